Context: an optimization exercise on an open-source flow, tuned for small area. The choices shown serve that exercise and are no tape-out recipe. RTL that was checked went through simulation tests only; none was proved equivalent to the original. Runs are listed by start time; runs that overlapped did not see each other's results, and the first one shown may already differ from the original design. The series may have gaps, and a smaller design here may also do less where the tests do not look. Function not checked in runs 1, 4 to 6, 13 and 14: the RTL went through the layout flow alone.

==> flow/design.v <==
module i2c_master(dout,sda,scl,sda_drv,scl_drv,done,ack_err,busy,clk,rst,din,newd,addr,op);
input clk,rst,op,newd;
input [7:0] din;
input [6:0] addr;
output [7:0] dout;
input sda;
input scl;
output sda_drv;
output scl_drv;
output reg done, ack_err, busy;
parameter sys_freq = 40000000; 
parameter i2c_freq = 100000; 
parameter clk_count4 = sys_freq / i2c_freq;
parameter clk_count1 = clk_count4/4;
reg sda_t, scl_t, scl_en;
reg r_scl;
reg [1:0] pulse;
integer count1;
always @(posedge clk) begin
	if(rst) begin
		pulse <= 0;
		count1 <= 0;
	end
	else if(busy == 0) begin
		pulse <= 0;
		count1 <= 0;
	end
	else if(count1 == clk_count1-1) begin
		pulse <= 1;
		count1 <= count1+1;
	end
	else if(count1 == clk_count1*2-1) begin
		pulse <= 2;
		count1 <= count1+1;
	end
	else if(count1 == clk_count1*3-1) begin
		pulse <= 3;
		count1 <= count1+1;
	end
	else if(count1 == clk_count1*4-1) begin
		pulse <= 0;
		count1 <= 0;
	end
	else begin
		count1 <= count1 + 1;
	end
end
typedef enum logic [3:0]
		  {IDLE = 4'd0, 
		  START = 4'd1, 
		  WRITE_ADD = 4'd2, 
		  ACK_1 = 4'd3, 
		  WRITE_DATA = 4'd4, 
		  ACK_2 = 4'd5, 
		  STOP = 4'd6, 
		  MASTER_NACK = 4'd7,
		  READ_DATA = 4'd8} state_type;
state_type state;
reg [7:0] tx_data, rx_data;
reg [7:0] add;
reg sda_en, r_ack;
reg [3:0] bit_count;
always@(posedge clk) begin
	if(rst) begin
		state <= IDLE;
		bit_count <= 0;
		sda_t <= 0;
		scl_t <= 0;
		scl_en <= 1;
		tx_data <= 0;
		add <= 0;
		ack_err <= 0;
		busy <= 0;
		done <= 0;
		sda_en <= 0;
		r_ack <= 0;
		rx_data <= 0;
		r_scl <= 0;
	end
	else
		case(state) 
			IDLE: begin
				done <= 0;
				if(newd) begin
					state <= START;
					tx_data <= din;
					add <= {addr,op};
					busy <= 1;
					ack_err <= 0;
				end
				else begin
					state <= IDLE;
					tx_data <= 0;
					add <= 0;
					busy <= 0;
					ack_err <= 0;
				end
			end
			START: begin
				sda_en <= 1'b1;
				case(pulse)
					0: begin sda_t <= 1'b1; scl_t <= 1; end
					1: begin sda_t <= 1'b1; scl_t <= 1; end
					2: begin sda_t <= 1'b0; scl_t <= 1; end
					3: begin sda_t <= 1'b0; scl_t <= 1; end
				endcase
				if(count1 == clk_count1*4-1) begin
					sda_en <= 1;
					state <= WRITE_ADD;
					scl_t <= 0;
				end
				else begin
					state <= START;
				end
			end 
			WRITE_ADD: begin
				if(bit_count<=7) begin
					case(pulse) 
					0: begin scl_t <= 0; sda_t <= 1'b0; end
					1: begin scl_t <= 0; sda_t <= add[7-bit_count]; end
					2: begin scl_t <= 1;  end
					3: begin scl_t <= 1;  end
					endcase
					if(count1 == clk_count1*4-1) begin
						bit_count <= bit_count + 1;
						scl_t <= 0;
						state <= WRITE_ADD;
					end
					else begin
						state <= WRITE_ADD;
					end
				end
				else begin
					bit_count <= 0;
					state <= ACK_1;
					scl_t <= 0;
					sda_en <= 0;
				end
			end
			ACK_1: begin
				sda_en <= 0;
				case(pulse) 
					0: begin 
						scl_en <= 0;  
						if(count1 == 20)
							r_scl <= scl;
						else 	
							r_scl <= r_scl;
					end
					1: begin 
						scl_en <= 1;
						sda_t<= 1'b0; r_ack <= sda;
						scl_t <= (r_scl == 1'b1) ? 1'b0: 1'b0;
					end
					2: begin 
						scl_en <= 1;
						scl_t <= (r_scl == 1'b1) ? 1'b1: 1'b0;
					end
					3: begin 
						scl_en <= 1;
						scl_t <= (r_scl == 1'b1) ? 1'b1: 1'b0;
					end
				endcase
				if(count1 == clk_count1*4-1) begin
					if(r_scl == 1'b0) 
						state <= ACK_1;
					else if(r_ack == 0 && add[0] == 0) begin
						state <= WRITE_DATA;
						sda_en <= 1;
						scl_t <= 0;
						bit_count <= 0;
					end
					else if(r_ack == 0 && add[0] == 1) begin
						state <= READ_DATA;
						sda_en <= 0;
						scl_t <= 0;
						bit_count <= 0;
					end
					else begin
						state <= STOP;
						sda_en <= 1;
						ack_err <= 1;
					end
				end
				else begin
					state <= ACK_1;
				end
			end
			WRITE_DATA: begin
				sda_en <= 1'b1;
				if(bit_count <= 7) begin
					case(pulse) 
						0: begin scl_t <= 0; sda_t <= 1'b0; end
						1: begin scl_t <= 0; sda_t <= tx_data[7-bit_count]; end
						2: begin scl_t <= 1;  end
						3: begin scl_t <= 1;  end
					endcase
					if(count1 == clk_count1*4-1) begin
						bit_count <= bit_count + 1;
						state <= WRITE_DATA;
						scl_t <= 0;
					end
					else 
						state <= WRITE_DATA;
				end
				else begin
					state <= ACK_2;
					bit_count <= 0;
					sda_en <= 0;
				end
			end
			READ_DATA: begin
				sda_en <= 0;
				if(bit_count <= 7) begin
					case(pulse) 
						0: begin scl_t <= 0; sda_t <= 1'b0; end
						1: begin scl_t <= 0; sda_t <= 1'b0;end
						2: begin scl_t <= 1; rx_data <= (count1 == 200)?{rx_data[6:0],sda}: rx_data; end
						3: begin scl_t <= 1;  end
					endcase
					if(count1 == clk_count1*4-1) begin
						bit_count <= bit_count + 1;
						state <= READ_DATA;
						scl_t <= 0;
					end
					else 
						state <= READ_DATA;
				end
				else begin
					state <= MASTER_NACK;
					bit_count <= 0;
					sda_en <= 1;
				end
			end
			ACK_2: begin
				sda_en <= 0;
				case(pulse) 
					0: begin scl_t <= 0; sda_t <= 1'b0; end
					1: begin scl_t <= 0; sda_t <= 1'b0;end
					2: begin scl_t <= 1; sda_t<= 1'b0; r_ack <= 0; end
					3: begin scl_t <= 1;  end
				endcase
				if(count1 == clk_count1*4-1) begin
					scl_t <= 1;
					sda_t <= 0;
					if(r_ack == 0) begin
						state <= STOP;
						sda_en <= 1;
					end
					else begin
						state <= STOP;
						sda_en <= 1;
						ack_err <= 1;
					end
				end
				else begin
					state <= ACK_2;
				end
			end
			MASTER_NACK: begin
				sda_en <= 1;
				case(pulse) 
					0: begin scl_t <= 0; sda_t <= 1'b1; end
					1: begin scl_t <= 0; sda_t <= 1'b1; end
					2: begin scl_t <= 1; sda_t <= 1'b1; end
					3: begin scl_t <= 1; sda_t <= 1'b1; end
				endcase
				if(count1== clk_count1*4-1) begin
					scl_t <= 1;
					sda_t <= 0;
					state <= STOP;
				end
				else 
					state <= MASTER_NACK;
			end
			STOP: begin
				case(pulse) 
					0: begin scl_t <= 1; sda_t <= 1'b0; end
					1: begin scl_t <= 1; sda_t <= 1'b0; end
					2: begin scl_t <= 1; sda_t <= 1'b1; end
					3: begin scl_t <= 1; sda_t <= 1'b1; end
				endcase
				if(count1== clk_count1*4-1) begin
					state <= IDLE;
					done <= 1;
					busy <= 0;
					sda_en <= 1;
					scl_t <= 0;
				end
				else 
					state <= STOP;
			end
		endcase
end
assign sda_drv = (sda_en)?(sda_t==1'b0)?1'b0:1'b1:1'b1;
assign scl_drv = (scl_en==1'b1) ? scl_t : 1'b1;
assign dout = rx_data;
endmodule
module i2c_Slave(scl,sda,sda_drv,scl_drv,ack_err,clk,rst,stretch,done);
input scl,clk,rst,stretch;
input sda;
output sda_drv, scl_drv;
output reg done,ack_err;
reg sda_en,sda_t,scl_t,scl_en;
parameter sys_freq = 40000000;
parameter i2c_freq = 100000;  
parameter clk_count4 = sys_freq/i2c_freq;
parameter clk_count1 = clk_count4/4;
integer count1,i;
reg [1:0] pulse;
reg [7:0] mem[128];
reg busy;
reg [7:0] din,dout;
reg r_mem,w_mem;
reg [6:0] addr;
reg [7:0] r_addr;
always@(posedge clk) begin
	if(rst) begin
		for(i = 0;i<128;i=i+1) 
			mem[i] <= i;
		dout <= 8'b0;
	end
	else if(r_mem == 1'b1)
		dout <= mem[addr];
	else if(w_mem == 1'b1)
		mem[addr] <= din;
end
always@(posedge clk) begin
	if(rst) begin
		pulse <= 0;
		count1 <= 0;
	end
	else if(busy == 1'b0) begin
		pulse <= 2;
		count1 <= 202;
	end
	else if(count1 == clk_count1-1)begin
		pulse <= 1;
		count1 <= count1 + 1;
    end
	else if(count1 == clk_count1*2-1)begin
		pulse <= 2;
		count1 <= count1 + 1;
    end
	else if(count1 == clk_count1*3-1)begin
		pulse <= 3;
		count1 <= count1 + 1;
    end
	else if(count1 == clk_count1*4-1) begin
		pulse <= 0;
		count1 <= 0;
	end
	else begin
		count1 <= count1 + 1;
	end
end
typedef enum logic [3:0] {idle = 0, read_addr = 1, send_ack1 = 2, send_data = 3, master_ack = 4, read_data = 5, send_ack2 = 6, wait_p = 7, detect_stop = 8,wait_stretch = 9} state_type;
state_type state;
reg [3:0] bitcnt;
reg r_ack;
always@(posedge clk) begin
	if(rst) begin
		state <= idle;
		bitcnt <= 0;
		busy <= 0;
		din <= 8'd0;
		done <= 0;
		ack_err <= 0;
		sda_en <= 0;
		sda_t <= 0;
		r_mem <= 0;
		r_addr <= 0;
		addr <= 0;
		scl_t <= 0;
		scl_en <= 0;
		w_mem <= 0;
		r_ack <= 0;
	end
	else begin
		case(state) 
			idle: begin
				done <= 0;
				sda_en <= 1'b0;
				scl_en <= 0;
				if(sda == 1'b0 && scl == 1'b1) begin
					state <= wait_p;
					busy <= 1;
				end
				else 
					state <= idle;
			end
			wait_p: begin
				if(pulse == 2'b11 && count1 == 399) begin
					state <= read_addr;
				end
				else 
					state <= wait_p;
			end
			read_addr: begin
				sda_en <= 0;
				if(bitcnt <= 7) begin
					case(pulse)
						0: begin end
						1: begin end
						2: begin r_addr <= (count1==200)?{r_addr[6:0],sda}:r_addr; end
						3: begin end
					endcase
					if(count1 == clk_count1*4-1) begin
						bitcnt <= bitcnt + 1;
						state <= read_addr;
					end
					else 
						state <= read_addr;
			     end
					else begin
						if(stretch == 1'b1) begin
							state <= wait_stretch;
							bitcnt <= 0;
							scl_en <= 1;
							addr <= r_addr[7:1];
						end
						else begin
							state <= send_ack1;
							bitcnt <= 0;
							sda_en <= 1;
							scl_en <= 0;
							addr <= r_addr[7:1];
						end
					end
			end
			wait_stretch: begin
				case(pulse) 
					0: begin 
						scl_en <= 1;
						scl_t <= 0;
					end
					1: begin 
					   scl_en <= 1;
					   scl_t <= 0;
					 end
					2: begin scl_en <= 0;end
					3: begin end
				endcase
				if(count1 == clk_count1*4-1) begin
						if(stretch == 1'b1)
							state <= wait_stretch;
						else begin
							state <= send_ack1;
							scl_en <= 1'b0;
							sda_en <= 1'b1;
						end
					end
					else 
					   state <= wait_stretch;
			end
			send_ack1: begin
				sda_en <= 1;
				case(pulse)
					0: begin sda_t <= 0; scl_en <= 1; scl_t <= 1; end
					1: begin scl_en <= 0; end
					2: begin end
					3: begin end
				endcase
				if(count1 == clk_count1*4-1) begin
					if(r_addr[0] == 1'b0) begin
						state <= read_data;
						r_mem <= 1'b0;
					end
					else begin
						state <= send_data;
						r_mem <= 1'b1;
					end
				end
				else 
					state <= send_ack1;
			end
			send_data: begin
				sda_en <= 1;
				if(bitcnt <= 7) begin
					r_mem <= 0;
					case(pulse)
					0: begin end
					1: begin sda_t <= (count1==100)?dout[7-bitcnt] : sda_t; end
					2: begin end
					3: begin end
					endcase
					if(count1 == clk_count1*4-1) begin
						bitcnt<= bitcnt + 1;
						state <= send_data;
					end
					else begin
						state <= send_data;
					end
				end
				else begin
					state <= master_ack;
					bitcnt <= 0;
					sda_en <= 0;
				end
			end
			read_data: begin
				sda_en <= 0;
				if(bitcnt<= 7) begin
					case(pulse)
					0: begin end
					1: begin end
					2: begin din <=(count1==200)?{din[6:0],sda}:din; end
					3: begin end
					endcase
					if(count1 == clk_count1*4-1) begin
						state<= read_data;
						bitcnt <= bitcnt + 1;
					end
					else	
						state <= read_data;
				end
				else begin
					state <= send_ack2;
					bitcnt <= 0;
					sda_en <= 1;
					w_mem <= 1;
				end
			end
			send_ack2: begin
			sda_en <= 1;
				case(pulse)
					0: begin sda_t <= 0; end
					1: begin w_mem <= 0; end
					2: begin end
					3: begin end
				endcase
				if(count1 == clk_count1*4-1) begin
					state <= detect_stop;
					sda_en <= 0;
				end
				else 
					state <= send_ack2;
			end
			master_ack: begin
				case(pulse)
					0: begin end
					1: begin end
					2: begin r_ack <=(count1==200)?sda:r_ack; end
					3: begin end
				endcase
				if(count1 == clk_count1*4-1) begin
					if(r_ack == 1'b1) begin
						state <= detect_stop;
						sda_en <= 0;
						ack_err <= 1;
					end
					else begin
						state <= detect_stop;
						sda_en <= 0;
						ack_err <= 0;
					end
				end
				else 
					state <= master_ack;
			end
			detect_stop: begin
				sda_en <= 0;
				if(count1 == 399 && pulse == 2'b11) begin
					state <= idle;
					done <= 1;
					busy <= 0;
				end
				else 
					state <= detect_stop;
			end
			default: state <= idle;
		endcase
	end
end
assign sda_drv = (sda_en==1'b1)?sda_t:1'b1;
assign scl_drv = (scl_en == 1'b1) ? scl_t: 1'b1;
endmodule
`timescale 1ns / 1ps
module i2c_top(
input clk, rst, newd, op, stretch,
input [6:0] addr,
input [7:0] din,
output [7:0] dout,
output busy,ack_err,
output done,
output sda, scl
);
wire ack_errm, ack_errs;
wire sda_m, scl_m, sda_s, scl_s;
i2c_master master (dout,sda,scl,sda_m,scl_m,done,ack_errm,busy,clk,rst,din,newd,addr,op);
i2c_Slave slave (.clk(clk),.rst(rst),.stretch(stretch),.sda(sda),.scl(scl),.sda_drv(sda_s),.scl_drv(scl_s),.ack_err(ack_errs),.done() );
assign sda = sda_m & sda_s;
assign scl = scl_m & scl_s;
assign ack_err = ack_errs | ack_errm;
endmodule
==> flow/run.sh <==
#!/bin/bash
# synth_recipe.tcl (not shown) runs the flow's synth.tcl, then flattens the netlist and writes it again
# the make line also repeats each setting of config.mk as NAME=value (left out here)
make -C /OpenROAD-flow-scripts/flow DESIGN_CONFIG=/design/flow/config.mk WORK_HOME=/design/flow/orfs CLKGATE_MAP_FILE= SYNTH_SCRIPT=/design/flow/synth_recipe.tcl finish
==> flow/config.mk <==
export PLATFORM = sky130hd
export DESIGN_NAME = i2c_top
export DESIGN_NICKNAME = i2c_top
export VERILOG_FILES = /design/flow/design.v
export SDC_FILE = /design/flow/constraint.sdc
export NUM_CORES = 4
export LEC_CHECK = 0
export CAP_MARGIN = 20
export CORE_MARGIN = 2
export CORE_UTILIZATION = 40
export SLEW_MARGIN = 20
==> flow/constraint.sdc <==
create_clock -name core_clock -period 10.0 [get_ports {clk}]
set_input_delay 2.0000 -clock core_clock [delete_from_list [all_inputs] [get_ports {clk}]]
set_output_delay 2.0000 -clock core_clock [all_outputs]
set_load 0.01 [all_outputs]
==> summary.md, run 1 <==
| Metric | Value |
|---|---|
| Run status | complete, no violations |
| Initial drt markers | 5,518 |
| CORE AREA | 138,000 um2 |
| Final std cells w/o fill | 6,328 |
| Synthesized flop and latch total | 1,181 |
| Crit path max-delay family | simple AND/OR/NAND/NOR gates |
| Reg2Reg Depth | 10 |
| Most common cell after layout, fill and taps aside | edfxtp_1 |
| Root Driver | clkbuf_16 |
| Layout Area Growth over Synthesis | 10.0% |
| Share of layout cells above drive strength 1 | 0.132 |
| Worst-path clk slew | 0.06 ns |
| Hold Buf Count CTS | 0 |
| Syn Area/Cell | 12.0 um2 |
| Post-layout min period | 4.73 ns |
| Synthesized Nets | 4,679 |
| Kind of critical path | flip-flop to flip-flop |
| Fin area | 61,300 um2 |
| CP required | 10.61 ns |
| Num CTS Buffers | 131 |
| CTS tree | done |
| Max_slew headroom | 0.185 |
| All-Layer GR Usage | 0.250 |
| Via/cell ratio | 6.19 |
| Number of global-route vias before repair | 37,100 |
| Skew final | 0.0346 ns |
| Die area | 142,000 um2 |
| Fill count | 12,500 |
| Final wirelength | 180,000 um |
| H-tree depth reported by CTS | 4 |
| Die H | 377 um |
| Critical path arrival | 5.35 ns |
| Layout Nets | 4,457 |
| CP max-delay cell | nor4_1 |
| Hold Path Cell Cnt | 2 |
| Clock Latency Late Sink | 0.78 ns |
| Mapped Cells | 4,653 |
| R2r setup slk | 5.27 ns |
| Final TNS setup | 0 ns |
| RSZ-0062 raised after global routing | false |
| Synthesized cell area | 55,700 um2 |
| Primary FF master, synth | edfxtp_1 |
| Hold Startpoint | master.ack_err |
| Slew @ Worst Pin | 1.22 ns |
| Pre-CTS WS | 4.99 ns |
| DP Area | 57,300 um2 |
| Final number of setup-violating endpoints | 0 |
| Max cap viols | 0 |
| Antenna viol nets, final | 0 |
| Initial Util | 0.404 |
| Row Count | 136 |
| Post-CTS setup repair buffer count | 0 |
| Sequential share of the synthesized area | 0.608 |
| Die width | 377 um |
| Dpl cells | 6,091 |
| GPL Wtd Cong | 0.901 |
| Pre-antenna DRT Iters | 8 |
| Clock Path Buffers | 3 |
| Largest net degree at the start of global routing | 132 |
| Resized cells post-CTS | 0 |
| Top Ports | 33 |
| WHS Endpoint | master.ack_err |
| Startpoint Class | flip-flop |
| Final Cycle Share | 0.473 |
| Slew Limit Fails | 0 |
| Reg-to-reg critical path endpoint | slave.dout[2] |
| CP Capture Type | flip-flop |
| Distinct cells, synth | 79 |
| Global-route wire length before repair | 260,000 um |
| Critical path peak fanout | 43 |
| TritonCTS Sinks | 1,181 |
| DRC Markers | 0 |
| Gr ovfl total | 0 |
| Crit path top cell by count | buf_4 |
| Buf/Inv on CP | 3 |
| Max Clk Rate | 0.211 GHz |
| Total number of vias | 39,200 |
| Worst reg2reg startpoint | slave.addr[1] |
| DPL Wire Length | 106,000 um |
| Post-route setup slack | 5.27 ns |
| Initial antenna violation count | 7 |
| Most frequent cells in the layout | edfxtp_1, or3_1, and2_1 |
| Port bufs | 32 |
| Worst path cell trace | buf_4 -> buf_4 -> or2_2 -> nor2_1 -> buf_4 -> a22o_1 -> nor3_1 -> o21ai_0 -> nor4_1 -> a311oi_1 |
| Final Hold Viols | 0 |
| Yosys warning total | 2 |
| Post-synth EDFFs | 1,024 |
| Hold crit path type | flip-flop to flip-flop |
| Async S/R FF share, synth | 0 |
| Max stage delay on crit path | 0.65 ns |
| Mean routed wirelength per cell | 28.5 um |
## cell families (layout without fill, tap and decap cells)
family          count (synthesis)  in the layout  share of synthesized area
simple gates                 1940           1940                      0.192
flops                        1181           1181                      0.608
other cells                     0              4                          0
buf+inv                       500            377                     0.0353
xor+xnor                       49             49                    0.00770
mux                           308            308                     0.0721
compound gates                669            669                     0.0831
fa+ha+maj                       6              6                    0.00135
## tightest hold or removal path, stage by stage (launching register included)
cell,delay [ns]
dfxtp_1,0.31
nand2_1,0.05
nand2_1,0.04
## sequential cells by signal, indices dropped and copies added (netlist names), 4 cells and up
register	cells
slave.addr	7
master.tx_data	8
slave.din	8
slave.bitcnt	4
master.count1	32
slave.r_addr	8
master.bit_count	4
master.state	4
slave.count1	32
master.add	8
slave.mem	1024
master.rx_data	8
slave.state	4
slave.dout	8
## metal layers
layer  track usage  routed length, um
met1         0.346              73100
met2         0.385              81600
met3        0.0515              19000
met4        0.0929               6260
met5             0                 53
## worst max-delay path by stage
stage / startpoint / to / cells after the start
global route: slave.addr[1] / slave.dout[2] / 10
floorplan: rst / slave.mem[127][0] / 8
global placement: rst / slave.mem[7][6] / 7
detailed placement: rst / slave.mem[7][1] / 7
CTS: slave.addr[1] / slave.dout[2] / 10
finish: slave.addr[1] / slave.dout[2] / 10
## layout make-up
cell class | count | area [um2] | share of cell area
flip-flops and latches | 1181 | 33900 | 0.554
diodes | 4 | 10.0 | 0.000163
multi-input cells | 2972 | 20000 | 0.326
well taps | 1794 | 2240 | 0.0366
repair buffers | 119 | 1030 | 0.0168
inverters | 26 | 101 | 0.00165
clock inverters | 61 | 447 | 0.00729
clock buffers | 171 | 3510 | 0.0573
## per-stage QoR
stage	hold slack, ns	utilization
after floorplan	0.415	-
after global placement	0.437	0.416
after detailed placement	0.442	0.416
after CTS	0.450	0.444
after global routing	0.483	0.445
final	0.448	0.445
## synth_stat cells, types with 28 or more instances
cell | number | area [um2]
nor4_1 | 28 | 175
mux4_2 | 66 | 1490
nor3_1 | 168 | 841
or2_2 | 137 | 857
nand2b_1 | 29 | 181
edfxtp_1 | 1024 | 30700
o21ai_0 | 118 | 591
dfxtp_1 | 157 | 3140
nor2_1 | 344 | 1290
nand2_1 | 160 | 601
or3_1 | 455 | 2850
o22ai_1 | 32 | 200
clkbuf_1 | 387 | 1450
a21oi_1 | 138 | 691
and3_1 | 35 | 219
a22o_1 | 35 | 307
xor2_1 | 32 | 280
a22oi_1 | 79 | 593
buf_2 | 62 | 310
mux2i_1 | 156 | 1560
mux2_2 | 86 | 968
and2_1 | 442 | 2770
nand3_1 | 53 | 265
a221oi_1 | 103 | 902
Power of run 1 is not shown: the default activity estimate is doubtful for this run.
==> run 2: changes to the inputs <==
==> flow/design.v (replaced) <==
module i2c_master(dout,sda,scl,sda_drv,scl_drv,done,ack_err,busy,clk,rst,din,newd,addr,op);
input clk,rst,op,newd;
input [7:0] din;
input [6:0] addr;
output [7:0] dout;
input sda;
input scl;
output sda_drv;
output scl_drv;
output reg done, ack_err, busy;
reg sda_t, scl_t, scl_en;
reg r_scl;
reg [1:0] pulse;
reg [6:0] sub;
wire sub_end = (sub == 7'd99);
wire bit_end = sub_end && (pulse == 2'd3);
always @(posedge clk) begin
	if(rst || busy == 1'b0) begin
		pulse <= 0;
		sub <= 0;
	end
	else if(sub_end) begin
		pulse <= pulse + 1'b1;
		sub <= 0;
	end
	else
		sub <= sub + 1'b1;
end
localparam IDLE = 4'd0, START = 4'd1, WRITE_ADD = 4'd2, ACK_1 = 4'd3, WRITE_DATA = 4'd4,
	ACK_2 = 4'd5, STOP = 4'd6, MASTER_NACK = 4'd7, READ_DATA = 4'd8;
reg [3:0] state;
reg [7:0] tx_data, rx_data;
reg [7:0] add;
reg sda_en, r_ack;
reg [3:0] bit_count;
always@(posedge clk)
	if(state == IDLE && newd) begin
		tx_data <= din;
		add <= {addr,op};
	end
always@(posedge clk) begin
	if(rst) begin
		state <= IDLE;
		bit_count <= 0;
		sda_t <= 0;
		scl_t <= 0;
		scl_en <= 1;
		ack_err <= 0;
		busy <= 0;
		done <= 0;
		sda_en <= 0;
		r_ack <= 0;
		rx_data <= 0;
		r_scl <= 0;
	end
	else
		case(state) 
			IDLE: begin
				done <= 0;
				ack_err <= 0;
				if(newd) begin
					state <= START;
					busy <= 1;
				end
				else
					busy <= 0;
			end
			START: begin
				sda_en <= 1'b1;
				scl_t <= 1;
				sda_t <= ~pulse[1];
				if(bit_end) begin
					state <= WRITE_ADD;
					scl_t <= 0;
				end
			end 
			WRITE_ADD: begin
				if(~bit_count[3]) begin
					scl_t <= pulse[1];
					case(pulse) 
					0: sda_t <= 1'b0;
					1: sda_t <= add[~bit_count[2:0]];
					default: ;
					endcase
					if(bit_end) begin
						bit_count <= bit_count + 1;
						scl_t <= 0;
					end
				end
				else begin
					bit_count <= 0;
					state <= ACK_1;
					scl_t <= 0;
					sda_en <= 0;
				end
			end
			ACK_1: begin
				sda_en <= 0;
				case(pulse) 
					0: begin 
						scl_en <= 0;  
						if(sub == 7'd20)
							r_scl <= scl;
					end
					1: begin 
						scl_en <= 1;
						sda_t<= 1'b0; r_ack <= sda;
						scl_t <= 1'b0;
					end
					default: begin 
						scl_en <= 1;
						scl_t <= r_scl;
					end
				endcase
				if(bit_end) begin
					if(r_scl == 1'b0) 
						state <= ACK_1;
					else if(r_ack == 0 && add[0] == 0) begin
						state <= WRITE_DATA;
						sda_en <= 1;
						scl_t <= 0;
						bit_count <= 0;
					end
					else if(r_ack == 0 && add[0] == 1) begin
						state <= READ_DATA;
						sda_en <= 0;
						scl_t <= 0;
						bit_count <= 0;
					end
					else begin
						state <= STOP;
						sda_en <= 1;
						ack_err <= 1;
					end
				end
			end
			WRITE_DATA: begin
				sda_en <= 1'b1;
				if(~bit_count[3]) begin
					scl_t <= pulse[1];
					case(pulse) 
						0: sda_t <= 1'b0;
						1: sda_t <= tx_data[~bit_count[2:0]];
						default: ;
					endcase
					if(bit_end) begin
						bit_count <= bit_count + 1;
						scl_t <= 0;
					end
				end
				else begin
					state <= ACK_2;
					bit_count <= 0;
					sda_en <= 0;
				end
			end
			READ_DATA: begin
				sda_en <= 0;
				if(~bit_count[3]) begin
					scl_t <= pulse[1];
					if(pulse[1] == 1'b0) sda_t <= 1'b0;
					if(pulse == 2'd2 && sub == 7'd0) rx_data <= {rx_data[6:0],sda};
					if(bit_end) begin
						bit_count <= bit_count + 1;
						scl_t <= 0;
					end
				end
				else begin
					state <= MASTER_NACK;
					bit_count <= 0;
					sda_en <= 1;
				end
			end
			ACK_2: begin
				sda_en <= 0;
				scl_t <= pulse[1];
				if(pulse != 2'd3) sda_t <= 1'b0;
				if(pulse == 2'd2) r_ack <= 0;
				if(bit_end) begin
					scl_t <= 1;
					sda_t <= 0;
					state <= STOP;
					sda_en <= 1;
					if(r_ack) ack_err <= 1;
				end
			end
			MASTER_NACK: begin
				sda_en <= 1;
				scl_t <= pulse[1];
				sda_t <= 1'b1;
				if(bit_end) begin
					scl_t <= 1;
					sda_t <= 0;
					state <= STOP;
				end
			end
			STOP: begin
				scl_t <= 1;
				sda_t <= pulse[1];
				if(bit_end) begin
					state <= IDLE;
					done <= 1;
					busy <= 0;
					sda_en <= 1;
					scl_t <= 0;
				end
			end
			default: ;
		endcase
end
assign sda_drv = ~sda_en | sda_t;
assign scl_drv = ~scl_en | scl_t;
assign dout = rx_data;
endmodule
module i2c_Slave(scl,sda,sda_drv,scl_drv,ack_err,clk,rst,stretch,done);
input scl,clk,rst,stretch;
input sda;
output sda_drv, scl_drv;
output reg done,ack_err;
reg sda_en,sda_t,scl_t,scl_en;
reg busy;
reg [7:0] din;
reg [6:0] addr;
reg [7:0] r_addr;
reg [1:0] pulse;
reg [6:0] sub;
wire sub_end = (sub == 7'd99);
wire bit_end = sub_end && (pulse == 2'd3);
always@(posedge clk) begin
	if(rst) begin
		pulse <= 0;
		sub <= 0;
	end
	else if(busy == 1'b0) begin
		pulse <= 2;
		sub <= 2;
	end
	else if(sub_end) begin
		pulse <= pulse + 1'b1;
		sub <= 0;
	end
	else
		sub <= sub + 1'b1;
end
reg [6:0] pos;
reg scrub;
reg [127:0] ring [0:7];
wire hit = (pos == addr);
localparam idle = 4'd0, read_addr = 4'd1, send_ack1 = 4'd2, send_data = 4'd3, master_ack = 4'd4,
	read_data = 4'd5, send_ack2 = 4'd6, wait_p = 4'd7, detect_stop = 4'd8, wait_stretch = 4'd9;
reg [3:0] state;
wire wr = hit && (state == send_ack2);
wire [7:0] init = {1'b0, pos};
reg [7:0] dout;
integer b;
always@(posedge clk) begin
	if(rst) begin
		pos <= 0;
		scrub <= 1;
	end
	else begin
		pos <= pos + 1'b1;
		if(pos == 7'd127) scrub <= 0;
	end
	for(b = 0; b < 8; b = b + 1)
		ring[b] <= {scrub ? init[b] : wr ? din[b] : ring[b][0], ring[b][127:1]};
end
always@(posedge clk)
	if(hit)
		for(b = 0; b < 8; b = b + 1)
			dout[b] <= ring[b][0];
reg [3:0] bitcnt;
reg r_ack;
always@(posedge clk) begin
	if(rst) begin
		state <= idle;
		bitcnt <= 0;
		busy <= 0;
		din <= 8'd0;
		done <= 0;
		ack_err <= 0;
		sda_en <= 0;
		sda_t <= 0;
		r_addr <= 0;
		addr <= 0;
		scl_t <= 0;
		scl_en <= 0;
		r_ack <= 0;
	end
	else begin
		case(state) 
			idle: begin
				done <= 0;
				sda_en <= 1'b0;
				scl_en <= 0;
				if(sda == 1'b0 && scl == 1'b1) begin
					state <= wait_p;
					busy <= 1;
				end
			end
			wait_p: begin
				if(bit_end)
					state <= read_addr;
			end
			read_addr: begin
				sda_en <= 0;
				if(~bitcnt[3]) begin
					if(pulse == 2'd2 && sub == 7'd0) r_addr <= {r_addr[6:0],sda};
					if(bit_end)
						bitcnt <= bitcnt + 1;
				end
				else begin
					bitcnt <= 0;
					addr <= r_addr[7:1];
					if(stretch == 1'b1) begin
						state <= wait_stretch;
						scl_en <= 1;
					end
					else begin
						state <= send_ack1;
						sda_en <= 1;
						scl_en <= 0;
					end
				end
			end
			wait_stretch: begin
				if(~pulse[1]) begin
					scl_en <= 1;
					scl_t <= 0;
				end
				else if(~pulse[0])
					scl_en <= 0;
				if(bit_end) begin
					if(stretch == 1'b0) begin
						state <= send_ack1;
						scl_en <= 1'b0;
						sda_en <= 1'b1;
					end
				end
			end
			send_ack1: begin
				sda_en <= 1;
				case(pulse)
					0: begin sda_t <= 0; scl_en <= 1; scl_t <= 1; end
					1: begin scl_en <= 0; end
					default: ;
				endcase
				if(bit_end)
					state <= r_addr[0] ? send_data : read_data;
			end
			send_data: begin
				sda_en <= 1;
				if(~bitcnt[3]) begin
					if(pulse == 2'd1 && sub == 7'd0) sda_t <= dout[~bitcnt[2:0]];
					if(bit_end)
						bitcnt<= bitcnt + 1;
				end
				else begin
					state <= master_ack;
					bitcnt <= 0;
					sda_en <= 0;
				end
			end
			read_data: begin
				sda_en <= 0;
				if(~bitcnt[3]) begin
					if(pulse == 2'd2 && sub == 7'd0) din <= {din[6:0],sda};
					if(bit_end)
						bitcnt <= bitcnt + 1;
				end
				else begin
					state <= send_ack2;
					bitcnt <= 0;
					sda_en <= 1;
				end
			end
			send_ack2: begin
				sda_en <= 1;
				if(pulse == 2'd0) sda_t <= 0;
				if(bit_end) begin
					state <= detect_stop;
					sda_en <= 0;
				end
			end
			master_ack: begin
				if(pulse == 2'd2 && sub == 7'd0) r_ack <= sda;
				if(bit_end) begin
					state <= detect_stop;
					sda_en <= 0;
					ack_err <= r_ack;
				end
			end
			detect_stop: begin
				sda_en <= 0;
				if(bit_end) begin
					state <= idle;
					done <= 1;
					busy <= 0;
				end
			end
			default: state <= idle;
		endcase
	end
end
assign sda_drv = ~sda_en | sda_t;
assign scl_drv = ~scl_en | scl_t;
endmodule
`timescale 1ns / 1ps
module i2c_top(
input clk, rst, newd, op, stretch,
input [6:0] addr,
input [7:0] din,
output [7:0] dout,
output busy,ack_err,
output done,
output sda, scl
);
wire ack_errm, ack_errs;
wire sda_m, scl_m, sda_s, scl_s;
i2c_master master (dout,sda,scl,sda_m,scl_m,done,ack_errm,busy,clk,rst,din,newd,addr,op);
i2c_Slave slave (.clk(clk),.rst(rst),.stretch(stretch),.sda(sda),.scl(scl),.sda_drv(sda_s),.scl_drv(scl_s),.ack_err(ack_errs),.done() );
assign sda = sda_m & sda_s;
assign scl = scl_m & scl_s;
assign ack_err = ack_errs | ack_errm;
endmodule
==> run 2 against run 1 <==
Still clean. Register-to-register slack improved by 1.7 ns. Non-clock buffer count down 85. Fmax increased by 17%. Critical path depth down 7. Flip-flop and latch count fell by 44. Setup slack improved by 0.69 ns. Clock skew decreased by 0.0073 ns. Hold slack worse by 0.14 ns. Synthesized area fell by 53%. Final cell count shrank 57%. Wire length is 81% lower. Sequential share of layout area rose by 19 points. Critical path type is now flip-flop to output pin. Critical endpoint is now sda. Highest routed layer is now met4.
==> summary.md, run 2 <==
| Metric | Value |
|---|---|
| Run status | complete, no violations |
| GPL Wtd Cong | 0.747 (-17%) |
| Final wirelength | 33,400 um (-81%) |
| Final Cycle Share | 0.404 (-0.0692) |
| Max cap viols | 0 (unchanged) |
| Port bufs | 32 (unchanged) |
| Post-layout min period | 4.04 ns (-0.692 ns) |
| Total number of vias | 11,100 (-72%) |
| Num CTS Buffers | 98 (-25%) |
| Top post-synthesis cells by count | dfxtp_1, nor2_1, mux2i_1 |
| Layout Area Growth over Synthesis | 17.9% |
| Yosys warning total | 3 (+1) |
| Number of global-route vias before repair | 11,300 (-70%) |
| Slew Limit Fails | 0 (unchanged) |
| Register area | 23,000 um2 (-32%) |
| Gr ovfl total | 0 (unchanged) |
| Final Hold Viols | 0 (unchanged) |
| Hold Startpoint | slave.ring[7][21] |
| Root Driver | clkbuf_16 |
| Max Clk Rate | 0.247 GHz (+17%) |
| Clock Path Buffers | 3 (unchanged) |
| Hold Buf Count CTS | 0 (unchanged) |
| TritonCTS Sinks | 1,137 (-3.7%) |
| Top Ports | 33 (unchanged) |
| Die area | 67,800 um2 (-52%) |
| Worst reg2reg startpoint | slave.pos[2] |
| Multi-input logic area | 3080 um2 (-85%) |
| Initial drt markers | 523 (-91%) |
| Final number of setup-violating endpoints | 0 (unchanged) |
| H-tree depth reported by CTS | 3 (-1) |
| Final TNS setup | 0 ns (unchanged) |
| Hold crit path type | flip-flop to flip-flop |
| Most common cell after layout, fill and taps aside | dfxtp_1 |
| Largest net degree at the start of global routing | 81 (-39%) |
| Worst path cell trace | nand2b_1 -> and2_1 -> clkdlybuf4s50_1 |
| Crit path max-delay family | buffers and inverters |
| CORE AREA | 64,700 um2 (-53%) |
| Max stage delay on crit path | 0.61 ns (-0.04 ns) |
| Cell with the most instances after synthesis | dfxtp_1 |
| Die H | 260 um (-31%) |
| Critical path arrival | 2.04 ns (-3.31 ns) |
| Max reg flops | 1,024 (unchanged) |
| R2r setup slk | 6.95 ns (+1.68 ns) |
| Skew final | 0.0273 ns (-0.00728 ns) |
| Synthesized cell area | 26,300 um2 (-53%) |
| Initial Util | 0.406 (+0.00197) |
| Distinct cells, synth | 67 (-15%) |
| CP Capture Type | output pin |
| Post-synth EDFFs | 24 (-98%) |
| Sequential share of the synthesized area | 0.875 (+0.267) |
| Die width | 260 um (-31%) |
| Synthesized flop and latch total | 1,137 (-3.7%) |
| Biggest register | slave.ring |
| Worst-path clk slew | 0.06 ns (about the same) |
| DPL Wire Length | 17,500 um (-84%) |
| CP required | 8.00 ns (-2.61 ns) |
| Post-layout util | 0.479 (+0.0341) |
| Slew @ Worst Pin | 0.964 ns (-0.252 ns) |
| Synthesized Nets | 1,696 (-64%) |
| Clock Latency Late Sink | 0.63 ns (-0.15 ns) |
| All-Layer GR Usage | 0.103 (-0.147) |
| Layout Nets | 1,795 (-60%) |
| Fill count | 5,541 (-56%) |
| Post-CTS setup repair buffer count | 0 (unchanged) |
| Setup crit start | master.sda_t |
| CP max-delay cell | clkdlybuf4s50_1 |
| Antenna viol nets, final | 0 (unchanged) |
| Primary FF master, synth | dfxtp_1 |
| Kind of critical path | flip-flop to output pin |
| Max_slew headroom | 0.352 (+0.167) |
| Pre-antenna DRT Iters | 4 (-4) |
| Syn Area/Cell | 15.8 um2 (+32%) |
| CTS tree | done |
| Initial antenna violation count | 0 (-7) |
| Mapped Cells | 1,661 (-64%) |
| Global-route wire length before repair | 56,900 um (-78%) |
| Startpoint Class | flip-flop |
| Top-area cell type share of the netlist area | 0.848 (+0.296) |
| Share of layout cells above drive strength 1 | 0.100 (-0.0318) |
| RSZ-0062 raised after global routing | false |
| Critical path peak fanout | 6 (-86%) |
| Most frequent cells in the layout | dfxtp_1, nor2_1, clkbuf_16 |
| Area leader, netlist | dfxtp_1 |
| Async S/R FF share, synth | 0 (unchanged) |
| Largest cells by area after synthesis | dfxtp_1, edfxtp_1, mux2i_1, nor2_1, a21oi_1 |
| Row Count | 93 (-32%) |
| Buf/Inv on CP | 1 (-2) |
| Resized cells post-CTS | 0 (unchanged) |
| Mean routed wirelength per cell | 12.4 um (-57%) |
| DRC Markers | 0 (unchanged) |
| Via/cell ratio | 4.10 (-34%) |
[run 2: changes by cell type after synthesis, moves of 135 or more]
cell / change
edfxtp_1: -1000
dfxtp_1: +956
or3_1: -451
and2_1: -441
clkbuf_1: -359
nor2_1: -245
nor3_1: -159
or2_2: -135
[run 2: through the flow]
| step | setup WS [ns] | hold WS [ns] | area, um2 | cells |
|---|---|---|---|---|
| 5_1_grt | 5.85 | 0.311 | 31000 | 2697 |
| 2_1_floorplan | 7.06 | 0.310 | 26300 | 1661 |
| 3_5_place_dp | 6.38 | 0.312 | 27500 | 2515 |
| 4_1_cts | 5.91 | 0.306 | 31000 | 2697 |
| 6_report | 5.96 | 0.304 | 31000 | 2698 |
| 3_3_place_gp | 6.38 | 0.310 | 27500 | 2515 |
[run 2: worst register-to-register path, cell delays in order (launching register included)]
cell	delay, ns
dfxtp_1	0.46
xnor2_1	0.16
nand4_1	0.13
nor4_2	0.74
nand3_1	0.62
mux2i_1	0.27
o21ai_0	0.53
[run 2: cell type report]
cell class | instances | share of cell area
flip-flops and latches | 1137 | 0.743
inverters | 13 | 0.00158
repair buffers | 34 | 0.0107
clock buffers | 143 | 0.0928
diodes | 1 | 0.0000808
multi-input cells | 476 | 0.0995
well taps | 855 | 0.0345
clock inverters | 39 | 0.0181
[run 2: logic make-up (layout without fill, tap and decap cells)]
kind of cell / Yosys count / after routing / share of synthesized area
AOI/OAI and AO/OA: 125 / 125 / 0.0305
xor gates and xnor gates: 23 / 23 / 0.00767
adders and majority gates: 15 / 15 / 0.00714
buffers and inverters: 48 / 229 / 0.00733
DFF: 1137 / 1137 / 0.875
muxes: 53 / 53 / 0.0212
other: 0 / 1 / 0
and+or+nand+nor: 260 / 260 / 0.0508
[run 2: final timing paths]
check,to,cells after the start
setup reg to reg,slave.ring[5][127],6
setup / recovery,sda,3
hold reg to reg,slave.ring[7][20],0
hold / removal,slave.ring[7][20],0
[run 2: per-layer routing]
metal | GRT usage | up-vias | wire (um)
li1 | - | 5626 | -
met1 | 0.149 | 5217 | 17700
met2 | 0.143 | 157 | 13400
met3 | 0.0273 | 65 | 1350
met4 | 0.0448 | 0 | 883
met5 | 0 | - | 0
Power of run 2 is not shown: the default activity estimate is doubtful for this run.
==> run 3: changes to the inputs <==
==> flow/design.v (replaced) <==
module i2c_master(clk, rst, newd, op, din, addr, dout, busy, done, sda, stretching,
	sda_drv, scl_drv, pulse_o, sub_o, state_o, bit_count_o, add_o, tx_data_o);
input clk,rst,op,newd;
input [7:0] din;
input [6:0] addr;
output [7:0] dout;
input sda;
input stretching;
output sda_drv;
output scl_drv;
output reg done, busy;
output [1:0] pulse_o;
output [6:0] sub_o;
output [3:0] state_o;
output [3:0] bit_count_o;
output [7:0] add_o, tx_data_o;
reg sda_t, scl_t, scl_en;
reg [1:0] pulse;
reg [6:0] sub;
wire sub_end = (sub == 7'd99);
wire bit_end = sub_end && (pulse == 2'd3);
always @(posedge clk) begin
	if(rst || busy == 1'b0) begin
		pulse <= 0;
		sub <= 0;
	end
	else if(sub_end) begin
		pulse <= pulse + 1'b1;
		sub <= 0;
	end
	else
		sub <= sub + 1'b1;
end
localparam IDLE = 4'd0, START = 4'd1, WRITE_ADD = 4'd2, ACK_1 = 4'd3, WRITE_DATA = 4'd4,
	ACK_2 = 4'd5, STOP = 4'd6, MASTER_NACK = 4'd7, READ_DATA = 4'd8;
reg [3:0] state;
reg [7:0] tx_data, rx_data;
reg [7:0] add;
reg sda_en;
reg [3:0] bit_count;
always@(posedge clk)
	if(state == IDLE && newd) begin
		tx_data <= din;
		add <= {addr,op};
	end
always@(posedge clk) begin
	if(rst) begin
		state <= IDLE;
		bit_count <= 0;
		sda_t <= 0;
		scl_t <= 0;
		scl_en <= 1;
		busy <= 0;
		done <= 0;
		sda_en <= 0;
		rx_data <= 0;
	end
	else
		case(state) 
			IDLE: begin
				done <= 0;
				if(newd) begin
					state <= START;
					busy <= 1;
				end
				else
					busy <= 0;
			end
			START: begin
				sda_en <= 1'b1;
				scl_t <= 1;
				sda_t <= ~pulse[1];
				if(bit_end) begin
					state <= WRITE_ADD;
					scl_t <= 0;
				end
			end 
			WRITE_ADD: begin
				if(~bit_count[3]) begin
					scl_t <= pulse[1];
					case(pulse) 
					0: sda_t <= 1'b0;
					1: sda_t <= add[~bit_count[2:0]];
					default: ;
					endcase
					if(bit_end) begin
						bit_count <= bit_count + 1;
						scl_t <= 0;
					end
				end
				else begin
					bit_count <= 0;
					state <= ACK_1;
					scl_t <= 0;
					sda_en <= 0;
				end
			end
			ACK_1: begin
				sda_en <= 0;
				case(pulse) 
					0: scl_en <= 0;
					1: begin 
						scl_en <= 1;
						sda_t<= 1'b0;
						scl_t <= 1'b0;
					end
					default: begin 
						scl_en <= 1;
						scl_t <= ~stretching;
					end
				endcase
				if(bit_end && !stretching) begin
					state <= add[0] ? READ_DATA : WRITE_DATA;
					sda_en <= ~add[0];
					scl_t <= 0;
					bit_count <= 0;
				end
			end
			WRITE_DATA: begin
				sda_en <= 1'b1;
				if(~bit_count[3]) begin
					scl_t <= pulse[1];
					case(pulse) 
						0: sda_t <= 1'b0;
						1: sda_t <= tx_data[~bit_count[2:0]];
						default: ;
					endcase
					if(bit_end) begin
						bit_count <= bit_count + 1;
						scl_t <= 0;
					end
				end
				else begin
					state <= ACK_2;
					bit_count <= 0;
					sda_en <= 0;
				end
			end
			READ_DATA: begin
				sda_en <= 0;
				if(~bit_count[3]) begin
					scl_t <= pulse[1];
					if(pulse[1] == 1'b0) sda_t <= 1'b0;
					if(pulse == 2'd2 && sub == 7'd0) rx_data <= {rx_data[6:0],sda};
					if(bit_end) begin
						bit_count <= bit_count + 1;
						scl_t <= 0;
					end
				end
				else begin
					state <= MASTER_NACK;
					bit_count <= 0;
					sda_en <= 1;
				end
			end
			ACK_2: begin
				sda_en <= 0;
				scl_t <= pulse[1];
				if(pulse != 2'd3) sda_t <= 1'b0;
				if(bit_end) begin
					scl_t <= 1;
					sda_t <= 0;
					state <= STOP;
					sda_en <= 1;
				end
			end
			MASTER_NACK: begin
				sda_en <= 1;
				scl_t <= pulse[1];
				sda_t <= 1'b1;
				if(bit_end) begin
					scl_t <= 1;
					sda_t <= 0;
					state <= STOP;
				end
			end
			STOP: begin
				scl_t <= 1;
				sda_t <= pulse[1];
				if(bit_end) begin
					state <= IDLE;
					done <= 1;
					busy <= 0;
					sda_en <= 1;
					scl_t <= 0;
				end
			end
			default: ;
		endcase
end
assign sda_drv = ~sda_en | sda_t;
assign scl_drv = ~scl_en | scl_t;
assign dout = rx_data;
assign pulse_o = pulse;
assign sub_o = sub;
assign state_o = state;
assign bit_count_o = bit_count;
assign add_o = add;
assign tx_data_o = tx_data;
endmodule
module i2c_Slave(clk, rst, stretch, pulse, sub, mstate, bit_count, add, tx_data,
	stretching, sda_drv, scl_drv, ack_err);
input clk, rst, stretch;
input [1:0] pulse;
input [6:0] sub;
input [3:0] mstate;
input [3:0] bit_count;
input [7:0] add, tx_data;
output reg stretching;
output sda_drv, scl_drv;
output reg ack_err;
localparam IDLE = 4'd0, START = 4'd1, WRITE_ADD = 4'd2, ACK_1 = 4'd3, WRITE_DATA = 4'd4,
	ACK_2 = 4'd5, STOP = 4'd6, MASTER_NACK = 4'd7, READ_DATA = 4'd8;
wire bit_end = (pulse == 2'd3) && (sub == 7'd99);
wire bit8 = bit_count[3];
wire s_read_addr   = (mstate == WRITE_ADD);
wire s_wait_p      = (mstate == START) && pulse[1] && !(pulse == 2'd2 && sub < 7'd2);
wire s_wait_str    = (mstate == ACK_1) && stretching;
wire s_send_ack1   = (mstate == ACK_1) && !stretching;
wire s_send_data   = (mstate == READ_DATA);
wire s_read_data   = (mstate == WRITE_DATA);
wire s_send_ack2   = (mstate == ACK_2);
wire s_master_ack  = (mstate == MASTER_NACK);
wire s_detect_stop = (mstate == STOP);
wire s_idle = !(s_wait_p | s_read_addr | (mstate == ACK_1) | s_send_data | s_read_data |
	s_send_ack2 | s_master_ack | s_detect_stop);
reg [6:0] pos;
reg scrub;
reg [127:0] ring [0:7];
wire hit = (pos == add[7:1]);
wire wr = hit && s_send_ack2;
wire [7:0] init = {1'b0, pos};
integer b;
always@(posedge clk) begin
	if(rst) begin
		pos <= 0;
		scrub <= 1;
	end
	else begin
		pos <= pos + 1'b1;
		if(pos == 7'd127) scrub <= 0;
	end
	for(b = 0; b < 8; b = b + 1)
		ring[b] <= {scrub ? init[b] : wr ? tx_data[b] : ring[b][0], ring[b][127:1]};
end
reg [7:0] dout;
always@(posedge clk)
	if(hit)
		for(b = 0; b < 8; b = b + 1)
			dout[b] <= ring[b][0];
always@(posedge clk)
	if((s_read_addr && bit8) || (s_wait_str && bit_end))
		stretching <= stretch;
reg sda_en, sda_t, scl_en, scl_t;
always@(posedge clk) begin
	if(rst) begin
		ack_err <= 0;
		sda_en <= 0;
		sda_t <= 0;
		scl_t <= 0;
		scl_en <= 0;
	end
	else begin
		if(s_idle) begin
			sda_en <= 0;
			scl_en <= 0;
		end
		if(s_read_addr) begin
			sda_en <= 0;
			if(bit8) begin
				if(stretch)
					scl_en <= 1;
				else begin
					sda_en <= 1;
					scl_en <= 0;
				end
			end
		end
		if(s_wait_str) begin
			if(~pulse[1]) begin
				scl_en <= 1;
				scl_t <= 0;
			end
			else if(~pulse[0])
				scl_en <= 0;
			if(bit_end && !stretch) begin
				scl_en <= 0;
				sda_en <= 1;
			end
		end
		if(s_send_ack1) begin
			sda_en <= 1;
			if(pulse == 2'd0) begin
				sda_t <= 0; scl_en <= 1; scl_t <= 1;
			end
			if(pulse == 2'd1)
				scl_en <= 0;
		end
		if(s_send_data) begin
			sda_en <= ~bit8;
			if(~bit8 && pulse == 2'd1 && sub == 7'd0) sda_t <= dout[~bit_count[2:0]];
		end
		if(s_read_data)
			sda_en <= bit8;
		if(s_send_ack2) begin
			sda_en <= ~bit_end;
			if(pulse == 2'd0) sda_t <= 0;
		end
		if(s_master_ack) begin
			if(bit_end) begin
				sda_en <= 0;
				ack_err <= 1;
			end
		end
		if(s_detect_stop)
			sda_en <= 0;
	end
end
assign sda_drv = ~sda_en | sda_t;
assign scl_drv = ~scl_en | scl_t;
endmodule
`timescale 1ns / 1ps
module i2c_top(
input clk, rst, newd, op, stretch,
input [6:0] addr,
input [7:0] din,
output [7:0] dout,
output busy,ack_err,
output done,
output sda, scl
);
wire [1:0] pulse;
wire [6:0] sub;
wire [3:0] state;
wire [3:0] bit_count;
wire [7:0] add, tx_data;
wire stretching;
wire sda_m, scl_m, sda_s, scl_s;
i2c_master master (.clk(clk), .rst(rst), .newd(newd), .op(op), .din(din), .addr(addr),
	.dout(dout), .busy(busy), .done(done), .sda(sda), .stretching(stretching),
	.sda_drv(sda_m), .scl_drv(scl_m), .pulse_o(pulse), .sub_o(sub), .state_o(state),
	.bit_count_o(bit_count), .add_o(add), .tx_data_o(tx_data));
i2c_Slave slave (.clk(clk), .rst(rst), .stretch(stretch), .pulse(pulse), .sub(sub),
	.mstate(state), .bit_count(bit_count), .add(add), .tx_data(tx_data),
	.stretching(stretching), .sda_drv(sda_s), .scl_drv(scl_s), .ack_err(ack_err));
assign sda = sda_m & sda_s;
assign scl = scl_m & scl_s;
endmodule
==> run 3 against run 2 <==
Hold slack improved by 0.0076 ns. Die area shrank 8.0%. Synthesized area decreased by 8.1%. Wire length fell by 11%. Synthesized cell count is 15% lower. Largest cell class unchanged. Final cell count fell by 12%. Count of clock-buffer cells in the layout shrank 6. Via count is 15% lower. Clock skew decreased by 0.012 ns. Flip-flop and latch count decreased by 44. First-iteration DRC count fell by 19%.
==> summary.md, run 3 <==
| Metric | Value |
|---|---|
| Total number of vias | 9,458 (-15%) |
| Top post-synthesis cells by count | dfxtp_1, nor2_1, nand2_1 |
| Max_slew headroom | 0.416 (+0.0635) |
| Run status | complete, no violations |
| Worst-path clk slew | 0.07 ns (about the same) |
| Initial antenna violation count | 0 (unchanged) |
| Share of layout cells above drive strength 1 | 0.108 (+0.00720) |
| Critical path arrival | 1.87 ns (-0.17 ns) |
| Yosys warning total | 3 (unchanged) |
| Slew Limit Fails | 0 (unchanged) |
| Die H | 250 um (-4.1%) |
| Synthesized cell area | 24,100 um2 (-8.1%) |
| Most common cell after layout, fill and taps aside | dfxtp_1 |
| Final Cycle Share | 0.387 (-0.0172) |
| Die area | 62,300 um2 (-8.0%) |
| CORE AREA | 60,000 um2 (-7.2%) |
| Number of global-route vias before repair | 9,645 (-15%) |
| Kind of critical path | flip-flop to output pin |
| Final wirelength | 29,800 um (-11%) |
| Buf/Inv on CP | 1 (unchanged) |
| Synthesized Nets | 1,442 (-15%) |
| N_diodes | 0 (-1) |
| Critical path peak fanout | 2 (-4) |
| Final TNS setup | 0 ns (unchanged) |
| Slew @ Worst Pin | 0.875 ns (-0.0890 ns) |
| Crit path max-delay family | buffers and inverters |
| Initial drt markers | 423 (-19%) |
| Gr ovfl total | 0 (unchanged) |
| Layout Nets | 1,553 (-13%) |
| CP required | 8.00 ns (about the same) |
| Initial Util | 0.402 (-0.00385) |
| CP Capture Type | output pin |
| Post-synth EDFFs | 25 (+4.2%) |
| Top-area cell type share of the netlist area | 0.885 (+0.0375) |
| Distinct cells, synth | 61 (-9.0%) |
| RSZ-0062 raised after global routing | false |
| GPL Wtd Cong | 0.763 (+2.2%) |
| Top Ports | 33 (unchanged) |
| Async S/R FF share, synth | 0 (unchanged) |
| Post-CTS setup repair buffer count | 0 (unchanged) |
| Fill count | 4,985 (-10%) |
| Hold Buf Count CTS | 0 (unchanged) |
| Syn Area/Cell | 17.1 um2 (+7.9%) |
| Post-layout min period | 3.87 ns (-0.172 ns) |
| Via/cell ratio | 3.97 (-3.1%) |
| Max cap viols | 0 (unchanged) |
| Hold crit path type | flip-flop to flip-flop |
| Most frequent cells in the layout | dfxtp_1, clkbuf_16, nor2_1 |
| Worst path cell trace | a22oi_1 -> clkdlybuf4s50_1 |
| Max reg flops | 1,024 (unchanged) |
| CTS tree | done |
| Startpoint Class | flip-flop |
| Die width | 250 um (-4.1%) |
| Max stage delay on crit path | 0.60 ns (about the same) |
| Clock Path Buffers | 3 (unchanged) |
| Layout Area Growth over Synthesis | 18.5% |
| Final Hold Viols | 0 (unchanged) |
| Num CTS Buffers | 94 (-4.1%) |
| Mapped Cells | 1,414 (-15%) |
| Resized cells post-CTS | 0 (unchanged) |
| Max Clk Rate | 0.258 GHz (+4.4%) |
| Row Count | 90 (-3.2%) |
| DRC Markers | 0 (unchanged) |
| Primary FF master, synth | dfxtp_1 |
| Pre-antenna DRT Iters | 4 (unchanged) |
| Antenna viol nets, final | 0 (unchanged) |
| Port bufs | 32 (unchanged) |
| CP max-delay cell | clkdlybuf4s50_1 |
| Cell with the most instances after synthesis | dfxtp_1 |
| Register area | 22,100 um2 (-3.8%) |
| Largest net degree at the start of global routing | 39 (-52%) |
| WHS | 0.312 ns (+0.00764 ns) |
| Largest cells by area after synthesis | dfxtp_1, edfxtp_1, mux2i_1, nor2_1, nand2_1 |
| Multi-input logic area | 1860 um2 (-40%) |
| Root Driver | clkbuf_16 |
| H-tree depth reported by CTS | 3 (unchanged) |
| DPL Wire Length | 15,400 um (-12%) |
| TritonCTS Sinks | 1,093 (-3.9%) |
| Skew final | 0.0153 ns (-0.0121 ns) |
| Sequential share of the synthesized area | 0.917 (+0.0412) |
| Synthesized flop and latch total | 1,093 (-3.9%) |
| Clock Latency Late Sink | 0.62 ns (about the same) |
| All-Layer GR Usage | 0.0988 (-0.00378) |
| Global-route wire length before repair | 49,700 um (-13%) |
| Mean routed wirelength per cell | 12.5 um (+1.2%) |
| Biggest register | slave.ring |
| Area leader, netlist | dfxtp_1 |
| Final number of setup-violating endpoints | 0 (unchanged) |
## run 3: per-layer routing
| layer | share of wire | wire length [um] | GRT usage | up-vias |
|---|---|---|---|---|
| li1 | - | - | - | 4797 |
| met1 | 0.54 | 16000 | 0.146 | 4422 |
| met2 | 0.39 | 11500 | 0.130 | 175 |
| met3 | 0.047 | 1410 | 0.0278 | 64 |
| met4 | 0.029 | 864 | 0.0522 | 0 |
| met5 | 0 | 0 | 0 | - |
## run 3: worst reg2reg max path: stages, from the launching register on
cell and delay (ns):
dfxtp_1 0.30, buf_4 0.28, clkinv_1 0.32, nor3_1 0.60
nand2_1 0.44, mux2i_1 0.22, o21ai_0 0.39
## run 3: final cells by class
class,instances,share of cell area
multi-input cells,281,0.0651
flip-flops and latches,1093,0.774
clock buffers,137,0.0985
clock inverters,32,0.0135
inverters,16,0.00210
repair buffers,39,0.0130
well taps,782,0.0342
## run 3: cells by family (layout without fill, tap and decap cells)
logic type                 after synthesis  count (layout)  synth area share
DFF                                   1093            1093             0.917
buffers and inverters                   40             224           0.00674
xor gates and xnor gates                18              18           0.00653
AOI/OAI and AO/OA                       85              85            0.0234
and+or+nand+nor                        145             145            0.0298
muxes                                   25              25            0.0127
adders and majority gates                8               8           0.00415
## run 3: worst paths after layout
path | startpoint | end | slack, ns | cells after the start
max | master.sda_en | sda | 6.13 | 2
min | slave.ring[7][88] | slave.ring[7][87] | 0.31 | 0
max reg2reg | master.state[0] | slave.ring[5][127] | 7.30 | 6
min reg2reg | slave.ring[7][88] | slave.ring[7][87] | 0.31 | 0
## run 3: metrics by stage
step	utilization	worst slack, ns	instance area (um2)	instances
floorplan	-	5.95	24100	1414
global placement	0.423	5.63	25400	2211
detailed placement	0.423	5.89	25400	2211
CTS	0.477	6.05	28600	2380
global route	0.477	6.05	28600	2380
finish	0.477	6.13	28600	2380
Power of run 3 is not shown: the default activity estimate is doubtful for this run.
==> run 4: changes to the inputs <==
--- a/flow/design.v
+++ b/flow/design.v
@@ -1,10 +1,10 @@
-module i2c_master(clk, rst, newd, op, din, addr, dout, busy, done, sda, stretching,
-	sda_drv, scl_drv, pulse_o, sub_o, state_o, bit_count_o, add_o, tx_data_o);
+module i2c_master(clk, rst, newd, op, addr, dout, busy, done, sda, stretching, data_bit,
+	sda_drv, scl_drv, pulse_o, sub_o, state_o, bit_count_o, add_o);
 input clk,rst,op,newd;
-input [7:0] din;
 input [6:0] addr;
 output [7:0] dout;
 input sda;
 input stretching;
+input data_bit;
 output sda_drv;
 output scl_drv;
@@ -14,5 +14,5 @@
 output [3:0] state_o;
 output [3:0] bit_count_o;
-output [7:0] add_o, tx_data_o;
+output [7:0] add_o;
 reg sda_t, scl_t, scl_en;
 reg [1:0] pulse;
@@ -35,5 +35,5 @@
 	ACK_2 = 4'd5, STOP = 4'd6, MASTER_NACK = 4'd7, READ_DATA = 4'd8;
 reg [3:0] state;
-reg [7:0] tx_data, rx_data;
+reg [7:0] rx_data;
 reg [7:0] add;
 reg sda_en;
@@ -41,5 +41,4 @@
 always@(posedge clk)
 	if(state == IDLE && newd) begin
-		tx_data <= din;
 		add <= {addr,op};
 	end
@@ -123,5 +122,5 @@
 					case(pulse) 
 						0: sda_t <= 1'b0;
-						1: sda_t <= tx_data[~bit_count[2:0]];
+						1: sda_t <= data_bit;
 						default: ;
 					endcase
@@ -197,14 +196,15 @@
 assign bit_count_o = bit_count;
 assign add_o = add;
-assign tx_data_o = tx_data;
 endmodule
-module i2c_Slave(clk, rst, stretch, pulse, sub, mstate, bit_count, add, tx_data,
-	stretching, sda_drv, scl_drv, ack_err);
-input clk, rst, stretch;
+module i2c_Slave(clk, rst, stretch, newd, din, pulse, sub, mstate, bit_count, add,
+	stretching, data_bit, sda_drv, scl_drv, ack_err);
+input clk, rst, stretch, newd;
+input [7:0] din;
+output data_bit;
 input [1:0] pulse;
 input [6:0] sub;
 input [3:0] mstate;
 input [3:0] bit_count;
-input [7:0] add, tx_data;
+input [7:0] add;
 output reg stretching;
 output sda_drv, scl_drv;
@@ -242,11 +242,16 @@
 	end
 	for(b = 0; b < 8; b = b + 1)
-		ring[b] <= {scrub ? init[b] : wr ? tx_data[b] : ring[b][0], ring[b][127:1]};
+		ring[b] <= {scrub ? init[b] : wr ? data[b] : ring[b][0], ring[b][127:1]};
 end
-reg [7:0] dout;
+reg [7:0] data;
 always@(posedge clk)
-	if(hit)
+	if(mstate == IDLE) begin
+		if(newd)
+			data <= din;
+	end
+	else if(hit && add[0])
 		for(b = 0; b < 8; b = b + 1)
-			dout[b] <= ring[b][0];
+			data[b] <= ring[b][0];
+assign data_bit = data[~bit_count[2:0]];
 always@(posedge clk)
 	if((s_read_addr && bit8) || (s_wait_str && bit_end))
@@ -299,5 +304,5 @@
 		if(s_send_data) begin
 			sda_en <= ~bit8;
-			if(~bit8 && pulse == 2'd1 && sub == 7'd0) sda_t <= dout[~bit_count[2:0]];
+			if(~bit8 && pulse == 2'd1 && sub == 7'd0) sda_t <= data_bit;
 		end
 		if(s_read_data)
@@ -334,13 +339,14 @@
 wire [3:0] state;
 wire [3:0] bit_count;
-wire [7:0] add, tx_data;
+wire [7:0] add;
+wire data_bit;
 wire stretching;
 wire sda_m, scl_m, sda_s, scl_s;
-i2c_master master (.clk(clk), .rst(rst), .newd(newd), .op(op), .din(din), .addr(addr),
+i2c_master master (.clk(clk), .rst(rst), .newd(newd), .op(op), .addr(addr), .data_bit(data_bit),
 	.dout(dout), .busy(busy), .done(done), .sda(sda), .stretching(stretching),
 	.sda_drv(sda_m), .scl_drv(scl_m), .pulse_o(pulse), .sub_o(sub), .state_o(state),
-	.bit_count_o(bit_count), .add_o(add), .tx_data_o(tx_data));
-i2c_Slave slave (.clk(clk), .rst(rst), .stretch(stretch), .pulse(pulse), .sub(sub),
-	.mstate(state), .bit_count(bit_count), .add(add), .tx_data(tx_data),
+	.bit_count_o(bit_count), .add_o(add));
+i2c_Slave slave (.clk(clk), .rst(rst), .stretch(stretch), .newd(newd), .din(din), .pulse(pulse), .sub(sub),
+	.mstate(state), .bit_count(bit_count), .add(add), .data_bit(data_bit),
 	.stretching(stretching), .sda_drv(sda_s), .scl_drv(scl_s), .ack_err(ack_err));
 assign sda = sda_m & sda_s;
--- a/flow/config.mk
+++ b/flow/config.mk
@@ -9,3 +9,4 @@
 export CORE_MARGIN = 2
 export CORE_UTILIZATION = 40
+export CTS_BUF_LIST = sky130_fd_sc_hd__clkbuf_2
 export SLEW_MARGIN = 20
==> run 4 against run 3 <==
Clock skew rose by 0.061 ns. Largest cell class unchanged. First-iteration DRC count grew 11%. Synthesized cell count rose by 1.3%. Design area is 4.6% lower. Still clean. Critical endpoint unchanged. Synthesized area is 0.29% lower.
==> summary.md, run 4 <==
| Metric | Value |
|---|---|
| Layout Area Growth over Synthesis | 13.3% |
| Final TNS setup | 0 ns (unchanged) |
| Primary FF master, synth | dfxtp_1 |
| Layout Nets | 1,705 (+9.8%) |
| Post-synth EDFFs | 17 (-32%) |
| Root Driver | clkbuf_2 |
| Startpoint Class | flip-flop |
| Die width | 249 um (-0.14%) |
| Post-CTS setup repair buffer count | 0 (unchanged) |
| TritonCTS Sinks | 1,085 (-0.73%) |
| Antenna viol nets, final | 0 (unchanged) |
| Fin area | 27,300 um2 (-4.6%) |
| Final std cells w/o fill | 2,601 (+9.3%) |
| Via/cell ratio | 4.00 (+0.56%) |
| Synthesized flop and latch total | 1,085 (-0.73%) |
| Hold crit path type | flip-flop to flip-flop |
| Kind of critical path | flip-flop to output pin |
| Resized cells post-CTS | 0 (unchanged) |
| R2r setup slk | 7.39 ns (+0.09 ns) |
| Initial drt markers | 468 (+11%) |
| GPL Wtd Cong | 0.792 (+3.8%) |
| Most common cell after layout, fill and taps aside | dfxtp_1 |
| Num CTS Buffers | 230 (+140%) |
| CP required | 8.00 ns (about the same) |
| Top Ports | 33 (unchanged) |
| Pre-antenna DRT Iters | 4 (unchanged) |
| Max_slew headroom | 0.311 (-0.105) |
| Final wirelength | 31,300 um (+5.2%) |
| Die area | 62,200 um2 (-0.28%) |
| Synthesized cell area | 24,100 um2 (-0.29%) |
| Cell with the most instances after synthesis | dfxtp_1 |
| Most frequent cells in the layout | dfxtp_1, clkbuf_2, nand2_1 |
| Top-area cell type share of the netlist area | 0.888 (+0.00253) |
| Row Count | 89 (-1.1%) |
| Port bufs | 32 (unchanged) |
| CORE AREA | 59,200 um2 (-1.3%) |
| Dpl cells | 2,218 (+0.32%) |
| Mapped Cells | 1,433 (+1.3%) |
| RSZ-0062 raised after global routing | false |
| Global-route wire length before repair | 52,900 um (+6.3%) |
| Slew Limit Fails | 0 (unchanged) |
| Top post-synthesis cells by count | dfxtp_1, nand2_1, nor2_1 |
| DRC Markers | 0 (unchanged) |
| DP Area | 25,300 um2 (-0.41%) |
| Max Clk Rate | 0.222 GHz (-14%) |
| Sequential share of the synthesized area | 0.909 (-0.00736) |
| Max reg flops | 1,024 (unchanged) |
| CP Capture Type | output pin |
| Hold Buf Count CTS | 0 (unchanged) |
| Skew final | 0.0767 ns (+0.0614 ns) |
| Die H | 249 um (-0.14%) |
| Worst reg2reg startpoint | master.state[0] |
| Run status | complete, no violations |
| Initial Util | 0.406 (+0.00412) |
| Pre-CTS WS | 6.54 ns (+0.646 ns) |
| Total number of vias | 10,400 (+9.9%) |
| Mean routed wirelength per cell | 12.0 um (-3.7%) |
| Biggest register | slave.ring |
| Reg2Reg Depth | 4 (-2) |
| Post-route setup slack | 5.49 ns (-0.637 ns) |
| Max cap viols | 0 (unchanged) |
| Post-layout min period | 4.51 ns (+0.637 ns) |
| Area leader, netlist | dfxtp_1 |
| All-Layer GR Usage | 0.106 (+0.00746) |
| Share of layout cells above drive strength 1 | 0.207 (+0.0998) |
| Yosys warning total | 3 (unchanged) |
| Final Hold Viols | 0 (unchanged) |
| Initial antenna violation count | 1 (+1) |
| Final Cycle Share | 0.451 (+0.0637) |
| Largest net degree at the start of global routing | 42 (+7.7%) |
| Largest cells by area after synthesis | dfxtp_1, edfxtp_1, mux2i_1, nand2_1, nor2_1 |
| DPL Wire Length | 16,100 um (+5.1%) |
| Critical path peak fanout | 2 (unchanged) |
| Final number of setup-violating endpoints | 0 (unchanged) |
| Critical path arrival | 2.51 ns (+0.64 ns) |
| Slew @ Worst Pin | 1.03 ns (+0.155 ns) |
| CTS tree | done |
| Distinct cells, synth | 64 (+4.9%) |
| Clock Latency Late Sink | 1.30 ns (+0.68 ns) |
| Clock Path Buffers | 3 (unchanged) |
| Syn Area/Cell | 16.8 um2 (-1.6%) |
| Reg-to-reg critical path endpoint | slave.data[7] |
| Async S/R FF share, synth | 0 (unchanged) |
| Gr ovfl total | 0 (unchanged) |
| Setup crit start | slave.sda_en |
| H-tree depth reported by CTS | 4 (+1) |
| Synthesized Nets | 1,461 (+1.3%) |
| Worst-path clk slew | 0.10 ns (+0.03 ns) |
| Number of global-route vias before repair | 11,100 (+15%) |
| CP Capture Point | sda |
-- run 4: changes by cell type after synthesis, moves of 4 or more --
cell	before	now
nand2_1	33	47
nand2b_1	3	13
edfxtp_1	25	17
and3_1	9	2
nor3_1	12	6
nor2_1	51	46
a21oi_1	21	25
o211ai_1	6	2
xor2_1	8	12
-- run 4: cell type report --
type	count	area, um2
timing repair buffer	38	365
fill	5273	32000
sequential	1085	21900
inverter	16	60.1
clock inverter	51	324
clock buffer	331	1660
antenna	1	2.50
tap	773	967
multi-input combinational	306	2020
-- run 4: worst min-delay path by stage --
stage               depth (start not counted)  slack, ns                  to               start
floorplan                                   0       0.31    slave.ring[0][0]    slave.ring[0][1]
global placement                            0       0.31   slave.ring[5][29]   slave.ring[5][30]
detailed placement                          0       0.31  slave.ring[2][113]  slave.ring[2][114]
CTS                                         0       0.24   slave.ring[3][30]   slave.ring[3][31]
global route                                0       0.25  slave.ring[6][116]  slave.ring[6][117]
finish                                      0       0.26    slave.ring[4][4]    slave.ring[4][5]
-- run 4: worst max-delay path: stages (launching register included) --
cell             delay (ns)
dfxtp_1                0.37
a22oi_1                0.25
clkdlybuf4s50_1        0.60
-- run 4: metal layers --
layer  global-route usage  vias to the layer above  wire length [um]
met2                0.140                      199             12900
met1                0.140                     4888             15800
met5                    0                        -                 0
met4               0.0773                        0               960
li1                     -                     5237                 -
met3               0.0413                       70              1650
-- run 4: metrics by stage --
stage | util | hold slack (ns)
final | 0.461 | 0.263
after global routing | 0.461 | 0.249
after CTS | 0.461 | 0.245
after detailed placement | 0.427 | 0.312
after global placement | 0.427 | 0.311
after floorplan | - | 0.310
-- run 4: logic make-up (layout without fill, tap and decap cells) --
logic type | Yosys count | after routing | synth area share
AO/OA/AOI/OAI | 93 | 93 | 0.0269
XOR/XNOR | 19 | 19 | 0.00691
adder cells (fa/ha/maj) | 8 | 8 | 0.00416
buffers and inverters | 42 | 436 | 0.00702
flip-flops | 1085 | 1085 | 0.909
multiplexers | 23 | 23 | 0.0112
other | 0 | 1 | 0
AND/OR/NAND/NOR | 163 | 163 | 0.0346
Power of run 4 is not shown: the default activity estimate is doubtful for this run.
==> run 5: changes to the inputs <==
--- a/flow/config.mk
+++ b/flow/config.mk
@@ -9,4 +9,4 @@
 export CORE_MARGIN = 2
 export CORE_UTILIZATION = 40
-export CTS_BUF_LIST = sky130_fd_sc_hd__clkbuf_2
+export CTS_BUF_LIST = sky130_fd_sc_hd__clkbuf_4
 export SLEW_MARGIN = 20
==> run 5 against run 4 <==
Still clean. Setup slack improved by 0.33 ns. Non-clock buffer count unchanged. Critical path depth rose by 1. Register-to-register slack lost 0.04 ns. Sequential share of layout area fell by 2.9 points. Highest routed layer unchanged.
==> summary.md, run 5 <==
| Metric | Value |
|---|---|
| Run status | complete, no violations |
| WHS | 0.281 ns (+0.0173 ns) |
| Post-layout min period | 4.18 ns (-0.327 ns) |
| Global-route wire length before repair | 53,700 um (+1.6%) |
| Initial drt markers | 502 (+7.3%) |
| Root Driver | clkbuf_4 |
| Synthesized cell area | 24,100 um2 (unchanged) |
| Distinct cells, synth | 64 (unchanged) |
| Post-CTS setup repair buffer count | 0 (unchanged) |
| Top-area cell type share of the netlist area | 0.888 (unchanged) |
| DRC Markers | 0 (unchanged) |
| Gr ovfl total | 0 (unchanged) |
| Share of layout cells above drive strength 1 | 0.211 (+0.00311) |
| Mapped Cells | 1,433 (unchanged) |
| Clock Path Buffers | 3 (unchanged) |
| Async S/R FF share, synth | 0 (unchanged) |
| Reg2Reg Depth | 4 (unchanged) |
| Hold Startpoint | slave.ring[4][122] |
| Die width | 249 um (unchanged) |
| Top post-synthesis cells by count | dfxtp_1, nand2_1, nor2_1 |
| Number of global-route vias before repair | 11,200 (+1.0%) |
| Row Count | 89 (unchanged) |
| Initial antenna violation count | 2 (+1) |
| Via/cell ratio | 3.99 (-0.10%) |
| H-tree depth reported by CTS | 4 (unchanged) |
| Worst-path clk slew | 0.07 ns (-0.03 ns) |
| Final number of setup-violating endpoints | 0 (unchanged) |
| Synthesized flop and latch total | 1,085 (unchanged) |
| R2r setup slk | 7.35 ns (-0.04 ns) |
| Layout Area Growth over Synthesis | 17.6% |
| Largest net degree at the start of global routing | 42 (unchanged) |
| Layout Nets | 1,712 (+0.41%) |
| Port bufs | 32 (unchanged) |
| CORE AREA | 59,200 um2 (unchanged) |
| Skew final | 0.0521 ns (-0.0246 ns) |
| Pre-antenna DRT Iters | 4 (unchanged) |
| Max cap viols | 0 (unchanged) |
| Most frequent cells in the layout | dfxtp_1, clkbuf_4, clkinv_1 |
| WHS Endpoint | slave.ring[4][121] |
| Num CTS Buffers | 237 (+3.0%) |
| Biggest register | slave.ring |
| Kind of critical path | flip-flop to output pin |
| Hold Path Cell Cnt | 0 (unchanged) |
| Hold crit path type | flip-flop to flip-flop |
| Initial Util | 0.406 (unchanged) |
| CP required | 8.00 ns (about the same) |
| Most common cell after layout, fill and taps aside | dfxtp_1 |
| Worst reg2reg startpoint | master.state[0] |
| Die H | 249 um (unchanged) |
| RSZ-0062 raised after global routing | false |
| Final Hold Viols | 0 (unchanged) |
| Antenna viol nets, final | 0 (unchanged) |
| Cell with the most instances after synthesis | dfxtp_1 |
| Post-synth EDFFs | 17 (unchanged) |
| Hold Buf Count CTS | 0 (unchanged) |
| Reg-to-reg critical path endpoint | slave.data[3] |
| Startpoint Class | flip-flop |
| Final TNS setup | 0 ns (unchanged) |
| Resized cells post-CTS | 0 (unchanged) |
| CP Capture Type | output pin |
| CTS tree | done |
| Synthesized Nets | 1,461 (unchanged) |
| Area leader, netlist | dfxtp_1 |
| Die area | 62,200 um2 (unchanged) |
| Clock Latency Late Sink | 0.98 ns (-0.32 ns) |
| TritonCTS Sinks | 1,085 (unchanged) |
| Final Cycle Share | 0.418 (-0.0327) |
| Slew @ Worst Pin | 1.02 ns (-0.0145 ns) |
| Max Clk Rate | 0.239 GHz (+7.8%) |
| Mean routed wirelength per cell | 12.0 um (about the same) |
| GPL Wtd Cong | 0.792 (unchanged) |
| Largest cells by area after synthesis | dfxtp_1, edfxtp_1, mux2i_1, nand2_1, nor2_1 |
| Final wirelength | 31,700 um (+1.1%) |
| Max reg flops | 1,024 (unchanged) |
| Syn Area/Cell | 16.8 um2 (unchanged) |
| Slew Limit Fails | 0 (unchanged) |
| Sequential share of the synthesized area | 0.909 (unchanged) |
| Total number of vias | 10,500 (+1.1%) |
| Critical path arrival | 2.18 ns (-0.33 ns) |
| Top Ports | 33 (unchanged) |
| Critical path peak fanout | 2 (unchanged) |
| Max_slew headroom | 0.321 (+0.00967) |
| Primary FF master, synth | dfxtp_1 |
| DPL Wire Length | 16,100 um (unchanged) |
| All-Layer GR Usage | 0.108 (+0.00154) |
| Yosys warning total | 3 (unchanged) |
run 5: cell counts after synthesis:
Identical to the previous run, type by type.
run 5: layer usage:
metal  routed length [um]  vias up  GRT usage
li1                     -     5291          -
met3                 1800       44     0.0429
met1                15800     4973      0.142
met4                  749        0     0.0754
met2                13300      199      0.144
met5                    0        -          0
run 5: worst max-delay path by stage:
| stage | cells after the start | slack (ns) | endpoint | startpoint |
|---|---|---|---|---|
| 2_1_floorplan | 5 | 7.22 | master.state[0] | newd |
| 3_3_place_gp | 5 | 6.59 | master.sub[2] | rst |
| 3_5_place_dp | 5 | 6.54 | master.sub[2] | rst |
| 4_1_cts | 3 | 5.63 | sda | slave.sda_t |
| 5_1_grt | 3 | 5.60 | sda | slave.sda_t |
| 6_report | 3 | 5.82 | sda | slave.sda_t |
run 5: final cells by class:
class,count,area (um2)
flip-flops and latches,1085,21900
fillers,5151,30900
clock inverters,73,474
repair buffers,38,365
clock buffers,339,2540
diodes,2,5.00
inverters,16,60.1
well taps,773,967
multi-input cells,306,2020
run 5: logic make-up (layout without fill, tap and decap cells):
kind of cell	Yosys count	count (layout)	share of synthesized area
AO/OA/AOI/OAI	93	93	0.0269
XOR/XNOR	19	19	0.00691
adder cells (fa/ha/maj)	8	8	0.00416
buffers and inverters	42	466	0.00702
flip-flops	1085	1085	0.909
multiplexers	23	23	0.0112
other	0	2	0
AND/OR/NAND/NOR	163	163	0.0346
run 5: through the flow:
step	cells	setup WS, ns	util	instance area, um2
after floorplan	1433	7.22	-	24100
after global placement	2218	6.59	0.427	25300
after detailed placement	2218	6.54	0.427	25300
after CTS	2630	5.63	0.478	28300
after global routing	2632	5.60	0.478	28300
final	2632	5.82	0.478	28300
run 5: worst max-delay path, cell delays in order (launching register included):
cell             delay (ns)
dfxtp_1                0.33
inv_1                  0.05
a22oi_1                0.24
clkdlybuf4s50_1        0.59
Power of run 5 is not shown: the default activity estimate is doubtful for this run.
==> run 6: changes to the inputs <==
--- a/flow/design.v
+++ b/flow/design.v
@@ -9,5 +9,6 @@
 output sda_drv;
 output scl_drv;
-output reg done, busy;
+output reg done;
+output busy;
 output [1:0] pulse_o;
 output [6:0] sub_o;
@@ -15,4 +16,7 @@
 output [3:0] bit_count_o;
 output [7:0] add_o;
+localparam IDLE = 4'd0, START = 4'd1, WRITE_ADD = 4'd2, ACK_1 = 4'd3, WRITE_DATA = 4'd4,
+	ACK_2 = 4'd5, STOP = 4'd6, MASTER_NACK = 4'd7, READ_DATA = 4'd8;
+reg [3:0] state;
 reg sda_t, scl_t, scl_en;
 reg [1:0] pulse;
@@ -21,5 +25,5 @@
 wire bit_end = sub_end && (pulse == 2'd3);
 always @(posedge clk) begin
-	if(rst || busy == 1'b0) begin
+	if(rst || state == IDLE) begin
 		pulse <= 0;
 		sub <= 0;
@@ -32,7 +36,4 @@
 		sub <= sub + 1'b1;
 end
-localparam IDLE = 4'd0, START = 4'd1, WRITE_ADD = 4'd2, ACK_1 = 4'd3, WRITE_DATA = 4'd4,
-	ACK_2 = 4'd5, STOP = 4'd6, MASTER_NACK = 4'd7, READ_DATA = 4'd8;
-reg [3:0] state;
 reg [7:0] rx_data;
 reg [7:0] add;
@@ -50,5 +51,4 @@
 		scl_t <= 0;
 		scl_en <= 1;
-		busy <= 0;
 		done <= 0;
 		sda_en <= 0;
@@ -59,10 +59,6 @@
 			IDLE: begin
 				done <= 0;
-				if(newd) begin
+				if(newd)
 					state <= START;
-					busy <= 1;
-				end
-				else
-					busy <= 0;
 			end
 			START: begin
@@ -180,5 +176,4 @@
 					state <= IDLE;
 					done <= 1;
-					busy <= 0;
 					sda_en <= 1;
 					scl_t <= 0;
@@ -191,4 +186,5 @@
 assign scl_drv = ~scl_en | scl_t;
 assign dout = rx_data;
+assign busy = (state != IDLE);
 assign pulse_o = pulse;
 assign sub_o = sub;
@@ -257,5 +253,5 @@
 	if((s_read_addr && bit8) || (s_wait_str && bit_end))
 		stretching <= stretch;
-reg sda_en, sda_t, scl_en, scl_t;
+reg sda_en, sda_t;
 always@(posedge clk) begin
 	if(rst) begin
@@ -263,42 +259,21 @@
 		sda_en <= 0;
 		sda_t <= 0;
-		scl_t <= 0;
-		scl_en <= 0;
 	end
 	else begin
-		if(s_idle) begin
+		if(s_idle)
 			sda_en <= 0;
-			scl_en <= 0;
-		end
 		if(s_read_addr) begin
 			sda_en <= 0;
-			if(bit8) begin
-				if(stretch)
-					scl_en <= 1;
-				else begin
-					sda_en <= 1;
-					scl_en <= 0;
-				end
-			end
+			if(bit8 && !stretch)
+				sda_en <= 1;
 		end
 		if(s_wait_str) begin
-			if(~pulse[1]) begin
-				scl_en <= 1;
-				scl_t <= 0;
-			end
-			else if(~pulse[0])
-				scl_en <= 0;
-			if(bit_end && !stretch) begin
-				scl_en <= 0;
+			if(bit_end && !stretch)
 				sda_en <= 1;
-			end
 		end
 		if(s_send_ack1) begin
 			sda_en <= 1;
-			if(pulse == 2'd0) begin
-				sda_t <= 0; scl_en <= 1; scl_t <= 1;
-			end
-			if(pulse == 2'd1)
-				scl_en <= 0;
+			if(pulse == 2'd0)
+				sda_t <= 0;
 		end
 		if(s_send_data) begin
@@ -323,5 +298,5 @@
 end
 assign sda_drv = ~sda_en | sda_t;
-assign scl_drv = ~scl_en | scl_t;
+assign scl_drv = ~s_wait_str;
 endmodule
 `timescale 1ns / 1ps
==> flow/flow/run.sh (new file) <==
#!/bin/bash
# Standard ORFS layout, with a lighter clock tree (small buffers, no dummy
# loads) and the smallest buffer on the ports.
set -uo pipefail
export CTS_ARGS="-sink_clustering_enable -repair_clock_nets -dont_use_dummy_load -buf_list sky130_fd_sc_hd__clkbuf_2"
export BUFFER_PORTS_ARGS="-buffer_cell sky130_fd_sc_hd__buf_1"
bash standard.sh > standard.log 2>&1
==> flow/standard.sh (new file) <==
#!/bin/bash
# synth_recipe.tcl (not shown) runs the flow's synth.tcl, then flattens the netlist and writes it again
# the make line also repeats each setting of config.mk as NAME=value (left out here)
make -C /OpenROAD-flow-scripts/flow DESIGN_CONFIG=/design/flow/config.mk WORK_HOME=/design/flow/orfs CLKGATE_MAP_FILE= SYNTH_SCRIPT=/design/flow/synth_recipe.tcl "${@:-finish}"
--- a/flow/config.mk
+++ b/flow/config.mk
@@ -9,4 +9,3 @@
 export CORE_MARGIN = 2
 export CORE_UTILIZATION = 40
-export CTS_BUF_LIST = sky130_fd_sc_hd__clkbuf_4
 export SLEW_MARGIN = 20
removed: flow/run.sh
==> run 6 against run 5 <==
Still clean. Utilization down 3.6 points. Flip-flop and latch count down 3. Wire length down 2.5%. Hold slack worse by 0.049 ns. Final cell count down 7.4%. Non-clock buffer count unchanged. Design area down 7.9%. Critical path type unchanged.
==> summary.md, run 6 <==
| Metric | Value |
|---|---|
| CP max-delay cell | dfxtp_1 |
| Reg-to-reg critical path endpoint | slave.ring[1][127] |
| Mapped Cells | 1,411 (-1.5%) |
| Top Ports | 33 (unchanged) |
| Global-route wire length before repair | 52,300 um (-2.7%) |
| RSZ-0062 raised after global routing | false |
| TritonCTS Sinks | 1,082 (-0.28%) |
| CORE AREA | 59,000 um2 (-0.38%) |
| Resized cells post-CTS | 0 (unchanged) |
| Final TNS setup | 0 ns (unchanged) |
| Buf/Inv on CP | 1 (-1) |
| Slew @ Worst Pin | 0.944 ns (-0.0718 ns) |
| Yosys warning total | 3 (unchanged) |
| DPL Wire Length | 16,000 um (-0.88%) |
| Hold Path Cell Cnt | 0 (unchanged) |
| Initial Util | 0.404 (-0.00203) |
| Skew final | 0.108 ns (+0.0563 ns) |
| Hold crit path type | flip-flop to flip-flop |
| Max reg flops | 1,024 (unchanged) |
| R2r setup slk | 7.34 ns (about the same) |
| Max_slew headroom | 0.370 (+0.0495) |
| Share of layout cells above drive strength 1 | 0.156 (-0.0544) |
| Sequential share of the synthesized area | 0.915 (+0.00549) |
| Synthesized Nets | 1,439 (-1.5%) |
| Most frequent cells in the layout | dfxtp_1, clkbuf_2, nand2_1 |
| Synthesized cell area | 23,900 um2 (-0.87%) |
| Max cap viols | 0 (unchanged) |
| Final Cycle Share | 0.490 (+0.0715) |
| All-Layer GR Usage | 0.108 (+0.000444) |
| Most common cell after layout, fill and taps aside | dfxtp_1 |
| Gr ovfl total | 0 (unchanged) |
| Via/cell ratio | 4.08 (+2.3%) |
| Primary FF master, synth | dfxtp_1 |
| Run status | complete, no violations |
| H-tree depth reported by CTS | 4 (unchanged) |
| Area leader, netlist | dfxtp_1 |
| Max Clk Rate | 0.204 GHz (-15%) |
| Layout Area Growth over Synthesis | 9.31% |
| Initial drt markers | 335 (-33%) |
| Reg2Reg Depth | 4 (unchanged) |
| Largest cells by area after synthesis | dfxtp_1, edfxtp_1, mux2i_1, nand2_1, nor2_1 |
| CP Capture Type | output pin |
| Initial antenna violation count | 2 (unchanged) |
| Total number of vias | 9,947 (-5.3%) |
| Hold Buf Count CTS | 0 (unchanged) |
| Crit path max-delay family | flip-flops |
| Port bufs | 32 (unchanged) |
| Die width | 248 um (-0.43%) |
| Num CTS Buffers | 237 (unchanged) |
| Slew Limit Fails | 0 (unchanged) |
| Syn Area/Cell | 16.9 um2 (+0.67%) |
| Register area | 21,800 um2 (-0.27%) |
| Layout Nets | 1,689 (-1.3%) |
| Final number of setup-violating endpoints | 0 (unchanged) |
| Final wirelength | 30,900 um (-2.5%) |
| Antenna viol nets, final | 0 (unchanged) |
| Row Count | 89 (unchanged) |
| Post-layout min period | 4.90 ns (+0.715 ns) |
| Startpoint Class | flip-flop |
| Cell with the most instances after synthesis | dfxtp_1 |
| Worst reg2reg startpoint | master.state[1] |
| Mean routed wirelength per cell | 12.7 um (+5.4%) |
| Top post-synthesis cells by count | dfxtp_1, nand2_1, nor2_1 |
| Post-CTS setup repair buffer count | 0 (unchanged) |
| Async S/R FF share, synth | 0 (unchanged) |
| Multi-input logic area | 1870 um2 (-7.1%) |
| Kind of critical path | flip-flop to output pin |
| Largest net degree at the start of global routing | 38 (-9.5%) |
| Post-synth EDFFs | 17 (unchanged) |
| Number of global-route vias before repair | 10,700 (-4.1%) |
| Worst-path clk slew | 0.11 ns (+0.04 ns) |
| Root Driver | clkbuf_2 |
| Die H | 248 um (-0.43%) |
| WHS Endpoint | slave.ring[3][44] |
| CTS tree | done |
| GPL Wtd Cong | 0.789 (-0.34%) |
| Biggest register | slave.ring |
| Clock Path Buffers | 3 (unchanged) |
| Top-area cell type share of the netlist area | 0.893 (+0.00530) |
| Final Hold Viols | 0 (unchanged) |
| Clock Latency Late Sink | 1.27 ns (+0.29 ns) |
| Hold Startpoint | slave.ring[3][45] |
| DRC Markers | 0 (unchanged) |
| Die area | 61,600 um2 (-0.86%) |
| Fill count | 5,245 (+1.8%) |
| Worst path cell trace | and4bb_2 -> a21oi_1 -> buf_1 |
| CP required | 8.00 ns (about the same) |
| Max stage delay on crit path | 0.94 ns (+0.35 ns) |
| Synthesized flop and latch total | 1,082 (-0.28%) |
| Pre-antenna DRT Iters | 4 (unchanged) |
| Critical path arrival | 2.90 ns (+0.72 ns) |
| Critical path peak fanout | 27 (+25) |
| Distinct cells, synth | 61 (-4.7%) |
[run 6: cell count changes after synthesis, sizes merged, moves of 5 or more]
cell,delta
a21oi,-9
buf,+6
clkbuf,-5
nor2,-6
o21ai,+5
xnor2,+7
xor2,-7
[run 6: logic make-up (layout without fill, tap and decap cells)]
family	after synthesis	after routing	synth area share
compound gates	82	82	0.0232
xor+xnor	19	19	0.00697
fa+ha+maj	8	8	0.00419
buf+inv	42	290	0.00729
flops	1082	1082	0.915
mux	26	26	0.0125
other cells	0	4	0
simple gates	152	152	0.0311
[run 6: how the worst max path moves through the flow]
stage / from / endpoint / slack, ns / depth (start not counted)
after floorplan: master.state[1] / busy / 6.66 / 4
after global placement: master.state[1] / scl / 6.36 / 3
after detailed placement: master.state[1] / scl / 6.35 / 3
after CTS: master.state[1] / scl / 4.81 / 3
after global routing: master.state[1] / scl / 4.77 / 3
final: master.state[1] / scl / 5.10 / 3
[run 6: per-layer routing]
metal	vias to the layer above	routed length (um)	track usage
li1	5017	-	-
met1	4659	16600	0.151
met2	217	11800	0.133
met3	54	1700	0.0475
met4	0	801	0.0707
met5	-	0	0
[run 6: layout make-up]
type	instances	area share
Multi-Input combinational cell	287	0.0718
Antenna cell	4	0.000384
Clock buffer	237	0.0455
Sequential cell	1082	0.837
Tap cell	773	0.0371
Timing Repair Buffer	38	0.00633
Inverter	15	0.00216
[run 6: worst register-to-register path: cells and delay by family, from the launching register on]
family | cells | cell delay [ns]
mux | 1 | 0.54
compound gates | 1 | 0.27
simple gates | 2 | 0.82
flops | 1 | 0.94
[run 6: through the flow]
| stage | hold WS [ns] | util | area, um2 | setup slack [ns] | cells |
|---|---|---|---|---|---|
| after floorplan | 0.310 | - | 23900 | 6.66 | 1411 |
| after global placement | 0.311 | 0.422 | 24900 | 6.36 | 2195 |
| after detailed placement | 0.312 | 0.422 | 24900 | 6.35 | 2195 |
| after CTS | 0.196 | 0.442 | 26100 | 4.81 | 2432 |
| after global routing | 0.223 | 0.442 | 26100 | 4.77 | 2434 |
| final | 0.232 | 0.442 | 26100 | 5.10 | 2436 |
Power of run 6 is not shown: the default activity estimate is doubtful for this run.
==> run 7: changes to the inputs <==
--- a/flow/design.v
+++ b/flow/design.v
@@ -1,4 +1,4 @@
 module i2c_master(clk, rst, newd, op, addr, dout, busy, done, sda, stretching, data_bit,
-	sda_drv, scl_drv, pulse_o, sub_o, state_o, bit_count_o, add_o);
+	sda_drv, scl_drv, pulse_o, sub0_o, sub1_o, bit_end_o, state_o, bit_count_o, add_o);
 input clk,rst,op,newd;
 input [6:0] addr;
@@ -12,5 +12,5 @@
 output busy;
 output [1:0] pulse_o;
-output [6:0] sub_o;
+output sub0_o, sub1_o, bit_end_o;
 output [3:0] state_o;
 output [3:0] bit_count_o;
@@ -19,20 +19,21 @@
 	ACK_2 = 4'd5, STOP = 4'd6, MASTER_NACK = 4'd7, READ_DATA = 4'd8;
 reg [3:0] state;
+localparam [6:0] SUB0 = 7'd1, SUB1 = 7'd2, SUB_END = 7'd93;
 reg sda_t, scl_t, scl_en;
 reg [1:0] pulse;
 reg [6:0] sub;
-wire sub_end = (sub == 7'd99);
+wire sub_end = (sub == SUB_END);
 wire bit_end = sub_end && (pulse == 2'd3);
 always @(posedge clk) begin
 	if(rst || state == IDLE) begin
 		pulse <= 0;
-		sub <= 0;
+		sub <= SUB0;
 	end
 	else if(sub_end) begin
 		pulse <= pulse + 1'b1;
-		sub <= 0;
+		sub <= SUB0;
 	end
 	else
-		sub <= sub + 1'b1;
+		sub <= {sub[5:0], sub[6] ^ sub[5]};
 end
 reg [7:0] rx_data;
@@ -137,5 +138,5 @@
 					scl_t <= pulse[1];
 					if(pulse[1] == 1'b0) sda_t <= 1'b0;
-					if(pulse == 2'd2 && sub == 7'd0) rx_data <= {rx_data[6:0],sda};
+					if(pulse == 2'd2 && sub == SUB0) rx_data <= {rx_data[6:0],sda};
 					if(bit_end) begin
 						bit_count <= bit_count + 1;
@@ -188,10 +189,12 @@
 assign busy = (state != IDLE);
 assign pulse_o = pulse;
-assign sub_o = sub;
+assign sub0_o = (sub == SUB0);
+assign sub1_o = (sub == SUB1);
+assign bit_end_o = bit_end;
 assign state_o = state;
 assign bit_count_o = bit_count;
 assign add_o = add;
 endmodule
-module i2c_Slave(clk, rst, stretch, newd, din, pulse, sub, mstate, bit_count, add,
+module i2c_Slave(clk, rst, stretch, newd, din, pulse, sub0, sub1, bit_end, mstate, bit_count, add,
 	stretching, data_bit, sda_drv, scl_drv, ack_err);
 input clk, rst, stretch, newd;
@@ -199,5 +202,5 @@
 output data_bit;
 input [1:0] pulse;
-input [6:0] sub;
+input sub0, sub1, bit_end;
 input [3:0] mstate;
 input [3:0] bit_count;
@@ -208,8 +211,7 @@
 localparam IDLE = 4'd0, START = 4'd1, WRITE_ADD = 4'd2, ACK_1 = 4'd3, WRITE_DATA = 4'd4,
 	ACK_2 = 4'd5, STOP = 4'd6, MASTER_NACK = 4'd7, READ_DATA = 4'd8;
-wire bit_end = (pulse == 2'd3) && (sub == 7'd99);
 wire bit8 = bit_count[3];
 wire s_read_addr   = (mstate == WRITE_ADD);
-wire s_wait_p      = (mstate == START) && pulse[1] && !(pulse == 2'd2 && sub < 7'd2);
+wire s_wait_p      = (mstate == START) && pulse[1] && !(pulse == 2'd2 && (sub0 || sub1));
 wire s_wait_str    = (mstate == ACK_1) && stretching;
 wire s_send_ack1   = (mstate == ACK_1) && !stretching;
@@ -234,6 +236,6 @@
 	end
 	else begin
-		pos <= pos + 1'b1;
-		if(pos == 7'd127) scrub <= 0;
+		pos <= {pos[5:0], pos[6] ^ pos[5] ^ (pos[5:0] == 6'd0)};
+		if(pos == 7'd64) scrub <= 0;
 	end
 	for(b = 0; b < 8; b = b + 1)
@@ -279,5 +281,5 @@
 		if(s_send_data) begin
 			sda_en <= ~bit8;
-			if(~bit8 && pulse == 2'd1 && sub == 7'd0) sda_t <= data_bit;
+			if(~bit8 && pulse == 2'd1 && sub0) sda_t <= data_bit;
 		end
 		if(s_read_data)
@@ -311,5 +313,5 @@
 );
 wire [1:0] pulse;
-wire [6:0] sub;
+wire sub0, sub1, bit_end;
 wire [3:0] state;
 wire [3:0] bit_count;
@@ -320,7 +322,7 @@
 i2c_master master (.clk(clk), .rst(rst), .newd(newd), .op(op), .addr(addr), .data_bit(data_bit),
 	.dout(dout), .busy(busy), .done(done), .sda(sda), .stretching(stretching),
-	.sda_drv(sda_m), .scl_drv(scl_m), .pulse_o(pulse), .sub_o(sub), .state_o(state),
+	.sda_drv(sda_m), .scl_drv(scl_m), .pulse_o(pulse), .sub0_o(sub0), .sub1_o(sub1), .bit_end_o(bit_end), .state_o(state),
 	.bit_count_o(bit_count), .add_o(add));
-i2c_Slave slave (.clk(clk), .rst(rst), .stretch(stretch), .newd(newd), .din(din), .pulse(pulse), .sub(sub),
+i2c_Slave slave (.clk(clk), .rst(rst), .stretch(stretch), .newd(newd), .din(din), .pulse(pulse), .sub0(sub0), .sub1(sub1), .bit_end(bit_end),
 	.mstate(state), .bit_count(bit_count), .add(add), .data_bit(data_bit),
 	.stretching(stretching), .sda_drv(sda_s), .scl_drv(scl_s), .ack_err(ack_err));
==> flow/flow/run.sh (replaced) <==
#!/bin/bash
# Standard ORFS layout, with a lighter clock tree (no dummy loads, chosen
# buffer and cluster size) and the smallest buffer on the ports.
set -uo pipefail
export CTS_ARGS="-sink_clustering_enable -repair_clock_nets -dont_use_dummy_load -buf_list sky130_fd_sc_hd__clkbuf_8 -sink_clustering_size 22 -sink_clustering_max_diameter 45"
export BUFFER_PORTS_ARGS="-buffer_cell sky130_fd_sc_hd__buf_1"
bash standard.sh > standard.log 2>&1
==> run 7 against run 6 <==
Still clean on timing, DRC and antenna. Final cell count shrank 8.0%. Fmax grew 12%. Non-clock buffer count fell by 1. Register-to-register slack worse by 0.13 ns. Via count fell by 9.5%. Critical endpoint unchanged. Highest routed layer unchanged.
==> summary.md, run 7 <==
| Metric | Value |
|---|---|
| Run status | complete, no violations |
| Final wirelength | 28,300 um (-8.4%) |
| Buf/Inv on CP | 1 (unchanged) |
| Setup crit start | master.state[1] |
| Crit path max-delay family | flip-flops |
| Distinct cells, synth | 61 (unchanged) |
| Mapped Cells | 1,371 (-2.8%) |
| Cell with the most instances after synthesis | dfxtp_1 |
| Area leader, netlist | dfxtp_1 |
| Resized cells post-CTS | 0 (unchanged) |
| Biggest register | slave.ring |
| Global-route wire length before repair | 47,000 um (-10%) |
| CORE AREA | 58,700 um2 (-0.57%) |
| Max cap viols | 0 (unchanged) |
| Post-CTS setup repair buffer count | 0 (unchanged) |
| Port bufs | 32 (unchanged) |
| Worst-path clk slew | 0.12 ns (about the same) |
| Most common cell after layout, fill and taps aside | dfxtp_1 |
| Final TNS setup | 0 ns (unchanged) |
| Async S/R FF share, synth | 0 (unchanged) |
| Top-area cell type share of the netlist area | 0.902 (+0.00865) |
| Final std cells w/o fill | 2,241 (-8.0%) |
| Layout Area Growth over Synthesis | 9.05% |
| CP required | 8.00 ns (about the same) |
| DPL Wire Length | 15,200 um (-4.9%) |
| Fill count | 5,077 (-3.2%) |
| Clock Latency Late Sink | 0.65 ns (-0.62 ns) |
| Multi-input logic area | 1690 um2 (-10%) |
| Final Cycle Share | 0.437 (-0.0527) |
| Yosys warning total | 3 (unchanged) |
| Post-layout min period | 4.37 ns (-0.527 ns) |
| Largest cells by area after synthesis | dfxtp_1, edfxtp_1, mux2i_1, nand2_1, nor2_1 |
| Top post-synthesis cells by count | dfxtp_1, nand2_1, nor2_1 |
| Die width | 247 um (-0.47%) |
| Startpoint Class | flip-flop |
| Clock Path Buffers | 3 (unchanged) |
| Number of global-route vias before repair | 9,128 (-15%) |
| Max Clk Rate | 0.229 GHz (+12%) |
| Worst path cell trace | nor2b_1 -> nand3_1 -> a21boi_0 -> buf_1 |
| DRC Markers | 0 (unchanged) |
| Synthesized Nets | 1,396 (-3.0%) |
| Hold Buf Count CTS | 0 (unchanged) |
| H-tree depth reported by CTS | 3 (-1) |
| Mean routed wirelength per cell | 12.6 um (-0.42%) |
| Initial antenna violation count | 1 (-1) |
| Hold crit path type | flip-flop to flip-flop |
| Initial drt markers | 370 (+10%) |
| CP max-delay cell | dfxtp_1 |
| Initial Util | 0.403 (-0.00160) |
| Synthesized cell area | 23,600 um2 (-0.96%) |
| Num CTS Buffers | 79 (-67%) |
| Synthesized flop and latch total | 1,082 (unchanged) |
| Via/cell ratio | 4.02 (-1.6%) |
| Slew Limit Fails | 0 (unchanged) |
| Dpl cells | 2,161 (-1.5%) |
| Primary FF master, synth | dfxtp_1 |
| Final Hold Viols | 0 (unchanged) |
| Top Ports | 33 (unchanged) |
| Critical path peak fanout | 22 (-19%) |
| Layout Nets | 1,494 (-12%) |
| Final number of setup-violating endpoints | 0 (unchanged) |
| TritonCTS Sinks | 1,082 (unchanged) |
| Slew @ Worst Pin | 0.766 ns (-0.178 ns) |
| CTS tree | done |
| Die area | 61,100 um2 (-0.94%) |
| Most frequent cells in the layout | dfxtp_1, clkbuf_8, nand2_1 |
| Worst reg2reg startpoint | master.state[1] |
| All-Layer GR Usage | 0.0965 (-0.0117) |
| Critical path arrival | 2.37 ns (-0.53 ns) |
| Share of layout cells above drive strength 1 | 0.0654 (-0.0907) |
| Root Driver | clkbuf_8 |
| Max reg flops | 1,024 (unchanged) |
| Register area | 21,800 um2 (unchanged) |
| Die H | 247 um (-0.47%) |
| Max stage delay on crit path | 0.81 ns (-0.13 ns) |
| Post-synth EDFFs | 17 (unchanged) |
| Row Count | 89 (unchanged) |
| Pre-antenna DRT Iters | 4 (unchanged) |
| GPL Wtd Cong | 0.748 (-5.2%) |
| Skew final | 0.0855 ns (-0.0229 ns) |
| Syn Area/Cell | 17.2 um2 (+1.9%) |
| Total number of vias | 9,006 (-9.5%) |
| Kind of critical path | flip-flop to output pin |
| CP Capture Type | output pin |
| Gr ovfl total | 0 (unchanged) |
| Sequential share of the synthesized area | 0.924 (+0.00886) |
| RSZ-0062 raised after global routing | false |
| Antenna viol nets, final | 0 (unchanged) |
| Max_slew headroom | 0.486 (+0.116) |
| Largest net degree at the start of global routing | 36 (-5.3%) |
| Hold Startpoint | slave.ring[5][94] |
[run 7: metal layers]
layer | global-route usage | vias up | wire, um
met5 | 0 | - | 0
met3 | 0.0308 | 86 | 1240
li1 | - | 4535 | -
met1 | 0.140 | 4267 | 15300
met2 | 0.128 | 118 | 10700
met4 | 0.0485 | 0 | 1110
[run 7: final cells by class]
cell class | count | share of cell area
Inverter | 12 | 0.00175
Timing Repair Buffer | 37 | 0.00612
Tap cell | 773 | 0.0375
Antenna cell | 1 | 0.0000971
Sequential cell | 1082 | 0.847
Clock buffer | 79 | 0.0422
Multi-Input combinational cell | 257 | 0.0654
[run 7: worst paths after layout]
kind | to | slack [ns] | cells past startpoint
worst max-delay path | scl | 5.63 | 4
worst min-delay path | slave.ring[5][93] | 0.24 | 0
worst max register to register | master.rx_data[6] | 7.21 | 5
worst min register to register | slave.ring[5][93] | 0.24 | 0
[run 7: worst reg2reg max path: stages (launching register included)]
cell and delay, ns:
dfxtp_1 0.55, or4b_1 0.85, nor4b_2 0.36, and3_1 0.57, mux2i_1 0.27, nor2_1 0.06
[run 7: cells by family (layout without fill, tap and decap cells)]
family,count (synthesis),count (layout),synth area share
flops,1082,1082,0.924
other cells,0,1,0
simple gates,137,137,0.0291
buf+inv,32,128,0.00535
xor+xnor,12,12,0.00445
fa+ha+maj,5,5,0.00265
mux,27,27,0.0136
compound gates,76,76,0.0213
[run 7: per-stage QoR]
step	hold slack [ns]	utilization	cell area, um2	setup slack, ns
finish	0.242	0.439	25800	5.63
global route	0.237	0.439	25800	5.44
CTS	0.249	0.439	25800	5.58
detailed placement	0.312	0.421	24700	6.23
global placement	0.311	0.421	24700	6.30
floorplan	0.310	-	23600	6.56
Power of run 7 is not shown: the default activity estimate is doubtful for this run.
==> run 8: changes to the inputs <==
==> flow/flow/run.sh (replaced) <==
#!/bin/bash
# Standard ORFS layout, with a lighter clock tree (no dummy loads, chosen
# buffer and cluster size) and the smallest buffer on the ports.
set -uo pipefail
export CTS_ARGS="-sink_clustering_enable -repair_clock_nets -dont_use_dummy_load -buf_list sky130_fd_sc_hd__clkbuf_4 -sink_clustering_size 12 -sink_clustering_max_diameter 40"
export BUFFER_PORTS_ARGS="-buffer_cell sky130_fd_sc_hd__buf_1"
bash standard.sh > standard.log 2>&1
==> run 8 against run 7 <==
Die area did not move. Synthesized cell count did not move. Global-route usage rose by 0.17 points. Critical path type unchanged. Fmax fell by 4.8%.
==> summary.md, run 8 <==
| Metric | Value |
|---|---|
| Layout Area Growth over Synthesis | 7.92% |
| Post-CTS setup repair buffer count | 0 (unchanged) |
| TritonCTS Sinks | 1,082 (unchanged) |
| Final TNS setup | 0 ns (unchanged) |
| Startpoint Class | flip-flop |
| Worst-path clk slew | 0.11 ns (about the same) |
| Area leader, netlist | dfxtp_1 |
| Share of layout cells above drive strength 1 | 0.0836 (+0.0181) |
| Num CTS Buffers | 108 (+37%) |
| Kind of critical path | flip-flop to output pin |
| Sequential share of the synthesized area | 0.924 (unchanged) |
| Mean routed wirelength per cell | 12.5 um (-0.68%) |
| Worst reg2reg startpoint | master.state[1] |
| Critical path arrival | 2.59 ns (+0.22 ns) |
| Critical path peak fanout | 25 (+14%) |
| Total number of vias | 9,174 (+1.9%) |
| Max Clk Rate | 0.218 GHz (-4.8%) |
| Run status | complete, no violations |
| CP Capture Type | output pin |
| Largest cells by area after synthesis | dfxtp_1, edfxtp_1, mux2i_1, nand2_1, nor2_1 |
| Setup crit start | master.state[0] |
| DP Area | 24,700 um2 (unchanged) |
| Hold Buf Count CTS | 0 (unchanged) |
| Hold Path Cell Cnt | 0 (unchanged) |
| Crit path max-delay family | simple AND/OR/NAND/NOR gates |
| Synthesized flop and latch total | 1,082 (unchanged) |
| Synthesized Nets | 1,396 (unchanged) |
| Gr ovfl total | 0 (unchanged) |
| Hold crit path type | flip-flop to flip-flop |
| Post-layout util | 0.435 (-0.00454) |
| Largest net degree at the start of global routing | 36 (unchanged) |
| Max cap viols | 0 (unchanged) |
| Top post-synthesis cells by count | dfxtp_1, nand2_1, nor2_1 |
| CP Capture Point | scl |
| Final number of setup-violating endpoints | 0 (unchanged) |
| Mapped Cells | 1,371 (unchanged) |
| Final Cycle Share | 0.459 (+0.0222) |
| Pre-antenna DRT Iters | 4 (unchanged) |
| Die width | 247 um (unchanged) |
| Primary FF master, synth | dfxtp_1 |
| Initial Util | 0.403 (unchanged) |
| Post-synth EDFFs | 17 (unchanged) |
| DPL Wire Length | 15,200 um (unchanged) |
| RSZ-0062 raised after global routing | false |
| Slew Limit Fails | 0 (unchanged) |
| All-Layer GR Usage | 0.0982 (+0.00171) |
| Final Hold Viols | 0 (unchanged) |
| Clock Latency Late Sink | 0.81 ns (+0.16 ns) |
| CP max-delay cell | nor2b_1 |
| Biggest register | slave.ring |
| Reg-to-reg critical path endpoint | master.rx_data[6] |
| Cell with the most instances after synthesis | dfxtp_1 |
| Yosys warning total | 3 (unchanged) |
| Most frequent cells in the layout | dfxtp_1, clkbuf_4, nand2_1 |
| Most common cell after layout, fill and taps aside | dfxtp_1 |
| CTS tree | done |
| Top Ports | 33 (unchanged) |
| Initial drt markers | 408 (+10%) |
| Skew final | 0.0631 ns (-0.0224 ns) |
| Antenna viol nets, final | 0 (unchanged) |
| R2r setup slk | 7.29 ns (+0.08 ns) |
| Syn Area/Cell | 17.2 um2 (unchanged) |
| Global-route wire length before repair | 47,900 um (+1.8%) |
| Root Driver | clkbuf_4 |
| CORE AREA | 58,700 um2 (unchanged) |
| Die area | 61,100 um2 (unchanged) |
| Layout Nets | 1,523 (+1.9%) |
| Port bufs | 32 (unchanged) |
| Top-area cell type share of the netlist area | 0.902 (unchanged) |
| CP required | 8.00 ns (about the same) |
| Reg2Reg Depth | 5 (unchanged) |
| Slew @ Worst Pin | 0.743 ns (-0.0226 ns) |
| Initial antenna violation count | 2 (+1) |
| Buf/Inv on CP | 2 (+1) |
| Synthesized cell area | 23,600 um2 (unchanged) |
| Final wirelength | 28,500 um (+0.78%) |
| GPL Wtd Cong | 0.748 (unchanged) |
| Worst path cell trace | buf_4 -> nor2b_1 -> nand3_1 -> a21boi_0 -> buf_1 |
| Row Count | 89 (unchanged) |
| Via/cell ratio | 4.03 (+0.39%) |
| DRC Markers | 0 (unchanged) |
| Resized cells post-CTS | 0 (unchanged) |
| Async S/R FF share, synth | 0 (unchanged) |
| Post-layout min period | 4.59 ns (+0.222 ns) |
| Die H | 247 um (unchanged) |
| Fin area | 25,500 um2 (-1.0%) |
| Max stage delay on crit path | 0.61 ns (-0.20 ns) |
| Max reg flops | 1,024 (unchanged) |
| Max_slew headroom | 0.504 (+0.0178) |
| Critical path depth | 5 (+1) |
| H-tree depth reported by CTS | 3 (unchanged) |
| Distinct cells, synth | 61 (unchanged) |
| Clock Path Buffers | 3 (unchanged) |
| Number of global-route vias before repair | 9,425 (+3.3%) |
-- run 8: cell counts after synthesis --
No cell type changed its count.
-- run 8: area by class of cell --
class	instances	area (um2)
diodes	5	12.5
clock buffers	108	811
fillers	5155	33200
inverters	12	45.0
multi-input cells	257	1690
flip-flops and latches	1082	21800
well taps	773	967
repair buffers	37	158
-- run 8: metrics by stage --
step,instances,setup WS (ns),hold slack [ns]
2_1_floorplan,1371,6.56,0.310
3_3_place_gp,2161,6.30,0.311
3_5_place_dp,2161,6.23,0.312
4_1_cts,2269,5.30,0.248
5_1_grt,2274,5.18,0.241
6_report,2274,5.41,0.251
-- run 8: worst min path at each step --
stage	start	to	slack, ns
2_1_floorplan	slave.ring[0][1]	slave.ring[0][0]	0.31
3_3_place_gp	slave.ring[4][38]	slave.ring[4][37]	0.31
3_5_place_dp	slave.ring[0][39]	slave.ring[0][38]	0.31
4_1_cts	slave.ring[7][88]	slave.ring[7][87]	0.25
5_1_grt	slave.ring[7][88]	slave.ring[7][87]	0.24
6_report	slave.ring[7][88]	slave.ring[7][87]	0.25
-- run 8: logic make-up after synthesis --
group,share of synthesized area
flops,0.924
fa+ha+maj,0.00265
buf+inv,0.00535
mux,0.0136
compound gates,0.0213
simple gates,0.0291
xor+xnor,0.00445
-- run 8: routing by layer --
layer  GRT usage  wire length (um)  part of all wire
met4      0.0524               910             0.032
met1       0.139             15200              0.53
met3      0.0345              1370             0.048
met2       0.130             11100              0.39
met5           0                 0                 0
Power of run 8 is not shown: the default activity estimate is doubtful for this run.
==> run 9: changes to the inputs <==
--- a/flow/config.mk
+++ b/flow/config.mk
@@ -6,4 +6,5 @@
 export NUM_CORES = 4
 export LEC_CHECK = 0
+export ABC_AREA = 1
 export CAP_MARGIN = 20
 export CORE_MARGIN = 2
==> run 9 against run 8 <==
Critical path type unchanged. Clock skew is 0.020 ns higher. Via count is 2.8% higher. Hold slack better by 0.0051 ns. Still clean. Non-clock buffer count is 5 lower. Design area is 0.18% lower. Count of clock-buffer cells in the layout is 1 lower. Synthesized cell count is 6.9% higher. Setup slack better by 0.32 ns. Critical endpoint is now busy. Final cell count is 4.5% higher. Die area is 0.19% lower. Fmax is 7.6% higher.
==> summary.md, run 9 <==
| Metric | Value |
|---|---|
| CTS tree | done |
| Synth Area in Compound Gates | 0.0173 (-0.00399) |
| Critical path arrival | 2.27 ns (-0.32 ns) |
| GPL Wtd Cong | 0.812 (+8.6%) |
| Slew @ Worst Pin | 0.819 ns (+0.0760 ns) |
| CP required | 8.00 ns (about the same) |
| Die area | 60,900 um2 (-0.19%) |
| Sequential share of the synthesized area | 0.925 (+0.00186) |
| Layout Area Growth over Synthesis | 7.95% (about the same) |
| Final wirelength | 28,400 um (-0.30%) |
| DPL Wire Length | 15,900 um (+4.1%) |
| Num CTS Buffers | 107 (-0.93%) |
| Synthesized Nets | 1,491 (+6.8%) |
| Top-area cell type share of the netlist area | 0.904 (+0.00182) |
| Layout Nets | 1,626 (+6.8%) |
| Pre-antenna DRT Iters | 5 (+1) |
| Async S/R FF share, synth | 0 (unchanged) |
| Area leader, netlist | dfxtp_1 |
| Gr ovfl total | 0 (unchanged) |
| Post-CTS setup repair buffer count | 0 (unchanged) |
| Max_slew headroom | 0.454 (-0.0500) |
| Clock Latency Late Sink | 0.83 ns (+0.02 ns) |
| Top post-synthesis cells by count | dfxtp_1, nand2_1, nor2_1 |
| Synth Area in XOR/XNOR | 0.00260 (-0.00185) |
| Largest family of logic cells by synthesized area | simple AND/OR/NAND/NOR gates |
| Final Hold Viols | 0 (unchanged) |
| Antenna viol nets, final | 0 (unchanged) |
| Pre-CTS WS | 6.35 ns (+0.113 ns) |
| Max reg flops | 1,024 (unchanged) |
| Skew final | 0.0836 ns (+0.0205 ns) |
| WHS Endpoint | slave.ring[5][12] |
| Reg2Reg Depth | 4 (-1) |
| Via/cell ratio | 3.97 (-1.6%) |
| Synth Area in Adders | 0.00265 (+0.00000533) |
| Resized cells post-CTS | 0 (unchanged) |
| Die width | 247 um (about the same) |
| Top Ports | 33 (unchanged) |
| Hold Startpoint | slave.ring[5][13] |
| Cell with the most instances after synthesis | dfxtp_1 |
| CP Capture Type | output pin |
| Initial drt markers | 389 (-4.7%) |
| Number of global-route vias before repair | 9,352 (-0.77%) |
| Final number of setup-violating endpoints | 0 (unchanged) |
| Max cap viols | 0 (unchanged) |
| TritonCTS Sinks | 1,082 (unchanged) |
| Total number of vias | 9,429 (+2.8%) |
| Root Driver | clkbuf_4 |
| Post-layout min period | 4.27 ns (-0.324 ns) |
| Mux contribution to synthesized area | 0 (-0.0136) |
| Register area | 21,800 um2 (unchanged) |
| Multi-input logic area | 1500 um2 (-11%) |
| Dpl cells | 2,265 (+4.8%) |
| Fill count | 5,179 (+0.47%) |
| Mean routed wirelength per cell | 12.0 um (-4.6%) |
| RSZ-0062 raised after global routing | false |
| Distinct cells, synth | 31 (-49%) |
| Critical path peak fanout | 16 (-36%) |
| Global-route wire length before repair | 47,000 um (-1.7%) |
| Biggest register | slave.ring |
| R2r setup slk | 7.38 ns (+0.09 ns) |
| H-tree depth reported by CTS | 3 (unchanged) |
| Primary FF master, synth | dfxtp_1 |
| Largest cells by area after synthesis | dfxtp_1, edfxtp_1, nand2_1, nor2_1, inv_1 |
| Post-Synth Simple-Gate Area | 0.0412 (+0.0121) |
| Syn Area/Cell | 16.1 um2 (-6.7%) |
| Hold crit path type | flip-flop to flip-flop |
| Startpoint Class | flip-flop |
| Row Count | 89 (unchanged) |
| Final Cycle Share | 0.427 (-0.0324) |
| Port bufs | 32 (unchanged) |
| Worst reg2reg startpoint | master.state[0] |
| Synthesized flop and latch total | 1,082 (unchanged) |
| Largest net degree at the start of global routing | 20 (-44%) |
| Post-route setup slack | 5.73 ns (+0.324 ns) |
| CORE AREA | 58,700 um2 (unchanged) |
| Most common cell after layout, fill and taps aside | dfxtp_1 |
| Kind of critical path | flip-flop to output pin |
| Yosys warning total | 3 (unchanged) |
| Initial antenna violation count | 5 (+3) |
| Worst-path clk slew | 0.11 ns (about the same) |
| Most frequent cells in the layout | dfxtp_1, nand2_1, clkbuf_4 |
| Hold Path Cell Cnt | 0 (unchanged) |
| Die H | 247 um (about the same) |
| Share of layout cells above drive strength 1 | 0.0826 (-0.00100) |
| Initial Util | 0.402 (-0.000810) |
| Mapped Cells | 1,466 (+6.9%) |
| Final std cells w/o fill | 2,376 (+4.5%) |
| Slew Limit Fails | 0 (unchanged) |
| Post-synth EDFFs | 17 (unchanged) |
| Clock Path Buffers | 3 (unchanged) |
| Reg-to-reg critical path endpoint | slave.data[1] |
| Hold Buf Count CTS | 0 (unchanged) |
| Synthesized cell area | 23,600 um2 (-0.20%) |
| Max Clk Rate | 0.234 GHz (+7.6%) |
| Final TNS setup | 0 ns (unchanged) |
| DRC Markers | 0 (unchanged) |
| Run status | complete, no violations |
| All-Layer GR Usage | 0.0972 (-0.00104) |
run 9: cell count changes in the layout (fill, tap and decap cells not counted), moves of 10 or more:
cell,before,now
nor2_1,34,56
nand3_1,7,31
nor2b_1,10,0
mux2i_1,22,0
inv_1,11,51
o21ai_1,0,17
nand2_1,40,118
run 9: logic make-up after synthesis:
group,count (synthesis)
AOI/OAI and AO/OA,76
adders and majority gates,5
DFF,1082
and+or+nand+nor,229
xor gates and xnor gates,7
buffers and inverters,67
run 9: worst max-delay path by stage:
stage / depth (start not counted) / end / start
6_report: 3 / busy / master.state[0]
5_1_grt: 3 / busy / master.state[0]
2_1_floorplan: 3 / slave.data[0] / newd
4_1_cts: 3 / busy / master.state[3]
3_3_place_gp: 3 / master.done / rst
3_5_place_dp: 3 / master.done / rst
run 9: stage by stage:
step / utilization / area, um2 / hold slack [ns]
floorplan: - / 23600 / 0.310
global placement: 0.420 / 24700 / 0.310
detailed placement: 0.420 / 24700 / 0.312
CTS: 0.434 / 25500 / 0.237
global route: 0.434 / 25500 / 0.249
finish: 0.434 / 25500 / 0.256
run 9: critical path, cell delays in order (launching register included):
cell and delay [ns]:
dfxtp_1 0.40, nor2_2 0.27, nand2_1 0.48, buf_1 0.27
run 9: final cells by class:
type                    count  area share
diodes                      4    0.000393
clock buffers             107      0.0315
inverters                  61     0.00899
multi-input cells         317      0.0591
flip-flops and latches   1082       0.857
well taps                 773      0.0380
repair buffers             32     0.00472
run 9: metal layers:
metal | global-route usage | wire, um | vias to the layer above
met5 | 0 | 0 | -
met4 | 0.0441 | 1010 | 0
met3 | 0.0333 | 1540 | 87
met2 | 0.123 | 10200 | 174
met1 | 0.147 | 15700 | 4352
li1 | - | - | 4816
Power of run 9 is not shown: the default activity estimate is doubtful for this run.
==> run 10: changes to the inputs <==
==> flow/flow/run.sh (replaced) <==
#!/bin/bash
# Standard ORFS layout, with a lighter clock tree (no dummy loads, chosen
# buffer and cluster size) and the smallest buffer on the ports.
set -uo pipefail
export CTS_ARGS="-sink_clustering_enable -repair_clock_nets -dont_use_dummy_load -buf_list sky130_fd_sc_hd__clkbuf_16 -sink_clustering_size 40 -sink_clustering_max_diameter 40"
export BUFFER_PORTS_ARGS="-buffer_cell sky130_fd_sc_hd__buf_1"
bash standard.sh > standard.log 2>&1
--- a/flow/config.mk
+++ b/flow/config.mk
@@ -10,3 +10,4 @@
 export CORE_MARGIN = 2
 export CORE_UTILIZATION = 40
+export PLACE_DENSITY = 0.8
 export SLEW_MARGIN = 20
==> run 10 against run 9 <==
Non-clock buffer count is the same. Global-route usage grew 1.4 points. Critical path type unchanged. Fmax grew 5.6%. Setup slack gained 0.22 ns. Critical endpoint is now scl. First-iteration DRC count grew 60%. Highest routed layer unchanged. Still clean on timing, DRC and antenna.
==> summary.md, run 10 <==
| Metric | Value |
|---|---|
| Run status | complete, no violations |
| Largest cells by area after synthesis | dfxtp_1, edfxtp_1, nand2_1, nor2_1, inv_1 |
| DPL Wire Length | 17,400 um (+9.9%) |
| Final Cycle Share | 0.404 (-0.0224) |
| Via/cell ratio | 4.01 (+1.0%) |
| CORE AREA | 58,700 um2 (unchanged) |
| Initial Util | 0.402 (unchanged) |
| Async S/R FF share, synth | 0 (unchanged) |
| Syn Area/Cell | 16.1 um2 (unchanged) |
| Die area | 60,900 um2 (unchanged) |
| Startpoint Class | flip-flop |
| Final TNS setup | 0 ns (unchanged) |
| Layout Area Growth over Synthesis | 13.6% |
| Critical path arrival | 2.04 ns (-0.23 ns) |
| DRC Markers | 0 (unchanged) |
| Sequential share of the synthesized area | 0.925 (unchanged) |
| Antenna viol nets, final | 0 (unchanged) |
| Fin area | 26,800 um2 (+5.3%) |
| DP Area | 24,700 um2 (unchanged) |
| RSZ-0062 raised after global routing | false |
| Initial drt markers | 622 (+60%) |
| Reg2Reg Depth | 4 (unchanged) |
| All-Layer GR Usage | 0.111 (+0.0138) |
| Root Driver | clkbuf_16 |
| Largest net degree at the start of global routing | 27 (+35%) |
| Slew Limit Fails | 0 (unchanged) |
| Max reg flops | 1,024 (unchanged) |
| Critical path peak fanout | 10 (-6) |
| Synthesized Nets | 1,491 (unchanged) |
| Die width | 247 um (unchanged) |
| CTS tree | done |
| Kind of critical path | flip-flop to output pin |
| Post-CTS setup repair buffer count | 0 (unchanged) |
| Max Clk Rate | 0.247 GHz (+5.6%) |
| WHS | 0.246 ns (-0.0103 ns) |
| Top post-synthesis cells by count | dfxtp_1, nand2_1, nor2_1 |
| Mapped Cells | 1,466 (unchanged) |
| Max cap viols | 0 (unchanged) |
| Clock Path Buffers | 3 (unchanged) |
| Max_slew headroom | 0.548 (+0.0939) |
| Mean routed wirelength per cell | 13.7 um (+14%) |
| Final Hold Viols | 0 (unchanged) |
| Most common cell after layout, fill and taps aside | dfxtp_1 |
| Cell with the most instances after synthesis | dfxtp_1 |
| Worst-path clk slew | 0.09 ns (-0.02 ns) |
| CP Capture Type | output pin |
| Final wirelength | 32,100 um (+13%) |
| GPL Wtd Cong | 0.756 (-6.9%) |
| Share of layout cells above drive strength 1 | 0.0703 (-0.0122) |
| Biggest register | slave.ring |
| Pre-antenna DRT Iters | 5 (unchanged) |
| Primary FF master, synth | dfxtp_1 |
| Num CTS Buffers | 86 (-20%) |
| Area leader, netlist | dfxtp_1 |
| Hold Buf Count CTS | 0 (unchanged) |
| Hold crit path type | flip-flop to flip-flop |
| Post-synth EDFFs | 17 (unchanged) |
| H-tree depth reported by CTS | 3 (unchanged) |
| Gr ovfl total | 0 (unchanged) |
| Global-route wire length before repair | 52,700 um (+12%) |
| Row Count | 89 (unchanged) |
| Synthesized cell area | 23,600 um2 (unchanged) |
| Most frequent cells in the layout | dfxtp_1, nand2_1, clkbuf_16 |
| CP required | 8.00 ns (about the same) |
| Number of global-route vias before repair | 9,791 (+4.7%) |
| Skew final | 0.0956 ns (+0.0121 ns) |
| Die H | 247 um (unchanged) |
| Top-area cell type share of the netlist area | 0.904 (unchanged) |
| Layout Nets | 1,605 (-1.3%) |
| Top Ports | 33 (unchanged) |
| Distinct cells, synth | 31 (unchanged) |
| Yosys warning total | 3 (unchanged) |
| Initial antenna violation count | 2 (-3) |
| Slew @ Worst Pin | 0.678 ns (-0.141 ns) |
| Synthesized flop and latch total | 1,082 (unchanged) |
| Dpl cells | 2,265 (unchanged) |
| Final std cells w/o fill | 2,352 (-1.0%) |
| Clock Latency Late Sink | 0.60 ns (-0.23 ns) |
| Post-layout min period | 4.04 ns (-0.224 ns) |
| Final number of setup-violating endpoints | 0 (unchanged) |
| TritonCTS Sinks | 1,082 (unchanged) |
| Port bufs | 32 (unchanged) |
| Total number of vias | 9,427 (-0.021%) |
| Resized cells post-CTS | 0 (unchanged) |
| Hold Path Cell Cnt | 0 (unchanged) |
==> run 10: cell count changes in the layout (fill, tap and decap cells not counted) <==
cell,before,now
clkbuf_16,0,86
clkbuf_4,107,0
diode_2,4,1
==> run 10: per-layer routing <==
| layer | vias up | wire, um | global-route usage |
|---|---|---|---|
| met5 | - | 0 | 0 |
| met4 | 0 | 1010 | 0.0470 |
| met3 | 81 | 1210 | 0.0277 |
| met2 | 147 | 14600 | 0.173 |
| met1 | 4451 | 15300 | 0.147 |
| li1 | 4748 | - | - |
==> run 10: cell type report <==
cell class | count | area, um2
fill | 4800 | 31900
sequential | 1082 | 21800
clock buffer | 86 | 2150
multi-input combinational | 317 | 1500
tap | 773 | 967
inverter | 61 | 229
timing repair buffer | 32 | 120
antenna | 1 | 2.50
==> run 10: worst max-delay path, stage by stage, from the launching register on <==
cell     delay, ns
dfxtp_1       0.37
nor2_1        0.32
nand2_2       0.21
o21ai_0       0.32
inv_1         0.09
buf_1         0.14
==> run 10: metrics by stage <==
step | utilization | worst slack, ns
CTS | 0.457 | 5.90
global placement | 0.420 | 6.53
finish | 0.457 | 5.96
floorplan | - | 6.97
global route | 0.457 | 5.83
detailed placement | 0.420 | 6.48
==> run 10: final timing paths <==
| kind | startpoint | endpoint | slack, ns |
|---|---|---|---|
| max reg2reg | master.state[3] | slave.data[3] | 7.56 |
| min reg2reg | slave.ring[7][121] | slave.ring[7][120] | 0.25 |
| max | master.state[3] | scl | 5.96 |
| min | slave.ring[7][121] | slave.ring[7][120] | 0.25 |
==> run 10: logic make-up after synthesis <==
kind of cell,count (synthesis),synth area share
compound gates,76,0.0173
buf+inv,67,0.0108
flops,1082,0.925
fa+ha+maj,5,0.00265
xor+xnor,7,0.00260
simple gates,229,0.0412
Power of run 10 is not shown: the default activity estimate is doubtful for this run.
==> run 11: changes to the inputs <==
==> flow/flow/run.sh (replaced) <==
#!/bin/bash
# The standard ORFS layout with three changes:
#  - synthesis maps logic with an area-oriented ABC script (flow/area.abc);
#  - a lighter clock tree: small buffers, no dummy loads;
#  - the smallest buffer on the ports.
set -uo pipefail
HERE=$(pwd)
export AREA_ABC_SCRIPT=$HERE/flow/area.abc
export CTS_ARGS="-sink_clustering_enable -repair_clock_nets -dont_use_dummy_load -buf_list sky130_fd_sc_hd__clkbuf_4 -sink_clustering_size 12 -sink_clustering_max_diameter 40"
export BUFFER_PORTS_ARGS="-buffer_cell sky130_fd_sc_hd__buf_1"
cat flow/synth_abc.tcl synth_recipe.tcl > area_synth.tcl
sed "s#SYNTH_SCRIPT=[^ ]*#SYNTH_SCRIPT=$HERE/area_synth.tcl#" standard.sh > area_standard.sh
bash area_standard.sh > standard.log 2>&1
==> flow/flow/area.abc (new file) <==
strash
&get -n
&deepsyn -T 60
&put
dch -f
amap
topo
==> flow/flow/synth_abc.tcl (new file) <==
# Run ORFS's abc step with an area-oriented script (flow/area.abc) in place
# of ORFS's own; everything else in the standard flow's synthesis stays as it is.
proc abc {args} {
  set i [lsearch -exact $args -script]
  if { $i >= 0 } { set args [lreplace $args $i [expr {$i + 1}] -script $::env(AREA_ABC_SCRIPT)] }
  yosys abc {*}$args
}
--- a/flow/config.mk
+++ b/flow/config.mk
@@ -10,4 +10,3 @@
 export CORE_MARGIN = 2
 export CORE_UTILIZATION = 40
-export PLACE_DENSITY = 0.8
 export SLEW_MARGIN = 20
==> run 11 against run 10 <==
Global-route usage down 1.2 points. Synthesized area is 1.6% lower. Register-to-register slack lost 0.58 ns. Die area is 1.6% lower. Critical path depth is 3 higher. Critical path type unchanged. Critical endpoint unchanged. Highest routed layer is now met5.
==> summary.md, run 11 <==
| Metric | Value |
|---|---|
| Run status | complete, no violations |
| Die area | 60,000 um2 (-1.6%) |
| Reg2Reg Depth | 11 (+7) |
| Distinct cells, synth | 33 (+6.5%) |
| Max reg flops | 1,024 (unchanged) |
| Kind of critical path | flip-flop to output pin |
| Critical path depth | 8 (+3) |
| Number of global-route vias before repair | 9,268 (-5.3%) |
| Clock Path Buffers | 3 (unchanged) |
| Critical path arrival | 2.86 ns (+0.82 ns) |
| Largest net degree at the start of global routing | 17 (-37%) |
| Sequential share of the synthesized area | 0.940 (+0.0148) |
| Hold Buf Count CTS | 0 (unchanged) |
| Top-area cell type share of the netlist area | 0.918 (+0.0145) |
| Initial drt markers | 321 (-48%) |
| Max stage delay on crit path | 0.49 ns (+0.12 ns) |
| Post-synth EDFFs | 17 (unchanged) |
| CP required | 8.00 ns (about the same) |
| Via/cell ratio | 4.00 (-0.12%) |
| Synthesized cell area | 23,200 um2 (-1.6%) |
| Crit path max-delay family | buffers and inverters |
| DPL Wire Length | 15,600 um (-11%) |
| Die width | 245 um (-0.78%) |
| Slew Limit Fails | 0 (unchanged) |
| Hold crit path type | flip-flop to flip-flop |
| Post-layout min period | 4.86 ns (+0.818 ns) |
| Most frequent cells in the layout | dfxtp_1, clkbuf_4, nor2_1 |
| Global-route wire length before repair | 47,700 um (-9.5%) |
| Synthesized Nets | 1,379 (-7.5%) |
| Startpoint Class | flip-flop |
| Synthesized flop and latch total | 1,082 (unchanged) |
| Max Clk Rate | 0.206 GHz (-17%) |
| Resized cells post-CTS | 0 (unchanged) |
| Mapped Cells | 1,354 (-7.6%) |
| Port bufs | 32 (unchanged) |
| Final TNS setup | 0 ns (unchanged) |
| Slew @ Worst Pin | 0.813 ns (+0.134 ns) |
| Met1 usage | 0.142 (-0.00578) |
| CP Capture Type | output pin |
| Critical path peak fanout | 7 (-3) |
| H-tree depth reported by CTS | 3 (unchanged) |
| All-Layer GR Usage | 0.0994 (-0.0116) |
| Initial antenna violation count | 8 (+6) |
| CP max-delay cell | dfxtp_1 |
| Skew final | 0.0627 ns (-0.0329 ns) |
| Row Count | 88 (-1.1%) |
| Num CTS Buffers | 107 (+24%) |
| Worst-path clk slew | 0.11 ns (+0.02 ns) |
| CORE AREA | 57,600 um2 (-1.9%) |
| Largest cells by area after synthesis | dfxtp_1, edfxtp_1, nor2_1, clkinv_1, o22ai_1 |
| Most common cell after layout, fill and taps aside | dfxtp_1 |
| Final number of setup-violating endpoints | 0 (unchanged) |
| Layout Nets | 1,522 (-5.2%) |
| Multi-input logic area | 1150 um2 (-23%) |
| Final Hold Viols | 0 (unchanged) |
| Max_slew headroom | 0.452 (-0.0954) |
| Final Cycle Share | 0.486 (+0.0818) |
| TritonCTS Sinks | 1,082 (unchanged) |
| Worst path cell trace | clkinv_1 -> nor2_1 -> clkinv_1 -> nor2_1 -> clkinv_1 -> nor2_1 -> a21oi_1 -> buf_1 |
| RSZ-0062 raised after global routing | false |
| Total number of vias | 9,067 (-3.8%) |
| Async S/R FF share, synth | 0 (unchanged) |
| Share of layout cells above drive strength 1 | 0.0729 (+0.00257) |
| Post-CTS setup repair buffer count | 0 (unchanged) |
| Antenna viol nets, final | 0 (unchanged) |
| Mean routed wirelength per cell | 12.5 um (-8.8%) |
| Top post-synthesis cells by count | dfxtp_1, nor2_1, clkinv_1 |
| M3 GR Usage | 0.0413 (+0.0137) |
| Layout Area Growth over Synthesis | 8.22% |
| Gr ovfl total | 0 (unchanged) |
| Syn Area/Cell | 17.1 um2 (+6.6%) |
| GRT busiest layer | met1 |
| Primary FF master, synth | dfxtp_1 |
| Die H | 245 um (-0.78%) |
| Root Driver | clkbuf_4 |
| Max cap viols | 0 (unchanged) |
| CTS tree | done |
| Final wirelength | 28,200 um (-12%) |
| Hold Path Cell Cnt | 0 (unchanged) |
| Cell with the most instances after synthesis | dfxtp_1 |
| Met2 Use GR | 0.127 (-0.0458) |
| Buf/Inv on CP | 4 (+2) |
| Fill count | 5,066 (+5.5%) |
| Initial Util | 0.403 (+0.00122) |
| Biggest register | slave.ring |
| GPL Wtd Cong | 0.802 (+6.1%) |
| DRC Markers | 0 (unchanged) |
| Area leader, netlist | dfxtp_1 |
| Top Ports | 33 (unchanged) |
| Clock Latency Late Sink | 0.85 ns (+0.25 ns) |
| Register area | 21,800 um2 (unchanged) |
| Yosys warning total | 3 (unchanged) |
| Pre-antenna DRT Iters | 4 (-1) |
run 11: cell types whose count changed after synthesis, moves of 14 or more:
cell	previous run	this run
clkinv_1	1	62
o22ai_1	1	19
nor2_1	56	70
o21ai_1	17	0
nand2_1	118	17
inv_1	51	0
nand3_1	31	6
o21ai_0	26	9
run 11: area by class of cell:
type | instances | area share
Sequential cell | 1082 | 0.869
Tap cell | 765 | 0.0381
Multi-Input combinational cell | 210 | 0.0460
Clock buffer | 107 | 0.0320
Inverter | 62 | 0.00926
Antenna cell | 5 | 0.000498
Timing Repair Buffer | 34 | 0.00538
run 11: metal layers:
| metal | vias up | share of wire |
|---|---|---|
| met2 | 172 | 0.37 |
| met3 | 107 | 0.068 |
| li1 | 4567 | - |
| met5 | - | 0.0018 |
| met4 | 8 | 0.039 |
| met1 | 4213 | 0.52 |
run 11: worst register-to-register path: cells and delay by family, from the launching register on:
family | cells | cell delay, ns
flops | 1 | 0.43
buf+inv | 3 | 0.60
simple gates | 4 | 1.17
compound gates | 4 | 0.76
run 11: final timing paths:
check	end	start	slack [ns]
worst max-delay path	scl	master.state[0]	5.14
worst min-delay path	slave.ring[7][74]	slave.ring[7][75]	0.27
worst min register to register	slave.ring[7][74]	slave.ring[7][75]	0.27
worst max register to register	master.sda_t	master.state[2]	6.98
run 11: kinds of logic (layout without fill, tap and decap cells):
logic type / Yosys count / after routing / share of synthesized area
DFF: 1082 / 1082 / 0.940
adders and majority gates: 5 / 5 / 0.00269
and+or+nand+nor: 118 / 118 / 0.0217
AOI/OAI and AO/OA: 87 / 87 / 0.0253
other: 0 / 5 / 0
buffers and inverters: 62 / 203 / 0.0100
run 11: metrics by stage:
step / hold WS, ns / utilization / setup WS (ns) / instances / area, um2
after floorplan: 0.310 / - / 6.46 / 1354 / 23200
after global placement: 0.311 / 0.422 / 6.09 / 2153 / 24300
after detailed placement: 0.312 / 0.422 / 6.05 / 2153 / 24300
after CTS: 0.262 / 0.436 / 5.09 / 2260 / 25100
after global routing: 0.259 / 0.436 / 4.89 / 2263 / 25100
final: 0.268 / 0.436 / 5.14 / 2265 / 25100
Power of run 11 is not shown: the default activity estimate is doubtful for this run.
==> run 12: changes to the inputs <==
==> flow/flow/area.abc (replaced) <==
strash
dch -f
amap
topo
==> run 12 against run 11 <==
Clock skew up 0.015 ns. Fmax is 0.34% higher. Hold slack better by 0.013 ns. Largest cell class unchanged. Highest routed layer is now met4.
==> summary.md, run 12 <==
| Metric | Value |
|---|---|
| Run status | complete, no violations |
| Layout Area Growth over Synthesis | 8.23% (about the same) |
| Slew @ Worst Pin | 1.02 ns (+0.206 ns) |
| R2r setup slk | 6.47 ns (-0.51 ns) |
| Yosys warning total | 3 (unchanged) |
| Async S/R FF share, synth | 0 (unchanged) |
| Startpoint Class | flip-flop |
| Num CTS Buffers | 108 (+0.93%) |
| Share of layout cells above drive strength 1 | 0.0741 (+0.00124) |
| Initial Util | 0.404 (+0.00110) |
| Initial antenna violation count | 2 (-6) |
| Kind of critical path | flip-flop to output pin |
| Largest cells by area after synthesis | dfxtp_1, edfxtp_1, nor2_1, clkinv_1, o221a_1 |
| Slew Limit Fails | 0 (unchanged) |
| Sequential share of the synthesized area | 0.936 (-0.00434) |
| Die H | 245 um (+0.23%) |
| Final number of setup-violating endpoints | 0 (unchanged) |
| Synth Area in XOR/XNOR | 0 (unchanged) |
| Post-CTS setup repair buffer count | 0 (unchanged) |
| Max Clk Rate | 0.206 GHz (+0.34%) |
| Post-layout min period | 4.84 ns (-0.0165 ns) |
| Die area | 60,300 um2 (+0.46%) |
| CP required | 8.00 ns (about the same) |
| Largest net degree at the start of global routing | 23 (+6) |
| Hold Buf Count CTS | 0 (unchanged) |
| CTS tree | done |
| Mapped Cells | 1,355 (+0.074%) |
| Final Hold Viols | 0 (unchanged) |
| All-Layer GR Usage | 0.0984 (-0.00107) |
| H-tree depth reported by CTS | 3 (unchanged) |
| Max reg flops | 1,024 (unchanged) |
| Synthesized Nets | 1,380 (+0.073%) |
| Final wirelength | 28,000 um (-0.97%) |
| DPL Wire Length | 15,300 um (-1.9%) |
| TritonCTS Sinks | 1,082 (unchanged) |
| Area leader, netlist | dfxtp_1 |
| Post-Synth Simple-Gate Area | 0.0229 (+0.00113) |
| Max stage delay on crit path | 0.55 ns (+0.06 ns) |
| Worst path cell trace | clkinv_1 -> nand2_1 -> nor2_1 -> clkinv_1 -> nor2_1 -> clkinv_1 -> buf_1 |
| Row Count | 88 (unchanged) |
| Most frequent cells in the layout | dfxtp_1, clkbuf_4, nor2_1 |
| Gr ovfl total | 0 (unchanged) |
| Skew final | 0.0775 ns (+0.0148 ns) |
| Top post-synthesis cells by count | dfxtp_1, nor2_1, clkinv_1 |
| Cell with the most instances after synthesis | dfxtp_1 |
| Antenna viol nets, final | 0 (unchanged) |
| Resized cells post-CTS | 0 (unchanged) |
| Die width | 245 um (+0.23%) |
| Clock Latency Late Sink | 0.84 ns (about the same) |
| Largest family of logic cells by synthesized area | compound AO/OA/AOI/OAI gates |
| Port bufs | 32 (unchanged) |
| Total number of vias | 9,222 (+1.7%) |
| Number of global-route vias before repair | 9,423 (+1.7%) |
| Synthesized flop and latch total | 1,082 (unchanged) |
| RSZ-0062 raised after global routing | false |
| Most common cell after layout, fill and taps aside | dfxtp_1 |
| Pre-antenna DRT Iters | 4 (unchanged) |
| WHS | 0.281 ns (+0.0130 ns) |
| Worst-path clk slew | 0.11 ns (about the same) |
| DRC Markers | 0 (unchanged) |
| Synth Area in Compound Gates | 0.0313 (+0.00600) |
| CP Capture Type | output pin |
| Global-route wire length before repair | 47,800 um (+0.23%) |
| Distinct cells, synth | 36 (+9.1%) |
| Max cap viols | 0 (unchanged) |
| Final TNS setup | 0 ns (unchanged) |
| Biggest register | slave.ring |
| CP max-delay cell | nor2_1 |
| Via/cell ratio | 4.07 (+1.7%) |
| Root Driver | clkbuf_4 |
| Crit path top cell by count | clkinv_1 |
| CORE AREA | 57,700 um2 (+0.19%) |
| Mean routed wirelength per cell | 12.3 um (-1.0%) |
| Hold crit path type | flip-flop to flip-flop |
| Mux contribution to synthesized area | 0 (unchanged) |
| Post-route setup slack | 5.16 ns (+0.0165 ns) |
| Initial drt markers | 363 (+13%) |
| Top-area cell type share of the netlist area | 0.914 (-0.00424) |
| Top Ports | 33 (unchanged) |
| Layout Nets | 1,524 (+0.13%) |
| Pre-CTS WS | 5.94 ns (-0.110 ns) |
| Fill count | 5,186 (+2.4%) |
| Synth Area in Adders | 0.00268 (-0.0000124) |
| Critical path arrival | 2.84 ns (-0.02 ns) |
| GPL Wtd Cong | 0.768 (-4.3%) |
| Post-synth EDFFs | 17 (unchanged) |
| Max_slew headroom | 0.319 (-0.133) |
| Syn Area/Cell | 17.2 um2 (+0.39%) |
| Critical path peak fanout | 13 (+6) |
| Synthesized cell area | 23,300 um2 (+0.46%) |
| Final Cycle Share | 0.484 (-0.00165) |
| Primary FF master, synth | dfxtp_1 |
| Clock Path Buffers | 3 (unchanged) |
## run 12: changes by cell type after synthesis, moves of 4 or more
cell	change
nand2_1	+7
o32ai_1	+6
clkinv_1	-17
a22oi_1	+6
o22a_1	+5
a211oi_1	-4
nor2_1	+4
o22ai_1	-12
o221a_1	+10
## run 12: cell families after synthesis
| family | after synthesis |
|---|---|
| buf+inv | 45 |
| fa+ha+maj | 5 |
| simple gates | 127 |
| flops | 1082 |
| compound gates | 96 |
## run 12: area by class of cell
| cell class | instances | area [um2] | area share |
|---|---|---|---|
| clock buffers | 108 | 811 | 0.0321 |
| flip-flops and latches | 1082 | 21800 | 0.865 |
| diodes | 4 | 10.0 | 0.000396 |
| repair buffers | 34 | 135 | 0.00535 |
| well taps | 765 | 957 | 0.0379 |
| inverters | 45 | 169 | 0.00669 |
| multi-input cells | 228 | 1330 | 0.0528 |
## run 12: worst max-delay path: cells and delay by family, from the launching register on
family	cells	cell delay [ns]
buffers and inverters	4	0.96
flip-flops	1	0.34
AND/OR/NAND/NOR	3	0.76
## run 12: final timing paths
path / from / endpoint / cells past startpoint
max: master.state[1] / busy / 7
max reg2reg: master.sub[5] / master.state[1] / 14
min: slave.ring[6][54] / slave.ring[6][53] / 0
min reg2reg: slave.ring[6][54] / slave.ring[6][53] / 0
## run 12: per-layer routing
metal	GRT usage	share of wire
met1	0.141	0.53
met2	0.129	0.39
met3	0.0324	0.048
met4	0.0542	0.038
met5	0	0
## run 12: metrics by stage
step	cell area, um2	instances	util
global placement	24400	2154	0.423
detailed placement	24400	2154	0.423
CTS	25200	2262	0.437
global route	25200	2266	0.438
finish	25200	2266	0.438
floorplan	23300	1355	-
Power of run 12 is not shown: the default activity estimate is doubtful for this run.
==> run 13: changes to the inputs <==
==> flow/design.v (replaced) <==
module i2c_master(clk, rst, newd, op, addr, stretch, stretching, data_bit, dout, busy, done,
	ack_err, sda, scl, state_o, bit_count_o, add_o, bit_end_o);
input clk, rst, op, newd, stretch;
input [6:0] addr;
input stretching;	 
input data_bit;		 
output [7:0] dout;
output busy;
output reg done, ack_err;
output reg sda, scl;	 
output [3:0] state_o, bit_count_o;
output [7:0] add_o;
output bit_end_o;
localparam IDLE = 4'd0, START = 4'd1, WRITE_ADD = 4'd2, ACK_1 = 4'd3, WRITE_DATA = 4'd4,
	ACK_2 = 4'd5, STOP = 4'd6, MASTER_NACK = 4'd7, READ_DATA = 4'd8;
reg [3:0] state;
localparam [6:0] SUB0 = 7'd1, SUB_END = 7'd93;
reg [1:0] pulse;
reg [6:0] sub;
wire sub_end = (sub == SUB_END);
wire bit_end = sub_end && (pulse == 2'd3);
wire at_phase_start = (sub == SUB0);
always @(posedge clk) begin
	if(rst || state == IDLE) begin
		pulse <= 0;
		sub <= SUB0;
	end
	else if(sub_end) begin
		pulse <= pulse + 1'b1;
		sub <= SUB0;
	end
	else
		sub <= {sub[5:0], sub[6] ^ sub[5]};
end
reg [7:0] rx_data;
reg [7:0] add;
reg [3:0] bit_count;
wire bit8 = bit_count[3];
wire add_bit = add[~bit_count[2:0]];
reg last_bit;
always @(posedge clk)
	if(state == IDLE && newd)
		add <= {addr,op};
always @(posedge clk) begin
	if(rst) begin
		state <= IDLE;
		bit_count <= 0;
		done <= 0;
		ack_err <= 0;
		rx_data <= 0;
		last_bit <= 0;
		sda <= 1;
		scl <= 0;
	end
	else begin
		done <= (state == STOP) && bit_end;
		case(state)
			IDLE: begin
				sda <= 1;
				scl <= 0;
				if(newd)
					state <= START;
			end
			START: begin
				sda <= ~pulse[1];
				scl <= ~bit_end;
				if(bit_end)
					state <= WRITE_ADD;
			end
			WRITE_ADD: begin
				if(~bit8) begin
					sda <= (pulse != 2'd0) && add_bit;
					scl <= pulse[1] && !bit_end;
					if(bit_end)
						bit_count <= bit_count + 1'b1;
				end
				else begin
					sda <= stretch | last_bit;
					scl <= 0;
					bit_count <= 0;
					state <= ACK_1;
				end
			end
			ACK_1: begin
				if(stretching) begin
					sda <= !(bit_end && !stretch) | last_bit;
					scl <= 0;
				end
				else begin
					sda <= 0;
					scl <= (pulse == 2'd0) || (pulse[1] && !bit_end);
					if(bit_end)
						state <= add[0] ? READ_DATA : WRITE_DATA;
				end
			end
			WRITE_DATA: begin
				if(~bit8) begin
					sda <= (pulse != 2'd0) && data_bit;
					scl <= pulse[1] && !bit_end;
					if(bit_end)
						bit_count <= bit_count + 1'b1;
				end
				else begin
					sda <= 0;
					scl <= 0;
					bit_count <= 0;
					state <= ACK_2;
				end
			end
			READ_DATA: begin
				if(~bit8) begin
					if(pulse != 2'd0)
						sda <= data_bit;
					if(pulse == 2'd1 && at_phase_start)
						last_bit <= data_bit;
					if(pulse == 2'd2 && at_phase_start)
						rx_data <= {rx_data[6:0], sda};
					scl <= pulse[1] && !bit_end;
					if(bit_end)
						bit_count <= bit_count + 1'b1;
				end
				else begin
					sda <= 0;
					scl <= 0;
					bit_count <= 0;
					state <= MASTER_NACK;
				end
			end
			ACK_2: begin
				sda <= 0;
				scl <= pulse[1];
				last_bit <= 0;
				if(bit_end)
					state <= STOP;
			end
			MASTER_NACK: begin
				sda <= ~bit_end;
				scl <= pulse[1];
				if(bit_end) begin
					state <= STOP;
					ack_err <= 1;
				end
			end
			STOP: begin
				sda <= pulse[1];
				scl <= ~bit_end;
				if(bit_end)
					state <= IDLE;
			end
			default: ;
		endcase
	end
end
assign dout = rx_data;
assign busy = (state != IDLE);
assign state_o = state;
assign bit_count_o = bit_count;
assign add_o = add;
assign bit_end_o = bit_end;
endmodule
module i2c_Slave(clk, rst, stretch, newd, din, mstate, bit_count, add, bit_end,
	stretching, data_bit);
input clk, rst, stretch, newd;
input [7:0] din;
input [3:0] mstate;
input [3:0] bit_count;
input [7:0] add;
input bit_end;
output reg stretching;
output data_bit;
localparam IDLE = 4'd0, START = 4'd1, WRITE_ADD = 4'd2, ACK_1 = 4'd3, WRITE_DATA = 4'd4,
	ACK_2 = 4'd5, STOP = 4'd6, MASTER_NACK = 4'd7, READ_DATA = 4'd8;
always@(posedge clk)
	if((mstate == WRITE_ADD && bit_count[3]) || (mstate == ACK_1 && bit_end))
		stretching <= stretch;
reg [6:0] pos;
reg scrub;
reg [127:0] ring [0:7];
wire hit = (pos == add[7:1]);
wire wr = hit && (mstate == ACK_2);
wire [7:0] init = {1'b0, pos};
reg [7:0] data;
integer b;
always@(posedge clk) begin
	if(rst) begin
		pos <= 0;
		scrub <= 1;
	end
	else begin
		pos <= {pos[5:0], pos[6] ^ pos[5] ^ (pos[5:0] == 6'd0)};
		if(pos == 7'd64) scrub <= 0;
	end
	for(b = 0; b < 8; b = b + 1)
		ring[b] <= {scrub ? init[b] : wr ? data[b] : ring[b][0], ring[b][127:1]};
end
always@(posedge clk)
	if(mstate == IDLE) begin
		if(newd)
			data <= din;
	end
	else if(hit && add[0])
		for(b = 0; b < 8; b = b + 1)
			data[b] <= ring[b][0];
assign data_bit = data[~bit_count[2:0]];
endmodule
`timescale 1ns / 1ps
module i2c_top(
input clk, rst, newd, op, stretch,
input [6:0] addr,
input [7:0] din,
output [7:0] dout,
output busy,ack_err,
output done,
output sda, scl
);
wire [3:0] state;
wire [3:0] bit_count;
wire [7:0] add;
wire bit_end, stretching, data_bit;
i2c_master master (.clk(clk), .rst(rst), .newd(newd), .op(op), .addr(addr), .stretch(stretch),
	.stretching(stretching), .data_bit(data_bit), .dout(dout), .busy(busy), .done(done),
	.ack_err(ack_err), .sda(sda), .scl(scl), .state_o(state), .bit_count_o(bit_count),
	.add_o(add), .bit_end_o(bit_end));
i2c_Slave slave (.clk(clk), .rst(rst), .stretch(stretch), .newd(newd), .din(din),
	.mstate(state), .bit_count(bit_count), .add(add), .bit_end(bit_end),
	.stretching(stretching), .data_bit(data_bit));
endmodule
==> run 13 against run 12 <==
Still clean. Critical path depth down 2. Synthesized area down 1.3%. First-iteration DRC count up 18%. Hold slack worse by 0.013 ns. Die area down 1.3%. Final cell count down 2.3%. Register-to-register slack better by 0.46 ns. Critical endpoint unchanged.
==> summary.md, run 13 <==
| Metric | Value |
|---|---|
| RSZ-0062 raised after global routing | false |
| Syn Area/Cell | 17.6 um2 (+2.1%) |
| CTS tree | done |
| Mean routed wirelength per cell | 12.2 um (-1.4%) |
| Biggest register | slave.ring |
| All-Layer GR Usage | 0.0956 (-0.00277) |
| Final Cycle Share | 0.457 (-0.0270) |
| Clock Path Buffers | 3 (unchanged) |
| Critical path peak fanout | 12 (-1) |
| Kind of critical path | flip-flop to output pin |
| Max cap viols | 0 (unchanged) |
| Die H | 244 um (-0.64%) |
| DRC Markers | 0 (unchanged) |
| Skew final | 0.111 ns (+0.0336 ns) |
| Top post-synthesis cells by count | dfxtp_1, nor2_1, clkinv_1 |
| Hold crit path type | flip-flop to flip-flop |
| Global-route wire length before repair | 45,500 um (-4.7%) |
| DPL Wire Length | 14,400 um (-6.1%) |
| GPL Wtd Cong | 0.802 (+4.5%) |
| CORE AREA | 56,600 um2 (-1.9%) |
| Largest net degree at the start of global routing | 29 (+26%) |
| Largest cells by area after synthesis | dfxtp_1, edfxtp_1, nor2_1, a22oi_1, clkinv_1 |
| Clock Latency Late Sink | 0.87 ns (+0.03 ns) |
| Slew @ Worst Pin | 0.979 ns (-0.0406 ns) |
| Initial Util | 0.407 (+0.00244) |
| Most common cell after layout, fill and taps aside | dfxtp_1 |
| Distinct cells, synth | 31 (-14%) |
| Area leader, netlist | dfxtp_1 |
| Resized cells post-CTS | 0 (unchanged) |
| Slew Limit Fails | 0 (unchanged) |
| Port bufs | 32 (unchanged) |
| Primary FF master, synth | dfxtp_1 |
| Initial antenna violation count | 4 (+2) |
| Via/cell ratio | 3.97 (-2.5%) |
| Synthesized flop and latch total | 1,079 (-0.28%) |
| Post-synth EDFFs | 17 (unchanged) |
| Gr ovfl total | 0 (unchanged) |
| Synthesized Nets | 1,335 (-3.3%) |
| Die area | 59,500 um2 (-1.3%) |
| Total number of vias | 8,789 (-4.7%) |
| Initial drt markers | 429 (+18%) |
| Synthesized cell area | 23,000 um2 (-1.3%) |
| Critical path arrival | 2.57 ns (-0.27 ns) |
| Row Count | 87 (-1.1%) |
| CP required | 8.00 ns (about the same) |
| Final number of setup-violating endpoints | 0 (unchanged) |
| Number of global-route vias before repair | 9,117 (-3.2%) |
| Most frequent cells in the layout | dfxtp_1, clkbuf_4, nor2_1 |
| Share of layout cells above drive strength 1 | 0.0783 (+0.00415) |
| Run status | complete, no violations |
| CP Capture Type | output pin |
| H-tree depth reported by CTS | 3 (unchanged) |
| Multi-input logic area | 1130 um2 (-15%) |
| Cell with the most instances after synthesis | dfxtp_1 |
| Pre-antenna DRT Iters | 4 (unchanged) |
| Async S/R FF share, synth | 0 (unchanged) |
| Yosys warning total | 3 (unchanged) |
| Sequential share of the synthesized area | 0.946 (+0.00970) |
| Layout Area Growth over Synthesis | 8.37% |
| Worst-path clk slew | 0.11 ns (about the same) |
| Layout Nets | 1,483 (-2.7%) |
| Antenna viol nets, final | 0 (unchanged) |
| Mapped Cells | 1,310 (-3.3%) |
| Num CTS Buffers | 112 (+3.7%) |
| Fill count | 4,999 (-3.6%) |
| Final TNS setup | 0 ns (unchanged) |
| Register area | 21,800 um2 (-0.27%) |
| Max_slew headroom | 0.346 (+0.0271) |
| Hold Buf Count CTS | 0 (unchanged) |
| Top Ports | 33 (unchanged) |
| Max reg flops | 1,024 (unchanged) |
| Final Hold Viols | 0 (unchanged) |
| Post-CTS setup repair buffer count | 0 (unchanged) |
| Final wirelength | 27,000 um (-3.6%) |
| Die width | 244 um (-0.64%) |
| Startpoint Class | flip-flop |
| TritonCTS Sinks | 1,079 (-0.28%) |
| Top-area cell type share of the netlist area | 0.923 (+0.00941) |
| Post-layout min period | 4.57 ns (-0.270 ns) |
| Max Clk Rate | 0.219 GHz (+5.9%) |
| Root Driver | clkbuf_4 |
run 13: cell families (layout without fill, tap and decap cells):
family,count (synthesis),in the layout,share of synthesized area
AOI/OAI and AO/OA,85,85,0.0260
other,0,2,0
DFF,1079,1079,0.946
buffers and inverters,33,179,0.00538
adders and majority gates,5,5,0.00272
and+or+nand+nor,108,108,0.0203
run 13: final cells by class:
type                            count  area share
Inverter                           33     0.00496
Antenna cell                        2    0.000201
Multi-Input combinational cell    198      0.0452
Clock buffer                      112      0.0337
Timing Repair Buffer               34     0.00542
Sequential cell                  1079       0.873
Tap cell                          756      0.0379
run 13: final timing paths:
check                         from                 to  slack [ns]  cells after the start
setup / recovery   master.state[1]               busy        5.43                      5
setup reg to reg   master.state[1]  master.rx_data[1]        6.93                      8
hold / removal    slave.ring[4][4]   slave.ring[4][3]        0.27                      0
hold reg to reg   slave.ring[4][4]   slave.ring[4][3]        0.27                      0
run 13: per-layer routing:
| metal | part of all wire | wire length [um] | global-route usage | vias up |
|---|---|---|---|---|
| met1 | 0.55 | 14800 | 0.142 | 4071 |
| met5 | 0 | 0 | 0 | - |
| li1 | - | - | - | 4465 |
| met4 | 0.033 | 889 | 0.0610 | 0 |
| met3 | 0.051 | 1380 | 0.0282 | 77 |
| met2 | 0.37 | 9910 | 0.118 | 176 |
run 13: metrics by stage:
stage | instance area, um2 | worst slack [ns] | hold slack (ns) | utilization | instances
floorplan | 23000 | 6.43 | 0.310 | - | 1310
global placement | 24100 | 6.32 | 0.310 | 0.426 | 2100
detailed placement | 24100 | 6.29 | 0.312 | 0.426 | 2100
CTS | 24900 | 5.30 | 0.265 | 0.441 | 2212
global route | 24900 | 5.14 | 0.267 | 0.441 | 2213
finish | 25000 | 5.43 | 0.268 | 0.441 | 2214
run 13: critical path: stages (launching register included):
cell	delay [ns]
dfxtp_1	0.39
nor3_1	0.35
clkinv_1	0.18
nor2_1	0.18
clkinv_1	0.37
buf_1	0.30
Power of run 13 is not shown: the default activity estimate is doubtful for this run.
==> run 14: changes to the inputs <==
==> flow/flow/area.abc (replaced) <==
strash
&get -n
&deepsyn -T 60
&put
dch -f
amap
topo
==> run 14 against run 13 <==
Clock skew fell by 0.055 ns. Die area fell by 0.23%. Non-clock buffer count fell by 2. Hold slack improved by 0.014 ns. Count of clock-buffer cells in the layout fell by 5. Flip-flop and latch count did not move.
==> summary.md, run 14 <==
| Metric | Value |
|---|---|
| Run status | complete, no violations |
| Top Ports | 33 (unchanged) |
| Pre-antenna DRT Iters | 4 (unchanged) |
| Slew Limit Fails | 0 (unchanged) |
| Crit path top cell by count | clkinv_1 |
| Largest cells by area after synthesis | dfxtp_1, edfxtp_1, clkinv_1, nor2_1, nand2_1 |
| Mux contribution to synthesized area | 0 (unchanged) |
| Final Cycle Share | 0.523 (+0.0657) |
| Layout Nets | 1,475 (-0.54%) |
| CORE AREA | 56,600 um2 (unchanged) |
| Hold crit path type | flip-flop to flip-flop |
| Synthesized Nets | 1,334 (-0.075%) |
| Number of global-route vias before repair | 8,759 (-3.9%) |
| RSZ-0062 raised after global routing | false |
| Cell with the most instances after synthesis | dfxtp_1 |
| Critical path arrival | 3.23 ns (+0.66 ns) |
| Slew @ Worst Pin | 0.843 ns (-0.135 ns) |
| Num CTS Buffers | 107 (-4.5%) |
| Post-Synth Simple-Gate Area | 0.0215 (+0.00124) |
| CP max-delay cell | nor2_1 |
| TritonCTS Sinks | 1,079 (unchanged) |
| Resized cells post-CTS | 0 (unchanged) |
| H-tree depth reported by CTS | 3 (unchanged) |
| All-Layer GR Usage | 0.0912 (-0.00441) |
| Worst reg2reg startpoint | master.state[0] |
| Setup crit start | master.state[0] |
| R2r setup slk | 7.07 ns (+0.14 ns) |
| Clock Latency Late Sink | 0.84 ns (-0.03 ns) |
| Mean routed wirelength per cell | 11.8 um (-3.0%) |
| Most frequent cells in the layout | dfxtp_1, clkbuf_4, clkinv_1 |
| Final Hold Viols | 0 (unchanged) |
| Die H | 244 um (-0.11%) |
| Crit path max-delay family | buffers and inverters |
| Yosys warning total | 3 (unchanged) |
| Largest family of logic cells by synthesized area | simple AND/OR/NAND/NOR gates |
| Most common cell after layout, fill and taps aside | dfxtp_1 |
| Max Clk Rate | 0.191 GHz (-13%) |
| Multi-input logic area | 1020 um2 (-10%) |
| Post-route setup slack | 4.77 ns (-0.657 ns) |
| Pre-CTS WS | 5.58 ns (-0.714 ns) |
| Synth Area in Compound Gates | 0.0200 (-0.00604) |
| Async S/R FF share, synth | 0 (unchanged) |
| Register area | 21,800 um2 (unchanged) |
| Largest net degree at the start of global routing | 16 (-45%) |
| Top post-synthesis cells by count | dfxtp_1, clkinv_1, nor2_1 |
| Worst path cell trace | nor3_1 -> clkinv_1 -> nor2_1 -> clkinv_1 -> buf_1 |
| Critical path peak fanout | 14 (+2) |
| Share of layout cells above drive strength 1 | 0.0739 (-0.00440) |
| Global-route wire length before repair | 43,500 um (-4.4%) |
| Die area | 59,400 um2 (-0.23%) |
| CTS tree | done |
| Mapped Cells | 1,309 (-0.076%) |
| Distinct cells, synth | 33 (+6.5%) |
| Reg2Reg Depth | 6 (-2) |
| Clock Path Buffers | 3 (unchanged) |
| Skew final | 0.0558 ns (-0.0553 ns) |
| Startpoint Class | flip-flop |
| Reg-to-reg critical path endpoint | slave.data[5] |
| Syn Area/Cell | 17.5 um2 (-0.15%) |
| DPL Wire Length | 13,900 um (-2.9%) |
| Final wirelength | 26,100 um (-3.2%) |
| DRC Markers | 0 (unchanged) |
| Gr ovfl total | 0 (unchanged) |
| Hold Buf Count CTS | 0 (unchanged) |
| Worst-path clk slew | 0.11 ns (about the same) |
| Area leader, netlist | dfxtp_1 |
| Max reg flops | 1,024 (unchanged) |
| Layout Area Growth over Synthesis | 8.18% |
| Synth Area in Adders | 0.00272 (+0.00000622) |
| GPL Wtd Cong | 0.802 (about the same) |
| Initial drt markers | 413 (-3.7%) |
| Sequential share of the synthesized area | 0.948 (+0.00216) |
| Max stage delay on crit path | 0.67 ns (+0.28 ns) |
| Synthesized flop and latch total | 1,079 (unchanged) |
| Buf/Inv on CP | 3 (unchanged) |
| Max_slew headroom | 0.436 (+0.0895) |
| Biggest register | slave.ring |
| Synth Area in XOR/XNOR | 0 (unchanged) |
| Post-synth EDFFs | 17 (unchanged) |
| Row Count | 87 (unchanged) |
| Primary FF master, synth | dfxtp_1 |
| Kind of critical path | flip-flop to output pin |
| Initial Util | 0.406 (-0.000928) |
| Final number of setup-violating endpoints | 0 (unchanged) |
| CP Capture Type | output pin |
| Fill count | 5,063 (+1.3%) |
| Port bufs | 32 (unchanged) |
| Post-CTS setup repair buffer count | 0 (unchanged) |
| CP Capture Point | busy |
| Final TNS setup | 0 ns (unchanged) |
| Via/cell ratio | 3.91 (-1.4%) |
| Synthesized cell area | 23,000 um2 (-0.23%) |
| Antenna viol nets, final | 0 (unchanged) |
| Root Driver | clkbuf_4 |
| Post-layout min period | 5.23 ns (+0.657 ns) |
| CP required | 8.00 ns (about the same) |
| Critical path depth | 5 (unchanged) |
| Initial antenna violation count | 2 (-2) |
| Top-area cell type share of the netlist area | 0.926 (+0.00211) |
| Die width | 244 um (-0.11%) |
| Total number of vias | 8,639 (-1.7%) |
| Max cap viols | 0 (unchanged) |
## run 14: changes by cell type in the layout (fill, tap and decap cells not counted), moves of 7 or more
cell      change
a22oi_1      -17
clkinv_1     +16
nor2_1       -14
o22a_1       -10
o22ai_1       +7
o32ai_1       -7
## run 14: metrics by stage
step,hold slack (ns),cell area (um2),utilization,cells
finish,0.282,24900,0.439,2208
global placement,0.310,24000,0.425,2097
detailed placement,0.312,24000,0.425,2097
floorplan,0.310,23000,-,1309
CTS,0.272,24800,0.439,2204
global route,0.277,24900,0.439,2208
## run 14: worst min-delay path by stage
stage | from | end | cells past startpoint
floorplan | slave.ring[0][1] | slave.ring[0][0] | 0
CTS | slave.ring[3][19] | slave.ring[3][18] | 0
detailed placement | slave.ring[1][28] | slave.ring[1][27] | 0
finish | slave.ring[4][76] | slave.ring[4][75] | 0
global route | slave.ring[4][93] | slave.ring[4][92] | 0
global placement | slave.ring[4][98] | slave.ring[4][97] | 0
## run 14: final cells by class
class | instances | share of cell area
tap | 756 | 0.0381
clock buffer | 107 | 0.0323
sequential | 1079 | 0.876
timing repair buffer | 32 | 0.00483
multi-input combinational | 181 | 0.0409
antenna | 4 | 0.000403
inverter | 49 | 0.00740
## run 14: layer usage
layer,routed length [um],GRT usage,part of all wire,up-vias
li1,-,-,-,4418
met1,14000,0.132,0.54,3988
met2,9720,0.116,0.37,148
met3,1350,0.0302,0.052,85
met4,1030,0.0540,0.040,0
met5,0,0,0,-
## run 14: cells by family (layout without fill, tap and decap cells)
| kind of cell | after synthesis | in the layout |
|---|---|---|
| and+or+nand+nor | 111 | 111 |
| AOI/OAI and AO/OA | 65 | 65 |
| adders and majority gates | 5 | 5 |
| DFF | 1079 | 1079 |
| other | 0 | 4 |
| buffers and inverters | 49 | 188 |
Power of run 14 is not shown: the default activity estimate is doubtful for this run.
==> run 15: changes to the inputs <==
--- a/flow/design.v
+++ b/flow/design.v
@@ -22,12 +22,10 @@
 wire at_phase_start = (sub == SUB0);
 always @(posedge clk) begin
-	if(rst || state == IDLE) begin
+	if(rst)
 		pulse <= 0;
+	else if(sub_end)
+		pulse <= pulse + 1'b1;
+	if(rst || state == IDLE || sub_end)
 		sub <= SUB0;
-	end
-	else if(sub_end) begin
-		pulse <= pulse + 1'b1;
-		sub <= SUB0;
-	end
 	else
 		sub <= {sub[5:0], sub[6] ^ sub[5]};
@@ -40,5 +38,5 @@
 reg last_bit;
 always @(posedge clk)
-	if(state == IDLE && newd)
+	if(state == IDLE)
 		add <= {addr,op};
 always @(posedge clk) begin
@@ -159,7 +157,7 @@
 assign bit_end_o = bit_end;
 endmodule
-module i2c_Slave(clk, rst, stretch, newd, din, mstate, bit_count, add, bit_end,
+module i2c_Slave(clk, rst, stretch, din, mstate, bit_count, add, bit_end,
 	stretching, data_bit);
-input clk, rst, stretch, newd;
+input clk, rst, stretch;
 input [7:0] din;
 input [3:0] mstate;
@@ -195,8 +193,6 @@
 end
 always@(posedge clk)
-	if(mstate == IDLE) begin
-		if(newd)
-			data <= din;
-	end
+	if(mstate == IDLE)
+		data <= din;
 	else if(hit && add[0])
 		for(b = 0; b < 8; b = b + 1)
@@ -222,5 +218,5 @@
 	.ack_err(ack_err), .sda(sda), .scl(scl), .state_o(state), .bit_count_o(bit_count),
 	.add_o(add), .bit_end_o(bit_end));
-i2c_Slave slave (.clk(clk), .rst(rst), .stretch(stretch), .newd(newd), .din(din),
+i2c_Slave slave (.clk(clk), .rst(rst), .stretch(stretch), .din(din),
 	.mstate(state), .bit_count(bit_count), .add(add), .bit_end(bit_end),
 	.stretching(stretching), .data_bit(data_bit));
==> run 15 against run 14 <==
Still clean on timing, DRC and antenna. Non-clock buffer count unchanged. Fmax up 29%. Final cell count about the same. Critical endpoint unchanged.
==> summary.md, run 15 <==
| Metric | Value |
|---|---|
| Most common cell after layout, fill and taps aside | dfxtp_1 |
| Die width | 244 um (about the same) |
| Run status | complete, no violations |
| Cell with the most instances after synthesis | dfxtp_1 |
| Top-area cell type share of the netlist area | 0.926 (about the same) |
| Register area | 21,800 um2 (unchanged) |
| Hold Buf Count CTS | 0 (unchanged) |
| CTS tree | done |
| Max reg flops | 1,024 (unchanged) |
| Mean routed wirelength per cell | 12.2 um (+3.4%) |
| Pre-antenna DRT Iters | 4 (unchanged) |
| Global-route wire length before repair | 44,700 um (+2.8%) |
| Root Driver | clkbuf_4 |
| CORE AREA | 56,600 um2 (unchanged) |
| Initial Util | 0.406 (about the same) |
| Biggest register | slave.ring |
| CP Capture Type | output pin |
| Largest net degree at the start of global routing | 23 (+7) |
| Synthesized cell area | 23,000 um2 (about the same) |
| Slew @ Worst Pin | 0.787 ns (-0.0561 ns) |
| Sequential share of the synthesized area | 0.948 (about the same) |
| WHS | 0.269 ns (-0.0127 ns) |
| Max Clk Rate | 0.247 GHz (+29%) |
| Port bufs | 32 (unchanged) |
| Resized cells post-CTS | 0 (unchanged) |
| Final number of setup-violating endpoints | 0 (unchanged) |
| Largest family of logic cells by synthesized area | simple AND/OR/NAND/NOR gates |
| RSZ-0062 raised after global routing | false |
| Mux contribution to synthesized area | 0 (unchanged) |
| Syn Area/Cell | 17.6 um2 (+0.13%) |
| Primary FF master, synth | dfxtp_1 |
| Post-layout min period | 4.04 ns (-1.19 ns) |
| Reg-to-reg critical path endpoint | master.rx_data[6] |
| Post-CTS setup repair buffer count | 0 (unchanged) |
| Via/cell ratio | 3.95 (+0.97%) |
| CP required | 8.00 ns (about the same) |
| Hold Startpoint | slave.ring[2][82] |
| Final TNS setup | 0 ns (unchanged) |
| Top post-synthesis cells by count | dfxtp_1, nor2_1, clkinv_1 |
| Layout Nets | 1,470 (-0.34%) |
| Gr ovfl total | 0 (unchanged) |
| Multi-input logic area | 1020 um2 (+0.62%) |
| Yosys warning total | 3 (unchanged) |
| Top Ports | 33 (unchanged) |
| Reg2Reg Depth | 9 (+3) |
| Synth Area in Adders | 0.00272 (about the same) |
| Row Count | 87 (unchanged) |
| Worst-path clk slew | 0.11 ns (about the same) |
| Critical path peak fanout | 11 (-3) |
| Number of global-route vias before repair | 8,719 (-0.46%) |
| Fill count | 5,040 (-0.45%) |
| Mapped Cells | 1,307 (-0.15%) |
| Startpoint Class | flip-flop |
| Max_slew headroom | 0.470 (+0.0346) |
| Hold crit path type | flip-flop to flip-flop |
| Layout Area Growth over Synthesis | 8.13% (about the same) |
| Post-Synth Simple-Gate Area | 0.0215 (about the same) |
| Setup crit start | master.state[3] |
| Total number of vias | 8,719 (+0.93%) |
| DP Area | 24,000 um2 (about the same) |
| Final Hold Viols | 0 (unchanged) |
| Die H | 244 um (about the same) |
| Share of layout cells above drive strength 1 | 0.0728 (-0.00113) |
| Distinct cells, synth | 32 (-3.0%) |
| Final wirelength | 27,000 um (+3.4%) |
| Antenna viol nets, final | 0 (unchanged) |
| Initial antenna violation count | 6 (+4) |
| Most frequent cells in the layout | dfxtp_1, clkbuf_4, nor2_1 |
| H-tree depth reported by CTS | 3 (unchanged) |
| WHS Endpoint | slave.ring[2][81] |
| Area leader, netlist | dfxtp_1 |
| Worst reg2reg startpoint | master.state[3] |
| Async S/R FF share, synth | 0 (unchanged) |
| Skew final | 0.0685 ns (+0.0127 ns) |
| Synthesized Nets | 1,332 (-0.15%) |
| All-Layer GR Usage | 0.0941 (+0.00295) |
| Synthesized flop and latch total | 1,079 (unchanged) |
| Initial drt markers | 325 (-21%) |
| Num CTS Buffers | 104 (-2.8%) |
| Slew Limit Fails | 0 (unchanged) |
| Fin area | 24,800 um2 (about the same) |
| TritonCTS Sinks | 1,079 (unchanged) |
| DRC Markers | 0 (unchanged) |
| DPL Wire Length | 14,900 um (+7.0%) |
| Synth Area in Compound Gates | 0.0203 (+0.000277) |
| Kind of critical path | flip-flop to output pin |
| Max cap viols | 0 (unchanged) |
| Clock Path Buffers | 3 (unchanged) |
| Post-synth EDFFs | 17 (unchanged) |
| GPL Wtd Cong | 0.778 (-3.0%) |
| Largest cells by area after synthesis | dfxtp_1, edfxtp_1, nor2_1, clkinv_1, nand2_1 |
| Synth Area in XOR/XNOR | 0 (unchanged) |
| Clock Latency Late Sink | 0.86 ns (+0.02 ns) |
| Hold Path Cell Cnt | 0 (unchanged) |
| Final Cycle Share | 0.404 (-0.119) |
| Critical path arrival | 2.04 ns (-1.19 ns) |
| R2r setup slk | 6.34 ns (-0.73 ns) |
| Die area | 59,300 um2 (about the same) |
==> run 15: cell count changes after synthesis, moves of 2 or more <==
| cell | previous run | this run |
|---|---|---|
| o21ai_0 | 8 | 11 |
| and3_1 | 0 | 4 |
| clkinv_1 | 49 | 46 |
| or2_0 | 1 | 6 |
| or3_1 | 5 | 1 |
| nor3_1 | 13 | 11 |
| nor2_1 | 47 | 50 |
| nand2_1 | 23 | 20 |
| o221ai_1 | 2 | 4 |
| a21oi_1 | 9 | 6 |
==> run 15: final cells by class <==
| class | instances | area share |
|---|---|---|
| well taps | 756 | 0.0381 |
| repair buffers | 32 | 0.00489 |
| multi-input cells | 182 | 0.0412 |
| inverters | 46 | 0.00695 |
| flip-flops and latches | 1079 | 0.877 |
| diodes | 8 | 0.000806 |
| clock buffers | 104 | 0.0314 |
==> run 15: worst max path at each step <==
stage	to	cells past startpoint
4_1_cts	busy	3
6_report	busy	3
3_5_place_dp	master.rx_data[5]	4
3_3_place_gp	master.rx_data[2]	4
2_1_floorplan	busy	2
5_1_grt	busy	3
==> run 15: worst max-delay path: stages (launching register included) <==
cell,delay [ns]
dfxtp_1,0.39
clkinv_1,0.26
nand3_1,0.40
buf_1,0.20
==> run 15: cells by family after synthesis <==
group | after synthesis
DFF | 1079
adders and majority gates | 5
buffers and inverters | 46
and+or+nand+nor | 111
AOI/OAI and AO/OA | 66
==> run 15: metal layers <==
metal  global-route usage  part of all wire  vias up
met4               0.0404             0.028        0
met3               0.0341             0.056       77
met2                0.120              0.38      152
met1                0.141              0.54     4087
li1                     -                 -     4403
met5                    0                 0        -
==> run 15: through the flow <==
step                instances  setup WS (ns)  utilization
floorplan                1307           7.16            -
finish                   2207           5.96        0.439
global placement         2095           6.31        0.425
CTS                      2199           5.85        0.438
detailed placement       2095           6.23        0.425
global route             2206           5.72        0.439
Power of run 15 is not shown: the default activity estimate is doubtful for this run.
==> run 16: changes to the inputs <==
--- a/flow/flow/run.sh
+++ b/flow/flow/run.sh
@@ -7,5 +7,5 @@
 HERE=$(pwd)
 export AREA_ABC_SCRIPT=$HERE/flow/area.abc
-export CTS_ARGS="-sink_clustering_enable -repair_clock_nets -dont_use_dummy_load -buf_list sky130_fd_sc_hd__clkbuf_4 -sink_clustering_size 12 -sink_clustering_max_diameter 40"
+export CTS_ARGS="-sink_clustering_enable -repair_clock_nets -dont_use_dummy_load -buf_list sky130_fd_sc_hd__clkbuf_8 -sink_clustering_size 20 -sink_clustering_max_diameter 60"
 export BUFFER_PORTS_ARGS="-buffer_cell sky130_fd_sc_hd__buf_1"
 cat flow/synth_abc.tcl synth_recipe.tcl > area_synth.tcl
==> run 16 against run 15 <==
Critical endpoint unchanged. Hold slack got worse by 0.015 ns. Register-to-register slack hardly changed. Sequential share of layout area is 0.38 points lower. Via count shrank 2.2%. Critical path type unchanged. Synthesized cell count stayed put. Wire length fell by 1.7%. Utilization grew 0.19 points. Global-route usage fell by 0.24 points. Final cell count decreased by 2.1%. Non-clock buffer count unchanged. Clock skew hardly changed.
==> summary.md, run 16 <==
| Metric | Value |
|---|---|
| GPL Wtd Cong | 0.778 (unchanged) |
| CORE AREA | 56,600 um2 (unchanged) |
| All-Layer GR Usage | 0.0918 (-0.00238) |
| Multi-input logic area | 1020 um2 (unchanged) |
| Mean routed wirelength per cell | 12.3 um (+0.41%) |
| Die width | 244 um (unchanged) |
| Synthesized Nets | 1,332 (unchanged) |
| Slew Limit Fails | 0 (unchanged) |
| Clock Latency Late Sink | 0.64 ns (-0.22 ns) |
| Mapped Cells | 1,307 (unchanged) |
| Yosys warning total | 3 (unchanged) |
| Final Hold Viols | 0 (unchanged) |
| Critical path arrival | 1.85 ns (-0.19 ns) |
| Antenna viol nets, final | 0 (unchanged) |
| Port bufs | 32 (unchanged) |
| Resized cells post-CTS | 0 (unchanged) |
| Initial antenna violation count | 4 (-2) |
| Sequential share of the synthesized area | 0.948 (unchanged) |
| Final wirelength | 26,500 um (-1.7%) |
| Layout Area Growth over Synthesis | 8.60% |
| Top post-synthesis cells by count | dfxtp_1, nor2_1, clkinv_1 |
| Hold crit path type | flip-flop to flip-flop |
| Die H | 244 um (unchanged) |
| Biggest register | slave.ring |
| CTS tree | done |
| Critical path peak fanout | 11 (unchanged) |
| Skew final | 0.0682 ns (-0.000283 ns) |
| Area leader, netlist | dfxtp_1 |
| Max reg flops | 1,024 (unchanged) |
| Via/cell ratio | 3.94 (-0.16%) |
| Startpoint Class | flip-flop |
| Syn Area/Cell | 17.6 um2 (unchanged) |
| TritonCTS Sinks | 1,079 (unchanged) |
| Fill count | 4,969 (-1.4%) |
| Pre-antenna DRT Iters | 4 (unchanged) |
| DRC Markers | 0 (unchanged) |
| Clock Path Buffers | 3 (unchanged) |
| Number of global-route vias before repair | 8,378 (-3.9%) |
| Async S/R FF share, synth | 0 (unchanged) |
| Synth Area in Adders | 0.00272 (unchanged) |
| Synthesized cell area | 23,000 um2 (unchanged) |
| Run status | complete, no violations |
| Synth Area in Compound Gates | 0.0203 (unchanged) |
| Synthesized flop and latch total | 1,079 (unchanged) |
| Slew @ Worst Pin | 0.796 ns (+0.00907 ns) |
| Hold Buf Count CTS | 0 (unchanged) |
| Max Clk Rate | 0.260 GHz (+4.9%) |
| Most frequent cells in the layout | dfxtp_1, clkbuf_8, nor2_1 |
| Post-Synth Simple-Gate Area | 0.0215 (unchanged) |
| Largest family of logic cells by synthesized area | simple AND/OR/NAND/NOR gates |
| Largest cells by area after synthesis | dfxtp_1, edfxtp_1, nor2_1, clkinv_1, nand2_1 |
| Post-layout min period | 3.85 ns (-0.189 ns) |
| Initial Util | 0.406 (unchanged) |
| Primary FF master, synth | dfxtp_1 |
| Max cap viols | 0 (unchanged) |
| Mux contribution to synthesized area | 0 (unchanged) |
| Largest net degree at the start of global routing | 23 (unchanged) |
| Kind of critical path | flip-flop to output pin |
| Max_slew headroom | 0.466 (-0.00477) |
| Row Count | 87 (unchanged) |
| Most common cell after layout, fill and taps aside | dfxtp_1 |
| Global-route wire length before repair | 43,500 um (-2.8%) |
| Top Ports | 33 (unchanged) |
| Gr ovfl total | 0 (unchanged) |
| Share of layout cells above drive strength 1 | 0.0477 (-0.0251) |
| Top-area cell type share of the netlist area | 0.926 (unchanged) |
| Final TNS setup | 0 ns (unchanged) |
| Worst-path clk slew | 0.10 ns (about the same) |
| Root Driver | clkbuf_8 |
| CP Capture Type | output pin |
| Die area | 59,300 um2 (unchanged) |
| Total number of vias | 8,524 (-2.2%) |
| RSZ-0062 raised after global routing | false |
| DPL Wire Length | 14,900 um (unchanged) |
| Register area | 21,800 um2 (unchanged) |
| Post-synth EDFFs | 17 (unchanged) |
| Synth Area in XOR/XNOR | 0 (unchanged) |
| Initial drt markers | 388 (+19%) |
| Final number of setup-violating endpoints | 0 (unchanged) |
| CP required | 8.00 ns (about the same) |
| Cell with the most instances after synthesis | dfxtp_1 |
| WHS | 0.254 ns (-0.0150 ns) |
| Final Cycle Share | 0.385 (-0.0189) |
| H-tree depth reported by CTS | 3 (unchanged) |
| Num CTS Buffers | 66 (-37%) |
| N_diodes | 0 (-8) |
| Distinct cells, synth | 32 (unchanged) |
| Post-CTS setup repair buffer count | 0 (unchanged) |
| Layout Nets | 1,432 (-2.6%) |
-- run 16: cell count changes in the layout (fill, tap and decap cells not counted), sizes merged --
cell / change
diode: -8
clkbuf: -38
-- run 16: area by class of cell --
type / count / share of cell area
clock buffer: 66 / 0.0364
inverter: 46 / 0.00692
multi-input combinational: 182 / 0.0410
sequential: 1079 / 0.873
tap: 756 / 0.0379
timing repair buffer: 32 / 0.00487
-- run 16: layer usage --
layer | up-vias | GRT usage | routed length [um]
li1 | 4281 | - | -
met1 | 4045 | 0.139 | 14500
met4 | 0 | 0.0416 | 883
met2 | 119 | 0.119 | 10000
met3 | 79 | 0.0267 | 1110
met5 | - | 0 | 0
-- run 16: cell families (layout without fill, tap and decap cells) --
family,after synthesis,in the layout
simple gates,111,111
fa+ha+maj,5,5
buf+inv,46,144
compound gates,66,66
flops,1079,1079
-- run 16: critical path, cell delays in order (launching register included) --
cell and delay, ns:
dfxtp_1 0.38, clkinv_1 0.27, nand3_1 0.41, buf_1 0.20
-- run 16: metrics by stage --
stage | worst slack, ns | instances | util | area, um2
2_1_floorplan | 7.16 | 1307 | - | 23000
3_3_place_gp | 6.31 | 2095 | 0.425 | 24000
3_5_place_dp | 6.23 | 2095 | 0.425 | 24000
4_1_cts | 6.09 | 2161 | 0.441 | 24900
5_1_grt | 6.00 | 2161 | 0.441 | 24900
6_report | 6.15 | 2161 | 0.441 | 24900
-- run 16: path summary, 6_finish.rpt --
path	from	slack [ns]	endpoint	depth (start not counted)
worst min register to register	slave.ring[6][6]	0.25	slave.ring[6][5]	0
worst max register to register	master.state[3]	6.33	master.rx_data[5]	9
worst min-delay path	slave.ring[6][6]	0.25	slave.ring[6][5]	0
worst max-delay path	master.state[3]	6.15	busy	3
Power of run 16 is not shown: the default activity estimate is doubtful for this run.
==> run 17: changes to the inputs <==
--- a/flow/design.v
+++ b/flow/design.v
@@ -14,11 +14,14 @@
 localparam IDLE = 4'd0, START = 4'd1, WRITE_ADD = 4'd2, ACK_1 = 4'd3, WRITE_DATA = 4'd4,
 	ACK_2 = 4'd5, STOP = 4'd6, MASTER_NACK = 4'd7, READ_DATA = 4'd8;
+localparam [3:0] C_IDLE = 4'b0000, C_START = 4'b?001, C_WRITE_ADD = 4'b?010, C_ACK_1 = 4'b?011,
+	C_WRITE_DATA = 4'b?100, C_ACK_2 = 4'b?101, C_STOP = 4'b?110, C_MASTER_NACK = 4'b?111,
+	C_READ_DATA = 4'b1???;
 reg [3:0] state;
-localparam [6:0] SUB0 = 7'd1, SUB_END = 7'd93;
+localparam [6:0] SUB0 = 7'b0011010;
 reg [1:0] pulse;
 reg [6:0] sub;
-wire sub_end = (sub == SUB_END);
+wire sub_end = ({sub[5:3], sub[1:0]} == 5'b00101);
 wire bit_end = sub_end && (pulse == 2'd3);
-wire at_phase_start = (sub == SUB0);
+wire at_phase_start = (sub[5:1] == 5'b01101);
 always @(posedge clk) begin
 	if(rst)
@@ -52,59 +55,7 @@
 	end
 	else begin
-		done <= (state == STOP) && bit_end;
-		case(state)
-			IDLE: begin
-				sda <= 1;
-				scl <= 0;
-				if(newd)
-					state <= START;
-			end
-			START: begin
-				sda <= ~pulse[1];
-				scl <= ~bit_end;
-				if(bit_end)
-					state <= WRITE_ADD;
-			end
-			WRITE_ADD: begin
-				if(~bit8) begin
-					sda <= (pulse != 2'd0) && add_bit;
-					scl <= pulse[1] && !bit_end;
-					if(bit_end)
-						bit_count <= bit_count + 1'b1;
-				end
-				else begin
-					sda <= stretch | last_bit;
-					scl <= 0;
-					bit_count <= 0;
-					state <= ACK_1;
-				end
-			end
-			ACK_1: begin
-				if(stretching) begin
-					sda <= !(bit_end && !stretch) | last_bit;
-					scl <= 0;
-				end
-				else begin
-					sda <= 0;
-					scl <= (pulse == 2'd0) || (pulse[1] && !bit_end);
-					if(bit_end)
-						state <= add[0] ? READ_DATA : WRITE_DATA;
-				end
-			end
-			WRITE_DATA: begin
-				if(~bit8) begin
-					sda <= (pulse != 2'd0) && data_bit;
-					scl <= pulse[1] && !bit_end;
-					if(bit_end)
-						bit_count <= bit_count + 1'b1;
-				end
-				else begin
-					sda <= 0;
-					scl <= 0;
-					bit_count <= 0;
-					state <= ACK_2;
-				end
-			end
-			READ_DATA: begin
+		done <= (state[2:0] == 3'b110) && bit_end;
+		casez(state)
+			C_READ_DATA: begin
 				if(~bit8) begin
 					if(pulse != 2'd0)
@@ -125,5 +76,57 @@
 				end
 			end
-			ACK_2: begin
+			C_IDLE: begin
+				sda <= 1;
+				scl <= 0;
+				if(newd)
+					state <= START;
+			end
+			C_START: begin
+				sda <= ~pulse[1];
+				scl <= ~bit_end;
+				if(bit_end)
+					state <= WRITE_ADD;
+			end
+			C_WRITE_ADD: begin
+				if(~bit8) begin
+					sda <= (pulse != 2'd0) && add_bit;
+					scl <= pulse[1] && !bit_end;
+					if(bit_end)
+						bit_count <= bit_count + 1'b1;
+				end
+				else begin
+					sda <= stretch | last_bit;
+					scl <= 0;
+					bit_count <= 0;
+					state <= ACK_1;
+				end
+			end
+			C_ACK_1: begin
+				if(stretching) begin
+					sda <= !(bit_end && !stretch) | last_bit;
+					scl <= 0;
+				end
+				else begin
+					sda <= 0;
+					scl <= (pulse == 2'd0) || (pulse[1] && !bit_end);
+					if(bit_end)
+						state <= add[0] ? READ_DATA : WRITE_DATA;
+				end
+			end
+			C_WRITE_DATA: begin
+				if(~bit8) begin
+					sda <= (pulse != 2'd0) && data_bit;
+					scl <= pulse[1] && !bit_end;
+					if(bit_end)
+						bit_count <= bit_count + 1'b1;
+				end
+				else begin
+					sda <= 0;
+					scl <= 0;
+					bit_count <= 0;
+					state <= ACK_2;
+				end
+			end
+			C_ACK_2: begin
 				sda <= 0;
 				scl <= pulse[1];
@@ -132,5 +135,5 @@
 					state <= STOP;
 			end
-			MASTER_NACK: begin
+			C_MASTER_NACK: begin
 				sda <= ~bit_end;
 				scl <= pulse[1];
@@ -140,5 +143,5 @@
 				end
 			end
-			STOP: begin
+			C_STOP: begin
 				sda <= pulse[1];
 				scl <= ~bit_end;
@@ -170,5 +173,5 @@
 	ACK_2 = 4'd5, STOP = 4'd6, MASTER_NACK = 4'd7, READ_DATA = 4'd8;
 always@(posedge clk)
-	if((mstate == WRITE_ADD && bit_count[3]) || (mstate == ACK_1 && bit_end))
+	if((mstate[2:0] == 3'b010 && bit_count[3]) || (mstate[2:0] == 3'b011 && bit_end))
 		stretching <= stretch;
 reg [6:0] pos;
@@ -176,5 +179,5 @@
 reg [127:0] ring [0:7];
 wire hit = (pos == add[7:1]);
-wire wr = hit && (mstate == ACK_2);
+wire wr = hit && (mstate[2:0] == 3'b101);	 
 wire [7:0] init = {1'b0, pos};
 reg [7:0] data;
--- a/flow/flow/run.sh
+++ b/flow/flow/run.sh
@@ -7,5 +7,5 @@
 HERE=$(pwd)
 export AREA_ABC_SCRIPT=$HERE/flow/area.abc
-export CTS_ARGS="-sink_clustering_enable -repair_clock_nets -dont_use_dummy_load -buf_list sky130_fd_sc_hd__clkbuf_8 -sink_clustering_size 20 -sink_clustering_max_diameter 60"
+export CTS_ARGS="-sink_clustering_enable -repair_clock_nets -dont_use_dummy_load -buf_list sky130_fd_sc_hd__clkbuf_4 -sink_clustering_size 12 -sink_clustering_max_diameter 40"
 export BUFFER_PORTS_ARGS="-buffer_cell sky130_fd_sc_hd__buf_1"
 cat flow/synth_abc.tcl synth_recipe.tcl > area_synth.tcl
==> run 17 against run 16 <==
Still clean. First-iteration DRC count is 5.7% higher. Synthesized area is 0.18% lower. Clock skew is 0.0014 ns higher. Fmax is 16% lower. Via count is 1.8% higher. Setup slack worse by 0.75 ns. Hold slack worse by 0.0032 ns. Non-clock buffer count is 3 higher.
==> summary.md, run 17 <==
| Metric | Value |
|---|---|
| Run status | complete, no violations |
| Startpoint Class | flip-flop |
| Antenna viol nets, final | 0 (unchanged) |
| Critical path arrival | 2.60 ns (+0.75 ns) |
| Total number of vias | 8,674 (+1.8%) |
| Clock Latency Late Sink | 0.82 ns (+0.18 ns) |
| Initial Util | 0.406 (about the same) |
| Max stage delay on crit path | 0.45 ns (+0.04 ns) |
| Async S/R FF share, synth | 0 (unchanged) |
| CP Capture Point | busy |
| Mapped Cells | 1,299 (-0.61%) |
| Initial antenna violation count | 1 (-3) |
| Row Count | 87 (unchanged) |
| CORE AREA | 56,500 um2 (-0.19%) |
| Layout Nets | 1,466 (+2.4%) |
| Slew @ Worst Pin | 0.844 ns (+0.0478 ns) |
| Post-CTS setup repair buffer count | 0 (unchanged) |
| CP required | 8.00 ns (about the same) |
| Crit path top cell by count | clkinv_1 |
| Post-synth EDFFs | 17 (unchanged) |
| Syn Area/Cell | 17.6 um2 (+0.43%) |
| Synthesized flop and latch total | 1,079 (unchanged) |
| Die width | 243 um (about the same) |
| Top-area cell type share of the netlist area | 0.927 (+0.00167) |
| Max cap viols | 0 (unchanged) |
| Biggest register | slave.ring |
| Critical path peak fanout | 16 (+5) |
| Worst-path clk slew | 0.12 ns (+0.02 ns) |
| Layout Area Growth over Synthesis | 8.20% |
| Primary FF master, synth | dfxtp_1 |
| Clock Path Buffers | 3 (unchanged) |
| Worst path cell trace | clkinv_1 -> nand2_1 -> nor2_1 -> clkinv_1 -> nor2_1 -> clkinv_1 -> buf_1 |
| Reg2Reg Depth | 7 (-2) |
| Max reg flops | 1,024 (unchanged) |
| Pre-antenna DRT Iters | 4 (unchanged) |
| Top Ports | 33 (unchanged) |
| Kind of critical path | flip-flop to output pin |
| H-tree depth reported by CTS | 3 (unchanged) |
| Global-route wire length before repair | 43,800 um (+0.75%) |
| CP max-delay cell | clkinv_1 |
| Largest net degree at the start of global routing | 19 (-17%) |
| Setup crit start | master.state[2] |
| Distinct cells, synth | 33 (+3.1%) |
| Most frequent cells in the layout | dfxtp_1, clkbuf_4, nor2_1 |
| Final Cycle Share | 0.460 (+0.0752) |
| GPL Wtd Cong | 0.770 (-1.0%) |
| Final Hold Viols | 0 (unchanged) |
| Post-layout min period | 4.60 ns (+0.752 ns) |
| Worst reg2reg startpoint | master.add[2] |
| Initial drt markers | 410 (+5.7%) |
| DRC Markers | 0 (unchanged) |
| Yosys warning total | 11 (+8) |
| Num CTS Buffers | 105 (+59%) |
| Resized cells post-CTS | 0 (unchanged) |
| Synthesized Nets | 1,324 (-0.60%) |
| Fill count | 4,986 (+0.34%) |
| Area leader, netlist | dfxtp_1 |
| Skew final | 0.0696 ns (+0.00140 ns) |
| Mean routed wirelength per cell | 11.8 um (-3.9%) |
| TritonCTS Sinks | 1,079 (unchanged) |
| Hold crit path type | flip-flop to flip-flop |
| RSZ-0062 raised after global routing | false |
| CTS tree | done |
| Most common cell after layout, fill and taps aside | dfxtp_1 |
| Share of layout cells above drive strength 1 | 0.0751 (+0.0274) |
| Largest cells by area after synthesis | dfxtp_1, edfxtp_1, nor2_1, clkinv_1, o22ai_1 |
| Reg-to-reg critical path endpoint | slave.ring[0][127] |
| All-Layer GR Usage | 0.0913 (-0.000495) |
| DPL Wire Length | 13,700 um (-8.3%) |
| Cell with the most instances after synthesis | dfxtp_1 |
| Slew Limit Fails | 0 (unchanged) |
| Max_slew headroom | 0.431 (-0.0342) |
| Die H | 243 um (about the same) |
| Via/cell ratio | 3.95 (+0.14%) |
| Register area | 21,800 um2 (unchanged) |
| Number of global-route vias before repair | 8,717 (+4.0%) |
| CP Capture Type | output pin |
| R2r setup slk | 7.37 ns (+1.04 ns) |
| Port bufs | 32 (unchanged) |
| Hold Buf Count CTS | 0 (unchanged) |
| Final TNS setup | 0 ns (unchanged) |
| Max Clk Rate | 0.217 GHz (-16%) |
| Gr ovfl total | 0 (unchanged) |
| Sequential share of the synthesized area | 0.950 (+0.00171) |
| Top post-synthesis cells by count | dfxtp_1, nor2_1, clkinv_1 |
| Multi-input logic area | 992 um2 (-2.9%) |
| Final number of setup-violating endpoints | 0 (unchanged) |
| Root Driver | clkbuf_4 |
| Synthesized cell area | 22,900 um2 (-0.18%) |
| Final wirelength | 25,900 um (-2.4%) |
| Die area | 59,200 um2 (-0.18%) |
-- run 17: cell count changes after synthesis, moves of 3 or more --
cell / previous run / this run
and3_1: 4 / 1
o21ai_0: 11 / 8
o22a_1: 0 / 7
nor2_1: 50 / 54
clkinv_1: 46 / 43
a22o_1: 6 / 0
nand2_1: 20 / 15
a2111oi_0: 1 / 4
or2_0: 6 / 1
nor4_1: 5 / 1
or3_1: 1 / 6
a21oi_1: 6 / 13
nand3_1: 9 / 6
-- run 17: layer usage --
metal | share of wire | GRT usage | vias up
met5 | 0 | 0 | -
met4 | 0.041 | 0.0518 | 0
met3 | 0.047 | 0.0292 | 82
li1 | - | - | 4399
met2 | 0.37 | 0.112 | 141
met1 | 0.55 | 0.138 | 4052
-- run 17: per-stage QoR --
step	area (um2)	instances	hold WS (ns)	utilization	setup slack (ns)
2_1_floorplan	22900	1299	0.310	-	6.08
3_3_place_gp	24000	2090	0.311	0.425	6.26
3_5_place_dp	24000	2090	0.312	0.425	6.26
4_1_cts	24800	2195	0.242	0.439	5.28
5_1_grt	24800	2196	0.248	0.439	5.10
6_report	24800	2196	0.251	0.439	5.40
-- run 17: cells by family (layout without fill, tap and decap cells) --
group / count (synthesis) / after routing / synth area share
adder cells (fa/ha/maj): 5 / 5 / 0.00273
buffers and inverters: 43 / 183 / 0.00704
flip-flops: 1079 / 1079 / 0.950
other: 0 / 1 / 0
AO/OA/AOI/OAI: 73 / 73 / 0.0218
AND/OR/NAND/NOR: 99 / 99 / 0.0187
-- run 17: worst min-delay path by stage --
stage                       start  slack, ns                 end  cells after the start
2_1_floorplan    slave.ring[0][1]       0.31    slave.ring[0][0]                      0
3_3_place_gp   slave.ring[7][114]       0.31  slave.ring[7][113]                      0
3_5_place_dp    slave.ring[0][30]       0.31   slave.ring[0][29]                      0
4_1_cts         slave.ring[3][16]       0.24   slave.ring[3][15]                      0
5_1_grt         slave.ring[3][12]       0.25   slave.ring[3][11]                      0
6_report        slave.ring[3][16]       0.25   slave.ring[3][15]                      0
-- run 17: final cells by class --
type	instances	area share
Timing Repair Buffer	35	0.00575
Sequential cell	1079	0.878
Clock buffer	105	0.0318
Multi-Input combinational cell	177	0.0400
Tap cell	756	0.0381
Inverter	43	0.00651
Antenna cell	1	0.000101
-- run 17: worst max-delay path, delay by kind of cell, from the launching register on --
kind          cells  cell delay (ns)
simple gates      3             0.40
flops             1             0.39
buf+inv           4             1.01
Power of run 17 is not shown: the default activity estimate is doubtful for this run.
==> run 18: changes to the inputs <==
--- a/flow/flow/run.sh
+++ b/flow/flow/run.sh
@@ -7,5 +7,5 @@
 HERE=$(pwd)
 export AREA_ABC_SCRIPT=$HERE/flow/area.abc
-export CTS_ARGS="-sink_clustering_enable -repair_clock_nets -dont_use_dummy_load -buf_list sky130_fd_sc_hd__clkbuf_4 -sink_clustering_size 12 -sink_clustering_max_diameter 40"
+export CTS_ARGS="-sink_clustering_enable -repair_clock_nets -dont_use_dummy_load -buf_list sky130_fd_sc_hd__clkbuf_8 -sink_clustering_buffer sky130_fd_sc_hd__clkbuf_4 -sink_clustering_size 12 -sink_clustering_max_diameter 40"
 export BUFFER_PORTS_ARGS="-buffer_cell sky130_fd_sc_hd__buf_1"
 cat flow/synth_abc.tcl synth_recipe.tcl > area_synth.tcl
==> run 18 against run 17 <==
Still clean. Fmax is 3.2% higher. Flip-flop and latch count unchanged. Hold slack gained 0.0089 ns. Clock skew up 0.0026 ns. Non-clock buffer count is the same. Die area did not move. Global-route usage hardly changed. Highest routed layer unchanged.
==> summary.md, run 18 <==
| Metric | Value |
|---|---|
| Top-area cell type share of the netlist area | 0.927 (unchanged) |
| DRC Markers | 0 (unchanged) |
| Clock Latency Late Sink | 0.65 ns (-0.17 ns) |
| All-Layer GR Usage | 0.0913 (about the same) |
| Die H | 243 um (unchanged) |
| GPL Wtd Cong | 0.770 (unchanged) |
| Cell with the most instances after synthesis | dfxtp_1 |
| WHS Endpoint | slave.ring[3][15] |
| Crit path top cell by count | clkinv_1 |
| Final wirelength | 25,800 um (-0.22%) |
| Mapped Cells | 1,299 (unchanged) |
| Max reg flops | 1,024 (unchanged) |
| Syn Area/Cell | 17.6 um2 (unchanged) |
| Via/cell ratio | 3.96 (+0.22%) |
| Hold Startpoint | slave.ring[3][16] |
| Most frequent cells in the layout | dfxtp_1, clkbuf_4, nor2_1 |
| Synthesized flop and latch total | 1,079 (unchanged) |
| Final number of setup-violating endpoints | 0 (unchanged) |
| Post-CTS setup repair buffer count | 0 (unchanged) |
| Reg-to-reg critical path endpoint | slave.ring[0][127] |
| Die area | 59,200 um2 (unchanged) |
| R2r setup slk | 7.38 ns (about the same) |
| Resized cells post-CTS | 0 (unchanged) |
| Yosys warning total | 11 (unchanged) |
| Initial antenna violation count | 0 (-1) |
| Largest net degree at the start of global routing | 19 (unchanged) |
| Final Cycle Share | 0.446 (-0.0142) |
| Mean routed wirelength per cell | 11.8 um (-0.18%) |
| Initial Util | 0.406 (unchanged) |
| Async S/R FF share, synth | 0 (unchanged) |
| CTS tree | done |
| Max stage delay on crit path | 0.46 ns (about the same) |
| Hold Path Cell Cnt | 0 (unchanged) |
| Synthesized cell area | 22,900 um2 (unchanged) |
| Most common cell after layout, fill and taps aside | dfxtp_1 |
| Critical path arrival | 2.46 ns (-0.14 ns) |
| Antenna viol nets, final | 0 (unchanged) |
| Top Ports | 33 (unchanged) |
| Run status | complete, no violations |
| Root Driver | clkbuf_8 |
| Slew @ Worst Pin | 0.852 ns (+0.00834 ns) |
| Top post-synthesis cells by count | dfxtp_1, nor2_1, clkinv_1 |
| Post-synth EDFFs | 17 (unchanged) |
| Critical path peak fanout | 16 (unchanged) |
| Final Hold Viols | 0 (unchanged) |
| DPL Wire Length | 13,700 um (unchanged) |
| Buf/Inv on CP | 4 (unchanged) |
| Num CTS Buffers | 105 (unchanged) |
| CORE AREA | 56,500 um2 (unchanged) |
| Kind of critical path | flip-flop to output pin |
| Area leader, netlist | dfxtp_1 |
| Worst path cell trace | clkinv_1 -> nand2_1 -> nor2_1 -> clkinv_1 -> nor2_1 -> clkinv_1 -> buf_1 |
| Final std cells w/o fill | 2,195 (-0.046%) |
| Number of global-route vias before repair | 8,712 (-0.057%) |
| Post-layout min period | 4.46 ns (-0.142 ns) |
| Biggest register | slave.ring |
| Layout Nets | 1,466 (unchanged) |
| Distinct cells, synth | 33 (unchanged) |
| Clock Path Buffers | 3 (unchanged) |
| RSZ-0062 raised after global routing | false |
| Max_slew headroom | 0.426 (-0.00562) |
| CP required | 8.00 ns (about the same) |
| Die width | 243 um (unchanged) |
| CP Capture Type | output pin |
| N_diodes | 0 (-1) |
| Gr ovfl total | 0 (unchanged) |
| Global-route wire length before repair | 43,800 um (unchanged) |
| Max cap viols | 0 (unchanged) |
| Crit path max-delay family | buffers and inverters |
| Hold Buf Count CTS | 0 (unchanged) |
| Dpl cells | 2,090 (unchanged) |
| CP max-delay cell | clkinv_1 |
| Worst-path clk slew | 0.12 ns (about the same) |
| Hold crit path type | flip-flop to flip-flop |
| Sequential share of the synthesized area | 0.950 (unchanged) |
| Reg2Reg Depth | 7 (unchanged) |
| Primary FF master, synth | dfxtp_1 |
| Slew Limit Fails | 0 (unchanged) |
| H-tree depth reported by CTS | 3 (unchanged) |
| Startpoint Class | flip-flop |
| Share of layout cells above drive strength 1 | 0.0751 (unchanged) |
| TritonCTS Sinks | 1,079 (unchanged) |
| Worst reg2reg startpoint | master.add[2] |
| Initial drt markers | 415 (+1.2%) |
| Skew final | 0.0723 ns (+0.00262 ns) |
| Total number of vias | 8,689 (+0.17%) |
| Port bufs | 32 (unchanged) |
| Pre-antenna DRT Iters | 4 (unchanged) |
| Max Clk Rate | 0.224 GHz (+3.2%) |
| Largest cells by area after synthesis | dfxtp_1, edfxtp_1, nor2_1, clkinv_1, o22ai_1 |
| Final TNS setup | 0 ns (unchanged) |
| Synthesized Nets | 1,324 (unchanged) |
| Row Count | 87 (unchanged) |
| Layout Area Growth over Synthesis | 8.43% |
[run 18: cell types whose count changed in the layout (fill, tap and decap cells not counted), sizes merged]
cell   change
diode      -1
[run 18: how the worst max path moves through the flow]
stage                    start    to  slack, ns  depth (start not counted)
3_5_place_dp   master.state[2]  busy       6.26                          7
6_report       master.state[2]  busy       5.54                          7
4_1_cts        master.state[2]  busy       5.48                          7
5_1_grt        master.state[2]  busy       5.29                          7
2_1_floorplan  master.state[2]  busy       6.08                          6
3_3_place_gp   master.state[2]  busy       6.26                          7
[run 18: logic make-up after synthesis]
| kind of cell | after synthesis | synth area share |
|---|---|---|
| compound gates | 73 | 0.0218 |
| simple gates | 99 | 0.0187 |
| fa+ha+maj | 5 | 0.00273 |
| flops | 1079 | 0.950 |
| buf+inv | 43 | 0.00704 |
[run 18: metal layers]
metal  part of all wire  global-route usage  up-vias
met5                  0                   0        -
met4              0.038              0.0466        0
met3              0.054              0.0329       83
met2               0.37               0.112      144
met1               0.54               0.138     4064
li1                   -                   -     4398
[run 18: final cells by class]
| cell class | count | area (um2) |
|---|---|---|
| Clock buffer | 105 | 845 |
| Fill cell | 4979 | 31600 |
| Inverter | 43 | 161 |
| Multi-Input combinational cell | 177 | 992 |
| Sequential cell | 1079 | 21800 |
| Tap cell | 756 | 946 |
| Timing Repair Buffer | 35 | 143 |
[run 18: per-stage QoR]
step	util	setup slack [ns]	area [um2]	hold slack, ns
4_1_cts	0.440	5.48	24900	0.260
2_1_floorplan	-	6.08	22900	0.310
6_report	0.440	5.54	24900	0.260
5_1_grt	0.440	5.29	24900	0.268
3_5_place_dp	0.425	6.26	24000	0.312
3_3_place_gp	0.425	6.26	24000	0.311
Power of run 18 is not shown: the default activity estimate is doubtful for this run.
==> run 19: changes to the inputs <==
--- a/flow/flow/run.sh
+++ b/flow/flow/run.sh
@@ -7,5 +7,5 @@
 HERE=$(pwd)
 export AREA_ABC_SCRIPT=$HERE/flow/area.abc
-export CTS_ARGS="-sink_clustering_enable -repair_clock_nets -dont_use_dummy_load -buf_list sky130_fd_sc_hd__clkbuf_8 -sink_clustering_buffer sky130_fd_sc_hd__clkbuf_4 -sink_clustering_size 12 -sink_clustering_max_diameter 40"
+export CTS_ARGS="-sink_clustering_enable -dont_use_dummy_load -buf_list sky130_fd_sc_hd__clkbuf_4 -sink_clustering_size 12 -sink_clustering_max_diameter 40"
 export BUFFER_PORTS_ARGS="-buffer_cell sky130_fd_sc_hd__buf_1"
 cat flow/synth_abc.tcl synth_recipe.tcl > area_synth.tcl
==> run 19 against run 18 <==
Critical path type unchanged. Still clean. Global-route usage barely moved. Utilization fell by 0.095 points. Sequential share of layout area rose by 0.19 points. Register-to-register slack barely moved. Synthesized area did not move. Fmax fell by 3.1%. Flip-flop and latch count did not move. Clock skew fell by 0.0026 ns. Final cell count barely moved.
==> summary.md, run 19 <==
| Metric | Value |
|---|---|
| Number of global-route vias before repair | 8,717 (+0.057%) |
| Layout Nets | 1,466 (unchanged) |
| Hold Path Cell Cnt | 0 (unchanged) |
| Synthesized cell area | 22,900 um2 (unchanged) |
| Synth Area in Adders | 0.00273 (unchanged) |
| Startpoint Class | flip-flop |
| Resized cells post-CTS | 0 (unchanged) |
| Die width | 243 um (unchanged) |
| Slew Limit Fails | 0 (unchanged) |
| Synth Area in XOR/XNOR | 0 (unchanged) |
| Final Hold Viols | 0 (unchanged) |
| Port bufs | 32 (unchanged) |
| WHS Endpoint | slave.ring[3][15] |
| Clock Latency Late Sink | 0.82 ns (+0.17 ns) |
| Hold Buf Count CTS | 0 (unchanged) |
| Final Cycle Share | 0.460 (+0.0142) |
| Largest family of logic cells by synthesized area | compound AO/OA/AOI/OAI gates |
| Most frequent cells in the layout | dfxtp_1, clkbuf_4, nor2_1 |
| Share of layout cells above drive strength 1 | 0.0751 (unchanged) |
| CP Capture Type | output pin |
| Final number of setup-violating endpoints | 0 (unchanged) |
| Kind of critical path | flip-flop to output pin |
| Most common cell after layout, fill and taps aside | dfxtp_1 |
| Mean routed wirelength per cell | 11.8 um (+0.18%) |
| Dpl cells | 2,090 (unchanged) |
| DRC Markers | 0 (unchanged) |
| Worst-path clk slew | 0.12 ns (about the same) |
| Cell with the most instances after synthesis | dfxtp_1 |
| All-Layer GR Usage | 0.0913 (about the same) |
| Sequential share of the synthesized area | 0.950 (unchanged) |
| Run status | complete, no violations |
| Hold crit path type | flip-flop to flip-flop |
| Max Clk Rate | 0.217 GHz (-3.1%) |
| Top-area cell type share of the netlist area | 0.927 (unchanged) |
| Die area | 59,200 um2 (unchanged) |
| Area leader, netlist | dfxtp_1 |
| Skew final | 0.0696 ns (-0.00262 ns) |
| Initial drt markers | 410 (-1.2%) |
| Final wirelength | 25,900 um (+0.22%) |
| Reg2Reg Depth | 7 (unchanged) |
| Largest cells by area after synthesis | dfxtp_1, edfxtp_1, nor2_1, clkinv_1, o22ai_1 |
| Post-layout min period | 4.60 ns (+0.142 ns) |
| Distinct cells, synth | 33 (unchanged) |
| CP required | 8.00 ns (about the same) |
| Max reg flops | 1,024 (unchanged) |
| Synth Area in Compound Gates | 0.0218 (unchanged) |
| Critical path peak fanout | 16 (unchanged) |
| Synthesized flop and latch total | 1,079 (unchanged) |
| Primary FF master, synth | dfxtp_1 |
| Row Count | 87 (unchanged) |
| Pre-antenna DRT Iters | 4 (unchanged) |
| Global-route wire length before repair | 43,800 um (unchanged) |
| Post-CTS setup repair buffer count | 0 (unchanged) |
| Mapped Cells | 1,299 (unchanged) |
| Hold Startpoint | slave.ring[3][16] |
| RSZ-0062 raised after global routing | false |
| Antenna viol nets, final | 0 (unchanged) |
| Async S/R FF share, synth | 0 (unchanged) |
| CTS tree | done |
| R2r setup slk | 7.37 ns (about the same) |
| Die H | 243 um (unchanged) |
| Total number of vias | 8,674 (-0.17%) |
| Gr ovfl total | 0 (unchanged) |
| GPL Wtd Cong | 0.770 (unchanged) |
| CORE AREA | 56,500 um2 (unchanged) |
| Initial Util | 0.406 (unchanged) |
| Final std cells w/o fill | 2,196 (+0.046%) |
| Top post-synthesis cells by count | dfxtp_1, nor2_1, clkinv_1 |
| Mux contribution to synthesized area | 0 (unchanged) |
| Max cap viols | 0 (unchanged) |
| Clock Path Buffers | 3 (unchanged) |
| Layout Area Growth over Synthesis | 8.20% |
| Worst reg2reg startpoint | master.add[2] |
| Largest net degree at the start of global routing | 19 (unchanged) |
| Max_slew headroom | 0.431 (+0.00562) |
| Post-synth EDFFs | 17 (unchanged) |
| Critical path arrival | 2.60 ns (+0.14 ns) |
| Reg-to-reg critical path endpoint | slave.ring[0][127] |
| Initial antenna violation count | 1 (+1) |
| Synthesized Nets | 1,324 (unchanged) |
| H-tree depth reported by CTS | 3 (unchanged) |
| Slew @ Worst Pin | 0.844 ns (-0.00834 ns) |
| Top Ports | 33 (unchanged) |
| Via/cell ratio | 3.95 (-0.22%) |
| Num CTS Buffers | 105 (unchanged) |
| Yosys warning total | 11 (unchanged) |
| Syn Area/Cell | 17.6 um2 (unchanged) |
| Biggest register | slave.ring |
| Post-Synth Simple-Gate Area | 0.0187 (unchanged) |
| TritonCTS Sinks | 1,079 (unchanged) |
| DPL Wire Length | 13,700 um (unchanged) |
| Root Driver | clkbuf_4 |
| Final TNS setup | 0 ns (unchanged) |
run 19: worst max path at each step:
stage / cells after the start / from / end / slack [ns]
2_1_floorplan: 6 / master.state[2] / busy / 6.08
5_1_grt: 7 / master.state[2] / busy / 5.10
3_5_place_dp: 7 / master.state[2] / busy / 6.26
3_3_place_gp: 7 / master.state[2] / busy / 6.26
4_1_cts: 7 / master.state[2] / busy / 5.28
6_report: 7 / master.state[2] / busy / 5.40
run 19: cell families (layout without fill, tap and decap cells):
family,count (synthesis),count (layout)
flops,1079,1079
simple gates,99,99
compound gates,73,73
buf+inv,43,183
fa+ha+maj,5,5
other cells,0,1
run 19: layer usage:
metal / part of all wire / global-route usage / up-vias / routed length (um)
li1: - / - / 4399 / -
met5: 0 / 0 / - / 0
met2: 0.37 / 0.112 / 141 / 9470
met3: 0.047 / 0.0292 / 82 / 1220
met1: 0.55 / 0.138 / 4052 / 14100
met4: 0.041 / 0.0518 / 0 / 1050
run 19: layout make-up:
type                            count  area, um2
Antenna cell                        1       2.50
Clock buffer                      105        788
Fill cell                        4986      31700
Inverter                           43        161
Multi-Input combinational cell    177        992
Sequential cell                  1079      21800
Tap cell                          756        946
Timing Repair Buffer               35        143
run 19: critical path, stage by stage (launching register included):
cell and delay [ns]:
dfxtp_1 0.39, clkinv_1 0.13, nand2_1 0.07, nor2_1 0.18, clkinv_1 0.16, nor2_1 0.15, clkinv_1 0.45, buf_1 0.27
run 19: per-stage QoR:
stage | utilization | hold WS [ns] | worst slack [ns] | area (um2)
2_1_floorplan | - | 0.310 | 6.08 | 22900
3_3_place_gp | 0.425 | 0.311 | 6.26 | 24000
3_5_place_dp | 0.425 | 0.312 | 6.26 | 24000
4_1_cts | 0.439 | 0.242 | 5.28 | 24800
5_1_grt | 0.439 | 0.248 | 5.10 | 24800
6_report | 0.439 | 0.251 | 5.40 | 24800
Power of run 19 is not shown: the default activity estimate is doubtful for this run.
==> run 20: changes to the inputs <==
--- a/flow/flow/run.sh
+++ b/flow/flow/run.sh
@@ -7,5 +7,5 @@
 HERE=$(pwd)
 export AREA_ABC_SCRIPT=$HERE/flow/area.abc
-export CTS_ARGS="-sink_clustering_enable -dont_use_dummy_load -buf_list sky130_fd_sc_hd__clkbuf_4 -sink_clustering_size 12 -sink_clustering_max_diameter 40"
+export CTS_ARGS="-sink_clustering_enable -repair_clock_nets -dont_use_dummy_load -buf_list sky130_fd_sc_hd__clkbuf_4 -sink_clustering_size 12 -sink_clustering_max_diameter 40"
 export BUFFER_PORTS_ARGS="-buffer_cell sky130_fd_sc_hd__buf_1"
 cat flow/synth_abc.tcl synth_recipe.tcl > area_synth.tcl
--- a/flow/config.mk
+++ b/flow/config.mk
@@ -10,3 +10,5 @@
 export CORE_MARGIN = 2
 export CORE_UTILIZATION = 40
+export GPL_ROUTABILITY_DRIVEN = 0
+export GPL_TIMING_DRIVEN = 0
 export SLEW_MARGIN = 20
==> run 20 against run 19 <==
Still clean on timing, DRC and antenna. Sequential share of layout area barely moved. Synthesized area barely moved. Register-to-register slack got worse by 0.13 ns. Count of clock-buffer cells in the layout rose by 2. Flip-flop and latch count did not move. Die area barely moved. Wire length fell by 3.9%. Clock skew rose by 0.032 ns. Design area barely moved. Fmax rose by 9.5%. Utilization barely moved. Critical endpoint unchanged. Largest cell class unchanged.
==> summary.md, run 20 <==
| Metric | Value |
|---|---|
| Clock Latency Late Sink | 0.87 ns (+0.05 ns) |
| Synthesized Nets | 1,324 (unchanged) |
| CP Capture Type | output pin |
| Pre-antenna DRT Iters | 4 (unchanged) |
| Primary FF master, synth | dfxtp_1 |
| Post-layout min period | 4.20 ns (-0.400 ns) |
| Most common cell after layout, fill and taps aside | dfxtp_1 |
| Global-route wire length before repair | 42,600 um (-2.8%) |
| Mean routed wirelength per cell | 11.3 um (-3.9%) |
| Async S/R FF share, synth | 0 (unchanged) |
| Worst-path clk slew | 0.11 ns (about the same) |
| Top post-synthesis cells by count | dfxtp_1, clkinv_1, nor2_1 |
| Max_slew headroom | 0.356 (-0.0749) |
| Pre-CTS WS | 6.34 ns (+0.0856 ns) |
| Biggest register | slave.ring |
| Total number of vias | 8,692 (+0.21%) |
| Final number of setup-violating endpoints | 0 (unchanged) |
| RSZ-0062 raised after global routing | false |
| Layout Area Growth over Synthesis | 8.17% (about the same) |
| Mapped Cells | 1,299 (unchanged) |
| Final wirelength | 24,900 um (-3.9%) |
| Post-synth EDFFs | 17 (unchanged) |
| Row Count | 87 (unchanged) |
| Area leader, netlist | dfxtp_1 |
| Share of layout cells above drive strength 1 | 0.0744 (-0.000643) |
| Initial Util | 0.406 (about the same) |
| Layout Nets | 1,465 (-0.068%) |
| Resized cells post-CTS | 0 (unchanged) |
| Critical path peak fanout | 18 (+2) |
| Max reg flops | 1,024 (unchanged) |
| All-Layer GR Usage | 0.0878 (-0.00345) |
| DRC Markers | 0 (unchanged) |
| Slew Limit Fails | 0 (unchanged) |
| Top Ports | 33 (unchanged) |
| Number of global-route vias before repair | 8,754 (+0.42%) |
| Fill count | 4,934 (-1.0%) |
| Distinct cells, synth | 35 (+6.1%) |
| Post-CTS setup repair buffer count | 0 (unchanged) |
| Max cap viols | 0 (unchanged) |
| Critical path arrival | 2.20 ns (-0.40 ns) |
| Synthesized cell area | 22,900 um2 (about the same) |
| Max Clk Rate | 0.238 GHz (+9.5%) |
| Port bufs | 32 (unchanged) |
| Root Driver | clkbuf_4 |
| Cell with the most instances after synthesis | dfxtp_1 |
| Run status | complete, no violations |
| Syn Area/Cell | 17.7 um2 (about the same) |
| Top-area cell type share of the netlist area | 0.927 (about the same) |
| Post-route setup slack | 5.80 ns (+0.400 ns) |
| DPL Wire Length | 12,600 um (-7.5%) |
| Multi-input logic area | 962 um2 (-3.0%) |
| Num CTS Buffers | 107 (+1.9%) |
| CP required | 8.00 ns (about the same) |
| Die H | 243 um (about the same) |
| Largest net degree at the start of global routing | 21 (+2) |
| Register area | 21,800 um2 (unchanged) |
| Hold crit path type | flip-flop to flip-flop |
| WHS | 0.255 ns (+0.00390 ns) |
| Gr ovfl total | 0 (unchanged) |
| CORE AREA | 56,500 um2 (unchanged) |
| Die width | 243 um (about the same) |
| CTS tree | done |
| Synthesized flop and latch total | 1,079 (unchanged) |
| TritonCTS Sinks | 1,079 (unchanged) |
| Kind of critical path | flip-flop to output pin |
| Final Cycle Share | 0.420 (-0.0400) |
| Startpoint Class | flip-flop |
| Clock Path Buffers | 3 (unchanged) |
| Slew @ Worst Pin | 0.965 ns (+0.121 ns) |
| Initial antenna violation count | 2 (+1) |
| Most frequent cells in the layout | dfxtp_1, clkbuf_4, clkinv_1 |
| Hold Buf Count CTS | 0 (unchanged) |
| Sequential share of the synthesized area | 0.950 (about the same) |
| Yosys warning total | 11 (unchanged) |
| H-tree depth reported by CTS | 3 (unchanged) |
| Antenna viol nets, final | 0 (unchanged) |
| Die area | 59,300 um2 (about the same) |
| Skew final | 0.101 ns (+0.0318 ns) |
| Largest cells by area after synthesis | dfxtp_1, edfxtp_1, clkinv_1, nor2_1, o221ai_1 |
| Via/cell ratio | 3.96 (+0.21%) |
| Initial drt markers | 340 (-17%) |
| Final TNS setup | 0 ns (unchanged) |
| Final Hold Viols | 0 (unchanged) |
==> run 20: changes by cell type after synthesis, sizes merged, moves of 5 or more <==
cell,change
nor2,-13
clkinv,+9
a211oi,-7
o221ai,+7
o22a,-6
nand2,+5
==> run 20: layout make-up <==
| class | count | area share |
|---|---|---|
| antenna | 2 | 0.000202 |
| clock buffer | 107 | 0.0324 |
| inverter | 52 | 0.00787 |
| multi-input combinational | 168 | 0.0388 |
| sequential | 1079 | 0.878 |
| tap | 756 | 0.0381 |
| timing repair buffer | 32 | 0.00484 |
==> run 20: critical path: stages, from the launching register on <==
cell,delay [ns]
dfxtp_1,0.50
clkinv_1,0.16
nand2_1,0.46
buf_1,0.21
==> run 20: worst paths after layout <==
path / start / endpoint / slack [ns] / cells past startpoint
setup / recovery: master.state[1] / busy / 5.80 / 3
hold reg to reg: slave.ring[4][12] / slave.ring[4][11] / 0.25 / 0
hold / removal: slave.ring[4][12] / slave.ring[4][11] / 0.25 / 0
setup reg to reg: master.state[1] / master.sub[3] / 7.24 / 6
==> run 20: kinds of logic after synthesis <==
kind of cell / after synthesis / synth area share
flip-flops: 1079 / 0.950
adder cells (fa/ha/maj): 5 / 0.00273
AND/OR/NAND/NOR: 93 / 0.0178
AO/OA/AOI/OAI: 70 / 0.0214
buffers and inverters: 52 / 0.00851
==> run 20: stage by stage <==
step                area (um2)  instances  utilization
global route             24800       2196        0.439
CTS                      24800       2194        0.439
global placement         24000       2087        0.425
floorplan                22900       1299            -
finish                   24800       2196        0.439
detailed placement       24000       2087        0.425
==> run 20: per-layer routing <==
metal,vias to the layer above,global-route usage,part of all wire
met5,-,0,0
li1,4388,-,-
met1,4046,0.129,0.53
met2,181,0.107,0.36
met3,77,0.0326,0.070
met4,0,0.0530,0.037
Power of run 20 is not shown: the default activity estimate is doubtful for this run.
==> run 21: changes to the inputs <==
--- a/flow/config.mk
+++ b/flow/config.mk
@@ -9,6 +9,5 @@
 export CAP_MARGIN = 20
 export CORE_MARGIN = 2
-export CORE_UTILIZATION = 40
-export GPL_ROUTABILITY_DRIVEN = 0
-export GPL_TIMING_DRIVEN = 0
+export CORE_UTILIZATION = 50
+export PLACE_DENSITY = 0.7
 export SLEW_MARGIN = 20
==> run 21 against run 20 <==
Still clean. Sequential share of layout area grew 0.66 points. Fmax shrank 2.8%. Design area down 0.75%. Final cell count shrank 7.1%. Non-clock buffer count up 3. Critical endpoint unchanged.
==> summary.md, run 21 <==
| Metric | Value |
|---|---|
| Run status | complete, no violations |
| Initial drt markers | 420 (+24%) |
| Reg2Reg Depth | 9 (+3) |
| Critical path depth | 8 (+5) |
| Critical path arrival | 2.33 ns (+0.13 ns) |
| Die H | 218 um (-10%) |
| Initial antenna violation count | 1 (-1) |
| Die width | 218 um (-10%) |
| CP Capture Type | output pin |
| Distinct cells, synth | 33 (-5.7%) |
| Primary FF master, synth | dfxtp_1 |
| Kind of critical path | flip-flop to output pin |
| Total number of vias | 8,531 (-1.9%) |
| R2r setup slk | 7.52 ns (+0.28 ns) |
| Layout Area Growth over Synthesis | 7.38% |
| Async S/R FF share, synth | 0 (unchanged) |
| Slew Limit Fails | 0 (unchanged) |
| Skew final | 0.0648 ns (-0.0366 ns) |
| Hold Buf Count CTS | 0 (unchanged) |
| All-Layer GR Usage | 0.114 (+0.0267) |
| Mapped Cells | 1,299 (unchanged) |
| Crit path top cell by count | clkinv_1 |
| Via/cell ratio | 4.18 (+5.6%) |
| Synthesized flop and latch total | 1,079 (unchanged) |
| CP max-delay cell | dfxtp_1 |
| DRC Markers | 0 (unchanged) |
| Worst reg2reg startpoint | master.state[2] |
| Largest cells by area after synthesis | dfxtp_1, edfxtp_1, nor2_1, clkinv_1, o22ai_1 |
| Final TNS setup | 0 ns (unchanged) |
| Syn Area/Cell | 17.6 um2 (about the same) |
| CP Capture Point | busy |
| Max cap viols | 0 (unchanged) |
| Clock Path Buffers | 3 (unchanged) |
| Post-CTS setup repair buffer count | 0 (unchanged) |
| Biggest register | slave.ring |
| Antenna viol nets, final | 0 (unchanged) |
| Hold Startpoint | slave.ring[2][41] |
| Most common cell after layout, fill and taps aside | dfxtp_1 |
| Final Hold Viols | 0 (unchanged) |
| Share of layout cells above drive strength 1 | 0.0757 (+0.00129) |
| Max_slew headroom | 0.354 (-0.00289) |
| Hold crit path type | flip-flop to flip-flop |
| Startpoint Class | flip-flop |
| Sequential share of the synthesized area | 0.950 (about the same) |
| Resized cells post-CTS | 0 (unchanged) |
| Port bufs | 32 (unchanged) |
| RSZ-0062 raised after global routing | false |
| Die area | 47,600 um2 (-20%) |
| Hold Path Cell Cnt | 0 (unchanged) |
| Final Cycle Share | 0.433 (+0.0121) |
| Setup crit start | master.state[2] |
| Yosys warning total | 11 (unchanged) |
| Post-synth EDFFs | 17 (unchanged) |
| Top post-synthesis cells by count | dfxtp_1, nor2_1, clkinv_1 |
| Largest net degree at the start of global routing | 19 (-9.5%) |
| Clock Latency Late Sink | 0.83 ns (-0.04 ns) |
| CORE AREA | 45,300 um2 (-20%) |
| Top-area cell type share of the netlist area | 0.927 (about the same) |
| Final wirelength | 25,700 um (+3.2%) |
| CTS tree | done |
| Post-layout min period | 4.33 ns (+0.121 ns) |
| Root Driver | clkbuf_4 |
| CP required | 8.00 ns (about the same) |
| Most frequent cells in the layout | dfxtp_1, clkbuf_4, nor2_1 |
| Max stage delay on crit path | 0.37 ns (-0.13 ns) |
| Area leader, netlist | dfxtp_1 |
| Synthesized cell area | 22,900 um2 (about the same) |
| Top Ports | 33 (unchanged) |
| Gr ovfl total | 0 (unchanged) |
| Max reg flops | 1,024 (unchanged) |
| Cell with the most instances after synthesis | dfxtp_1 |
| Initial Util | 0.506 (+0.100) |
| Num CTS Buffers | 106 (-0.93%) |
| Row Count | 78 (-10%) |
| Slew @ Worst Pin | 0.960 ns (-0.00580 ns) |
| H-tree depth reported by CTS | 3 (unchanged) |
| GPL Wtd Cong | 0.798 |
| Worst-path clk slew | 0.11 ns (about the same) |
| Number of global-route vias before repair | 8,682 (-0.82%) |
| Synthesized Nets | 1,324 (unchanged) |
| Layout Nets | 1,467 (+0.14%) |
| Crit path max-delay family | buffers and inverters |
| Final number of setup-violating endpoints | 0 (unchanged) |
| Pre-antenna DRT Iters | 4 (unchanged) |
| Worst path cell trace | clkinv_1 -> nand2_1 -> nor2_1 -> clkinv_1 -> nor2_1 -> buf_4 -> clkinv_1 -> buf_1 |
| Mean routed wirelength per cell | 12.6 um (+11%) |
| Buf/Inv on CP | 5 (+3) |
| DPL Wire Length | 13,500 um (+6.5%) |
| Global-route wire length before repair | 43,400 um (+1.8%) |
| TritonCTS Sinks | 1,079 (unchanged) |
| Max Clk Rate | 0.231 GHz (-2.8%) |
| Reg-to-reg critical path endpoint | slave.data[2] |
| Critical path peak fanout | 16 (-2) |
run 21: changes by cell type after synthesis, moves of 3 or more:
| cell | before | now |
|---|---|---|
| nor2_1 | 41 | 54 |
| clkinv_1 | 52 | 43 |
| a211oi_1 | 2 | 9 |
| o221ai_1 | 9 | 2 |
| o22a_1 | 1 | 7 |
| nand2_1 | 20 | 15 |
| a2111oi_0 | 1 | 4 |
| nor3_1 | 12 | 9 |
| o21a_1 | 5 | 2 |
| or2_0 | 4 | 1 |
| or3_1 | 3 | 6 |
run 21: worst min-delay path by stage:
stage                              end  slack (ns)
floorplan             slave.ring[0][0]        0.31
global placement    slave.ring[7][123]        0.31
detailed placement    slave.ring[0][0]        0.31
CTS                  slave.ring[2][33]        0.25
global route         slave.ring[0][29]        0.26
finish               slave.ring[2][40]        0.25
run 21: layer usage:
metal | global-route usage | vias up | wire (um)
li1 | - | 4385 | -
met1 | 0.174 | 3940 | 14200
met2 | 0.144 | 141 | 9570
met3 | 0.0365 | 65 | 1200
met4 | 0.0583 | 0 | 732
met5 | 0 | - | 0
run 21: layout make-up:
class / instances / area, um2
flip-flops and latches: 1079 / 21800
fillers: 3565 / 20700
multi-input cells: 177 / 992
clock buffers: 106 / 796
well taps: 600 / 751
inverters: 43 / 161
repair buffers: 35 / 143
diodes: 1 / 2.50
run 21: worst register-to-register path: stages (launching register included):
cell and delay, ns:
dfxtp_1 0.37, clkinv_1 0.13, nand2_1 0.08, nor2_1 0.18, clkinv_1 0.14, nor2_1 0.11, buf_4 0.27, clkinv_1 0.13
buf_4 0.22, o21ai_1 0.48
run 21: through the flow:
step	cells	hold slack, ns	utilization	worst slack [ns]	area [um2]
4_1_cts	2040	0.249	0.544	5.60	24600
2_1_floorplan	1299	0.310	-	6.08	22900
3_5_place_dp	1934	0.312	0.526	5.97	23800
6_report	2041	0.254	0.544	5.67	24600
3_3_place_gp	1934	0.310	0.526	5.95	23800
5_1_grt	2041	0.256	0.544	5.38	24600
run 21: logic make-up after synthesis:
family | after synthesis | share of synthesized area
buf+inv | 43 | 0.00704
fa+ha+maj | 5 | 0.00273
compound gates | 73 | 0.0218
simple gates | 99 | 0.0187
flops | 1079 | 0.950
Power of run 21 is not shown: the default activity estimate is doubtful for this run.
==> run 22: changes to the inputs <==
--- a/flow/config.mk
+++ b/flow/config.mk
@@ -9,5 +9,5 @@
 export CAP_MARGIN = 20
 export CORE_MARGIN = 2
-export CORE_UTILIZATION = 50
-export PLACE_DENSITY = 0.7
+export CORE_UTILIZATION = 40
+export PLACE_DENSITY = 0.95
 export SLEW_MARGIN = 20
==> run 22 against run 21 <==
Still clean on timing, DRC and antenna. Global-route usage down 0.76 points. Die area up 25%. Synthesized area did not move. Wire length grew 19%. Critical path type unchanged.
==> summary.md, run 22 <==
| Metric | Value |
|---|---|
| Critical path arrival | 2.79 ns (+0.46 ns) |
| Synth Area in Compound Gates | 0.0218 (unchanged) |
| Setup crit start | master.state[2] |
| Top post-synthesis cells by count | dfxtp_1, nor2_1, clkinv_1 |
| Syn Area/Cell | 17.6 um2 (unchanged) |
| Share of layout cells above drive strength 1 | 0.0725 (-0.00322) |
| Final wirelength | 30,600 um (+19%) |
| H-tree depth reported by CTS | 3 (unchanged) |
| Area leader, netlist | dfxtp_1 |
| Slew @ Worst Pin | 0.985 ns (+0.0259 ns) |
| Distinct cells, synth | 33 (unchanged) |
| Largest net degree at the start of global routing | 19 (unchanged) |
| Synthesized cell area | 22,900 um2 (unchanged) |
| Primary FF master, synth | dfxtp_1 |
| TritonCTS Sinks | 1,079 (unchanged) |
| Synthesized flop and latch total | 1,079 (unchanged) |
| Synth Area in XOR/XNOR | 0 (unchanged) |
| CTS tree | done |
| Antenna viol nets, final | 0 (unchanged) |
| DRC Markers | 0 (unchanged) |
| RSZ-0062 raised after global routing | false |
| Hold Startpoint | slave.ring[3][42] |
| Global-route wire length before repair | 49,900 um (+15%) |
| Final Hold Viols | 0 (unchanged) |
| Crit path max-delay family | buffers and inverters |
| Sequential share of the synthesized area | 0.950 (unchanged) |
| Critical path depth | 8 (unchanged) |
| Max_slew headroom | 0.343 (-0.0105) |
| CP Capture Type | output pin |
| Initial antenna violation count | 0 (-1) |
| Crit path top cell by count | clkinv_1 |
| Run status | complete, no violations |
| Layout Area Growth over Synthesis | 8.06% |
| Final TNS setup | 0 ns (unchanged) |
| Skew final | 0.121 ns (+0.0562 ns) |
| Kind of critical path | flip-flop to output pin |
| Most frequent cells in the layout | dfxtp_1, clkbuf_4, nor2_1 |
| GPL Wtd Cong | 0.813 (+1.9%) |
| Number of global-route vias before repair | 9,487 (+9.3%) |
| Final number of setup-violating endpoints | 0 (unchanged) |
| Die width | 243 um (+12%) |
| Max Clk Rate | 0.209 GHz (-9.7%) |
| Row Count | 87 (+12%) |
| Pre-antenna DRT Iters | 5 (+1) |
| Cell with the most instances after synthesis | dfxtp_1 |
| Die area | 59,200 um2 (+25%) |
| Post-layout min period | 4.79 ns (+0.466 ns) |
| Post-route setup slack | 5.21 ns (-0.466 ns) |
| Initial Util | 0.406 (-0.100) |
| Pre-CTS WS | 5.97 ns (+0.000820 ns) |
| Post-synth EDFFs | 17 (unchanged) |
| Initial drt markers | 522 (+24%) |
| Biggest register | slave.ring |
| Gr ovfl total | 0 (unchanged) |
| All-Layer GR Usage | 0.107 (-0.00760) |
| Hold crit path type | flip-flop to flip-flop |
| Register area | 21,800 um2 (unchanged) |
| Async S/R FF share, synth | 0 (unchanged) |
| Port bufs | 32 (unchanged) |
| N_diodes | 0 (-1) |
| Total number of vias | 8,725 (+2.3%) |
| Max reg flops | 1,024 (unchanged) |
| Worst-path clk slew | 0.12 ns (about the same) |
| Multi-input logic area | 992 um2 (unchanged) |
| Root Driver | clkbuf_4 |
| Synth Area in Adders | 0.00273 (unchanged) |
| Fill count | 4,683 (+31%) |
| Hold Path Cell Cnt | 0 (unchanged) |
| CORE AREA | 56,500 um2 (+25%) |
| Most common cell after layout, fill and taps aside | dfxtp_1 |
| Resized cells post-CTS | 0 (unchanged) |
| Clock Path Buffers | 3 (unchanged) |
| Max stage delay on crit path | 0.42 ns (+0.05 ns) |
| Mux contribution to synthesized area | 0 (unchanged) |
| Num CTS Buffers | 103 (-2.8%) |
| Worst path cell trace | clkinv_1 -> nand2_1 -> nor2_1 -> clkinv_1 -> nor2_1 -> buf_4 -> clkinv_1 -> buf_1 |
| Buf/Inv on CP | 5 (unchanged) |
| Mapped Cells | 1,299 (unchanged) |
| WHS | 0.202 ns (-0.0528 ns) |
| Die H | 243 um (+12%) |
| Critical path peak fanout | 16 (unchanged) |
| Largest cells by area after synthesis | dfxtp_1, edfxtp_1, nor2_1, clkinv_1, o22ai_1 |
| Largest family of logic cells by synthesized area | compound AO/OA/AOI/OAI gates |
| Top-area cell type share of the netlist area | 0.927 (unchanged) |
| Reg2Reg Depth | 6 (-3) |
| Hold Buf Count CTS | 0 (unchanged) |
| Top Ports | 33 (unchanged) |
| Yosys warning total | 11 (unchanged) |
| Startpoint Class | flip-flop |
| CP required | 8.00 ns (about the same) |
| Slew Limit Fails | 0 (unchanged) |
| DPL Wire Length | 18,900 um (+40%) |
| R2r setup slk | 7.26 ns (-0.26 ns) |
| Max cap viols | 0 (unchanged) |
| Post-CTS setup repair buffer count | 0 (unchanged) |
| Via/cell ratio | 3.98 (-4.7%) |
| Worst reg2reg startpoint | master.add[1] |
| CP max-delay cell | clkinv_1 |
| Post-Synth Simple-Gate Area | 0.0187 (unchanged) |
| Final Cycle Share | 0.479 (+0.0466) |
| Clock Latency Late Sink | 0.85 ns (+0.02 ns) |
| Mean routed wirelength per cell | 14.0 um (+11%) |
| Layout Nets | 1,462 (-0.34%) |
| Synthesized Nets | 1,324 (unchanged) |
| Post-layout util | 0.438 (-0.105) |
[run 22: cell counts after synthesis]
No cell type changed its count.
[run 22: routing by layer]
layer	wire, um	GRT usage	vias to the layer above
met1	14300	0.137	4085
met3	1340	0.0263	78
met2	14200	0.171	189
met4	874	0.0491	0
li1	-	-	4373
met5	0	0	-
[run 22: worst register-to-register path, stage by stage, from the launching register on]
cell and delay (ns):
edfxtp_1 0.45, nor2b_1 0.15, a2111oi_0 0.44, nand4_1 0.25, o21ai_0 0.71, nor2_1 0.11, a211oi_1 0.48
[run 22: area by class of cell]
type | instances | share of cell area
well taps | 756 | 0.0382
clock buffers | 103 | 0.0312
inverters | 43 | 0.00652
multi-input cells | 177 | 0.0401
flip-flops and latches | 1079 | 0.879
repair buffers | 33 | 0.00515
[run 22: worst paths after layout]
check | end
setup reg to reg | slave.ring[3][127]
hold / removal | slave.ring[3][41]
setup / recovery | busy
hold reg to reg | slave.ring[3][41]
[run 22: metrics by stage]
| step | instance area [um2] | std cells |
|---|---|---|
| 2_1_floorplan | 22900 | 1299 |
| 3_3_place_gp | 24000 | 2088 |
| 3_5_place_dp | 24000 | 2088 |
| 4_1_cts | 24800 | 2191 |
| 5_1_grt | 24800 | 2191 |
| 6_report | 24800 | 2191 |
[run 22: kinds of logic (layout without fill, tap and decap cells)]
| logic type | count (synthesis) | count (layout) |
|---|---|---|
| compound gates | 73 | 73 |
| fa+ha+maj | 5 | 5 |
| buf+inv | 43 | 179 |
| flops | 1079 | 1079 |
| simple gates | 99 | 99 |
Power of run 22 is not shown: the default activity estimate is doubtful for this run.
==> run 23: changes to the inputs <==
--- a/flow/flow/run.sh
+++ b/flow/flow/run.sh
@@ -7,5 +7,5 @@
 HERE=$(pwd)
 export AREA_ABC_SCRIPT=$HERE/flow/area.abc
-export CTS_ARGS="-sink_clustering_enable -repair_clock_nets -dont_use_dummy_load -buf_list sky130_fd_sc_hd__clkbuf_4 -sink_clustering_size 12 -sink_clustering_max_diameter 40"
+export CTS_ARGS="-sink_clustering_enable -repair_clock_nets -dont_use_dummy_load -buf_list sky130_fd_sc_hd__clkbuf_4 -sink_clustering_size 12 -sink_clustering_max_diameter 40 -balance_levels"
 export BUFFER_PORTS_ARGS="-buffer_cell sky130_fd_sc_hd__buf_1"
 cat flow/synth_abc.tcl synth_recipe.tcl > area_synth.tcl
--- a/flow/config.mk
+++ b/flow/config.mk
@@ -10,4 +10,3 @@
 export CORE_MARGIN = 2
 export CORE_UTILIZATION = 40
-export PLACE_DENSITY = 0.95
 export SLEW_MARGIN = 20
==> run 23 against run 22 <==
Design area grew 0.25%. Count of clock-buffer cells in the layout is 6 higher. Critical path depth is 5 lower. Flip-flop and latch count is the same. Synthesized area about the same. Still clean. Clock skew shrank 0.038 ns. Register-to-register slack worse by 0.17 ns. Critical path type unchanged. Utilization up 0.11 points. Hold slack better by 0.062 ns.
==> summary.md, run 23 <==
| Metric | Value |
|---|---|
| Run status | complete, no violations |
| Sequential share of the synthesized area | 0.950 (about the same) |
| Share of layout cells above drive strength 1 | 0.0763 (+0.00386) |
| Most frequent cells in the layout | dfxtp_1, clkbuf_4, clkinv_1 |
| Primary FF master, synth | dfxtp_1 |
| Distinct cells, synth | 35 (+6.1%) |
| Initial drt markers | 337 (-35%) |
| Kind of critical path | flip-flop to output pin |
| DPL Wire Length | 14,500 um (-23%) |
| Initial antenna violation count | 2 (+2) |
| Top Ports | 33 (unchanged) |
| Worst path cell trace | nor3_1 -> nand2_1 -> buf_1 |
| RSZ-0062 raised after global routing | false |
| Final number of setup-violating endpoints | 0 (unchanged) |
| Port bufs | 32 (unchanged) |
| Max_slew headroom | 0.326 (-0.0167) |
| Root Driver | clkbuf_4 |
| Final TNS setup | 0 ns (unchanged) |
| Most common cell after layout, fill and taps aside | dfxtp_1 |
| Skew final | 0.0829 ns (-0.0380 ns) |
| Row Count | 87 (unchanged) |
| DRC Markers | 0 (unchanged) |
| Clock Latency Late Sink | 0.84 ns (about the same) |
| Die width | 243 um (about the same) |
| Total number of vias | 8,699 (-0.30%) |
| Max Clk Rate | 0.239 GHz (+15%) |
| Critical path arrival | 2.18 ns (-0.61 ns) |
| Reg2Reg Depth | 6 (unchanged) |
| Synthesized cell area | 22,900 um2 (about the same) |
| Hold Buf Count CTS | 0 (unchanged) |
| Worst-path clk slew | 0.11 ns (about the same) |
| Top-area cell type share of the netlist area | 0.927 (about the same) |
| Max reg flops | 1,024 (unchanged) |
| Yosys warning total | 11 (unchanged) |
| Hold crit path type | flip-flop to flip-flop |
| Post-synth EDFFs | 17 (unchanged) |
| WHS Endpoint | slave.ring[0][121] |
| Critical path depth | 3 (-5) |
| Final Cycle Share | 0.418 (-0.0615) |
| TritonCTS Sinks | 1,079 (unchanged) |
| Global-route wire length before repair | 44,800 um (-10%) |
| CP Capture Type | output pin |
| Fill count | 4,903 (+4.7%) |
| Synthesized flop and latch total | 1,079 (unchanged) |
| Via/cell ratio | 3.95 (-0.80%) |
| Max stage delay on crit path | 0.42 ns (about the same) |
| Mapped Cells | 1,299 (unchanged) |
| Die area | 59,300 um2 (about the same) |
| Largest net degree at the start of global routing | 21 (+2) |
| Synthesized Nets | 1,324 (unchanged) |
| Crit path max-delay family | simple AND/OR/NAND/NOR gates |
| Slew Limit Fails | 0 (unchanged) |
| Layout Area Growth over Synthesis | 8.31% |
| CTS tree | done |
| Area leader, netlist | dfxtp_1 |
| Reg-to-reg critical path endpoint | master.sub[3] |
| Clock Path Buffers | 3 (unchanged) |
| H-tree depth reported by CTS | 3 (unchanged) |
| Largest cells by area after synthesis | dfxtp_1, edfxtp_1, clkinv_1, nor2_1, o221ai_1 |
| Initial Util | 0.406 (about the same) |
| Post-CTS setup repair buffer count | 0 (unchanged) |
| GPL Wtd Cong | 0.749 (-7.8%) |
| CP required | 8.00 ns (about the same) |
| Hold Startpoint | slave.ring[0][122] |
| Final Hold Viols | 0 (unchanged) |
| Buf/Inv on CP | 1 (-4) |
| Number of global-route vias before repair | 8,900 (-6.2%) |
| Biggest register | slave.ring |
| CORE AREA | 56,500 um2 (unchanged) |
| Hold Path Cell Cnt | 0 (unchanged) |
| Pre-antenna DRT Iters | 6 (+1) |
| Max cap viols | 0 (unchanged) |
| Num CTS Buffers | 109 (+5.8%) |
| Startpoint Class | flip-flop |
| Slew @ Worst Pin | 0.997 ns (+0.0119 ns) |
| Layout Nets | 1,468 (+0.41%) |
| Cell with the most instances after synthesis | dfxtp_1 |
| All-Layer GR Usage | 0.0947 (-0.0122) |
| Resized cells post-CTS | 0 (unchanged) |
| Syn Area/Cell | 17.7 um2 (about the same) |
| Die H | 243 um (about the same) |
| CP max-delay cell | nand2_1 |
| Gr ovfl total | 0 (unchanged) |
| Critical path peak fanout | 18 (+2) |
| Antenna viol nets, final | 0 (unchanged) |
| R2r setup slk | 7.09 ns (-0.17 ns) |
| Final wirelength | 26,600 um (-13%) |
| Async S/R FF share, synth | 0 (unchanged) |
| Post-layout min period | 4.18 ns (-0.615 ns) |
| Setup crit start | master.state[2] |
| Worst reg2reg startpoint | master.state[1] |
| Mean routed wirelength per cell | 12.1 um (-14%) |
| Top post-synthesis cells by count | dfxtp_1, clkinv_1, nor2_1 |
run 23: how the worst max path moves through the flow:
stage | to | slack (ns)
final | busy | 5.82
after global routing | busy | 5.59
after CTS | busy | 5.70
after detailed placement | busy | 6.67
after global placement | busy | 6.68
after floorplan | busy | 7.11
run 23: kinds of logic after synthesis:
group	Yosys count	share of synthesized area
DFF	1079	0.950
buffers and inverters	52	0.00851
and+or+nand+nor	93	0.0178
adders and majority gates	5	0.00273
AOI/OAI and AO/OA	70	0.0214
run 23: layout make-up:
| class | instances | area (um2) | share of cell area |
|---|---|---|---|
| sequential | 1079 | 21800 | 0.877 |
| multi-input combinational | 168 | 962 | 0.0387 |
| tap | 756 | 946 | 0.0381 |
| antenna | 5 | 12.5 | 0.000504 |
| timing repair buffer | 33 | 128 | 0.00514 |
| inverter | 52 | 195 | 0.00786 |
| clock buffer | 109 | 818 | 0.0330 |
run 23: per-stage QoR:
| stage | cells | utilization | hold slack [ns] | area [um2] | worst slack, ns |
|---|---|---|---|---|---|
| finish | 2202 | 0.440 | 0.263 | 24800 | 5.82 |
| global route | 2199 | 0.439 | 0.256 | 24800 | 5.59 |
| CTS | 2197 | 0.439 | 0.261 | 24800 | 5.70 |
| detailed placement | 2088 | 0.425 | 0.312 | 24000 | 6.67 |
| global placement | 2088 | 0.425 | 0.310 | 24000 | 6.68 |
| floorplan | 1299 | - | 0.310 | 22900 | 7.11 |
run 23: worst register-to-register path, cell delays in order, from the launching register on:
cell      delay (ns)
dfxtp_1         0.48
clkinv_1        0.15
nand2_1         0.48
clkinv_1        0.69
nor2_1          0.39
clkinv_1        0.20
or3_1           0.36
run 23: per-layer routing:
metal  share of wire  track usage
met1            0.53        0.138
met2            0.37        0.120
met3           0.058       0.0351
met4           0.039       0.0509
met5               0            0
Power of run 23 is not shown: the default activity estimate is doubtful for this run.
==> run 24: changes to the inputs <==
--- a/flow/flow/run.sh
+++ b/flow/flow/run.sh
@@ -7,5 +7,5 @@
 HERE=$(pwd)
 export AREA_ABC_SCRIPT=$HERE/flow/area.abc
-export CTS_ARGS="-sink_clustering_enable -repair_clock_nets -dont_use_dummy_load -buf_list sky130_fd_sc_hd__clkbuf_4 -sink_clustering_size 12 -sink_clustering_max_diameter 40 -balance_levels"
+export CTS_ARGS="-sink_clustering_enable -repair_clock_nets -dont_use_dummy_load -buf_list sky130_fd_sc_hd__clkbuf_4 -sink_clustering_size 12 -sink_clustering_max_diameter 40 -sink_clustering_levels 2"
 export BUFFER_PORTS_ARGS="-buffer_cell sky130_fd_sc_hd__buf_1"
 cat flow/synth_abc.tcl synth_recipe.tcl > area_synth.tcl
==> run 24 against run 23 <==
Count of clock-buffer cells in the layout is the same. Largest cell class unchanged. Via count is the same. Synthesized cell count is the same. Non-clock buffer count is the same. Register-to-register slack is essentially flat. Critical endpoint unchanged. Utilization is the same. Highest routed layer unchanged.
==> summary.md, run 24 <==
| Metric | Value |
|---|---|
| Async S/R FF share, synth | 0 (unchanged) |
| Critical path depth | 3 (unchanged) |
| Biggest register | slave.ring |
| Max_slew headroom | 0.326 (unchanged) |
| Slew Limit Fails | 0 (unchanged) |
| Gr ovfl total | 0 (unchanged) |
| Multi-input logic area | 962 um2 (unchanged) |
| Hold Buf Count CTS | 0 (unchanged) |
| Distinct cells, synth | 35 (unchanged) |
| Top Ports | 33 (unchanged) |
| Die H | 243 um (unchanged) |
| Layout Nets | 1,468 (unchanged) |
| Clock Path Buffers | 3 (unchanged) |
| TritonCTS Sinks | 1,079 (unchanged) |
| Port bufs | 32 (unchanged) |
| R2r setup slk | 7.09 ns (about the same) |
| Slew @ Worst Pin | 0.997 ns (unchanged) |
| Top post-synthesis cells by count | dfxtp_1, clkinv_1, nor2_1 |
| Critical path arrival | 2.18 ns (about the same) |
| GPL Wtd Cong | 0.749 (unchanged) |
| Kind of critical path | flip-flop to output pin |
| Final Hold Viols | 0 (unchanged) |
| Mean routed wirelength per cell | 12.1 um (unchanged) |
| CP Capture Point | busy |
| Die width | 243 um (unchanged) |
| RSZ-0062 raised after global routing | false |
| Pre-antenna DRT Iters | 6 (unchanged) |
| Share of layout cells above drive strength 1 | 0.0763 (unchanged) |
| DPL Wire Length | 14,500 um (unchanged) |
| Num CTS Buffers | 109 (unchanged) |
| Buf/Inv on CP | 1 (unchanged) |
| Final Cycle Share | 0.418 (unchanged) |
| Hold Startpoint | slave.ring[0][122] |
| CP max-delay cell | nand2_1 |
| Cell with the most instances after synthesis | dfxtp_1 |
| Max Clk Rate | 0.239 GHz (unchanged) |
| Resized cells post-CTS | 0 (unchanged) |
| Hold crit path type | flip-flop to flip-flop |
| Final TNS setup | 0 ns (unchanged) |
| Max cap viols | 0 (unchanged) |
| Die area | 59,300 um2 (unchanged) |
| Post-synth EDFFs | 17 (unchanged) |
| Largest cells by area after synthesis | dfxtp_1, edfxtp_1, clkinv_1, nor2_1, o221ai_1 |
| CTS tree | done |
| Register area | 21,800 um2 (unchanged) |
| CP Capture Type | output pin |
| Total number of vias | 8,699 (unchanged) |
| Synthesized Nets | 1,324 (unchanged) |
| Most frequent cells in the layout | dfxtp_1, clkbuf_4, clkinv_1 |
| Clock Latency Late Sink | 0.84 ns (about the same) |
| Worst reg2reg startpoint | master.state[1] |
| Mapped Cells | 1,299 (unchanged) |
| Synthesized cell area | 22,900 um2 (unchanged) |
| CP required | 8.00 ns (about the same) |
| Worst-path clk slew | 0.11 ns (about the same) |
| Top-area cell type share of the netlist area | 0.927 (unchanged) |
| Layout Area Growth over Synthesis | 8.31% (unchanged) |
| Via/cell ratio | 3.95 (unchanged) |
| Global-route wire length before repair | 44,800 um (unchanged) |
| Most common cell after layout, fill and taps aside | dfxtp_1 |
| Syn Area/Cell | 17.7 um2 (unchanged) |
| Fill count | 4,903 (unchanged) |
| Skew final | 0.0829 ns (unchanged) |
| Initial antenna violation count | 2 (unchanged) |
| Run status | complete, no violations |
| Final wirelength | 26,600 um (unchanged) |
| H-tree depth reported by CTS | 3 (unchanged) |
| Initial drt markers | 337 (unchanged) |
| Largest net degree at the start of global routing | 21 (unchanged) |
| Area leader, netlist | dfxtp_1 |
| Yosys warning total | 11 (unchanged) |
| All-Layer GR Usage | 0.0947 (unchanged) |
| Post-CTS setup repair buffer count | 0 (unchanged) |
| Root Driver | clkbuf_4 |
| Initial Util | 0.406 (unchanged) |
| Row Count | 87 (unchanged) |
| Synthesized flop and latch total | 1,079 (unchanged) |
| Post-layout min period | 4.18 ns (unchanged) |
| Reg-to-reg critical path endpoint | master.sub[3] |
| Number of global-route vias before repair | 8,900 (unchanged) |
| Primary FF master, synth | dfxtp_1 |
| DRC Markers | 0 (unchanged) |
| Post-layout util | 0.440 (unchanged) |
| CORE AREA | 56,500 um2 (unchanged) |
| Sequential share of the synthesized area | 0.950 (unchanged) |
| Worst path cell trace | nor3_1 -> nand2_1 -> buf_1 |
| Final number of setup-violating endpoints | 0 (unchanged) |
| Reg2Reg Depth | 6 (unchanged) |
| Max stage delay on crit path | 0.42 ns (about the same) |
| Antenna viol nets, final | 0 (unchanged) |
| Crit path max-delay family | simple AND/OR/NAND/NOR gates |
| Setup crit start | master.state[2] |
| Critical path peak fanout | 18 (unchanged) |
| Max reg flops | 1,024 (unchanged) |
| Startpoint Class | flip-flop |
==> run 24: cell counts after synthesis <==
Identical to the previous run, type by type.
==> run 24: layer usage <==
metal  vias up  GRT usage  share of wire
li1       4393          -              -
met1      4047      0.138           0.53
met2       165      0.120           0.37
met3        94     0.0351          0.058
met4         0     0.0509          0.039
met5         -          0              0
==> run 24: stage by stage <==
step	instance area, um2	hold slack (ns)	instances	worst slack, ns
2_1_floorplan	22900	0.310	1299	7.11
3_3_place_gp	24000	0.310	2088	6.68
3_5_place_dp	24000	0.312	2088	6.67
4_1_cts	24800	0.261	2197	5.70
5_1_grt	24800	0.256	2199	5.59
6_report	24800	0.263	2202	5.82
==> run 24: cell type report <==
class	instances	area share
Inverter	52	0.00786
Tap cell	756	0.0381
Timing Repair Buffer	33	0.00514
Antenna cell	5	0.000504
Clock buffer	109	0.0330
Sequential cell	1079	0.877
Multi-Input combinational cell	168	0.0387
==> run 24: how the worst min path moves through the flow <==
stage                     cells after the start            endpoint
after CTS                                     0  slave.ring[0][121]
after global routing                          0   slave.ring[4][33]
after floorplan                               0    slave.ring[0][0]
after global placement                        0   slave.ring[7][92]
final                                         0  slave.ring[0][121]
after detailed placement                      0  slave.ring[0][105]
==> run 24: kinds of logic after synthesis <==
logic type	share of synthesized area
simple gates	0.0178
fa+ha+maj	0.00273
compound gates	0.0214
buf+inv	0.00851
flops	0.950
Power of run 24 is not shown: the default activity estimate is doubtful for this run.

## static timing again, ports no longer ideal
How much do the figures lean on ideal ports? The routed layouts below were timed once more, with nothing changed but the port constraints.
Step 1 (the two cells are an assumption about what drives the block):
set clk [get_ports {clk}]
set_driving_cell -lib_cell sky130_fd_sc_hd__clkbuf_16 $clk
set_driving_cell -lib_cell sky130_fd_sc_hd__buf_2 [delete_from_list [all_inputs] $clk]
Step 2 adds t to the input delays and takes it off the output delays; t is the mean of the earliest and latest rising clock arrival at the registers after step 1. Input paths then give back, and output paths get back, about the clock's delay inside the block.
Slacks: ideal ports / drivers / drivers and shift; pairs: ideal ports / drivers.
run	shift t [ns]	slack for setup (ns)	slew at the worst register clock pin (ns)	worst data-port slew with drivers (ns)
run 1	0.852	5.265 / 5.265 / 4.914	0.07 / 0.07	0.05
run 2	0.673	5.957 / 5.908 / 6.338	0.07 / 0.07	0.04
run 3	0.663	6.129 / 6.078 / 5.882	0.07 / 0.07	0.06
run 4	1.304	5.493 / 5.444 / 6.550	0.11 / 0.11	0.04
run 5	0.998	5.819 / 5.768 / 6.567	0.07 / 0.07	0.04
run 6	1.286	5.105 / 5.056 / 6.343	0.12 / 0.12	0.04
run 7	0.672	5.631 / 5.580 / 6.252	0.12 / 0.12	0.04
run 8	0.849	5.409 / 5.359 / 6.207	0.12 / 0.12	0.04
run 9	0.836	5.733 / 5.683 / 6.355	0.11 / 0.11	0.08
run 10	0.619	5.958 / 5.905 / 6.431	0.09 / 0.09	0.06
run 11	0.848	5.139 / 5.092 / 5.939	0.12 / 0.12	0.13
run 12	0.850	5.156 / 5.105 / 5.955	0.12 / 0.12	0.06
run 13	0.841	5.425 / 5.383 / 6.223	0.12 / 0.12	0.13
run 14	0.847	4.769 / 4.721 / 5.567	0.12 / 0.12	0.05
run 15	0.873	5.958 / 5.910 / 6.344	0.12 / 0.12	0.05
run 16	0.658	6.147 / 6.099 / 6.334	0.11 / 0.11	0.05
run 17	0.834	5.395 / 5.351 / 6.184	0.12 / 0.12	0.04
run 18	0.669	5.538 / 5.488 / 6.157	0.12 / 0.12	0.04
run 19	0.834	5.395 / 5.351 / 6.184	0.12 / 0.12	0.04
run 20	0.859	5.795 / 5.746 / 6.352	0.12 / 0.12	0.05
run 21	0.827	5.675 / 5.625 / 6.041	0.12 / 0.12	0.04
run 22	0.831	5.209 / 5.168 / 5.999	0.12 / 0.12	0.05
run 23	0.850	5.824 / 5.777 / 6.626	0.11 / 0.11	0.04
run 24	0.850	5.824 / 5.777 / 6.626	0.11 / 0.11	0.04
After both steps setup and hold are still met in every run listed. For run 1, which loses most, drivers alone change the setup slack by 0.000 ns; drivers and shift together by -0.351 ns.
